This design comes from an exercise in tuning for small area on the open sky130 flow, not from production work. RTL that was checked went through simulation tests only; none was proved equivalent to the original. Runs are listed by start time; runs that overlapped did not see each other's results, and the first one shown may already differ from the original design. Not every run is shown, and edits may drop behaviour that the tests do not exercise. The RTL of runs 2, 3, 20, 24 and 25 was laid out without a check of its function. No driver is modelled on the clock port, so clocking that relies on it looks cheaper here than on a real chip. Power is estimated from default activity; no workload was simulated.

<file path="design/flow/design.v">
module alu(input	[15:0] a, b, 
		   input	[1:0]  alucont,
           output reg [15:0] result);
  always@(*)
    case(alucont[1:0])
      2'b00: result <= a + b;
      2'b01: result <= a & b;
      2'b10: result <= a - b; 
      default: result <= 16'b0;
    endcase
endmodule
module regfile(input         clk, 
               input         RegWr, 
               input  [2:0]  Rs1, Rs2, Rd, 
               input  [15:0] WBus, 
               output [15:0] Bus1, Bus2);
	reg [15:0] rf[7:0];
	always @(posedge clk)
		if (RegWr && Rd != 0)
			rf[Rd] <= WBus ;
  	assign Bus1 = (Rs1 != 0) ? rf[Rs1] : 0 ;
  	assign Bus2 = (Rs2 != 0) ? rf[Rs2] : 0 ;
endmodule
module adder(input  [15:0] a, b,
             output [15:0] y);
  assign y = a + b;
endmodule
module subtractor(input  [15:0] a, b,
				output	Z, N, V, 
             	output [15:0] y);
	assign y = a - b;
	assign N = y[15];
	assign V = (a[15] ^ b[15]) & (a[15] ^ y[15]);
	assign Z = ~|y;
endmodule
module signext #(parameter WIDTH = 8)  
				(input  [WIDTH-1:0] a,
				input	extendcont,
				output [15:0] y);
  assign y = extendcont ? {{(16-WIDTH){a[WIDTH-1]}}, a} : {{(16-WIDTH){1'b0}}, a};
endmodule
module flopr #(parameter WIDTH = 16)  
              (input                  clk, reset,
               input      [WIDTH-1:0] d, 
               output reg [WIDTH-1:0] q);
  always @(negedge clk, posedge reset)
    if (reset) q <= 0;
    else       q <= d;
endmodule
module flopenr #(parameter WIDTH = 16)
                (input                  clk, reset,
                 input                  en,
                 input      [WIDTH-1:0] d, 
                 output reg [WIDTH-1:0] q);
  always @(negedge clk, posedge reset)
    if      (reset) q <= 0;
    else if (en)    q <= d;
endmodule
module mux2 #(parameter WIDTH = 16)
             (input  [WIDTH-1:0] d0, d1, 
              input              s, 
              output [WIDTH-1:0] y);
  assign y = s ? d1 : d0; 
endmodule
module mux4 #(parameter WIDTH = 16)
             (input  [WIDTH-1:0] d0, d1, d2, d3,
              input  [1:0]       s, 
              output [WIDTH-1:0] y);
  assign y = s[1] ? (s[0] ? d3 : d2) : (s[0] ? d1 : d0); 
endmodule
module controller(input        clk, reset,
                input  [3:0] opcode,
                input        M, N, V, Z, stall,
				output  [1:0] RegSrc1, RegSrc2, RegDest, MEMWBdata, EXALUOp, PCSrc,
				output sign_extend_imm, MEMMemRd, MEMMemWr, MEMSignExtendMemData, EXALUSrc, EXMemDataIn, 
    			output WBRegWr, EXRegWr, MEMRegWr, EXMemRd, EXMemWr, DMemWr, killF
				);
	wire  DRegWr, DALUSrc, DMemDataIn, DMemRd, DSignExtendMemData, selectedRegWr, selectedMemWr;
	wire  EXSignExtendMemData;
	wire [1:0] DALUOp, DWBdata, EXWBdata;
	mainControlUnit mcu(opcode, M,
	RegSrc1, RegSrc2, RegDest, DWBdata,
	sign_extend_imm, DRegWr, DALUSrc, DMemDataIn, DMemRd, DMemWr, DSignExtendMemData);
	alucontrol ac(opcode, DALUOp);
	pccontrol pc(opcode, Z, N, V, PCSrc, killF);
	mux2 #(2) ctrlSignalSelector({DRegWr, DMemWr}, 2'b00, stall, {selectedRegWr, selectedMemWr});
	flopr #(4) EX_IDEXBuffer(clk, reset, {DALUSrc, DALUOp, DMemDataIn}, {EXALUSrc, EXALUOp, EXMemDataIn});
	flopr #(5) MEM_IDEXBuffer(clk, reset, {DMemRd, selectedMemWr, DSignExtendMemData, DWBdata}, {EXMemRd, EXMemWr, EXSignExtendMemData, EXWBdata});
	flopr #(1) WB_IDEXBuffer(clk, reset, {selectedRegWr}, {EXRegWr}); 
	flopr #(5) MEM_EXMEMBuffer(clk, reset, {EXMemRd, EXMemWr, EXSignExtendMemData, EXWBdata}, {MEMMemRd, MEMMemWr, MEMSignExtendMemData, MEMWBdata});
	flopr #(1) WB_EXMEMBuffer(clk, reset, {EXRegWr}, {MEMRegWr});
	flopr #(1) WB_MEMWBBuffer(clk, reset, {MEMRegWr}, {WBRegWr});
endmodule
module mainControlUnit(input  [3:0] op, input mode,
               output       [1:0] RegSrc1, RegSrc2,
               output       [1:0] RegDest, WBdata,
               output       sign_extend_imm, RegWr,
               output       ALUsrc, MemDataIn,
               output 		MemRd, MemWr, 
			   output		Sign_Extend_Data);
  reg [14:0] controls;
  assign {RegSrc1, RegSrc2, RegDest,
          sign_extend_imm, RegWr,
          ALUsrc, MemDataIn, MemRd,
		  MemWr, Sign_Extend_Data, WBdata} = controls;
  always @(*)
    casez({op, mode})
      {4'b0000,   1'b?}: controls <= 15'b000000010000000;  
	  {4'b0001,   1'b?}: controls <= 15'b000000010000000;  
	  {4'b0010,   1'b?}: controls <= 15'b000000010000000;  
	  {4'b0011,  1'b?}: controls <= 15'b010101111000000;  
	  {4'b0100,  1'b?}: controls <= 15'b010101011000000;  
	  {4'b0101,    1'b?}: controls <= 15'b010101111010001;  
	  {4'b0110,   1'b0}: controls <= 15'b010101111010010;  
	  {4'b0110,   1'b1}: controls <= 15'b010101111010110;  
	  {4'b0111,    1'b?}: controls <= 15'b010100101001000;  
	  {4'b1000,   1'b0}: controls <= 15'b010100100000000;  
	  {4'b1000,  1'b1}: controls <= 15'b110100100000000;  
	  {4'b1001,   1'b0}: controls <= 15'b010100100000000;  
	  {4'b1001,  1'b1}: controls <= 15'b110100100000000;  
	  {4'b1010,   1'b0}: controls <= 15'b010100100000000;  
	  {4'b1010,  1'b1}: controls <= 15'b110100100000000;  
	  {4'b1011,   1'b0}: controls <= 15'b010100100000000;  
	  {4'b1011,  1'b1}: controls <= 15'b110100100000000;  
	  {4'b1100,   1'b?}: controls <= 15'b000000000000000;  
	  {4'b1101,  1'b?}: controls <= 15'b000010010000011;  
	  {4'b1110,   1'b?}: controls <= 15'b100000000000000;  
	  {4'b1111,   1'b?}: controls <= 15'b111100000101000;  
	  default: controls <= 15'b111111111111111;  
    endcase
endmodule
module alucontrol(input	[3:0] opcode,
				output reg	[1:0] ALUop);
  always @(*)
    case(opcode)
		4'b0000: ALUop <= 2'b01; 
     	4'b0001: ALUop <= 2'b00;
		4'b0010: ALUop <= 2'b10;
		4'b0011: ALUop <= 2'b00;
		4'b0100: ALUop <= 2'b01;
		4'b0101: ALUop <= 2'b00;
		4'b0110: ALUop <= 2'b00;
		4'b0111: ALUop <= 2'b00;
		4'b1000: ALUop <= 2'b00;
		4'b1001: ALUop <= 2'b00;
		4'b1010: ALUop <= 2'b00;
		4'b1011: ALUop <= 2'b00;
		4'b1100: ALUop <= 2'b00;
		4'b1101: ALUop <= 2'b00;
		4'b1110: ALUop <= 2'b00;
		4'b1111: ALUop <= 2'b00;
		default: ALUop <= 2'b00;
    endcase
endmodule
module pccontrol(input	[3:0] IDOpcode,
	input Z, N, V,
	output [1:0] PCsrc,
	output killF);
	wire branchTaken, jump, rtrn;
	assign branchTaken = ((IDOpcode == 4'b1000) && ((Z == 1) || (N != V))) ||
	((IDOpcode == 4'b1001) && (N == V)) ||
	((IDOpcode == 4'b1010) && (Z == 1)) ||
	((IDOpcode == 4'b1011) && (Z == 0));
	assign jump = (IDOpcode == 4'b1100) || (IDOpcode == 4'b1101);
	assign rtrn = IDOpcode == 4'b1110;
	assign PCsrc = branchTaken ? 2'b01 : 
	(jump ? 2'b10 : 
	(rtrn ?	2'b11 : 2'b00));
	assign killF = (IDOpcode[3:2] == 2'b10) || (IDOpcode == 4'b1100) || (IDOpcode == 4'b1101) || (IDOpcode == 4'b1110);
endmodule
module datapath(input         clk, reset,
				input  [1:0] RegSrc1, RegSrc2, RegDest, MEMWBdata, EXALUOp, PCSrc,
				input sign_extend_imm, MEMSignExtendMemData, EXALUSrc, EXMemDataIn,
    			input WBRegWr, EXRegWr, MEMRegWr, DMemWr, EXMemRd, EXMemWr, killF,
                output	Z, N, V, mode, stall,
                output [15:0] instrAddrF,
                input  [15:0] instrF,
                output [15:0] DataInM, ALUOutM,
                input  [15:0] DataOut, 
                output [3:0]  Opcode);
	wire [15:0] PCPlus2F, branchAddr, selectedInstruction;
	wire [15:0] untakenBranchPC;
	wire [15:0] PCNext;
	wire [1:0] ForwardBus1, ForwardBus2;
	wire ForwardME;
	wire [2:0] RegSrc1D, RegSrc2D, RegDestD;
	wire [15:0] Bus1D, Bus2D, SubOut, instrAddrD, PCPlus2D;
	wire [15:0] ForwardedData1, ForwardedData2, extendedImmediateD, extendedImmediateS, instrD;
	wire EXForwardME;
	wire [2:0] RegDestE;
	wire [15:0] ALUOutE, ALUIn2, SelectedDataIn, DataInE, extendedImmediateE, instrAddrE,
	Bus1E, Bus2E, PCPlus2E;
	wire [15:0] PCPlus2M, extendedDataOut, WrittenDataM;
	wire [2:0] RegDestM;
	wire [15:0] WrittenDataW;
	wire [2:0] RegDestW;
	hazard    h(RegDestE, RegDestM, RegSrc1D, RegSrc2D,
	EXRegWr, MEMRegWr, EXMemRd, DMemWr,
	ForwardME,
	ForwardBus1, ForwardBus2, 
	stall);
	mux2 #(16) untakenBranchMUX(PCPlus2F, instrAddrF, killF, untakenBranchPC);
	mux4 PCinput(untakenBranchPC, branchAddr, {instrAddrF[15:13], instrD[11:0], 1'b0}, Bus1D, PCSrc, PCNext);
	flopenr #(16) PC(clk, reset, ~stall, PCNext, instrAddrF);	 
	adder       pcadd1(instrAddrF, 16'b10, PCPlus2F);	 
	mux2 #(16) fetchedInstructionSelector(instrF, 16'b0000000000000000, killF, selectedInstruction);
	flopenr #(16) PCBufferF(clk, reset, ~stall, instrAddrF, instrAddrD);	 
	flopenr #(16) PCPlusBufferF(clk, reset, ~stall, PCPlus2F, PCPlus2D);	 
	flopenr #(16) FetchedInstrBufferF(clk, reset, ~stall, selectedInstruction, instrD);	 
	assign Opcode = instrD[15:12];
	assign mode = instrD[11];
	mux4 #(3) regSrc1Selector(instrD[8:6], instrD[7:5], 3'b111, 3'b000, RegSrc1, RegSrc1D);			
	mux4 #(3) regSrc2Selector(instrD[5:3], instrD[10:8], instrD[10:8], instrD[11:9], RegSrc2, RegSrc2D);
	mux4 #(3) regDestSelector(instrD[11:9], instrD[10:8], 3'b111, 3'b000, RegDest, RegDestD);
	regfile rf(clk, WBRegWr, RegSrc1D, RegSrc2D, RegDestW, WrittenDataW, Bus1D, Bus2D);
	mux4 #(16) ForwardBus1Selector(Bus1D, ALUOutE, WrittenDataM, WrittenDataW, ForwardBus1, ForwardedData1);
	mux4 #(16) ForwardBus2Selector(Bus2D, ALUOutE, WrittenDataM, WrittenDataW, ForwardBus2, ForwardedData2);
	signext #(5) itype_extender(instrD[4:0], sign_extend_imm, extendedImmediateD);
	adder branchAdder(extendedImmediateD, instrAddrD, branchAddr);
	subtractor sb(ForwardedData1, ForwardedData2, Z, N, V, SubOut);
	flopr #(16) ImmBufferE(clk, reset, extendedImmediateD, extendedImmediateE);
	flopr #(16) PCBufferE(clk, reset, instrAddrD, instrAddrE);
	flopr #(16) Bus1BufferE(clk, reset, ForwardedData1, Bus1E);
	flopr #(16) Bus2BufferE(clk, reset, ForwardedData2, Bus2E);
	flopr #(3) RdE(clk, reset, RegDestD, RegDestE);
	flopr #(16) PCPlusBufferE(clk, reset, PCPlus2D, PCPlus2E);
	flopr #(16) ExtendedSTypeImmediate(clk, reset, {{(7){instrD[8]}} ,instrD[8:0]}, extendedImmediateS);
	flopr #(1)  ForwardMEBuffer(clk, reset, ForwardME, EXForwardME);
	mux2 #(16) ALUInputSelector(Bus2E, extendedImmediateE, EXALUSrc, ALUIn2);
	alu ALU(Bus1E, ALUIn2, EXALUOp, ALUOutE);
	mux2 #(16) ForwardedMemDataSelector(Bus2E, DataOut, EXForwardME, DataInE);
	mux2 #(16) DataInSelector(DataInE, extendedImmediateS, EXMemDataIn, SelectedDataIn);
	flopr #(16) ALUOutBuffer(clk, reset, ALUOutE, ALUOutM);
	flopr #(16)	DataInBuffer(clk, reset, SelectedDataIn, DataInM);
	flopr #(16)	NextPCBuffer(clk, reset, PCPlus2E, PCPlus2M);
	flopr #(3)	RdMBuffer(clk, reset, RegDestE, RegDestM);
	signext #(8) MemDataExtender(DataOut[7:0], MEMSignExtendMemData, extendedDataOut);
	mux4 #(16) WBDataSelector(ALUOutM, DataOut, extendedDataOut, PCPlus2M, MEMWBdata, WrittenDataM);
	flopr #(16) WBDataBuffer(clk, reset, WrittenDataM, WrittenDataW);
	flopr #(3) RdWBuffer(clk, reset, RegDestM, RegDestW);	  
endmodule
module hazard(input [2:0] Rd2, Rd3, Rs1, Rs2, 
              input ExRegWr, MemRegWr, ExMemRd, DMemWr,
              output reg ForwardMemEx,
              output reg [1:0] ForwardBus1, ForwardBus2,
              output reg stall);
 	always @(*)
		begin
			ForwardBus1 = 2'b00; ForwardBus2 = 2'b00;
      		if (Rs1 != 0)
        		if (Rs1 == Rd2 & ExRegWr)
					ForwardBus1 = 2'b01 ;
        		else if (Rs1 == Rd3 & MemRegWr)
					ForwardBus1 = 2'b10 ;
      		if (Rs2 != 0)
        		if (Rs2 == Rd2 & ExRegWr)
					ForwardBus2 = 2'b01 ;
        		else if (Rs2 == Rd3 & MemRegWr)
					ForwardBus2 = 2'b10 ;
			ForwardMemEx = ExMemRd && DMemWr && Rd2 == Rd3 ;
			stall = ExMemRd && (ForwardBus1 == 1 || ForwardBus2 == 1) && !ForwardMemEx ;  
		end
endmodule
module cpu(input         clk, reset,
	input [15:0] dataout, instruction,
	output  MemRd, MemWr,
	output [15:0] datain, instrAddr, dataAddr);
  wire [3:0] opcode;
  wire M, Z, N, V, stall;
  wire [1:0] RegSrc1, RegSrc2, RegDest, MEMWBdata, EXALUOp, PCSrc;
  wire sign_extend_imm, MEMSignExtendMemData, EXALUSrc,
  WBRegWr, EXRegWr, MEMRegWr, EXMemRd, EXMemWr, killF, EXMemDataIn, DMemWr;
  controller c(clk, reset, opcode, M, N, V, Z, stall,
  RegSrc1, RegSrc2, RegDest, MEMWBdata, EXALUOp, PCSrc,
  sign_extend_imm, MemRd, MemWr, MEMSignExtendMemData, EXALUSrc, EXMemDataIn,
  WBRegWr, EXRegWr, MEMRegWr, EXMemRd, EXMemWr, DMemWr, killF);
  datapath dp(clk, reset, RegSrc1, RegSrc2, RegDest, MEMWBdata, EXALUOp, PCSrc,
  sign_extend_imm, MEMSignExtendMemData, EXALUSrc, EXMemDataIn,
  WBRegWr, EXRegWr, MEMRegWr, DMemWr, EXMemRd, EXMemWr, killF, Z, N, V, M, stall,
  instrAddr, instruction, datain, dataAddr, dataout, opcode);
endmodule
</file>
<file path="design/flow/run.sh">
#!/bin/bash
# synth_recipe.tcl (not shown) runs the flow's synth.tcl, then flattens the netlist and writes it again
# the make line also repeats each setting of config.mk as NAME=value (left out here)
make -C /OpenROAD-flow-scripts/flow DESIGN_CONFIG=/design/flow/config.mk WORK_HOME=/design/flow/orfs CLKGATE_MAP_FILE= SYNTH_SCRIPT=/design/flow/synth_recipe.tcl finish
</file>
<file path="design/flow/config.mk">
export PLATFORM = sky130hd
export DESIGN_NAME = cpu
export DESIGN_NICKNAME = cpu
export VERILOG_FILES = /design/flow/design.v
export SDC_FILE = /design/flow/constraint.sdc
export NUM_CORES = 4
export LEC_CHECK = 0
export CAP_MARGIN = 20
export CORE_MARGIN = 2
export CORE_UTILIZATION = 40
export SLEW_MARGIN = 20
</file>
<file path="design/flow/constraint.sdc">
create_clock -name core_clock -period 20.0 [get_ports {clk}]
set_input_delay 4.0000 -clock core_clock [delete_from_list [all_inputs] [get_ports {clk}]]
set_output_delay 4.0000 -clock core_clock [all_outputs]
set_load 0.01 [all_outputs]
</file>
==> results.toml, run 1 <==
[final_layout]
syn_to_final_growth_pct = 19.37
top_register = "dp.rf.rf"
final_cell_mix = "dfrtn_1 (212), nand2_1 (179), nor2_1 (145)"
seqCellArea_sq_um = 9149
nNetsFinal = 1966
multi_input_area_sq_um = 8287
final_common_cell = "dfrtn_1"
final_util_pct = 48.29
antenna-diode-count = 0
drive_gt1_share_pct = 10.79
largest_register_ffs = 128
num-fill-cells = 4077

[timing]
tightest_slew_ns = 1.117
grt_setup_unrepaired = "false"
setup_viol = 0
fin_skew_ns = 0.01670
setup_tns_ns = 0
hold_violations = 0
max-slew-margin-rel_pct = 25.10
maxSlewViolCount = 0

[place]
io_buffer_count = 83
place_congestion = 0.9478
place_hpwl_mm = 42.22

[floorplan]
dieHeight_um = 215.2
die-width_um = 215.2
ios = 84
coreArea_sq_um = 44120
die_area_sq_um = 46330
initial_core_util_pct = 40.45
rows = 77

[clock_network]
cts_hold_buffers = 0
cts_setup_buffers = 0
clk_latency_ns = 0.55
clock-sinks = 340
root_buffer = "clkbuf_16"
cts_buffers = 39
clock_path_buffers = 3
clk_pin_slew_ns = 0.05
htreeDepth = 2
cts_tree = "done"

[routing]
wl_mm = 58.10
vias_per_cell = 5.802
wl_per_cell_um = 23.23
detail-route-antenna-nets = 0
drcViolationCount = 0
drt-initial-drc-count = 1580
firstDrtPassIters = 5
vias = 14510

[run_status]
status = "complete, no violations"

[logic_synthesis]
ys.flop_type = "dfrtn_1"
ys_async_sr_fraction_pct = 62.35
yosysUniqueCellTypes = 77
synth-seq-cells = 340
synth_cells = 1736
avgSynthCellArea_sq_um = 10.28
synth-edff-count = 128
yosys_warnings = 11
synth_area_sq_um = 17850
ys_seq_area_share_pct = 51.25

[grt]
antenna_found_initial = 0
globalRouteOverflowTotal = 0
track_usage_pct = 24.83
grt_max_degree = 95
grt_pass1_vias = 13600
grt_pass1_wl_mm = 86.65

[min_path]
hp-class = "flop to flop"

[run]
cap_violations = 0

[worst_setup_path]
arrival_ns = 9.87
slowest_delay_ns = 0.58
slowest_stage = "clkdlybuf4s50_1"
startpoint_type = "input pin"
required_ns = 10.38
crit_type = "input pin to flop"
crit_top_cell = "a21oi_1"
critPathCaptureType = "flop"
cp_max_fo = 7
## path summary, 6_finish.rpt
| path | end | depth (start not counted) | from | slack [ns] |
|---|---|---|---|---|
| max | dp.PC.q[14]$_DFFE_NP0P_ | 26 | dataout[7] | 0.51 |
| max reg2reg | dp.PC.q[14]$_DFFE_NP0P_ | 26 | dp.rf.rf[6][2]$_DFFE_PP_ | 3.65 |
| min reg2reg | dp.NextPCBuffer.q[12]$_DFF_NP0_ | 0 | dp.PCPlusBufferE.q[12]$_DFF_NP0_ | 0.29 |
| max in group asynchronous | dp.PC.q[8]$_DFFE_NP0P_ | 3 | reset | 4.92 |
| min in group asynchronous | dp.DataInBuffer.q[10]$_DFF_NP0_ | 2 | reset | 13.84 |
| min | dp.NextPCBuffer.q[12]$_DFF_NP0_ | 0 | dp.PCPlusBufferE.q[12]$_DFF_NP0_ | 0.29 |
## cell type report
type                            count  area share (%)
Sequential cell                   340           42.94
Inverter                           44          0.8104
Tap cell                          592           3.476
Clock buffer                       53           5.121
Clock inverter                     16           1.122
Timing Repair Buffer              187           7.640
Multi-Input combinational cell   1269           38.89
## per-stage QoR
stage	cells	instance area [sq um]	setup slack [ns]	hold slack, ns
6_report	2501	21310	0.5062	0.2920
5_1_grt	2501	21310	0.1091	0.3000
4_1_cts	2501	21270	0.2131	0.2913
3_5_place_dp	2432	19940	-0.3495	0.2968
3_3_place_gp	2431	19940	-0.2050	0.2942
2_1_floorplan	1751	17910	0.4094	0.2917
## cells in the mapped netlist (all sizes together) (4+ instances only)
| master | instances | share of area [%] |
|---|---|---|
| dfrtn | 212 | 30 |
| nand4 | 11 | 0.39 |
| mux2 | 17 | 1.1 |
| nor4 | 6 | 0.21 |
| or2 | 6 | 0.21 |
| a2111oi | 4 | 0.23 |
| o211ai | 28 | 1.2 |
| o21a | 19 | 0.80 |
| a211oi | 82 | 3.4 |
| xnor2 | 42 | 2.1 |
| o31ai | 12 | 0.58 |
| o41ai | 4 | 0.24 |
| nand2b | 20 | 0.74 |
| a32oi | 12 | 0.59 |
| o22ai | 26 | 0.91 |
| nor2b | 54 | 1.9 |
| o32ai | 7 | 0.34 |
| and4 | 4 | 0.20 |
| buf | 28 | 0.72 |
| clkbuf | 70 | 1.5 |
| o21ai | 85 | 2.4 |
| nor2 | 145 | 3.0 |
| nand3 | 40 | 1.1 |
| o32a | 5 | 0.28 |
| inv | 44 | 0.93 |
| or3 | 10 | 0.35 |
| a21oi | 122 | 3.4 |
| nand2 | 179 | 3.8 |
| o221ai | 9 | 0.44 |
| nor3 | 33 | 0.99 |
| a22oi | 9 | 0.38 |
| a221o | 4 | 0.22 |
| o22a | 4 | 0.20 |
| a221oi | 6 | 0.36 |
| and2 | 8 | 0.28 |
| xor2 | 29 | 1.4 |
| a31oi | 10 | 0.35 |
| edfxtp | 128 | 22 |
| and3 | 14 | 0.49 |
| a21o | 12 | 0.50 |
| ha | 48 | 3.4 |
| mux2i | 87 | 4.9 |
## logic make-up (layout without fill, tap and decap cells)
kind of cell | Yosys count | in the layout | share of synthesized area [%]
mux | 104 | 104 | 5.951
simple gates | 539 | 539 | 14.11
flops | 340 | 340 | 51.25
other cells | 1 | 16 | 0.02101
compound gates | 488 | 488 | 18.36
xor+xnor | 71 | 71 | 3.484
buf+inv | 142 | 300 | 3.119
fa+ha+maj | 51 | 51 | 3.701
## critical path: cells and delay by family
kind | cells | cell delay (ns)
multiplexers | 1 | 0.09
AND/OR/NAND/NOR | 6 | 1.71
buffers and inverters | 2 | 0.77
adder cells (fa/ha/maj) | 2 | 0.73
AO/OA/AOI/OAI | 15 | 2.59
## metal layers
layer	vias to the layer above	wire length (um)	track usage, %
met4	0	1881	8.621
li1	6677	-	-
met5	-	0	0
met1	7215	26090	35.02
met3	101	3371	3.142
met2	517	26760	39.52
## timing repair
action	CTS	global route
setup endpoints to repair	0	16
resized for setup	0	7
endpoints found under the hold margin	0	0
Power of run 1 is not shown: the default activity estimate is doubtful for this run.
==> run 2, diff against run 1 <==
==> design/flow/design.v (replaced) <==
module cpu(input         clk, reset,
           input  [15:0] dataout, instruction,
           output        MemRd, MemWr,
           output [15:0] datain, instrAddr, dataAddr);
  reg  [15:0] pc;                       
  reg  [15:0] ins;                      
  reg         regwrE, memrdE, memwrE;   
  reg         fmeE;
  reg  [1:0]  wbE;
  reg  [2:0]  rdE;
  reg  [15:0] resE, sdE;
  reg         regwrM, memrdM, memwrM;   
  reg  [1:0]  wbM;
  reg  [2:0]  rdM;
  reg  [15:0] aluM, dinM;
  reg         regwrW;                   
  reg  [2:0]  rdW;
  reg  [15:0] wdW;
  reg  [15:0] r1, r2, r3, r4, r5, r6, r7;
  wire [3:0] op = ins[15:12];
  wire       m  = ins[11];
  wire isAnd  = op == 4'b0000;
  wire isSub  = op == 4'b0010;
  wire isAndi = op == 4'b0100;
  wire isLw   = op == 4'b0101;
  wire isLb   = op == 4'b0110;
  wire isSw   = op == 4'b0111;
  wire isBr   = op[3:2] == 2'b10;
  wire isJc   = op[3:1] == 3'b110;      
  wire isCall = op == 4'b1101;
  wire isRet  = op == 4'b1110;
  wire isSv   = op == 4'b1111;
  wire rtype  = op[3:2] == 2'b00 && op[1:0] != 2'b11;    
  wire itype  = !op[3] && !rtype;                        
  wire regWrD = rtype || (itype && !isSw) || isCall;
  wire memRdD = isLw || isLb;
  wire memWrD = isSw || isSv;
  wire killF  = op[3] && !isSv;
  reg [2:0] rs1, rs2, rd;
  always @(*) begin
    if (isRet)                 rs1 = 3'b111;
    else if (isSv || (isBr && m)) rs1 = 3'b000;
    else if (itype || isBr)    rs1 = ins[7:5];
    else                       rs1 = ins[8:6];
    if (isSv)                  rs2 = ins[11:9];
    else if (itype || isBr)    rs2 = ins[10:8];
    else                       rs2 = ins[5:3];
    if (isCall)                rd = 3'b111;
    else if (itype && !isSw)   rd = ins[10:8];
    else                       rd = ins[11:9];
  end
  function [15:0] rfread(input [2:0] a, input [15:0] x1, x2, x3, x4, x5, x6, x7);
    case (a)
      3'd1: rfread = x1;
      3'd2: rfread = x2;
      3'd3: rfread = x3;
      3'd4: rfread = x4;
      3'd5: rfread = x5;
      3'd6: rfread = x6;
      3'd7: rfread = x7;
      default: rfread = 16'd0;
    endcase
  endfunction
  wire [15:0] wdM = wbM == 2'b01 ? dataout :
                    wbM[1]       ? {{8{wbM[0] & dataout[7]}}, dataout[7:0]} :
                                   aluM;
  wire e1 = rs1 != 0 && rs1 == rdE && regwrE;
  wire m1 = rs1 != 0 && rs1 == rdM && regwrM;
  wire e2 = rs2 != 0 && rs2 == rdE && regwrE;
  wire m2 = rs2 != 0 && rs2 == rdM && regwrM;
  wire [15:0] A  = e1 ? resE : m1 ? wdM : rfread(rs1, r1, r2, r3, r4, r5, r6, r7);
  wire [15:0] F2 = e2 ? resE : m2 ? wdM : rfread(rs2, r1, r2, r3, r4, r5, r6, r7);
  wire fwdME = memrdE && memWrD && rdE == rdM;
  wire stall = memrdE && (e1 || e2) && !fwdME;
  wire [15:0] imm  = {{11{ins[4] && !isAndi}}, ins[4:0]};
  wire [15:0] B    = itype ? imm : F2;
  wire        sub  = isSub || isBr;
  wire [15:0] sum  = A + (sub ? ~B : B) + {15'd0, sub};
  wire [15:0] res  = isCall ? pc : (isAnd || isAndi) ? (A & B) : sum;
  wire Z = sum == 16'd0;
  wire N = sum[15];
  wire V = (A[15] ^ F2[15]) & (A[15] ^ sum[15]);
  wire taken = isBr && (op[1] ? (Z ^ op[0]) : (op[0] ? (N == V) : (Z || N != V)));
  wire [15:0] pc2 = pc + 16'd2;
  wire [15:0] bt  = pc + {{11{ins[4]}}, ins[4:0]} + 16'hfffe;
  wire [15:0] pcn = taken ? bt :
                    isJc  ? {pc[15:13], ins[11:0], 1'b0} :
                    isRet ? r7 :
                    killF ? pc : pc2;
  always @(negedge clk, posedge reset)
    if (reset) begin
      pc <= 16'd0; ins <= 16'd0;
      regwrE <= 1'b0; memrdE <= 1'b0; memwrE <= 1'b0;
      regwrM <= 1'b0; memrdM <= 1'b0; memwrM <= 1'b0;
      regwrW <= 1'b0;
    end else begin
      if (!stall) begin
        pc  <= pcn;
        ins <= killF ? 16'd0 : instruction;
      end
      regwrE <= regWrD && !stall;
      memwrE <= memWrD && !stall;
      memrdE <= memRdD;
      regwrM <= regwrE; memrdM <= memrdE; memwrM <= memwrE;
      regwrW <= regwrM;
    end
  always @(negedge clk) begin
    rdE  <= rd;
    wbE  <= {isLb, isLw || (isLb && m)};
    resE <= res;
    sdE  <= isSv ? {{7{ins[8]}}, ins[8:0]} : F2;
    fmeE <= memrdE && isSw && rdE == rdM;
    rdM  <= rdE; wbM <= wbE; aluM <= resE;
    dinM <= fmeE ? dataout : sdE;
    rdW  <= rdM; wdW <= wdM;
  end
  always @(posedge clk)
    if (regwrW)
      case (rdW)
        3'd1: r1 <= wdW;
        3'd2: r2 <= wdW;
        3'd3: r3 <= wdW;
        3'd4: r4 <= wdW;
        3'd5: r5 <= wdW;
        3'd6: r6 <= wdW;
        3'd7: r7 <= wdW;
        default: ;
      endcase
  assign instrAddr = pc;
  assign dataAddr  = aluM;
  assign datain    = dinM;
  assign MemWr     = memwrM;
  assign MemRd     = memrdM;
endmodule
--- a/design/flow/config.mk
+++ b/design/flow/config.mk
@@ -6,4 +6,5 @@
 export NUM_CORES = 4
 export LEC_CHECK = 0
+export ABC_AREA = 1
 export CAP_MARGIN = 20
 export CORE_MARGIN = 2
==> run 2 against run 1 <==
Still clean; critical path depth rose by 8; register-to-register slack gained 0.93 ns; global-route usage rose by 2.0 points; first-iteration DRC count increased by 0.95%; critical path type unchanged; largest cell class unchanged.
==> results.toml, run 2 <==
[grt]
grt_pass1_wl_mm = 69.76
globalRouteOverflowTotal = 0
grt_max_degree = 40
grt_pass1_vias = 11800
track_usage_pct = 26.81
antenna_found_initial = 1

[routing]
firstDrtPassIters = 6
drt-initial-drc-count = 1595
wl_per_cell_um = 20.56
vias = 12460
vias_per_cell = 5.558
drcViolationCount = 0
detail-route-antenna-nets = 0
wl_mm = 46.07

[final_layout]
nNetsFinal = 1857
final_common_cell = "nand2_1"
final_cell_mix = "nand2_1 (380), inv_1 (285), nand3_1 (122)"
antenna-diode-count = 0
syn_to_final_growth_pct = 19.88
drive_gt1_share_pct = 7.560

[clock_network]
cts_buffers = 28
clk_pin_slew_ns = 0.05
clk_latency_ns = 0.60
cts_resized = 0
cts_tree = "done"
cts_setup_buffers = 0
cts_hold_buffers = 0
root_buffer = "clkbuf_16"
clock_path_buffers = 3
clock-sinks = 245
htreeDepth = 1

[logic_synthesis]
yosysUniqueCellTypes = 53
synth-edff-count = 112
ys_seq_area_share_pct = 46.93
synth_area_leaders = "edfxtp_1 (25%), dfxtp_1 (14%), nand2_1 (11%), dfrtn_1 (7.4%), inv_1 (5.5%)"
synth-seq-cells = 245
yosysMostFrequentCell = "nand2_1"
avgSynthCellArea_sq_um = 8.254
synth_area_sq_um = 13260
yosys_warnings = 1
synth_area_leader_cell = "edfxtp_1"
synth_top_area_share_pct = 25.37
synth_cells = 1606
synth_common_cells = "nand2_1 (380), inv_1 (193), nand3_1 (122)"
ys.flop_type = "edfxtp_1"
ys_async_sr_fraction_pct = 15.92

[timing]
worst_hold_slack_ns = 0.3047
hold_violations = 0
fin_skew_ns = 0.06386
maxSlewViolCount = 0
setup_tns_ns = 0
max-slew-margin-rel_pct = 21.15
grt_setup_unrepaired = "false"
tightest_slew_ns = 1.183
setup_viol = 0

[pwr]
p_total_mw = 2.982
power_density_nw_per_um2 = 187.7
leakage_nw = 7.360
ir_worst_vdd_mv = 0.08148

[floorplan]
die_area_sq_um = 34610
die-width_um = 186.0
rows = 66
coreArea_sq_um = 32620
initial_core_util_pct = 40.64
dieHeight_um = 186.0
ios = 84

[run_status]
status = "complete, no violations"

[worst_setup_path]
slowest_stage = "clkdlybuf4s50_1"
required_ns = 10.39
critPathCaptureType = "flop"
cp_max_fo = 13
startpoint_type = "input pin"
slowest_delay_ns = 0.48
arrival_ns = 8.91
crit_type = "input pin to flop"
crit_top_cell = "nand2_1"

[place]
place_hpwl_mm = 33.52
place_congestion = 0.9626
io_buffer_count = 83

[run]
cap_violations = 0

[min_path]
hp-class = "flop to flop"
-- run 2: cell count changes in the layout (fill, tap and decap cells not counted), sizes merged, moves of 21 or more --
cell / change
dfrtn: -173
nor2: -41
a31oi: +21
buf: -84
nand2: +218
o21ai: +34
inv: +256
a211oi: -82
nor2b: -54
nand3: +87
dfxtp: +94
a21oi: -52
xnor2: -28
mux2i: -86
-- run 2: power by group --
| part | leakage (nW) | internal, mW | switching (mW) |
|---|---|---|---|
| registers | 2.30 | 0.707 | 0.129 |
| logic | 4.07 | 0.550 | 0.985 |
| clock network | 0.988 | 0.339 | 0.271 |
-- run 2: final cells by class --
cell class | count | area, sq um
Clock buffer | 35 | 822.0
Clock inverter | 111 | 508.0
Timing Repair Buffer | 103 | 980.9
Inverter | 202 | 760.7
Multi-Input combinational cell | 1103 | 6045
Sequential cell | 245 | 6221
Tap cell | 442 | 553.0
Fill cell | 3180 | 16730
-- run 2: final timing paths --
check                                 start  cells after the start  slack, ns             endpoint
setup / recovery                 dataout[1]                     34       1.48   pc[12]$_DFFE_NP0P_
hold / removal             memwrE$_DFF_NP0_                      0       0.30     memwrM$_DFF_NP0_
setup reg to reg            r7[2]$_DFFE_PP_                     33       4.58   pc[12]$_DFFE_NP0P_
hold reg to reg            memwrE$_DFF_NP0_                      0       0.30     memwrM$_DFF_NP0_
max in group asynchronous             reset                      3       5.80    pc[9]$_DFFE_NP0P_
min in group asynchronous             reset                      3      13.78  ins[15]$_DFFE_NP0N_
-- run 2: per-layer routing --
layer / vias to the layer above / track usage [%] / wire (um)
met2: 663 / 41.10 / 19990
met1: 5891 / 38.51 / 20290
met5: - / 0 / 0
met3: 97 / 4.167 / 4223
met4: 0 / 9.071 / 1564
li1: 5805 / - / -
-- run 2: cell families (layout without fill, tap and decap cells) --
kind of cell	Yosys count	in the layout	synth area share [%]
AND/OR/NAND/NOR	675	675	22.08
AO/OA/AOI/OAI	317	317	14.22
buffers and inverters	258	451	7.712
flip-flops	245	245	46.93
XOR/XNOR	48	48	3.172
adder cells (fa/ha/maj)	46	46	4.455
multiplexers	17	17	1.435
-- run 2: critical path, delay by kind of cell --
family	cells	cell delay, ns
xor+xnor	2	0.31
buf+inv	4	0.79
compound gates	6	1.24
fa+ha+maj	1	0.44
simple gates	21	2.11
-- run 2: through the flow --
step / std cells / setup WS, ns / cell area [sq um] / util [%]
2_1_floorplan: 1606 / 2.281 / 13260 / -
3_3_place_gp: 2096 / 1.109 / 14560 / 44.63
3_5_place_dp: 2096 / 1.025 / 14560 / 44.65
4_1_cts: 2241 / 1.567 / 15890 / 48.72
5_1_grt: 2241 / 0.8933 / 15890 / 48.72
6_report: 2241 / 1.482 / 15890 / 48.72
==> run 3, diff against run 2 <==
--- a/design/flow/design.v
+++ b/design/flow/design.v
@@ -14,7 +14,4 @@
   reg  [2:0]  rdM;
   reg  [15:0] aluM, dinM;
-  reg         regwrW;                   
-  reg  [2:0]  rdW;
-  reg  [15:0] wdW;
   reg  [15:0] r1, r2, r3, r4, r5, r6, r7;
   wire [3:0] op = ins[15:12];
@@ -93,5 +90,4 @@
       regwrE <= 1'b0; memrdE <= 1'b0; memwrE <= 1'b0;
       regwrM <= 1'b0; memrdM <= 1'b0; memwrM <= 1'b0;
-      regwrW <= 1'b0;
     end else begin
       if (!stall) begin
@@ -103,5 +99,4 @@
       memrdE <= memRdD;
       regwrM <= regwrE; memrdM <= memrdE; memwrM <= memwrE;
-      regwrW <= regwrM;
     end
   always @(negedge clk) begin
@@ -113,16 +108,15 @@
     rdM  <= rdE; wbM <= wbE; aluM <= resE;
     dinM <= fmeE ? dataout : sdE;
-    rdW  <= rdM; wdW <= wdM;
   end
-  always @(posedge clk)
-    if (regwrW)
-      case (rdW)
-        3'd1: r1 <= wdW;
-        3'd2: r2 <= wdW;
-        3'd3: r3 <= wdW;
-        3'd4: r4 <= wdW;
-        3'd5: r5 <= wdW;
-        3'd6: r6 <= wdW;
-        3'd7: r7 <= wdW;
+  always @(negedge clk)
+    if (regwrM)
+      case (rdM)
+        3'd1: r1 <= wdM;
+        3'd2: r2 <= wdM;
+        3'd3: r3 <= wdM;
+        3'd4: r4 <= wdM;
+        3'd5: r5 <= wdM;
+        3'd6: r6 <= wdM;
+        3'd7: r7 <= wdM;
         default: ;
       endcase
==> run 3 against run 2 <==
Cell count is 0.89% higher; hold slack worse by 0.0072 ns; global-route usage is 0.24 points higher; register-to-register slack better by 7.4 ns; die area is 3.0% lower; first-iteration DRC count is 5.8% lower; synthesized area is 3.0% lower; critical path type unchanged; critical endpoint unchanged; highest routed layer unchanged.
==> results.toml, run 3 <==
[run_status]
status = "complete, no violations"

[clock_network]
root_buffer = "clkbuf_16"
cts_hold_buffers = 0
clock-sinks = 225
htreeDepth = 1
clock_path_buffers = 3
cts_setup_buffers = 0
cts_resized = 0
cts_tree = "done"
clk_pin_slew_ns = 0.04
clk_latency_ns = 0.62
cts_buffers = 28

[grt]
globalRouteOverflowTotal = 0
grt_pass1_vias = 12460
track_usage_pct = 27.05
antenna_found_initial = 0
grt_pass1_wl_mm = 69.48
grt_max_degree = 39

[logic_synthesis]
yosys_warnings = 1
synth_common_cells = "nand2_1 (375), inv_1 (195), o21ai_0 (129)"
synthMuxAreaShare_pct = 1.479
synth-seq-cells = 225
synth-edff-count = 112
synth_fa_ha_area_share_pct = 4.594
ys.flop_type = "edfxtp_1"
synth_top_area_share_pct = 26.16
synth_area_leaders = "edfxtp_1 (26%), dfxtp_1 (12%), nand2_1 (11%), dfrtn_1 (7.4%), inv_1 (5.7%)"
synth_xor_area_share_pct = 3.270
avgSynthCellArea_sq_um = 8.173
ys_async_sr_fraction_pct = 16.89
yosysUniqueCellTypes = 51
yosysMostFrequentCell = "nand2_1"
synth_compound_area_share_pct = 15.42
synth_area_sq_um = 12860
synth_simple_gate_area_share_pct = 22.14
ys_seq_area_share_pct = 45.24
synth_top_family_by_area = "simple AND/OR/NAND/NOR gates"
synth_area_leader_cell = "edfxtp_1"
synth_cells = 1573

[min_path]
hold_start = "memwrE$_DFF_NP0_"
hp-class = "flop to flop"
hold_depth = 0
holdPathEnd = "memwrM$_DFF_NP0_"

[final_layout]
nNetsFinal = 1917
antenna-diode-count = 0
final_util_pct = 50.06
syn_to_final_growth_pct = 23.18
final_cell_mix = "inv_1 (382), nand2_1 (375), o21ai_0 (129)"
final_common_cell = "inv_1"
drive_gt1_share_pct = 7.639

[worst_setup_path]
crit_type = "input pin to flop"
cp_max_fo = 21
required_ns = 10.39
critPathCaptureType = "flop"
r2r-start = "ins[15]$_DFFE_NP0N_"
arrival_ns = 9.71
reg2reg_slack_ns = 11.95
crit_top_cell = "nand2_1"
startpoint_type = "input pin"
slowest_delay_ns = 0.47
slowest_stage = "clkdlybuf4s50_1"
reg2regPathDepth = 37
rr_endpoint = "pc[12]$_DFFE_NP0P_"

[routing]
dr.max_layer_used = "met4"
wl_per_cell_um = 20.24
drt-initial-drc-count = 1502
met3_length_mm = 4.353
vias_per_cell = 5.566
wl_mm = 45.77
drcViolationCount = 0
wl_met2_mm = 20.06
firstDrtPassIters = 6
detail-route-antenna-nets = 0
wl_met1_mm = 19.58
vias = 12580

[timing]
setup_tns_ns = 0
grt_setup_unrepaired = "false"
worst_hold_slack_ns = 0.2976
fin_skew_ns = 0.08250
hold_violations = 0
setup_viol = 0
tightest_slew_ns = 1.007
maxSlewViolCount = 0
max-slew-margin-rel_pct = 32.66

[floorplan]
die_area_sq_um = 33590
initial_core_util_pct = 40.64
coreArea_sq_um = 31640
ios = 84
dieHeight_um = 183.3
rows = 65
die-width_um = 183.3

[place]
io_buffer_count = 83
place_hpwl_mm = 33.16
place_congestion = 0.9435

[run]
cap_violations = 0
## run 3: worst max path at each step
stage | start | slack [ns] | end
2_1_floorplan | dataout[1] | 2.03 | pc[0]$_DFFE_NP0P_
3_3_place_gp | dataout[1] | 0.52 | pc[7]$_DFFE_NP0P_
3_5_place_dp | dataout[1] | 0.32 | pc[3]$_DFFE_NP0P_
4_1_cts | dataout[1] | 0.85 | pc[12]$_DFFE_NP0P_
5_1_grt | dataout[1] | 0.05 | pc[10]$_DFFE_NP0P_
6_report | dataout[1] | 0.68 | pc[12]$_DFFE_NP0P_
## run 3: through the flow
step           setup slack [ns]  cell area [sq um]  std cells
2_1_floorplan             2.026              12860       1573
3_3_place_gp             0.5176              14110       2023
3_5_place_dp             0.3168              14110       2023
4_1_cts                  0.8538              15830       2261
5_1_grt                 0.04560              15840       2261
6_report                 0.6772              15840       2261
## run 3: kinds of logic (layout without fill, tap and decap cells)
| family | after synthesis | after routing |
|---|---|---|
| buffers and inverters | 258 | 544 |
| adder cells (fa/ha/maj) | 46 | 46 |
| multiplexers | 17 | 17 |
| XOR/XNOR | 48 | 48 |
| flip-flops | 225 | 225 |
| AO/OA/AOI/OAI | 333 | 333 |
| AND/OR/NAND/NOR | 646 | 646 |
## run 3: layout make-up
cell class	instances	area (sq um)
Clock buffer	31	733.2
Clock inverter	208	998.5
Timing Repair Buffer	103	980.9
Sequential cell	225	5816
Fill cell	3064	15800
Multi-Input combinational cell	1090	6047
Tap cell	402	503.0
Inverter	202	758.2
## run 3: per-layer routing
layer / vias to the layer above / GRT usage (%)
li1: 5889 / -
met1: 5835 / 36.00
met2: 744 / 41.30
met3: 116 / 6.811
met4: 0 / 12.74
met5: - / 0
## run 3: critical path, delay by kind of cell
| kind | cells | cell delay (ns) |
|---|---|---|
| AND/OR/NAND/NOR | 19 | 2.91 |
| XOR/XNOR | 2 | 0.43 |
| buffers and inverters | 2 | 0.56 |
| AO/OA/AOI/OAI | 7 | 1.39 |
| adder cells (fa/ha/maj) | 1 | 0.43 |
Power of run 3 is not shown: the default activity estimate is doubtful for this run.
==> run 4, diff against run 3 <==
--- a/design/flow/design.v
+++ b/design/flow/design.v
@@ -4,5 +4,7 @@
            output [15:0] datain, instrAddr, dataAddr);
   reg  [15:0] pc;                       
-  reg  [15:0] ins;                      
+  reg  [15:9] insHi;                    
+  reg  [8:0]  insLo;
+  wire [15:0] ins = {insHi, insLo};
   reg         regwrE, memrdE, memwrE;   
   reg         fmeE;
@@ -59,4 +61,36 @@
     endcase
   endfunction
+  function [15:0] add16(input [15:0] a, b, input cin);
+    integer i;
+    reg c;
+    begin
+      c = cin;
+      for (i = 0; i < 16; i = i + 1) begin
+        add16[i] = a[i] ^ b[i] ^ c;
+        c = (a[i] & b[i]) | (c & (a[i] ^ b[i]));
+      end
+    end
+  endfunction
+  function [15:0] pfx16(input [15:0] a, b, input cin);
+    integer i, l;
+    reg [15:0] g, p, G, P;
+    begin
+      g = a & b;
+      p = a ^ b;
+      G = g; P = p;
+      G[0] = g[0] | (p[0] & cin);
+      for (l = 0; l < 4; l = l + 1)
+        for (i = (2 << l) - 1; i < 16; i = i + (2 << l)) begin
+          G[i] = G[i] | (P[i] & G[i - (1 << l)]);
+          P[i] = P[i] & P[i - (1 << l)];
+        end
+      for (l = 2; l >= 0; l = l - 1)
+        for (i = 3 * (1 << l) - 1; i < 16; i = i + (2 << l)) begin
+          G[i] = G[i] | (P[i] & G[i - (1 << l)]);
+          P[i] = P[i] & P[i - (1 << l)];
+        end
+      pfx16 = p ^ {G[14:0], cin};
+    end
+  endfunction
   wire [15:0] wdM = wbM == 2'b01 ? dataout :
                     wbM[1]       ? {{8{wbM[0] & dataout[7]}}, dataout[7:0]} :
@@ -73,5 +107,5 @@
   wire [15:0] B    = itype ? imm : F2;
   wire        sub  = isSub || isBr;
-  wire [15:0] sum  = A + (sub ? ~B : B) + {15'd0, sub};
+  wire [15:0] sum  = pfx16(A, sub ? ~B : B, sub);
   wire [15:0] res  = isCall ? pc : (isAnd || isAndi) ? (A & B) : sum;
   wire Z = sum == 16'd0;
@@ -79,6 +113,23 @@
   wire V = (A[15] ^ F2[15]) & (A[15] ^ sum[15]);
   wire taken = isBr && (op[1] ? (Z ^ op[0]) : (op[0] ? (N == V) : (Z || N != V)));
-  wire [15:0] pc2 = pc + 16'd2;
-  wire [15:0] bt  = pc + {{11{ins[4]}}, ins[4:0]} + 16'hfffe;
+  wire [5:0]  off = {ins[4], ins[4:0]} + 6'b111110;
+  wire [15:0] lo2 = add16({10'd0, pc[5:0]}, 16'd2, 1'b0);
+  wire [15:0] lob = add16({10'd0, pc[5:0]}, {10'd0, off}, 1'b0);
+  wire [9:0]  hi  = pc[15:6];
+  wire [9:0]  hiInc, hiDec;
+  wire [10:0] ci, bi;                    
+  assign ci[0] = 1'b1;
+  assign bi[0] = 1'b1;
+  genvar g;
+  generate
+    for (g = 0; g < 10; g = g + 1) begin : incdec
+      assign hiInc[g]  = hi[g] ^ ci[g];
+      assign hiDec[g]  = hi[g] ^ bi[g];
+      assign ci[g + 1] = ci[g] & hi[g];
+      assign bi[g + 1] = bi[g] & !hi[g];
+    end
+  endgenerate
+  wire [15:0] pc2 = {lo2[6] ? hiInc : hi, lo2[5:0]};
+  wire [15:0] bt  = {lob[6] == off[5] ? hi : lob[6] ? hiInc : hiDec, lob[5:0]};
   wire [15:0] pcn = taken ? bt :
                     isJc  ? {pc[15:13], ins[11:0], 1'b0} :
@@ -87,11 +138,11 @@
   always @(negedge clk, posedge reset)
     if (reset) begin
-      pc <= 16'd0; ins <= 16'd0;
+      pc <= 16'd0; insHi <= 7'd0;
       regwrE <= 1'b0; memrdE <= 1'b0; memwrE <= 1'b0;
       regwrM <= 1'b0; memrdM <= 1'b0; memwrM <= 1'b0;
     end else begin
       if (!stall) begin
-        pc  <= pcn;
-        ins <= killF ? 16'd0 : instruction;
+        pc         <= pcn;
+        insHi      <= killF ? 7'd0 : instruction[15:9];
       end
       regwrE <= regWrD && !stall;
@@ -100,4 +151,6 @@
       regwrM <= regwrE; memrdM <= memrdE; memwrM <= memwrE;
     end
+  always @(negedge clk)
+    if (!stall) insLo <= killF ? 9'd0 : instruction[8:0];
   always @(negedge clk) begin
     rdE  <= rd;
==> design/flow/flow/run.sh (new file) <==
#!/bin/bash
# The standard layout with 1x port buffers, one inverter for the
# falling-edge clock and a clock tree of small buffers without dummy loads.
# Each step's output goes to a log of its own in this folder.
set -euo pipefail
here=$(cd "$(dirname "${BASH_SOURCE[0]}")" && pwd)
export BUFFER_PORTS_ARGS="-buffer_cell sky130_fd_sc_hd__buf_1"
export CTS_ARGS="-sink_clustering_enable -repair_clock_nets -dont_use_dummy_load -buf_list \"sky130_fd_sc_hd__clkbuf_4 sky130_fd_sc_hd__clkbuf_8\" -sink_clustering_size 10 -sink_clustering_max_diameter 40"
export PRE_CTS_TCL="$here/pre_cts.tcl"
bash standard.sh synth > synth.log 2>&1
bash standard.sh floorplan > floorplan.log 2>&1
bash standard.sh place > place.log 2>&1
bash standard.sh cts > cts.log 2>&1
bash standard.sh finish > finish.log 2>&1
==> design/flow/flow/pre_cts.tcl (new file) <==
# Keep the one inverter that makes the falling-edge clock instead of cloning it
# next to every flip-flop; clock_tree_synthesis buffers the net it drives.
proc repair_clock_inverters {args} {
  puts "repair_clock_inverters skipped"
}
==> design/flow/standard.sh (new file) <==
#!/bin/bash
# synth_recipe.tcl (not shown) runs the flow's synth.tcl, then flattens the netlist and writes it again
# the make line also repeats each setting of config.mk as NAME=value (left out here)
make -C /OpenROAD-flow-scripts/flow DESIGN_CONFIG=/design/flow/config.mk WORK_HOME=/design/flow/orfs CLKGATE_MAP_FILE= SYNTH_SCRIPT=/design/flow/synth_recipe.tcl "${@:-finish}"
removed: design/flow/run.sh
==> run 4 against run 3 <==
Cell count fell by 15%; still clean on timing, DRC and antenna; die area decreased by 4.1%; first-iteration DRC count is 24% lower; setup slack better by 0.65 ns; sequential cell count stayed put; hold slack lost 0.0029 ns; cell area fell by 14%; routed wire length shrank 10%.
==> results.toml, run 4 <==
[logic_synthesis]
synth-seq-cells = 225
synth_compound_area_share_pct = 15.20
synth_xor_area_share_pct = 2.335
synth_simple_gate_area_share_pct = 21.78
ys_seq_area_share_pct = 47.56
ys_async_sr_fraction_pct = 12.89
ys.flop_type = "edfxtp_1"
synth-edff-count = 121
yosys_warnings = 1
synth_cells = 1427
yosysMostFrequentCell = "nand2_1"
synth_top_area_share_pct = 29.49
synth_area_leaders = "edfxtp_1 (29%), dfxtp_1 (12%), nand2_1 (9.5%), dfrtn_1 (5.9%), inv_1 (4.9%)"
yosysUniqueCellTypes = 53
synth_area_sq_um = 12320
synth_common_cells = "nand2_1 (311), inv_1 (160), edfxtp_1 (121)"
synth_area_leader_cell = "edfxtp_1"
avgSynthCellArea_sq_um = 8.635
synthMuxAreaShare_pct = 0.2742
synth_fa_ha_area_share_pct = 5.565
synth_top_family_by_area = "simple AND/OR/NAND/NOR gates"

[clock_network]
cts_setup_buffers = 0
cts_hold_buffers = 0
clk_pin_slew_ns = 0.05
cts_resized = 0
clk_latency_ns = 1.05
cts_tree = "done"

[routing]
drt-initial-drc-count = 1149
firstDrtPassIters = 6
drcViolationCount = 0
vias_per_cell = 5.568
vias = 10690
detail-route-antenna-nets = 0
wl_per_cell_um = 21.44
wl_mm = 41.15

[floorplan]
ios = 84
die_area_sq_um = 32220
die-width_um = 179.5
rows = 64
dieHeight_um = 179.5
initial_core_util_pct = 40.49
coreArea_sq_um = 30430

[timing]
fin_skew_ns = 0.06321
maxSlewViolCount = 0
setup_tns_ns = 0
setup_viol = 0
max-slew-margin-rel_pct = 25.44
tightest_slew_ns = 1.112
hold_violations = 0
grt_setup_unrepaired = "false"

[final_layout]
final_cell_mix = "nand2_1 (311), inv_1 (160), edfxtp_1 (121)"
nNetsFinal = 1606
layoutNonFillerInstCount = 1919
final_common_cell = "nand2_1"
final_util_pct = 44.64
drive_gt1_share_pct = 8.404
antenna-diode-count = 0
syn_to_final_growth_pct = 10.25

[worst_setup_path]
crit_top_cell = "o21ai_0"
arrival_ns = 9.56
reg2reg_slack_ns = 11.32
cp_max_fo = 25
worst-path-buf-inv = 4
crit_type = "input pin to flop"
slowest_delay_ns = 0.53
startpoint_type = "input pin"
required_ns = 10.89
slowest_stage = "fa_1"
critPathCaptureType = "flop"
crit_family = "compound AO/OA/AOI/OAI gates"

[min_path]
hp-class = "flop to flop"

[grt]
grt_max_degree = 36
globalRouteOverflowTotal = 0
grt_pass1_wl_mm = 62.06
track_usage_pct = 25.24
grt_pass1_vias = 10260
antenna_found_initial = 0

[run_status]
status = "complete, no violations"

[pwr]
ir_worst_vdd_mv = 0.09022
p_total_mw = 2.408
power_density_nw_per_um2 = 177.2
leakage_nw = 5.825

[place]
dp_cells = 1885
place_congestion = 0.9473
io_buffer_count = 83
place_hpwl_mm = 30.59

[run]
cap_violations = 0
-- run 4: cell count changes after synthesis, moves of 14 or more --
cell and delta:
a22oi_1 +17, inv_1 -35, o22ai_1 -19, o221ai_1 -14, xor2_1 -14, o21ai_0 -25
nand2_1 -64
-- run 4: area by class of cell --
| class | instances | area [sq um] |
|---|---|---|
| clock buffers | 34 | 467.9 |
| fillers | 3040 | 16840 |
| inverters | 175 | 660.6 |
| multi-input cells | 977 | 5569 |
| flip-flops and latches | 225 | 5862 |
| well taps | 396 | 495.5 |
| repair buffers | 112 | 529.3 |
-- run 4: final timing paths --
kind / startpoint / end / cells past startpoint
min in group asynchronous: reset / insHi[11]$_DFFE_NP0N_ / 3
hold reg to reg: memwrE$_DFF_NP0_ / memwrM$_DFF_NP0_ / 0
setup / recovery: dataout[1] / pc[14]$_DFFE_NP0P_ / 32
hold / removal: memwrE$_DFF_NP0_ / memwrM$_DFF_NP0_ / 0
setup reg to reg: insHi[15]$_DFFE_NP0N_ / pc[14]$_DFFE_NP0P_ / 39
max in group asynchronous: reset / pc[2]$_DFFE_NP0P_ / 3
-- run 4: cells by family after synthesis --
kind of cell	count (synthesis)
adders and majority gates	47
muxes	3
xor gates and xnor gates	32
buffers and inverters	225
DFF	225
and+or+nand+nor	579
AOI/OAI and AO/OA	316
-- run 4: per-layer routing --
metal | routed length (um) | GRT usage (%) | part of all wire (%) | up-vias
li1 | - | - | - | 5065
met1 | 17430 | 33.77 | 42 | 4983
met2 | 18600 | 39.88 | 45 | 527
met3 | 3439 | 4.417 | 8.4 | 110
met4 | 1680 | 11.90 | 4.1 | 0
met5 | 0 | 0 | 0 | -
-- run 4: through the flow --
step                worst slack [ns]  cell area [sq um]  hold slack, ns
floorplan                      1.182              12320          0.2917
global placement              0.3857              13120          0.2951
detailed placement            0.3297              13120          0.2952
CTS                            1.368              13580          0.2951
global route                  0.7231              13580          0.3196
finish                         1.327              13580          0.2946
-- run 4: where the power goes --
group          switching (mW)  internal [mW]
clock                   0.167          0.149
sequential             0.0966          0.657
combinational           0.892          0.446
total                    1.16           1.25
==> run 5, diff against run 4 <==
--- a/design/flow/flow/run.sh
+++ b/design/flow/flow/run.sh
@@ -6,5 +6,5 @@
 here=$(cd "$(dirname "${BASH_SOURCE[0]}")" && pwd)
 export BUFFER_PORTS_ARGS="-buffer_cell sky130_fd_sc_hd__buf_1"
-export CTS_ARGS="-sink_clustering_enable -repair_clock_nets -dont_use_dummy_load -buf_list \"sky130_fd_sc_hd__clkbuf_4 sky130_fd_sc_hd__clkbuf_8\" -sink_clustering_size 10 -sink_clustering_max_diameter 40"
+export CTS_ARGS="-sink_clustering_enable -repair_clock_nets -dont_use_dummy_load -buf_list sky130_fd_sc_hd__clkbuf_8 -sink_clustering_size 16 -sink_clustering_max_diameter 60"
 export PRE_CTS_TCL="$here/pre_cts.tcl"
 bash standard.sh synth > synth.log 2>&1
==> run 5 against run 4 <==
Combinational power about the same; count of clock-buffer cells in the layout unchanged; cell count unchanged; non-clock buffer count unchanged; largest cell class unchanged; critical endpoint unchanged; synthesized cell count unchanged; routed wire length unchanged; global-route usage unchanged; setup slack unchanged; critical path type unchanged; power unchanged; core utilization unchanged; sequential cell count unchanged.
==> results.toml, run 5 <==
[clock_network]
clk_pin_slew_ns = 0.05
cts_tree = "done"
cts_resized = 0
cts_setup_buffers = 0
clk_latency_ns = 1.05
cts_hold_buffers = 0

[timing]
hold_violations = 0
fin_skew_ns = 0.06321
setup_tns_ns = 0
setup_viol = 0
maxSlewViolCount = 0
max-slew-margin-rel_pct = 25.44
tightest_slew_ns = 1.112
setup_ws_ns = 1.327
worst_hold_slack_ns = 0.2946
grt_setup_unrepaired = "false"

[worst_setup_path]
arrival_ns = 9.56
critPathCaptureType = "flop"
reg2reg_slack_ns = 11.32
crit_family = "compound AO/OA/AOI/OAI gates"
required_ns = 10.89
startpoint_type = "input pin"
crit_type = "input pin to flop"
crit_top_cell = "o21ai_0"
crit_cells = 32
slowest_delay_ns = 0.53
cp_max_fo = 25
rr_endpoint = "pc[14]$_DFFE_NP0P_"
worst-path-buf-inv = 4
reg2regPathDepth = 39
r2r-start = "insHi[15]$_DFFE_NP0N_"
slowest_stage = "fa_1"

[routing]
drcViolationCount = 0
drt-initial-drc-count = 1149
detail-route-antenna-nets = 0
wl_per_cell_um = 21.44
firstDrtPassIters = 6
wl_mm = 41.15
vias = 10690
vias_per_cell = 5.568

[pwr]
leakage_nw = 5.825
ir_worst_vdd_mv = 0.09022
power_density_nw_per_um2 = 177.2
p_total_mw = 2.408

[logic_synthesis]
yosys_warnings = 1
avgSynthCellArea_sq_um = 8.635
synth-edff-count = 121
synth_area_leaders = "edfxtp_1 (29%), dfxtp_1 (12%), nand2_1 (9.5%), dfrtn_1 (5.9%), inv_1 (4.9%)"
ys.flop_type = "edfxtp_1"
yosysUniqueCellTypes = 53
synth_area_leader_cell = "edfxtp_1"
yosysMostFrequentCell = "nand2_1"
synth-seq-cells = 225
synth_top_area_share_pct = 29.49
synth_common_cells = "nand2_1 (311), inv_1 (160), edfxtp_1 (121)"
synth_cells = 1427
ys_seq_area_share_pct = 47.56
synth_area_sq_um = 12320
ys_async_sr_fraction_pct = 12.89

[final_layout]
final_area_sq_um = 13580
final_cell_mix = "nand2_1 (311), inv_1 (160), edfxtp_1 (121)"
layoutNonFillerInstCount = 1919
nNetsFinal = 1606
final_util_pct = 44.64
final_common_cell = "nand2_1"
syn_to_final_growth_pct = 10.25
antenna-diode-count = 0
drive_gt1_share_pct = 8.404

[grt]
globalRouteOverflowTotal = 0
antenna_found_initial = 0
grt_pass1_wl_mm = 62.06
grt_pass1_vias = 10260
track_usage_pct = 25.24
grt_max_degree = 36

[min_path]
hp-class = "flop to flop"
hold_depth = 0
hold_start = "memwrE$_DFF_NP0_"
holdPathEnd = "memwrM$_DFF_NP0_"

[floorplan]
dieHeight_um = 179.5
die-width_um = 179.5
coreArea_sq_um = 30430
rows = 64
ios = 84
initial_core_util_pct = 40.49
die_area_sq_um = 32220

[place]
io_buffer_count = 83
placed_area_sq_um = 13120
place_hpwl_mm = 30.59
place_congestion = 0.9473
dp_slack_ns = 0.3297
dp_cells = 1885

[run_status]
status = "complete, no violations"

[run]
cap_violations = 0
==> run 5: cell counts after synthesis <==
Identical to the previous run, type by type.
==> run 5: logic make-up (layout without fill, tap and decap cells) <==
| family | after synthesis | count (layout) | synth area share (%) |
|---|---|---|---|
| AOI/OAI and AO/OA | 316 | 316 | 15.20 |
| xor gates and xnor gates | 32 | 32 | 2.336 |
| adders and majority gates | 47 | 47 | 5.565 |
| buffers and inverters | 225 | 321 | 7.281 |
| DFF | 225 | 225 | 47.56 |
| muxes | 3 | 3 | 0.2741 |
| and+or+nand+nor | 579 | 579 | 21.78 |
==> run 5: report_power, final <==
part	switching, mW	internal (mW)	total (mW)
clock	0.167	0.149	0.316
sequential	0.0966	0.657	0.753
combinational	0.892	0.446	1.34
total	1.16	1.25	2.41
==> run 5: metal layers <==
| metal | up-vias | global-route usage [%] | part of all wire, % |
|---|---|---|---|
| met5 | - | 0 | 0 |
| met4 | 0 | 11.90 | 4.1 |
| met3 | 110 | 4.417 | 8.4 |
| met2 | 527 | 39.88 | 45 |
| met1 | 4983 | 33.77 | 42 |
| li1 | 5065 | - | - |
==> run 5: layout make-up <==
| class | instances | area (sq um) |
|---|---|---|
| Multi-Input combinational cell | 977 | 5569 |
| Fill cell | 3040 | 16840 |
| Inverter | 175 | 660.6 |
| Clock buffer | 34 | 467.9 |
| Tap cell | 396 | 495.5 |
| Sequential cell | 225 | 5862 |
| Timing Repair Buffer | 112 | 529.3 |
==> run 5: worst max path at each step <==
stage | startpoint | endpoint | slack [ns]
2_1_floorplan | dataout[1] | pc[15]$_DFFE_NP0P_ | 1.18
3_3_place_gp | dataout[1] | pc[7]$_DFFE_NP0P_ | 0.39
3_5_place_dp | dataout[1] | pc[6]$_DFFE_NP0P_ | 0.33
4_1_cts | dataout[1] | pc[15]$_DFFE_NP0P_ | 1.37
5_1_grt | dataout[1] | pc[6]$_DFFE_NP0P_ | 0.72
6_report | dataout[1] | pc[14]$_DFFE_NP0P_ | 1.33
==> run 6, diff against run 5 <==
--- a/design/flow/flow/run.sh
+++ b/design/flow/flow/run.sh
@@ -6,5 +6,5 @@
 here=$(cd "$(dirname "${BASH_SOURCE[0]}")" && pwd)
 export BUFFER_PORTS_ARGS="-buffer_cell sky130_fd_sc_hd__buf_1"
-export CTS_ARGS="-sink_clustering_enable -repair_clock_nets -dont_use_dummy_load -buf_list sky130_fd_sc_hd__clkbuf_8 -sink_clustering_size 16 -sink_clustering_max_diameter 60"
+export CTS_ARGS="-sink_clustering_enable -repair_clock_nets -dont_use_dummy_load -buf_list sky130_fd_sc_hd__clkbuf_8 -sink_clustering_size 16 -sink_clustering_max_diameter 60 -delay_buffer_derate 0"
 export PRE_CTS_TCL="$here/pre_cts.tcl"
 bash standard.sh synth > synth.log 2>&1
--- a/design/flow/config.mk
+++ b/design/flow/config.mk
@@ -7,6 +7,7 @@
 export LEC_CHECK = 0
 export ABC_AREA = 1
-export CAP_MARGIN = 20
+export CAP_MARGIN = 5
 export CORE_MARGIN = 2
 export CORE_UTILIZATION = 40
-export SLEW_MARGIN = 20
+export GPL_TIMING_DRIVEN = 0
+export SLEW_MARGIN = 5
==> run 6 against run 5 <==
Critical endpoint unchanged; still clean; hold slack worse by 0.0011 ns; synthesized cell count unchanged; count of clock-buffer cells in the layout did not move; register-to-register slack improved by 0.18 ns; cell count up 1.5%; non-clock buffer count grew 29; largest power group unchanged; first-iteration DRC count is 17% higher; via count increased by 2.9%; critical path type unchanged; routed wire length increased by 5.0%; combinational power about the same; power up 1.0%.
==> results.toml, run 6 <==
[pwr]
ir_worst_vdd_mv = 0.08714
power_density_nw_per_um2 = 177.3
leakage_nw = 5.834

[floorplan]
die_area_sq_um = 32220
coreArea_sq_um = 30430
initial_core_util_pct = 40.49
die-width_um = 179.5
rows = 64
dieHeight_um = 179.5
ios = 84

[routing]
wl_per_cell_um = 22.18
detail-route-antenna-nets = 0
vias = 11000
wl_mm = 43.21
drt-initial-drc-count = 1348
vias_per_cell = 5.644
drcViolationCount = 0
firstDrtPassIters = 7

[worst_setup_path]
cp_max_fo = 9
arrival_ns = 10.23
worst-path-buf-inv = 4
slowest_delay_ns = 0.90
reg2regPathDepth = 42
critPathCaptureType = "flop"
crit_type = "input pin to flop"
crit_family = "compound AO/OA/AOI/OAI gates"
startpoint_type = "input pin"
required_ns = 10.90
rr_endpoint = "pc[14]$_DFFE_NP0P_"
slowest_stage = "o21ai_0"
reg2reg_slack_ns = 11.50
r2r-start = "insHi[15]$_DFFE_NP0N_"
crit_top_cell = "nand2_1"

[place]
dp_slack_ns = -0.4677
placed_area_sq_um = 13250
place_congestion = 0.9371
io_buffer_count = 83
dp_cells = 1914
place_hpwl_mm = 33.04

[clock_network]
clk_pin_slew_ns = 0.05
clk_latency_ns = 1.05
cts_tree = "done"
cts_setup_buffers = 0

[timing]
fin_skew_ns = 0.04823
hold_violations = 0
tightest_slew_ns = 1.279
grt_setup_unrepaired = "false"
setup_viol = 0
setup_tns_ns = 0
maxSlewViolCount = 0
setup_ws_ns = 0.6710
max-slew-margin-rel_pct = 13.82

[min_path]
hold_depth = 0
hp-class = "flop to flop"
holdPathEnd = "memwrM$_DFF_NP0_"
hold_start = "memwrE$_DFF_NP0_"

[logic_synthesis]
synth_xor_area_share_pct = 2.335
synth_cells = 1427
synth_area_leader_cell = "edfxtp_1"
synth-seq-cells = 225
ys_async_sr_fraction_pct = 12.89
synth_simple_gate_area_share_pct = 21.78
yosys_warnings = 1
synth_area_leaders = "edfxtp_1 (29%), dfxtp_1 (12%), nand2_1 (9.5%), dfrtn_1 (5.9%), inv_1 (4.9%)"
yosysMostFrequentCell = "nand2_1"
yosysUniqueCellTypes = 53
synth_fa_ha_area_share_pct = 5.565
synth_compound_area_share_pct = 15.20
ys_seq_area_share_pct = 47.56
synthMuxAreaShare_pct = 0.2742
synth_common_cells = "nand2_1 (311), inv_1 (160), edfxtp_1 (121)"
ys.flop_type = "edfxtp_1"
synth-edff-count = 121
synth_top_family_by_area = "simple AND/OR/NAND/NOR gates"
synth_top_area_share_pct = 29.49
avgSynthCellArea_sq_um = 8.635
synth_area_sq_um = 12320

[final_layout]
final_cell_mix = "nand2_1 (311), inv_1 (159), edfxtp_1 (121)"
drive_gt1_share_pct = 8.183
syn_to_final_growth_pct = 11.36
layoutNonFillerInstCount = 1948
nNetsFinal = 1635
final_area_sq_um = 13720
antenna-diode-count = 0
final_common_cell = "nand2_1"
num-fill-cells = 3038

[run_status]
status = "complete, no violations"

[grt]
track_usage_pct = 26.55
grt_pass1_wl_mm = 65.11
grt_max_degree = 30
antenna_found_initial = 1
grt_pass1_vias = 10780
globalRouteOverflowTotal = 0

[run]
cap_violations = 0
## run 6: cell counts after synthesis
No cell type changed its count.
## run 6: layout make-up
class                      count  area [sq um]  share of cell area [%]
buffer                        50         236.5                   1.723
clock buffer                  34         467.9                   3.410
inverter                     175         660.6                   4.814
multi-input combinational    977          5584                   40.69
sequential                   225          5861                   42.71
tap                          396         495.5                   3.611
timing repair buffer          91         416.7                   3.036
## run 6: cell families after synthesis
kind of cell,Yosys count
multiplexers,3
adder cells (fa/ha/maj),47
flip-flops,225
AND/OR/NAND/NOR,579
buffers and inverters,225
XOR/XNOR,32
AO/OA/AOI/OAI,316
## run 6: worst register-to-register path: cells and delay by family (launching register included)
| kind | cells | cell delay [ns] |
|---|---|---|
| AND/OR/NAND/NOR | 18 | 3.06 |
| adder cells (fa/ha/maj) | 2 | 1.01 |
| XOR/XNOR | 1 | 0.15 |
| flip-flops | 1 | 0.38 |
| AO/OA/AOI/OAI | 14 | 2.64 |
| buffers and inverters | 7 | 1.12 |
## run 6: repair_timing
item,4_1_cts,5_1_grt
gates resized for setup,0,1
hold buffers,0,0
setup endpoints to repair,0,3
## run 6: per-layer routing
metal	share of wire (%)	vias up	wire, um	global-route usage, %
li1	-	5124	-	-
met1	42	5177	18110	35.22
met2	47	590	20130	43.19
met3	7.6	102	3275	3.505
met4	3.9	2	1676	12.42
met5	0.023	-	10	0
## run 6: per-stage QoR
| step | hold slack, ns | utilization (%) | total power, mW |
|---|---|---|---|
| floorplan | 0.2917 | - | 1.704 |
| global placement | 0.2941 | 43.15 | 2.120 |
| detailed placement | 0.2952 | 43.56 | 2.146 |
| CTS | 0.2952 | 45.09 | 2.410 |
| global route | 0.3197 | 45.09 | 2.607 |
| finish | 0.2935 | 45.09 | 2.432 |
## run 6: where the power goes
| group | switching, mW | leakage [nW] | internal [mW] |
|---|---|---|---|
| registers | 0.0948 | 2.12 | 0.658 |
| logic | 0.912 | 3.46 | 0.445 |
| clock network | 0.174 | 0.250 | 0.149 |
| total | 1.18 | 5.83 | 1.25 |
## run 6: worst max path at each step
stage / from / endpoint / slack [ns] / cells after the start
2_1_floorplan: dataout[1] / pc[15]$_DFFE_NP0P_ / 1.18 / 31
4_1_cts: dataout[1] / pc[14]$_DFFE_NP0P_ / 0.60 / 32
5_1_grt: dataout[2] / pc[15]$_DFFE_NP0P_ / 0.05 / 33
3_3_place_gp: dataout[1] / pc[15]$_DFFE_NP0P_ / -0.35 / 32
3_5_place_dp: dataout[1] / pc[14]$_DFFE_NP0P_ / -0.47 / 32
6_report: dataout[2] / pc[14]$_DFFE_NP0P_ / 0.67 / 33
==> run 7, diff against run 6 <==
--- a/design/flow/design.v
+++ b/design/flow/design.v
@@ -4,7 +4,5 @@
            output [15:0] datain, instrAddr, dataAddr);
   reg  [15:0] pc;                       
-  reg  [15:9] insHi;                    
-  reg  [8:0]  insLo;
-  wire [15:0] ins = {insHi, insLo};
+  reg  [15:0] ins;                      
   reg         regwrE, memrdE, memwrE;   
   reg         fmeE;
@@ -138,11 +136,11 @@
   always @(negedge clk, posedge reset)
     if (reset) begin
-      pc <= 16'd0; insHi <= 7'd0;
+      pc <= 16'd0; ins <= 16'd0;
       regwrE <= 1'b0; memrdE <= 1'b0; memwrE <= 1'b0;
       regwrM <= 1'b0; memrdM <= 1'b0; memwrM <= 1'b0;
     end else begin
       if (!stall) begin
-        pc         <= pcn;
-        insHi      <= killF ? 7'd0 : instruction[15:9];
+        pc  <= pcn;
+        ins <= killF ? 16'd0 : instruction;
       end
       regwrE <= regWrD && !stall;
@@ -151,6 +149,4 @@
       regwrM <= regwrE; memrdM <= memrdE; memwrM <= memwrE;
     end
-  always @(negedge clk)
-    if (!stall) insLo <= killF ? 9'd0 : instruction[8:0];
   always @(negedge clk) begin
     rdE  <= rd;
--- a/design/flow/flow/run.sh
+++ b/design/flow/flow/run.sh
@@ -6,5 +6,5 @@
 here=$(cd "$(dirname "${BASH_SOURCE[0]}")" && pwd)
 export BUFFER_PORTS_ARGS="-buffer_cell sky130_fd_sc_hd__buf_1"
-export CTS_ARGS="-sink_clustering_enable -repair_clock_nets -dont_use_dummy_load -buf_list sky130_fd_sc_hd__clkbuf_8 -sink_clustering_size 16 -sink_clustering_max_diameter 60 -delay_buffer_derate 0"
+export CTS_ARGS="-sink_clustering_enable -repair_clock_nets -dont_use_dummy_load -buf_list sky130_fd_sc_hd__clkbuf_16 -sink_clustering_size 35 -sink_clustering_max_diameter 80 -delay_buffer_derate 0"
 export PRE_CTS_TCL="$here/pre_cts.tcl"
 bash standard.sh synth > synth.log 2>&1
--- a/design/flow/config.mk
+++ b/design/flow/config.mk
@@ -9,5 +9,5 @@
 export CAP_MARGIN = 5
 export CORE_MARGIN = 2
-export CORE_UTILIZATION = 40
+export CORE_UTILIZATION = 65
 export GPL_TIMING_DRIVEN = 0
 export SLEW_MARGIN = 5
==> run 7 against run 6 <==
Cell count down 7.6%; largest cell class unchanged; via count up 4.8%; non-clock buffer count up 4; critical endpoint is now pc[8]$_DFFE_NP0P_; synthesized area down 1.3%; critical path type unchanged; still clean.
==> results.toml, run 7 <==
[clock_network]
clk_pin_slew_ns = 0.05
cts_hold_buffers = 0
cts_tree = "done"
clk_latency_ns = 1.00

[worst_setup_path]
critPathCaptureType = "flop"
crit_top_cell = "o21ai_0"
required_ns = 10.79
cp_max_fo = 9
arrival_ns = 10.19
reg2reg_slack_ns = 11.72
crit_type = "input pin to flop"
slowest_stage = "o21ai_1"
startpoint_type = "input pin"
slowest_delay_ns = 0.69

[min_path]
hp-class = "flop to flop"

[routing]
drcViolationCount = 0
firstDrtPassIters = 7
vias = 11520
wl_mm = 40.86
wl_per_cell_um = 22.71
drt-initial-drc-count = 1442
detail-route-antenna-nets = 0
vias_per_cell = 6.403

[timing]
grt_setup_unrepaired = "false"
hold_violations = 0
maxSlewViolCount = 0
max-slew-margin-rel_pct = 14.83
setup_viol = 0
tightest_slew_ns = 1.264
fin_skew_ns = 0.05768

[floorplan]
die_area_sq_um = 19810
rows = 50
die-width_um = 140.8
ios = 84
coreArea_sq_um = 18520
initial_core_util_pct = 65.66
dieHeight_um = 140.8

[grt]
grt_pass1_vias = 10760
globalRouteOverflowTotal = 0
antenna_found_initial = 1
track_usage_pct = 41.59
grt_pass1_wl_mm = 61.45
grt_max_degree = 39

[logic_synthesis]
synth_area_sq_um = 12160
synth_common_cells = "nand2_1 (292), inv_1 (180), o21ai_0 (161)"
ys_async_sr_fraction_pct = 16.89
avgSynthCellArea_sq_um = 8.420
yosys_warnings = 1
synth-seq-cells = 225
synth_top_area_share_pct = 27.66
yosysUniqueCellTypes = 51
synth_area_leader_cell = "edfxtp_1"
synth_area_leaders = "edfxtp_1 (28%), dfxtp_1 (12%), nand2_1 (9.0%), dfrtn_1 (7.8%), o21ai_0 (6.6%)"
ys_seq_area_share_pct = 47.83
synth-edff-count = 112
synth_cells = 1444
yosysMostFrequentCell = "nand2_1"
ys.flop_type = "edfxtp_1"

[final_layout]
antenna-diode-count = 0
syn_to_final_growth_pct = 12.50
final_area_sq_um = 13680
nNetsFinal = 1648
final_common_cell = "nand2_1"
final_cell_mix = "nand2_1 (292), inv_1 (179), o21ai_0 (158)"
drive_gt1_share_pct = 6.709
num-fill-cells = 1413

[place]
io_buffer_count = 83
placed_area_sq_um = 12870
place_hpwl_mm = 31.06
place_congestion = 1.033

[run_status]
status = "complete, no violations"

[run]
cap_violations = 0
==> run 7: changes by cell type in the layout (fill, tap and decap cells not counted), sizes merged, moves of 7 or more <==
cell / delta
o22ai: +13
o21bai: -7
dfrtn: +9
nand4: -14
inv: +18
a31oi: -13
nand2: -19
nand3: -12
o21ai: +64
a22oi: -17
edfxtp: -9
o221ai: +12
==> run 7: area by class of cell <==
type,count,area (sq um),share of cell area (%)
Tap cell,234,292.8,2.141
Inverter,189,711.9,5.205
Multi-Input combinational cell,974,5394,39.43
Buffer,56,256.5,1.875
Timing Repair Buffer,89,406.6,2.973
Sequential cell,225,5816,42.52
Clock buffer,32,800.8,5.854
==> run 7: cells by family after synthesis <==
family                     count (synthesis)  share of synthesized area [%]
muxes                                      2                         0.1852
buffers and inverters                    245                          7.966
AOI/OAI and AO/OA                        357                          16.83
DFF                                      225                          47.83
and+or+nand+nor                          536                          19.24
adders and majority gates                 47                          5.640
xor gates and xnor gates                  32                          2.305
==> run 7: repair_timing <==
action	CTS	global route
buffers inserted	0	0
gates resized for setup	0	1
setup endpoints to repair	0	3
==> run 7: path summary, 6_finish.rpt <==
kind	start	to	cells past startpoint
worst min register to register	memwrE$_DFF_NP0_	memwrM$_DFF_NP0_	0
worst max register to register	ins[15]$_DFFE_NP0N_	pc[8]$_DFFE_NP0P_	43
worst max-delay path	dataout[3]	pc[8]$_DFFE_NP0P_	35
worst min-delay path	memwrE$_DFF_NP0_	memwrM$_DFF_NP0_	0
min in group asynchronous	reset	ins[9]$_DFFE_NP0N_	2
max in group asynchronous	reset	pc[9]$_DFFE_NP0P_	2
==> run 7: per-stage QoR <==
step                hold slack, ns  setup TNS [ns]  cells  utilization [%]  setup slack [ns]
finish                      0.3104               0   1799            73.86            0.6072
global route                0.3201               0   1799            73.86           0.03095
CTS                         0.3093               0   1799            73.85            0.3143
detailed placement          0.2969          -8.072   1767            69.53           -0.6235
global placement            0.3051          -3.435   1761            68.92           -0.3331
floorplan                   0.2917               0   1444                -             1.082
==> run 7: worst max-delay path: cells and delay by family <==
kind / cells / cell delay [ns]
buf+inv: 3 / 0.24
simple gates: 16 / 1.94
compound gates: 13 / 3.26
xor+xnor: 1 / 0.12
fa+ha+maj: 2 / 0.63
==> run 7: metal layers <==
| layer | global-route usage, % | part of all wire, % | vias to the layer above |
|---|---|---|---|
| li1 | - | - | 5139 |
| met1 | 53.32 | 37 | 5378 |
| met2 | 67.73 | 46 | 823 |
| met3 | 7.846 | 11 | 177 |
| met4 | 21.79 | 6.1 | 2 |
| met5 | 0 | 0.032 | - |
Power of run 7 is not shown: the default activity estimate is doubtful for this run.
==> run 8, diff against run 7 <==
--- a/design/flow/flow/run.sh
+++ b/design/flow/flow/run.sh
@@ -6,6 +6,7 @@
 here=$(cd "$(dirname "${BASH_SOURCE[0]}")" && pwd)
 export BUFFER_PORTS_ARGS="-buffer_cell sky130_fd_sc_hd__buf_1"
-export CTS_ARGS="-sink_clustering_enable -repair_clock_nets -dont_use_dummy_load -buf_list sky130_fd_sc_hd__clkbuf_16 -sink_clustering_size 35 -sink_clustering_max_diameter 80 -delay_buffer_derate 0"
+export CTS_ARGS="-sink_clustering_enable -repair_clock_nets -dont_use_dummy_load -buf_list sky130_fd_sc_hd__clkbuf_8 -sink_clustering_size 16 -sink_clustering_max_diameter 60"
 export PRE_CTS_TCL="$here/pre_cts.tcl"
+export POST_CTS_TCL="$here/post_cts.tcl"
 bash standard.sh synth > synth.log 2>&1
 bash standard.sh floorplan > floorplan.log 2>&1
==> design/flow/flow/post_cts.tcl (new file) <==
set upsized 0
foreach inst [[ord::get_db_block] getInsts] {
  if {[[$inst getMaster] getName] != "sky130_fd_sc_hd__clkbuf_8"} { continue }
  set net [[$inst findITerm X] getNet]
  if {$net == "NULL"} { continue }
  if {[llength [$net getITerms]] - 1 > 16} {
    replace_cell [$inst getName] sky130_fd_sc_hd__clkbuf_16
    incr upsized
  }
}
puts "post_cts: upsized $upsized clock buffers"
if {$upsized > 0} {
  detailed_placement
  check_placement -verbose
}
--- a/design/flow/config.mk
+++ b/design/flow/config.mk
@@ -7,7 +7,6 @@
 export LEC_CHECK = 0
 export ABC_AREA = 1
-export CAP_MARGIN = 5
+export CAP_MARGIN = 20
 export CORE_MARGIN = 2
-export CORE_UTILIZATION = 65
-export GPL_TIMING_DRIVEN = 0
-export SLEW_MARGIN = 5
+export CORE_UTILIZATION = 40
+export SLEW_MARGIN = 20
==> run 8 against run 7 <==
Largest cell class unchanged; non-clock buffer count decreased by 34; cell count up 6.9%; die area is 61% higher; critical path type unchanged; cell area is 2.0% lower; setup slack improved by 0.73 ns; core utilization is 29 points lower; count of clock-buffer cells in the layout grew 2; critical path depth decreased by 2; still clean on timing, DRC and antenna; sequential share of layout area increased by 0.86 points.
==> results.toml, run 8 <==
[logic_synthesis]
avgSynthCellArea_sq_um = 8.420
yosysMostFrequentCell = "nand2_1"
yosys_warnings = 1
ys.flop_type = "edfxtp_1"
synth_common_cells = "nand2_1 (292), inv_1 (180), o21ai_0 (161)"
synthMuxAreaShare_pct = 0.1852
synth-edff-count = 112
synth_simple_gate_area_share_pct = 19.24
synth-seq-cells = 225
synth_fa_ha_area_share_pct = 5.640
ys_async_sr_fraction_pct = 16.89
yosysUniqueCellTypes = 51
synth_area_leaders = "edfxtp_1 (28%), dfxtp_1 (12%), nand2_1 (9.0%), dfrtn_1 (7.8%), o21ai_0 (6.6%)"
synth_area_sq_um = 12160
synth_top_area_share_pct = 27.66
synth_area_leader_cell = "edfxtp_1"
synth_top_family_by_area = "simple AND/OR/NAND/NOR gates"
synth_compound_area_share_pct = 16.83
ys_seq_area_share_pct = 47.83
synth_xor_area_share_pct = 2.305
synth_cells = 1444

[final_layout]
final_util_pct = 44.99
drive_gt1_share_pct = 7.306
final_common_cell = "nand2_1"
layoutNonFillerInstCount = 1923
seqCellArea_sq_um = 5816
nNetsFinal = 1616
final_cell_mix = "nand2_1 (292), inv_1 (180), o21ai_0 (161)"
multi_input_area_sq_um = 5379
syn_to_final_growth_pct = 10.27
final_area_sq_um = 13410
num-fill-cells = 2912
antenna-diode-count = 0

[worst_setup_path]
slowest_delay_ns = 0.37
crit_type = "input pin to flop"
crit_top_cell = "o21ai_0"
startpoint_type = "input pin"
required_ns = 10.89
slowest_stage = "ha_1"
worst-path-buf-inv = 3
crit_family = "compound AO/OA/AOI/OAI gates"
critPathCaptureType = "flop"
cp_max_fo = 29
arrival_ns = 9.55

[timing]
hold_violations = 0
grt_setup_unrepaired = "false"
fin_skew_ns = 0.04134
setup_viol = 0
maxSlewViolCount = 0
tightest_slew_ns = 0.9825
setup_tns_ns = 0
max-slew-margin-rel_pct = 34.50

[routing]
vias_per_cell = 5.707
wl_mm = 41.29
drcViolationCount = 0
detail-route-antenna-nets = 0
firstDrtPassIters = 6
wl_per_cell_um = 21.47
vias = 10970
drt-initial-drc-count = 1406

[floorplan]
ios = 84
dieHeight_um = 178.3
rows = 63
die_area_sq_um = 31810
coreArea_sq_um = 29800
initial_core_util_pct = 40.80
die-width_um = 178.3

[place]
place_hpwl_mm = 29.90
dp_cells = 1889
place_congestion = 0.9678
io_buffer_count = 83
placed_area_sq_um = 12920

[pwr]
power_density_nw_per_um2 = 181.7
p_total_mw = 2.435
leakage_nw = 5.844
ir_worst_vdd_mv = 0.09501

[clock_network]
clk_latency_ns = 1.03
cts_tree = "done"
clk_pin_slew_ns = 0.05

[grt]
grt_pass1_vias = 10490
grt_max_degree = 39
globalRouteOverflowTotal = 0
antenna_found_initial = 1
track_usage_pct = 26.67
grt_pass1_wl_mm = 62.58

[run]
cap_violations = 0

[min_path]
hp-class = "flop to flop"

[run_status]
status = "complete, no violations"
[run 8: path summary, 6_finish.rpt]
kind	end	slack [ns]	startpoint	cells after the start
worst max-delay path	pc[7]$_DFFE_NP0P_	1.34	dataout[3]	33
worst min-delay path	memwrM$_DFF_NP0_	0.30	memwrE$_DFF_NP0_	0
worst max register to register	pc[7]$_DFFE_NP0P_	11.79	ins[15]$_DFFE_NP0N_	41
worst min register to register	memwrM$_DFF_NP0_	0.30	memwrE$_DFF_NP0_	0
max in group asynchronous	ins[1]$_DFFE_NP0N_	6.67	reset	3
min in group asynchronous	ins[8]$_DFFE_NP0N_	12.94	reset	3
[run 8: metrics by stage]
stage	hold WS [ns]	setup WS, ns
2_1_floorplan	0.2917	1.082
3_3_place_gp	0.2950	0.4021
5_1_grt	0.3136	0.6445
6_report	0.2970	1.337
3_5_place_dp	0.2992	0.2863
[run 8: where the power goes]
group / leakage [nW] / internal, mW / switching [mW] / total [mW]
clock: 0.260 / 0.157 / 0.170 / 0.327
sequential: 2.14 / 0.654 / 0.0904 / 0.744
combinational: 3.45 / 0.455 / 0.909 / 1.36
total: 5.84 / 1.27 / 1.17 / 2.44
[run 8: layer usage]
layer / up-vias / GRT usage, % / share of wire, %
met2: 569 / 40.67 / 44
met5: - / 0 / 0
met3: 110 / 4.390 / 9.3
met1: 5216 / 36.73 / 42
met4: 0 / 13.21 / 4.1
li1: 5079 / - / -
[run 8: kinds of logic after synthesis]
family          Yosys count
simple gates            536
compound gates          357
xor+xnor                 32
buf+inv                 245
fa+ha+maj                47
flops                   225
mux                       2
[run 8: cell type report]
cell class              count  share of cell area (%)
flip-flops and latches    225                   43.38
multi-input cells         974                   40.12
inverters                 189                   5.310
repair buffers            111                   3.892
clock buffers              34                   3.658
well taps                 390                   3.640
==> run 9, diff against run 8 <==
--- a/design/flow/flow/run.sh
+++ b/design/flow/flow/run.sh
@@ -9,4 +9,5 @@
 export PRE_CTS_TCL="$here/pre_cts.tcl"
 export POST_CTS_TCL="$here/post_cts.tcl"
+export PRE_GLOBAL_PLACE_TCL="$here/pre_place.tcl"
 bash standard.sh synth > synth.log 2>&1
 bash standard.sh floorplan > floorplan.log 2>&1
==> design/flow/flow/pre_place.tcl (new file) <==
# Global placement runs without its timing-driven repair; remove the buffers synthesis
# left, as the timing-driven mode would, and leave fixes to the later repair steps.
remove_buffers
--- a/design/flow/config.mk
+++ b/design/flow/config.mk
@@ -10,3 +10,4 @@
 export CORE_MARGIN = 2
 export CORE_UTILIZATION = 40
+export GPL_TIMING_DRIVEN = 0
 export SLEW_MARGIN = 20
==> run 9 against run 8 <==
Still clean; clock power barely moved; combinational power barely moved; global-route usage fell by 0.32 points; core utilization fell by 0.17 points; sequential cell count did not move; die area did not move; highest routed layer unchanged.
==> results.toml, run 9 <==
[place]
io_buffer_count = 83
dp_slack_ns = -0.6573
place_congestion = 0.9345
place_hpwl_mm = 30.22
dp_cells = 1872

[grt]
antenna_found_initial = 1
grt_max_degree = 33
grt_pass1_vias = 10270
track_usage_pct = 26.35
globalRouteOverflowTotal = 0
grt_pass1_wl_mm = 61.60

[floorplan]
rows = 63
die_area_sq_um = 31810
coreArea_sq_um = 29800
dieHeight_um = 178.3
die-width_um = 178.3
initial_core_util_pct = 40.80
ios = 84

[logic_synthesis]
ys_seq_area_share_pct = 47.83
synth_area_leader_cell = "edfxtp_1"
synth_common_cells = "nand2_1 (292), inv_1 (180), o21ai_0 (161)"
yosys_warnings = 1
synth_area_sq_um = 12160
synth-edff-count = 112
synth_compound_area_share_pct = 16.83
synthMuxAreaShare_pct = 0.1852
synth_simple_gate_area_share_pct = 19.24
yosysUniqueCellTypes = 51
avgSynthCellArea_sq_um = 8.420
synth_cells = 1444
synth_top_area_share_pct = 27.66
ys_async_sr_fraction_pct = 16.89
synth-seq-cells = 225
yosysMostFrequentCell = "nand2_1"
synth_xor_area_share_pct = 2.305
synth_fa_ha_area_share_pct = 5.640
synth_area_leaders = "edfxtp_1 (28%), dfxtp_1 (12%), nand2_1 (9.0%), dfrtn_1 (7.8%), o21ai_0 (6.6%)"
synth_top_family_by_area = "simple AND/OR/NAND/NOR gates"
ys.flop_type = "edfxtp_1"

[routing]
vias = 10770
firstDrtPassIters = 8
drcViolationCount = 0
wl_mm = 40.76
vias_per_cell = 5.647
drt-initial-drc-count = 1335
wl_per_cell_um = 21.37
detail-route-antenna-nets = 0

[final_layout]
final_common_cell = "nand2_1"
nNetsFinal = 1599
drive_gt1_share_pct = 7.058
layoutNonFillerInstCount = 1907
final_cell_mix = "nand2_1 (292), inv_1 (179), o21ai_0 (152)"
syn_to_final_growth_pct = 9.859

[clock_network]
clk_pin_slew_ns = 0.05
cts_tree = "done"
clk_latency_ns = 1.03

[worst_setup_path]
crit_type = "input pin to flop"
reg2reg_slack_ns = 10.86
arrival_ns = 10.17
slowest_stage = "o21ai_1"
rr_endpoint = "pc[14]$_DFFE_NP0P_"
startpoint_type = "input pin"
slowest_delay_ns = 0.69
cp-startpoint = "dataout[2]"
required_ns = 10.87
worst-path-buf-inv = 4
crit_family = "compound AO/OA/AOI/OAI gates"
critPathCaptureType = "flop"
crit_end = "pc[14]$_DFFE_NP0P_"
r2r-start = "ins[15]$_DFFE_NP0N_"
cp_max_fo = 29
reg2regPathDepth = 43
crit_cells = 35

[pwr]
switchingPower_mw = 1.163
seq_power_share_pct = 30.8
leakage_nw = 5.767
swShare_pct = 48.13
ir_worst_vdd_mv = 0.09964
power_density_nw_per_um2 = 181.0
p_int_mw = 1.254
power_frac_comb_pct = 55.7
power_frac_clock_pct = 13.5

[timing]
maxSlewViolCount = 0
tightest_slew_ns = 1.072
grt_setup_unrepaired = "false"
fin_skew_ns = 0.1566
hold_violations = 0
setup_viol = 0
setup_ws_ns = 0.7037
max-slew-margin-rel_pct = 28.36

[run_status]
status = "complete, no violations"

[run]
cap_violations = 0

[min_path]
hp-class = "flop to flop"
run 9: metal layers:
layer / vias to the layer above / track usage, % / wire [um]
met2: 592 / 41.51 / 18320
met4: 0 / 12.26 / 1978
met1: 5013 / 35.82 / 16750
li1: 5039 / - / -
met3: 124 / 3.815 / 3703
met5: - / 0 / 0
run 9: kinds of logic after synthesis:
kind of cell | count (synthesis)
AO/OA/AOI/OAI | 357
XOR/XNOR | 32
adder cells (fa/ha/maj) | 47
buffers and inverters | 245
flip-flops | 225
multiplexers | 2
AND/OR/NAND/NOR | 536
run 9: final cells by class:
| type | count | area, sq um |
|---|---|---|
| inverter | 189 | 711.9 |
| tap | 390 | 488.0 |
| sequential | 225 | 5817 |
| multi-input combinational | 974 | 5420 |
| antenna | 1 | 2.502 |
| timing repair buffer | 94 | 426.7 |
| clock buffer | 34 | 490.5 |
| fill | 2972 | 16440 |
run 9: worst min-delay path by stage:
stage | from | endpoint | slack, ns | cells after the start
after floorplan | memwrE$_DFF_NP0_ | memwrM$_DFF_NP0_ | 0.29 | 0
after global placement | memwrE$_DFF_NP0_ | memwrM$_DFF_NP0_ | 0.29 | 0
after detailed placement | memwrE$_DFF_NP0_ | memwrM$_DFF_NP0_ | 0.30 | 0
after global routing | memwrE$_DFF_NP0_ | memwrM$_DFF_NP0_ | 0.31 | 0
final | memwrE$_DFF_NP0_ | memwrM$_DFF_NP0_ | 0.30 | 0
run 9: stage by stage:
step / total power, mW / setup TNS [ns] / instance area [sq um] / hold slack [ns] / util [%]
2_1_floorplan: 1.696 / 0 / 12160 / 0.2917 / -
3_3_place_gp: 2.090 / -9.280 / 12700 / 0.2939 / 42.63
3_5_place_dp: 2.122 / -9.674 / 12860 / 0.2992 / 43.16
5_1_grt: 2.592 / 0 / 13350 / 0.3098 / 44.82
6_report: 2.417 / 0 / 13360 / 0.2979 / 44.83
run 9: worst register-to-register path, delay by kind of cell (launching register included):
family                   cells  cell delay [ns]
flip-flops                   1             0.50
adder cells (fa/ha/maj)      2             1.10
buffers and inverters        5             0.50
AND/OR/NAND/NOR             26             5.38
AO/OA/AOI/OAI               10             1.46
run 9: power by group through the flow:
stage | clock network [mW] | registers [mW] | logic [mW]
finish | 0.327 | 0.744 | 1.35
global route | 0.343 | 0.756 | 1.49
detailed placement | 0.0561 | 0.752 | 1.31
global placement | 0.0561 | 0.752 | 1.28
floorplan | 0.0561 | 0.736 | 0.904
==> run 10, diff against run 9 <==
--- a/design/flow/config.mk
+++ b/design/flow/config.mk
@@ -9,5 +9,5 @@
 export CAP_MARGIN = 20
 export CORE_MARGIN = 2
-export CORE_UTILIZATION = 40
+export CORE_UTILIZATION = 55
 export GPL_TIMING_DRIVEN = 0
 export SLEW_MARGIN = 20
==> run 10 against run 9 <==
Still clean; count of clock-buffer cells in the layout unchanged; first-iteration DRC count is 13% lower; clock power hardly changed; global-route usage is 8.6 points higher; power fell by 0.36%; sequential cell count unchanged; sequential share of layout area up 0.37 points; sequential power is 0.7% lower; synthesized cell count unchanged; largest cell class unchanged.
==> results.toml, run 10 <==
[final_layout]
num-fill-cells = 1986
final_common_cell = "nand2_1"
final_util_pct = 60.87
syn_to_final_growth_pct = 8.923
final_cell_mix = "nand2_1 (292), inv_1 (179), o21ai_0 (151)"
drive_gt1_share_pct = 7.312
antenna-diode-count = 0
nNetsFinal = 1601

[pwr]
leakage_nw = 5.790
switchingPower_mw = 1.153
p_total_mw = 2.408
power_frac_clock_pct = 13.5
swShare_pct = 47.89
power_density_nw_per_um2 = 181.8
seq_power_share_pct = 30.7
power_frac_comb_pct = 55.8
p_int_mw = 1.255
ir_worst_vdd_mv = 0.1014

[timing]
fin_skew_ns = 0.1506
worst_hold_slack_ns = 0.3078
hold_violations = 0
grt_setup_unrepaired = "false"
maxSlewViolCount = 0
tightest_slew_ns = 1.104
setup_viol = 0
setup_ws_ns = 0.8175
max-slew-margin-rel_pct = 26.22
setup_tns_ns = 0

[worst_setup_path]
slowest_delay_ns = 0.37
required_ns = 10.73
critPathCaptureType = "flop"
worst-path-buf-inv = 3
startpoint_type = "input pin"
crit_type = "input pin to flop"
arrival_ns = 9.91
crit_top_cell = "o21ai_0"
slowest_stage = "o21ai_2"
crit_family = "compound AO/OA/AOI/OAI gates"
cp_max_fo = 29

[logic_synthesis]
synth_fa_ha_area_share_pct = 5.640
synth_simple_gate_area_share_pct = 19.24
yosysUniqueCellTypes = 51
synth_area_leader_cell = "edfxtp_1"
synth_area_leaders = "edfxtp_1 (28%), dfxtp_1 (12%), nand2_1 (9.0%), dfrtn_1 (7.8%), o21ai_0 (6.6%)"
synth_common_cells = "nand2_1 (292), inv_1 (180), o21ai_0 (161)"
ys_seq_area_share_pct = 47.83
yosys_warnings = 1
synthMuxAreaShare_pct = 0.1852
synth_cells = 1444
yosysMostFrequentCell = "nand2_1"
synth-seq-cells = 225
synth_xor_area_share_pct = 2.305
ys.flop_type = "edfxtp_1"
synth_top_area_share_pct = 27.66
synth_area_sq_um = 12160
synth_top_family_by_area = "simple AND/OR/NAND/NOR gates"
synth-edff-count = 112
ys_async_sr_fraction_pct = 16.89
avgSynthCellArea_sq_um = 8.420
synth_compound_area_share_pct = 16.83

[floorplan]
coreArea_sq_um = 21760
initial_core_util_pct = 55.88
die_area_sq_um = 23310
rows = 54
die-width_um = 152.7
ios = 84
dieHeight_um = 152.7

[routing]
drt-initial-drc-count = 1166
wl_per_cell_um = 22.47
wl_mm = 40.40
drcViolationCount = 0
vias_per_cell = 6.075
vias = 10920
detail-route-antenna-nets = 0
firstDrtPassIters = 6

[grt]
grt_pass1_vias = 10450
grt_max_degree = 33
antenna_found_initial = 0
globalRouteOverflowTotal = 0
track_usage_pct = 35.00
grt_pass1_wl_mm = 62.02

[place]
place_hpwl_mm = 29.60
io_buffer_count = 83
dp_slack_ns = -0.6371
place_congestion = 0.9649

[clock_network]
clk_pin_slew_ns = 0.06
cts_tree = "done"
clk_latency_ns = 1.03

[min_path]
hp-class = "flop to flop"

[run]
cap_violations = 0

[run_status]
status = "complete, no violations"
-- run 10: cell counts after synthesis --
No cell type changed its count.
-- run 10: cells by family after synthesis --
| family | count (synthesis) |
|---|---|
| fa+ha+maj | 47 |
| flops | 225 |
| compound gates | 357 |
| mux | 2 |
| simple gates | 536 |
| xor+xnor | 32 |
| buf+inv | 245 |
-- run 10: final cells by class --
class | count | area [sq um] | area share, %
Clock buffer | 34 | 490.5 | 3.704
Inverter | 189 | 711.9 | 5.376
Multi-Input combinational cell | 974 | 5418 | 40.91
Sequential cell | 225 | 5817 | 43.92
Tap cell | 280 | 350.3 | 2.646
Timing Repair Buffer | 96 | 455.4 | 3.439
-- run 10: path summary, 6_finish.rpt --
path	startpoint	to	slack, ns	cells past startpoint
min in group asynchronous	reset	pc[10]$_DFFE_NP0P_	12.85	2
hold reg to reg	memwrE$_DFF_NP0_	memwrM$_DFF_NP0_	0.31	0
hold / removal	memwrE$_DFF_NP0_	memwrM$_DFF_NP0_	0.31	0
setup / recovery	dataout[3]	pc[6]$_DFFE_NP0P_	0.82	33
max in group asynchronous	reset	pc[2]$_DFFE_NP0P_	6.70	3
setup reg to reg	ins[15]$_DFFE_NP0N_	pc[6]$_DFFE_NP0P_	10.99	41
-- run 10: worst reg2reg max path: cells and delay by family, from the launching register on --
family                   cells  cell delay (ns)
AO/OA/AOI/OAI               10             1.51
adder cells (fa/ha/maj)      2             1.10
buffers and inverters        4             0.47
flip-flops                   1             0.49
AND/OR/NAND/NOR             25             5.26
-- run 10: layer usage --
| metal | GRT usage (%) | share of wire [%] | vias up |
|---|---|---|---|
| li1 | - | - | 5032 |
| met1 | 48.74 | 42 | 5161 |
| met2 | 54.45 | 45 | 614 |
| met3 | 5.461 | 9.5 | 115 |
| met4 | 15.56 | 4.4 | 0 |
| met5 | 0 | 0 | - |
-- run 10: metrics by stage --
stage	std cells	cell area, sq um
after global routing	1798	13240
after floorplan	1444	12160
after detailed placement	1764	12730
after global placement	1751	12560
final	1798	13240
-- run 10: power groups by stage --
| stage | clock network, mW | logic [mW] | registers [mW] |
|---|---|---|---|
| floorplan | 0.0561 | 0.904 | 0.736 |
| global route | 0.349 | 1.49 | 0.749 |
| global placement | 0.0561 | 1.28 | 0.746 |
| finish | 0.324 | 1.34 | 0.739 |
| detailed placement | 0.0561 | 1.31 | 0.747 |
==> run 11, diff against run 10 <==
--- a/design/flow/flow/run.sh
+++ b/design/flow/flow/run.sh
@@ -6,5 +6,5 @@
 here=$(cd "$(dirname "${BASH_SOURCE[0]}")" && pwd)
 export BUFFER_PORTS_ARGS="-buffer_cell sky130_fd_sc_hd__buf_1"
-export CTS_ARGS="-sink_clustering_enable -repair_clock_nets -dont_use_dummy_load -buf_list sky130_fd_sc_hd__clkbuf_8 -sink_clustering_size 16 -sink_clustering_max_diameter 60"
+export CTS_ARGS="-sink_clustering_enable -repair_clock_nets -dont_use_dummy_load -buf_list \"sky130_fd_sc_hd__clkbuf_8 sky130_fd_sc_hd__clkbuf_2\" -root_buf sky130_fd_sc_hd__clkbuf_8 -sink_clustering_size 16 -sink_clustering_max_diameter 60"
 export PRE_CTS_TCL="$here/pre_cts.tcl"
 export POST_CTS_TCL="$here/post_cts.tcl"
==> design/flow/flow/post_cts.tcl (replaced) <==
set upsized 0
foreach inst [[ord::get_db_block] getInsts] {
  set master [[$inst getMaster] getName]
  if {![regexp {^sky130_fd_sc_hd__clkbuf_(\d+)$} $master -> size]} { continue }
  set net [[$inst findITerm X] getNet]
  if {$net == "NULL"} { continue }
  set loads [expr {[llength [$net getITerms]] - 1}]
  set want $size
  if {$loads > 16} { set want 16 } elseif {$loads > 8 && $size < 8} { set want 8 } elseif {$loads > 4 && $size < 4} { set want 4 }
  if {$want > $size} {
    replace_cell [$inst getName] sky130_fd_sc_hd__clkbuf_$want
    incr upsized
  }
}
puts "post_cts: upsized $upsized clock buffers"
if {$upsized > 0} {
  detailed_placement
  check_placement -verbose
}
--- a/design/flow/config.mk
+++ b/design/flow/config.mk
@@ -9,5 +9,5 @@
 export CAP_MARGIN = 20
 export CORE_MARGIN = 2
-export CORE_UTILIZATION = 55
+export CORE_UTILIZATION = 40
 export GPL_TIMING_DRIVEN = 0
 export SLEW_MARGIN = 20
==> run 11 against run 10 <==
Synthesized cell count did not move; routed wire length is 0.89% higher; sequential power is 0.7% higher; clock power barely moved; combinational power about the same; cell area is 0.86% higher; setup slack got worse by 0.11 ns; critical endpoint is now pc[14]$_DFFE_NP0P_; largest power group unchanged.
==> results.toml, run 11 <==
[grt]
grt_pass1_wl_mm = 61.60
grt_max_degree = 33
track_usage_pct = 26.35
antenna_found_initial = 1
globalRouteOverflowTotal = 0
grt_pass1_vias = 10270

[timing]
setup_viol = 0
maxSlewViolCount = 0
fin_skew_ns = 0.1566
worst_hold_slack_ns = 0.2979
grt_setup_unrepaired = "false"
tightest_slew_ns = 1.072
max-slew-margin-rel_pct = 28.36
hold_violations = 0

[worst_setup_path]
critPathCaptureType = "flop"
slowest_stage = "o21ai_1"
required_ns = 10.87
crit_type = "input pin to flop"
rr_endpoint = "pc[14]$_DFFE_NP0P_"
slowest_delay_ns = 0.69
arrival_ns = 10.17
r2r-start = "ins[15]$_DFFE_NP0N_"
reg2regPathDepth = 43
cp-startpoint = "dataout[2]"
reg2reg_slack_ns = 10.86
cp_max_fo = 29
startpoint_type = "input pin"

[floorplan]
die-width_um = 178.3
die_area_sq_um = 31810
rows = 63
dieHeight_um = 178.3
initial_core_util_pct = 40.80
coreArea_sq_um = 29800
ios = 84

[min_path]
holdPathEnd = "memwrM$_DFF_NP0_"
hp-class = "flop to flop"
hold_start = "memwrE$_DFF_NP0_"
hold_depth = 0

[routing]
detail-route-antenna-nets = 0
drt-initial-drc-count = 1335
wl_mm = 40.76
drcViolationCount = 0
firstDrtPassIters = 8
wl_per_cell_um = 21.37
vias_per_cell = 5.647
vias = 10770

[logic_synthesis]
yosys_warnings = 1
synth_top_area_share_pct = 27.66
ys_seq_area_share_pct = 47.83
synth-edff-count = 112
synth-seq-cells = 225
avgSynthCellArea_sq_um = 8.420
synth_common_cells = "nand2_1 (292), inv_1 (180), o21ai_0 (161)"
ys.flop_type = "edfxtp_1"
synth_area_sq_um = 12160
synth_area_leader_cell = "edfxtp_1"
ys_async_sr_fraction_pct = 16.89
synth_cells = 1444
yosysUniqueCellTypes = 51
yosysMostFrequentCell = "nand2_1"
synth_area_leaders = "edfxtp_1 (28%), dfxtp_1 (12%), nand2_1 (9.0%), dfrtn_1 (7.8%), o21ai_0 (6.6%)"

[run]
cap_violations = 0

[final_layout]
final_common_cell = "nand2_1"
nNetsFinal = 1599
layoutNonFillerInstCount = 1907
drive_gt1_share_pct = 7.058
syn_to_final_growth_pct = 9.859
final_cell_mix = "nand2_1 (292), inv_1 (179), o21ai_0 (152)"
final_util_pct = 44.83

[clock_network]
clk_pin_slew_ns = 0.05
clk_latency_ns = 1.03
cts_tree = "done"

[place]
place_congestion = 0.9345
place_hpwl_mm = 30.22
io_buffer_count = 83
dp_cells = 1872

[pwr]
power_density_nw_per_um2 = 181.0
ir_worst_vdd_mv = 0.09964
leakage_nw = 5.767

[run_status]
status = "complete, no violations"
run 11: metal layers:
metal / track usage [%] / part of all wire (%) / wire length, um / up-vias
li1: - / - / - / 5039
met4: 12.26 / 4.9 / 1978 / 0
met5: 0 / 0 / 0 / -
met2: 41.51 / 45 / 18320 / 592
met3: 3.815 / 9.1 / 3703 / 124
met1: 35.82 / 41 / 16750 / 5013
run 11: area by class of cell:
cell class	count	area, sq um
inverter	189	711.9
antenna	1	2.502
tap	390	488.0
multi-input combinational	974	5420
fill	2972	16440
clock buffer	34	490.5
sequential	225	5817
timing repair buffer	94	426.7
run 11: through the flow:
stage	cell area, sq um	power, mW	setup WS [ns]	TNS [ns]
after global placement	12700	2.090	-0.6517	-9.280
after floorplan	12160	1.696	1.082	0
after detailed placement	12860	2.122	-0.6573	-9.674
after global routing	13350	2.592	0.04596	0
final	13360	2.417	0.7037	0
run 11: logic make-up (layout without fill, tap and decap cells):
family          after synthesis  after routing  synth area share (%)
xor+xnor                     32             32                 2.305
fa+ha+maj                    47             47                 5.640
other cells                   0              1                     0
mux                           2              2                0.1852
compound gates              357            357                 16.83
buf+inv                     245            317                 7.966
flops                       225            225                 47.83
simple gates                536            536                 19.24
run 11: where the power goes:
group	internal, mW	switching, mW	total, mW	leakage (nW)
registers	0.655	0.0893	0.744	2.14
logic	0.441	0.905	1.35	3.37
clock network	0.158	0.170	0.327	0.260
total	1.25	1.16	2.42	5.77
run 11: critical path, delay by kind of cell:
| family | cells | cell delay (ns) |
|---|---|---|
| adder cells (fa/ha/maj) | 2 | 0.48 |
| buffers and inverters | 4 | 0.30 |
| AO/OA/AOI/OAI | 13 | 3.18 |
| AND/OR/NAND/NOR | 15 | 2.04 |
| XOR/XNOR | 1 | 0.14 |
run 11: worst max-delay path by stage:
stage                                     to
after floorplan            pc[6]$_DFFE_NP0P_
after global placement    pc[14]$_DFFE_NP0P_
after detailed placement  pc[14]$_DFFE_NP0P_
after global routing       pc[9]$_DFFE_NP0P_
final                     pc[14]$_DFFE_NP0P_
==> run 12, diff against run 11 <==
--- a/design/flow/flow/run.sh
+++ b/design/flow/flow/run.sh
@@ -6,5 +6,5 @@
 here=$(cd "$(dirname "${BASH_SOURCE[0]}")" && pwd)
 export BUFFER_PORTS_ARGS="-buffer_cell sky130_fd_sc_hd__buf_1"
-export CTS_ARGS="-sink_clustering_enable -repair_clock_nets -dont_use_dummy_load -buf_list \"sky130_fd_sc_hd__clkbuf_8 sky130_fd_sc_hd__clkbuf_2\" -root_buf sky130_fd_sc_hd__clkbuf_8 -sink_clustering_size 16 -sink_clustering_max_diameter 60"
+export CTS_ARGS="-sink_clustering_enable -repair_clock_nets -dont_use_dummy_load -buf_list sky130_fd_sc_hd__clkbuf_8 -sink_clustering_size 16 -sink_clustering_max_diameter 60"
 export PRE_CTS_TCL="$here/pre_cts.tcl"
 export POST_CTS_TCL="$here/post_cts.tcl"
==> design/flow/flow/post_cts.tcl (replaced) <==
set resized 0
foreach inst [[ord::get_db_block] getInsts] {
  set master [[$inst getMaster] getName]
  if {![regexp {^sky130_fd_sc_hd__clkbuf_(\d+)$} $master -> size]} { continue }
  set net [[$inst findITerm X] getNet]
  if {$net == "NULL"} { continue }
  set loads [expr {[llength [$net getITerms]] - 1}]
  set want $size
  if {$loads > 16} {
    set want 16
  } elseif {[string match "delaybuf_*" [$inst getName]] && $loads == 1} {
    set want 2
  }
  if {$want != $size} {
    replace_cell [$inst getName] sky130_fd_sc_hd__clkbuf_$want
    incr resized
  }
}
puts "post_cts: resized $resized clock buffers"
if {$resized > 0} {
  detailed_placement
  check_placement -verbose
}
==> run 12 against run 11 <==
Clock skew rose by 0.026 ns; core utilization fell by 0.24 points; power down 1.5%; synthesized area unchanged; global-route usage shrank 0.19 points.
==> results.toml, run 12 <==
[logic_synthesis]
synth_top_family_by_area = "simple AND/OR/NAND/NOR gates"
synth-seq-cells = 225
synth_simple_gate_area_share_pct = 19.24
avgSynthCellArea_sq_um = 8.420
synth_common_cells = "nand2_1 (292), inv_1 (180), o21ai_0 (161)"
synth_cells = 1444
yosys_warnings = 1
ys_async_sr_fraction_pct = 16.89
synth_area_leaders = "edfxtp_1 (28%), dfxtp_1 (12%), nand2_1 (9.0%), dfrtn_1 (7.8%), o21ai_0 (6.6%)"
yosysMostFrequentCell = "nand2_1"
synth_compound_area_share_pct = 16.83
synth_fa_ha_area_share_pct = 5.640
ys.flop_type = "edfxtp_1"
synthMuxAreaShare_pct = 0.1852
ys_seq_area_share_pct = 47.83
synth_area_sq_um = 12160
synth_top_area_share_pct = 27.66
synth_area_leader_cell = "edfxtp_1"
synth_xor_area_share_pct = 2.305
yosysUniqueCellTypes = 51
synth-edff-count = 112

[final_layout]
seqCellArea_sq_um = 5817
final_common_cell = "nand2_1"
syn_to_final_growth_pct = 9.272
num-fill-cells = 2988
multi_input_area_sq_um = 5428
drive_gt1_share_pct = 7.190
final_cell_mix = "nand2_1 (292), inv_1 (179), o21ai_0 (152)"
nNetsFinal = 1599
final_util_pct = 44.59

[worst_setup_path]
reg2reg_slack_ns = 10.92
arrival_ns = 10.01
slowest_stage = "nand2_2"
cp_max_fo = 29
rr_endpoint = "pc[14]$_DFFE_NP0P_"
crit_type = "input pin to flop"
required_ns = 10.74
startpoint_type = "input pin"
critPathCaptureType = "flop"
r2r-start = "ins[15]$_DFFE_NP0N_"
slowest_delay_ns = 0.43
crit_top_cell = "o21ai_0"
reg2regPathDepth = 43

[timing]
setup_viol = 0
max-slew-margin-rel_pct = 29.64
hold_violations = 0
tightest_slew_ns = 1.053
maxSlewViolCount = 0
fin_skew_ns = 0.1829
grt_setup_unrepaired = "false"
setup_tns_ns = 0

[routing]
detail-route-antenna-nets = 0
drt-initial-drc-count = 1241
vias_per_cell = 5.620
wl_mm = 40.63
vias = 10720
firstDrtPassIters = 6
wl_per_cell_um = 21.30
drcViolationCount = 0

[clock_network]
clk_latency_ns = 0.96
cts_tree = "done"
clk_pin_slew_ns = 0.05

[floorplan]
dieHeight_um = 178.3
coreArea_sq_um = 29800
die-width_um = 178.3
rows = 63
die_area_sq_um = 31810
initial_core_util_pct = 40.80
ios = 84

[min_path]
hold_start = "memwrE$_DFF_NP0_"
holdPathEnd = "memwrM$_DFF_NP0_"
hp-class = "flop to flop"
hold_depth = 0

[run_status]
status = "complete, no violations"

[grt]
antenna_found_initial = 1
globalRouteOverflowTotal = 0
track_usage_pct = 26.16
grt_pass1_wl_mm = 61.33
grt_pass1_vias = 10250
grt_max_degree = 33

[pwr]
ir_worst_vdd_mv = 0.09943
power_density_nw_per_um2 = 179.2
p_total_mw = 2.380
leakage_nw = 5.742

[place]
io_buffer_count = 83
place_congestion = 0.9345
place_hpwl_mm = 30.22

[run]
cap_violations = 0
run 12: how the worst max path moves through the flow:
stage,startpoint,to,slack (ns),cells past startpoint
after floorplan,dataout[1],pc[6]$_DFFE_NP0P_,1.08,33
after global placement,dataout[1],pc[14]$_DFFE_NP0P_,-0.65,34
after detailed placement,dataout[3],pc[14]$_DFFE_NP0P_,-0.66,35
after global routing,dataout[3],pc[9]$_DFFE_NP0P_,0.03,33
final,dataout[3],pc[14]$_DFFE_NP0P_,0.73,35
run 12: routing by layer:
metal | wire (um) | vias to the layer above | track usage, %
li1 | - | 5041 | -
met1 | 16990 | 5029 | 35.44
met2 | 18080 | 534 | 40.78
met3 | 3413 | 114 | 3.645
met4 | 2142 | 0 | 13.62
met5 | 0 | - | 0
run 12: area by class of cell:
class	instances	area share, %
well taps	390	3.673
diodes	1	0.01884
clock buffers	34	3.099
inverters	189	5.359
multi-input cells	974	40.86
flip-flops and latches	225	43.78
repair buffers	94	3.212
run 12: power by group:
group | total [mW] | switching [mW] | leakage [nW] | internal, mW
clock network | 0.295 | 0.163 | 0.233 | 0.131
registers | 0.745 | 0.0896 | 2.14 | 0.655
logic | 1.34 | 0.900 | 3.37 | 0.441
total | 2.38 | 1.15 | 5.74 | 1.23
run 12: critical path, delay by kind of cell:
kind / cells / cell delay, ns
buffers and inverters: 4 / 0.31
and+or+nand+nor: 14 / 1.90
adders and majority gates: 2 / 0.61
AOI/OAI and AO/OA: 14 / 3.05
xor gates and xnor gates: 1 / 0.11
run 12: cells by family after synthesis:
kind of cell | Yosys count
compound gates | 357
buf+inv | 245
mux | 2
fa+ha+maj | 47
simple gates | 536
xor+xnor | 32
flops | 225
run 12: through the flow:
stage	setup WS, ns	instance area (sq um)	cells	hold slack, ns
floorplan	1.082	12160	1444	0.2917
finish	0.7275	13290	1907	0.2978
global placement	-0.6517	12700	1861	0.2939
detailed placement	-0.6573	12860	1872	0.2992
global route	0.02815	13280	1906	0.3098
==> run 13, diff against run 12 <==
--- a/design/flow/flow/post_cts.tcl
+++ b/design/flow/flow/post_cts.tcl
@@ -11,4 +11,8 @@
   } elseif {[string match "delaybuf_*" [$inst getName]] && $loads == 1} {
     set want 2
+  } elseif {$loads <= 6 && $size > 4} {
+    set want 4
+  } elseif {0} {
+    set want 2
   }
   if {$want != $size} {
==> run 13 against run 12 <==
Largest power group unchanged; largest cell class unchanged; critical path type unchanged; die area unchanged; combinational power about the same; critical endpoint unchanged; setup slack worse by 0.036 ns; highest routed layer unchanged; still clean on timing, DRC and antenna.
==> results.toml, run 13 <==
[run_status]
status = "complete, no violations"

[place]
io_buffer_count = 83
dp_cells = 1872
placed_area_sq_um = 12860
place_congestion = 0.9345
place_hpwl_mm = 30.22

[worst_setup_path]
critPathCaptureType = "flop"
cp_max_fo = 29
startpoint_type = "input pin"
required_ns = 10.76
reg2regPathDepth = 43
r2r-start = "ins[15]$_DFFE_NP0N_"
crit_top_cell = "o21ai_0"
crit_type = "input pin to flop"
slowest_delay_ns = 0.44
reg2reg_slack_ns = 10.88
arrival_ns = 10.07
rr_endpoint = "pc[14]$_DFFE_NP0P_"
slowest_stage = "nand2_2"

[logic_synthesis]
synth-edff-count = 112
avgSynthCellArea_sq_um = 8.420
ys_async_sr_fraction_pct = 16.89
synth-seq-cells = 225
yosys_warnings = 1
synth_area_leaders = "edfxtp_1 (28%), dfxtp_1 (12%), nand2_1 (9.0%), dfrtn_1 (7.8%), o21ai_0 (6.6%)"
synth_area_sq_um = 12160
synth_common_cells = "nand2_1 (292), inv_1 (180), o21ai_0 (161)"
yosysMostFrequentCell = "nand2_1"
ys_seq_area_share_pct = 47.83
synth_area_leader_cell = "edfxtp_1"
ys.flop_type = "edfxtp_1"
synth_cells = 1444
yosysUniqueCellTypes = 51
synth_top_area_share_pct = 27.66

[routing]
wl_per_cell_um = 21.35
vias_per_cell = 5.626
detail-route-antenna-nets = 0
wl_met2_mm = 18.12
firstDrtPassIters = 8
vias = 10740
wl_met1_mm = 16.91
wl_mm = 40.74
drt-initial-drc-count = 1156
drcViolationCount = 0
dr.max_layer_used = "met4"
met3_length_mm = 3.557

[final_layout]
syn_to_final_growth_pct = 8.984
final_common_cell = "nand2_1"
seqCellArea_sq_um = 5817
num-fill-cells = 2994
final_cell_mix = "nand2_1 (292), inv_1 (179), o21ai_0 (152)"
drive_gt1_share_pct = 7.190
layoutNonFillerInstCount = 1908
final_area_sq_um = 13250
final_util_pct = 44.47
multi_input_area_sq_um = 5428
nNetsFinal = 1599

[clock_network]
cts_tree = "done"
clk_pin_slew_ns = 0.05
clk_latency_ns = 0.99

[grt]
grt_pass1_vias = 10260
track_usage_pct = 26.18
globalRouteOverflowTotal = 0
antenna_found_initial = 2
grt_pass1_wl_mm = 61.39
grt_max_degree = 33

[timing]
fin_skew_ns = 0.1835
grt_setup_unrepaired = "false"
max-slew-margin-rel_pct = 28.65
maxSlewViolCount = 0
tightest_slew_ns = 1.068
hold_violations = 0
setup_viol = 0
worst_hold_slack_ns = 0.2981

[floorplan]
coreArea_sq_um = 29800
ios = 84
rows = 63
die_area_sq_um = 31810
dieHeight_um = 178.3
die-width_um = 178.3
initial_core_util_pct = 40.80

[run]
cap_violations = 0

[min_path]
holdPathEnd = "memwrM$_DFF_NP0_"
hold_start = "memwrE$_DFF_NP0_"
hold_depth = 0
hp-class = "flop to flop"

[pwr]
p_total_mw = 2.369
ir_worst_vdd_mv = 0.09967
leakage_nw = 5.727
power_density_nw_per_um2 = 178.8
## run 13: cell count changes in the layout (fill, tap and decap cells not counted), sizes merged
| cell | before | now |
|---|---|---|
| diode | 1 | 2 |
## run 13: per-layer routing
layer	up-vias	track usage, %
met3	122	3.687
li1	5034	-
met4	0	13.72
met2	575	40.72
met5	-	0
met1	5004	35.49
## run 13: power breakdown
part / internal [mW] / switching [mW]
combinational: 0.440 / 0.904
sequential: 0.655 / 0.0894
clock: 0.119 / 0.162
total: 1.21 / 1.15
## run 13: cell type report
class                   instances  share of cell area (%)
multi-input cells             974                   40.96
clock buffers                  34                   2.823
repair buffers                 94                   3.220
flip-flops and latches        225                   43.90
inverters                     189                   5.373
diodes                          2                 0.03777
well taps                     390                   3.683
## run 13: worst max-delay path by stage
| stage | start | endpoint | slack (ns) | depth (start not counted) |
|---|---|---|---|---|
| after floorplan | dataout[1] | pc[6]$_DFFE_NP0P_ | 1.08 | 33 |
| after global placement | dataout[1] | pc[14]$_DFFE_NP0P_ | -0.65 | 34 |
| after detailed placement | dataout[3] | pc[14]$_DFFE_NP0P_ | -0.66 | 35 |
| after global routing | dataout[3] | pc[9]$_DFFE_NP0P_ | 0.05 | 33 |
| final | dataout[3] | pc[14]$_DFFE_NP0P_ | 0.69 | 35 |
## run 13: cell families (layout without fill, tap and decap cells)
kind of cell	Yosys count	after routing	share of synthesized area (%)
buf+inv	245	317	7.966
simple gates	536	536	19.24
other cells	0	2	0
flops	225	225	47.83
mux	2	2	0.1852
xor+xnor	32	32	2.305
compound gates	357	357	16.83
fa+ha+maj	47	47	5.640
## run 13: per-stage QoR
step	setup WS [ns]	setup TNS, ns
6_report	0.6912	0
5_1_grt	0.05486	0
3_5_place_dp	-0.6573	-9.674
3_3_place_gp	-0.6517	-9.280
2_1_floorplan	1.082	0
## run 13: worst max-delay path, delay by kind of cell
family / cells / cell delay [ns]
AO/OA/AOI/OAI: 14 / 3.12
buffers and inverters: 4 / 0.31
XOR/XNOR: 1 / 0.11
AND/OR/NAND/NOR: 14 / 1.92
adder cells (fa/ha/maj): 2 / 0.61
==> run 14, diff against run 13 <==
--- a/design/flow/flow/post_cts.tcl
+++ b/design/flow/flow/post_cts.tcl
@@ -26,2 +26,7 @@
   check_placement -verbose
 }
+
+# Synthesis leaves cells sized for speed on paths with slack to spare; size them down.
+repair_timing -recover_power 100 -verbose
+detailed_placement
+check_placement -verbose
==> run 14 against run 13 <==
Cell area is 0.77% lower; sequential power hardly changed; sequential cell count stayed put; count of clock-buffer cells in the layout stayed put; hold slack hardly changed; register-to-register slack better by 0.07 ns; cell count hardly changed; power is 0.49% lower; critical endpoint unchanged; highest routed layer unchanged.
==> results.toml, run 14 <==
[timing]
tightest_slew_ns = 1.063
maxSlewViolCount = 0
worst_hold_slack_ns = 0.2981
fin_skew_ns = 0.1829
grt_setup_unrepaired = "false"
hold_violations = 0
max-slew-margin-rel_pct = 28.94
setup_viol = 0

[logic_synthesis]
synth_xor_area_share_pct = 2.305
yosysMostFrequentCell = "nand2_1"
synth-seq-cells = 225
synth_area_leader_cell = "edfxtp_1"
avgSynthCellArea_sq_um = 8.420
synth_simple_gate_area_share_pct = 19.24
synth_top_family_by_area = "simple AND/OR/NAND/NOR gates"
synth_area_sq_um = 12160
synth_top_area_share_pct = 27.66
yosys_warnings = 1
ys_seq_area_share_pct = 47.83
synth_common_cells = "nand2_1 (292), inv_1 (180), o21ai_0 (161)"
synth_area_leaders = "edfxtp_1 (28%), dfxtp_1 (12%), nand2_1 (9.0%), dfrtn_1 (7.8%), o21ai_0 (6.6%)"
synthMuxAreaShare_pct = 0.1852
ys_async_sr_fraction_pct = 16.89
synth_compound_area_share_pct = 16.83
yosysUniqueCellTypes = 51
synth_cells = 1444
ys.flop_type = "edfxtp_1"
synth-edff-count = 112
synth_fa_ha_area_share_pct = 5.640

[pwr]
swShare_pct = 48.76
power_density_nw_per_um2 = 179.3
p_int_mw = 1.208
seq_power_share_pct = 31.6
switchingPower_mw = 1.149
p_total_mw = 2.357
power_frac_comb_pct = 56.5
leakage_nw = 5.698
ir_worst_vdd_mv = 0.09771
power_frac_clock_pct = 11.9

[final_layout]
nNetsFinal = 1599
final_common_cell = "nand2_1"
final_util_pct = 44.13
syn_to_final_growth_pct = 8.140
final_cell_mix = "nand2_1 (295), inv_1 (181), o21ai_0 (158)"
layoutNonFillerInstCount = 1907
drive_gt1_share_pct = 5.937

[grt]
grt_pass1_vias = 10260
antenna_found_initial = 1
track_usage_pct = 26.19
grt_pass1_wl_mm = 61.45
globalRouteOverflowTotal = 0
grt_max_degree = 33

[routing]
drcViolationCount = 0
wl_mm = 40.76
wl_per_cell_um = 21.37
drt-initial-drc-count = 1269
vias = 10760
vias_per_cell = 5.644
detail-route-antenna-nets = 0
firstDrtPassIters = 9

[worst_setup_path]
worst-path-buf-inv = 4
crit_family = "compound AO/OA/AOI/OAI gates"
slowest_delay_ns = 0.47
cp_max_fo = 29
crit_top_cell = "o21ai_0"
required_ns = 10.76
crit_type = "input pin to flop"
startpoint_type = "input pin"
arrival_ns = 10.01
critPathCaptureType = "flop"
slowest_stage = "fa_1"

[floorplan]
die-width_um = 178.3
ios = 84
initial_core_util_pct = 40.80
die_area_sq_um = 31810
dieHeight_um = 178.3
rows = 63
coreArea_sq_um = 29800

[place]
place_hpwl_mm = 30.22
io_buffer_count = 83
place_congestion = 0.9345
dp_cells = 1872

[run_status]
status = "complete, no violations"

[run]
cap_violations = 0

[min_path]
hp-class = "flop to flop"

[clock_network]
cts_tree = "done"
clk_latency_ns = 0.99
clk_pin_slew_ns = 0.05
run 14: final cells by class:
cell class,instances,area (sq um)
flip-flops and latches,225,5817
well taps,390,488.0
repair buffers,94,374.1
diodes,1,2.502
fillers,3015,16650
clock buffers,34,374.1
multi-input cells,974,5380
inverters,189,711.9
run 14: kinds of logic (layout without fill, tap and decap cells):
group,Yosys count,after routing
simple gates,536,536
compound gates,357,357
buf+inv,245,317
flops,225,225
fa+ha+maj,47,47
xor+xnor,32,32
mux,2,2
other cells,0,1
run 14: worst paths after layout:
| kind | from | to | slack, ns | cells after the start |
|---|---|---|---|---|
| min in group asynchronous | reset | ins[5]$_DFFE_NP0N_ | 12.87 | 2 |
| setup / recovery | dataout[3] | pc[14]$_DFFE_NP0P_ | 0.75 | 34 |
| setup reg to reg | ins[15]$_DFFE_NP0N_ | pc[14]$_DFFE_NP0P_ | 10.95 | 38 |
| max in group asynchronous | reset | pc[9]$_DFFE_NP0P_ | 6.03 | 3 |
| hold / removal | memwrE$_DFF_NP0_ | memwrM$_DFF_NP0_ | 0.30 | 0 |
| hold reg to reg | memwrE$_DFF_NP0_ | memwrM$_DFF_NP0_ | 0.30 | 0 |
run 14: worst reg2reg max path, delay by kind of cell (launching register included):
kind                       cells  cell delay [ns]
adders and majority gates      2             0.81
AOI/OAI and AO/OA             12             2.63
buffers and inverters          3             0.49
DFF                            1             0.50
and+or+nand+nor               21             4.46
run 14: power by group through the flow:
stage	logic (mW)	registers [mW]	clock network (mW)
final	1.33	0.744	0.281
after floorplan	0.904	0.736	0.0561
after detailed placement	1.31	0.752	0.0561
after global routing	1.48	0.755	0.298
after global placement	1.28	0.752	0.0561
run 14: layer usage:
layer / part of all wire, % / track usage (%) / vias up
met1: 42 / 35.77 / 5035
met2: 45 / 41.33 / 559
met4: 5.1 / 12.70 / 0
met3: 8.5 / 3.133 / 132
met5: 0 / 0 / -
li1: - / - / 5038
run 14: per-stage QoR:
step | worst slack (ns) | area, sq um | TNS, ns
final | 0.7525 | 13150 | 0
after global routing | 0.1196 | 13150 | 0
after floorplan | 1.082 | 12160 | 0
after detailed placement | -0.6573 | 12860 | -9.674
after global placement | -0.6517 | 12700 | -9.280
==> run 15, diff against run 14 <==
--- a/design/flow/flow/run.sh
+++ b/design/flow/flow/run.sh
@@ -10,4 +10,8 @@
 export POST_CTS_TCL="$here/post_cts.tcl"
 export PRE_GLOBAL_PLACE_TCL="$here/pre_place.tcl"
+# the Liberty file restructure maps to: the platform's, less its don't-use cells
+dont_use=$(sed -n '/^export DONT_USE_CELLS/,/^$/p' "$FLOW_HOME/platforms/sky130hd/config.mk" | grep -oE 'sky130_fd_sc_hd__[A-Za-z0-9_]+' | tr '\n' ' ')
+python3 "$here/filter_lib.py" "$FLOW_HOME/platforms/sky130hd/lib/sky130_fd_sc_hd__tt_025C_1v80.lib" "$PWD/restructure.lib" $dont_use > filter_lib.log 2>&1
+export RESTRUCTURE_LIB="$PWD/restructure.lib"
 bash standard.sh synth > synth.log 2>&1
 bash standard.sh floorplan > floorplan.log 2>&1
==> design/flow/flow/filter_lib.py (new file) <==
#!/usr/bin/env python3
"""Copy a Liberty file without the cells named on the command line (the platform's
don't-use cells), so that a mapping that reads it cannot pick them."""
import re
import sys

src, dst, drop = sys.argv[1], sys.argv[2], set(sys.argv[3:])
text = open(src).read()
out = []
pos = 0
for m in re.finditer(r'\n(\s*)cell\s*\(\s*"?([\w$]+)"?\s*\)\s*\{', text):
    if m.start() < pos:
        continue
    if m.group(2) not in drop:
        continue
    # find the brace that closes this cell group
    depth, i = 0, m.end() - 1
    while True:
        c = text[i]
        if c == '{':
            depth += 1
        elif c == '}':
            depth -= 1
            if depth == 0:
                break
        i += 1
    out.append(text[pos:m.start()])
    pos = i + 1
out.append(text[pos:])
open(dst, 'w').write(''.join(out))
==> design/flow/flow/pre_place.tcl (replaced) <==
# Before global placement: map the combinational logic again for area with OpenROAD's
# restructure (ABC), to the platform's cells less its don't-use ones, leaving every register as synthesis made it, then remove the buffers
# synthesis left, as timing-driven placement would; later repair steps fix timing.
set_dont_use $::env(DONT_USE_CELLS)
restructure -target area -liberty_file $::env(RESTRUCTURE_LIB) \
  -tielo_port sky130_fd_sc_hd__conb_1/LO -tiehi_port sky130_fd_sc_hd__conb_1/HI \
  -work_dir $::env(OBJECTS_DIR) -abc_logfile $::env(LOG_DIR)/restructure_abc.log
remove_buffers
==> run 15 against run 14 <==
Largest power group unchanged; non-clock buffer count increased by 46; synthesized area unchanged; core utilization decreased by 2.2 points; sequential power increased by 0.9%.
==> results.toml, run 15 <==
[run_status]
status = "complete, no violations"

[timing]
setup_viol = 0
fin_skew_ns = 0.1746
maxSlewViolCount = 0
max-slew-margin-rel_pct = 28.66
grt_setup_unrepaired = "false"
tightest_slew_ns = 1.065
setup_tns_ns = 0
setup_ws_ns = 0.3799
hold_violations = 0
worst_hold_slack_ns = 0.2950

[routing]
vias_per_cell = 6.298
firstDrtPassIters = 10
wl_mm = 39.34
drcViolationCount = 0
drt-initial-drc-count = 1581
vias = 10130
wl_per_cell_um = 24.45
detail-route-antenna-nets = 0

[worst_setup_path]
crit_family = "compound AO/OA/AOI/OAI gates"
crit_type = "input pin to flop"
required_ns = 10.67
cp_max_fo = 16
reg2regPathDepth = 46
arrival_ns = 10.29
reg2reg_slack_ns = 9.15
r2r-start = "ins[13]$_DFFE_NP0N_"
worst-path-buf-inv = 3
slowest_stage = "or4_1"
startpoint_type = "input pin"
slowest_delay_ns = 0.48
critPathCaptureType = "flop"
rr_endpoint = "pc[9]$_DFFE_NP0P_"

[logic_synthesis]
synth_cells = 1444
synth-seq-cells = 225
ys_async_sr_fraction_pct = 16.89
synth_area_sq_um = 12160
yosys_warnings = 1
avgSynthCellArea_sq_um = 8.420
yosysUniqueCellTypes = 51
synth_area_leaders = "edfxtp_1 (28%), dfxtp_1 (12%), nand2_1 (9.0%), dfrtn_1 (7.8%), o21ai_0 (6.6%)"
synth_area_leader_cell = "edfxtp_1"
synth-edff-count = 112
ys_seq_area_share_pct = 47.83
ys.flop_type = "edfxtp_1"
yosysMostFrequentCell = "nand2_1"
synth_common_cells = "nand2_1 (292), inv_1 (180), o21ai_0 (161)"
synth_top_area_share_pct = 27.66

[pwr]
p_total_mw = 2.225
leakage_nw = 4.105
ir_worst_vdd_mv = 0.07382
power_density_nw_per_um2 = 177.9

[floorplan]
dieHeight_um = 178.3
rows = 63
coreArea_sq_um = 29800
die-width_um = 178.3
initial_core_util_pct = 40.80
die_area_sq_um = 31810
ios = 84

[grt]
globalRouteOverflowTotal = 0
antenna_found_initial = 0
track_usage_pct = 24.74
grt_pass1_wl_mm = 58.10
grt_max_degree = 39
grt_pass1_vias = 9409

[final_layout]
final_area_sq_um = 12510
final_common_cell = "clkinv_1"
nNetsFinal = 1255
num-fill-cells = 2988
final_cell_mix = "clkinv_1 (129), edfxtp_1 (112), o22ai_1 (94)"
drive_gt1_share_pct = 9.106
layoutNonFillerInstCount = 1609
final_util_pct = 41.98
antenna-diode-count = 0
syn_to_final_growth_pct = 2.871

[clock_network]
clk_pin_slew_ns = 0.06
clk_latency_ns = 1.00
cts_tree = "done"

[place]
dp_slack_ns = -2.190
place_hpwl_mm = 30.18
dp_cells = 1568
place_congestion = 0.9814
placed_area_sq_um = 12080
io_buffer_count = 83

[min_path]
holdPathEnd = "memwrM$_DFF_NP0_"
hold_start = "memwrE$_DFF_NP0_"
hp-class = "flop to flop"
hold_depth = 0

[run]
cap_violations = 0
==> run 15: cell types whose count changed in the layout (fill, tap and decap cells not counted), sizes merged, moves of 33 or more <==
cell    delta
o21ai    -110
clkinv   +129
a22oi     +55
inv      -186
nand3     -90
a222oi    +33
o22a      +54
ha        -34
nand2    -246
o22ai     +55
buf       +35
==> run 15: cell families after synthesis <==
kind of cell	share of synthesized area, %
and+or+nand+nor	19.24
AOI/OAI and AO/OA	16.83
buffers and inverters	7.966
DFF	47.83
adders and majority gates	5.640
xor gates and xnor gates	2.305
muxes	0.1852
==> run 15: how the worst max path moves through the flow <==
stage | cells past startpoint | from | endpoint | slack (ns)
5_1_grt | 31 | dataout[2] | pc[0]$_DFFE_NP0P_ | 0.04
2_1_floorplan | 33 | dataout[1] | pc[6]$_DFFE_NP0P_ | 1.08
3_5_place_dp | 31 | dataout[1] | pc[5]$_DFFE_NP0P_ | -2.19
3_3_place_gp | 31 | dataout[1] | pc[10]$_DFFE_NP0P_ | -3.58
6_report | 31 | dataout[2] | pc[9]$_DFFE_NP0P_ | 0.38
==> run 15: worst register-to-register path: cells and delay by family, from the launching register on <==
kind,cells,cell delay [ns]
buffers and inverters,9,2.25
AO/OA/AOI/OAI,23,5.17
flip-flops,1,0.47
AND/OR/NAND/NOR,14,2.64
==> run 15: where the power goes <==
group          internal [mW]  switching [mW]
logic                  0.439           0.762
registers              0.650           0.101
clock network          0.117           0.157
total                   1.21            1.02
==> run 15: metal layers <==
layer / track usage (%) / routed length, um
met4: 10.98 / 1583
met1: 31.94 / 15760
met2: 39.82 / 18170
met3: 5.413 / 3836
met5: 0 / 0
==> run 15: final cells by class <==
type | count | area, sq um | share of cell area (%)
clock buffers | 35 | 370.4 | 2.961
inverters | 133 | 508.0 | 4.062
multi-input cells | 686 | 4581 | 36.62
flip-flops and latches | 225 | 5816 | 46.50
well taps | 390 | 488.0 | 3.902
repair buffers | 140 | 744.5 | 5.952
==> run 16, diff against run 15 <==
==> design/flow/flow/pre_place.tcl (replaced) <==
# Before global placement: map the combinational logic again for area with OpenROAD's
# restructure (ABC), to the platform's cells less its don't-use ones, leaving every register as synthesis made it, then remove the buffers
# synthesis left, as timing-driven placement would; later repair steps fix timing.
set_dont_use $::env(DONT_USE_CELLS)
foreach pass {1 2} {
  restructure -target area -liberty_file $::env(RESTRUCTURE_LIB) \
    -tielo_port sky130_fd_sc_hd__conb_1/LO -tiehi_port sky130_fd_sc_hd__conb_1/HI \
    -work_dir $::env(OBJECTS_DIR) -abc_logfile $::env(LOG_DIR)/restructure_abc.log
}
remove_buffers
==> run 16 against run 15 <==
Sequential share of layout area decreased by 0.14 points; register-to-register slack got worse by 0.85 ns; setup slack got worse by 0.022 ns; die area unchanged; critical path type unchanged; global-route usage decreased by 0.072 points; critical path depth increased by 2; sequential power increased by 1%; via count increased by 0.90%.
==> results.toml, run 16 <==
[grt]
track_usage_pct = 24.66
grt_pass1_wl_mm = 57.84
globalRouteOverflowTotal = 0
antenna_found_initial = 0
grt_pass1_vias = 9542
grt_max_degree = 39

[routing]
detail-route-antenna-nets = 0
wl_met2_mm = 17.97
wl_mm = 39.42
drt-initial-drc-count = 1735
firstDrtPassIters = 7
wl_per_cell_um = 24.51
wl_met1_mm = 15.55
vias_per_cell = 6.358
met3_length_mm = 4.002
dr.max_layer_used = "met4"
drcViolationCount = 0
vias = 10220

[logic_synthesis]
yosysMostFrequentCell = "nand2_1"
synth_common_cells = "nand2_1 (292), inv_1 (180), o21ai_0 (161)"
synth_top_area_share_pct = 27.66
ys_seq_area_share_pct = 47.83
synth_area_sq_um = 12160
ys_async_sr_fraction_pct = 16.89
ys.flop_type = "edfxtp_1"
avgSynthCellArea_sq_um = 8.420
synth-seq-cells = 225
synth_area_leader_cell = "edfxtp_1"
synth_cells = 1444
synth_area_leaders = "edfxtp_1 (28%), dfxtp_1 (12%), nand2_1 (9.0%), dfrtn_1 (7.8%), o21ai_0 (6.6%)"
yosysUniqueCellTypes = 51
yosys_warnings = 1
synth-edff-count = 112

[min_path]
hold_depth = 0
hold_start = "memwrE$_DFF_NP0_"
holdPathEnd = "memwrM$_DFF_NP0_"
hp-class = "flop to flop"

[floorplan]
die_area_sq_um = 31810
rows = 63
initial_core_util_pct = 40.80
coreArea_sq_um = 29800
dieHeight_um = 178.3
die-width_um = 178.3
ios = 84

[pwr]
power_density_nw_per_um2 = 183.2
p_total_mw = 2.298
leakage_nw = 4.135
ir_worst_vdd_mv = 0.08938

[worst_setup_path]
cp-startpoint = "dataout[2]"
reg2reg_slack_ns = 8.30
slowest_delay_ns = 0.48
arrival_ns = 10.31
crit_top_cell = "o22ai_1"
critPathCaptureType = "flop"
rr_endpoint = "pc[11]$_DFFE_NP0P_"
slowest_stage = "or4_1"
cp_max_fo = 12
required_ns = 10.67
r2r-start = "ins[12]$_DFFE_NP0N_"
crit_type = "input pin to flop"
reg2regPathDepth = 46
startpoint_type = "input pin"

[run_status]
status = "complete, no violations"

[final_layout]
final_util_pct = 42.11
num-fill-cells = 2935
final_cell_mix = "clkinv_1 (131), edfxtp_1 (112), o22ai_1 (89)"
final_common_cell = "clkinv_1"
drive_gt1_share_pct = 9.031
final_area_sq_um = 12550
antenna-diode-count = 0
syn_to_final_growth_pct = 3.190
multi_input_area_sq_um = 4601
seqCellArea_sq_um = 5816
nNetsFinal = 1254
layoutNonFillerInstCount = 1608

[clock_network]
clk_latency_ns = 0.98
clk_pin_slew_ns = 0.05
cts_tree = "done"

[timing]
hold_violations = 0
fin_skew_ns = 0.1672
max-slew-margin-rel_pct = 24.86
tightest_slew_ns = 1.127
setup_viol = 0
maxSlewViolCount = 0

[place]
dp_cells = 1559
io_buffer_count = 83
place_congestion = 0.9423
place_hpwl_mm = 29.54
placed_area_sq_um = 12080

[run]
cap_violations = 0
run 16: worst max-delay path, delay by kind of cell:
family	cells	cell delay [ns]
compound gates	16	3.48
simple gates	9	1.68
buf+inv	7	0.94
xor+xnor	1	0.17
run 16: per-stage QoR:
step | hold WS [ns] | setup TNS, ns | setup slack (ns)
5_1_grt | 0.3074 | -0.01085 | -0.01085
2_1_floorplan | 0.2917 | 0 | 1.082
3_5_place_dp | 0.2952 | -30.10 | -2.211
3_3_place_gp | 0.2952 | -55.08 | -3.764
6_report | 0.2948 | 0 | 0.3582
run 16: logic make-up after synthesis:
family / after synthesis / synth area share, %
fa+ha+maj: 47 / 5.640
buf+inv: 245 / 7.966
flops: 225 / 47.83
compound gates: 357 / 16.83
mux: 2 / 0.1852
simple gates: 536 / 19.24
xor+xnor: 32 / 2.305
run 16: where the power goes:
group	switching (mW)	total (mW)	internal (mW)
combinational	0.778	1.26	0.478
clock	0.161	0.282	0.121
sequential	0.108	0.760	0.652
total	1.05	2.30	1.25
run 16: layer usage:
metal	vias to the layer above	track usage, %
met5	-	0
met4	0	12.60
met3	134	3.623
met2	698	39.24
met1	4847	32.71
li1	4545	-
run 16: layout make-up:
cell class | count | share of cell area [%]
clock buffer | 36 | 3.062
inverter | 134 | 4.079
multi-input combinational | 683 | 36.67
sequential | 225 | 46.35
tap | 390 | 3.889
timing repair buffer | 140 | 5.944
run 16: how the worst max path moves through the flow:
| stage | to | slack (ns) | cells past startpoint |
|---|---|---|---|
| 5_1_grt | pc[11]$_DFFE_NP0P_ | -0.01 | 34 |
| 6_report | pc[11]$_DFFE_NP0P_ | 0.36 | 33 |
| 2_1_floorplan | pc[6]$_DFFE_NP0P_ | 1.08 | 33 |
| 3_5_place_dp | pc[3]$_DFFE_NP0P_ | -2.21 | 32 |
| 3_3_place_gp | pc[8]$_DFFE_NP0P_ | -3.76 | 29 |
==> run 17, diff against run 16 <==
==> design/flow/flow/pre_place.tcl (replaced) <==
# Before global placement: map the combinational logic again for area with OpenROAD's
# restructure (ABC), to the platform's cells less its don't-use ones, leaving every register as synthesis made it, then remove the buffers
# synthesis left, as timing-driven placement would; later repair steps fix timing.
set_dont_use $::env(DONT_USE_CELLS)
restructure -target area -liberty_file $::env(RESTRUCTURE_LIB) \
  -tielo_port sky130_fd_sc_hd__conb_1/LO -tiehi_port sky130_fd_sc_hd__conb_1/HI \
  -work_dir $::env(OBJECTS_DIR) -abc_logfile $::env(LOG_DIR)/restructure_abc.log
remove_buffers
--- a/design/flow/config.mk
+++ b/design/flow/config.mk
@@ -7,7 +7,7 @@
 export LEC_CHECK = 0
 export ABC_AREA = 1
-export CAP_MARGIN = 20
+export CAP_MARGIN = 10
 export CORE_MARGIN = 2
 export CORE_UTILIZATION = 40
 export GPL_TIMING_DRIVEN = 0
-export SLEW_MARGIN = 20
+export SLEW_MARGIN = 10
==> run 17 against run 16 <==
Routed wire length is 0.40% lower; synthesized area did not move; non-clock buffer count down 7; combinational power fell by 6%; global-route usage increased by 0.37 points; clock skew up 0.0077 ns; sequential power fell by 1%; core utilization shrank 0.45 points; sequential cell count unchanged; still clean; largest power group unchanged.
==> results.toml, run 17 <==
[pwr]
power_density_nw_per_um2 = 178.3
ir_worst_vdd_mv = 0.08503
seq_power_share_pct = 33.9
power_frac_comb_pct = 53.9
p_total_mw = 2.213
p_int_mw = 1.195
swShare_pct = 46.01
power_frac_clock_pct = 12.2
leakage_nw = 4.056
switchingPower_mw = 1.018

[floorplan]
initial_core_util_pct = 40.80
ios = 84
die_area_sq_um = 31810
coreArea_sq_um = 29800
rows = 63
die-width_um = 178.3
dieHeight_um = 178.3

[logic_synthesis]
ys_async_sr_fraction_pct = 16.89
synth_cells = 1444
yosys_warnings = 1
synth_area_sq_um = 12160
ys.flop_type = "edfxtp_1"
synth_top_area_share_pct = 27.66
avgSynthCellArea_sq_um = 8.420
yosysMostFrequentCell = "nand2_1"
synth-seq-cells = 225
ys_seq_area_share_pct = 47.83
synth_common_cells = "nand2_1 (292), inv_1 (180), o21ai_0 (161)"
synth-edff-count = 112
synth_area_leaders = "edfxtp_1 (28%), dfxtp_1 (12%), nand2_1 (9.0%), dfrtn_1 (7.8%), o21ai_0 (6.6%)"
yosysUniqueCellTypes = 51
synth_area_leader_cell = "edfxtp_1"

[place]
io_buffer_count = 83
placed_area_sq_um = 12050
place_congestion = 0.9814
place_hpwl_mm = 29.98
dp_cells = 1561
dp_slack_ns = -2.189

[timing]
maxSlewViolCount = 0
setup_viol = 0
setup_ws_ns = 0.3641
fin_skew_ns = 0.1749
max-slew-margin-rel_pct = 18.59
setup_tns_ns = 0
grt_setup_unrepaired = "false"
hold_violations = 0
tightest_slew_ns = 1.217

[worst_setup_path]
slowest_stage = "or4_1"
cp_max_fo = 12
critPathCaptureType = "flop"
reg2regPathDepth = 46
worst-path-buf-inv = 5
startpoint_type = "input pin"
arrival_ns = 10.44
slowest_delay_ns = 0.48
required_ns = 10.80
crit_family = "compound AO/OA/AOI/OAI gates"
reg2reg_slack_ns = 8.49
crit_cells = 34
crit_type = "input pin to flop"

[grt]
antenna_found_initial = 1
grt_pass1_vias = 9552
grt_max_degree = 39
globalRouteOverflowTotal = 0
track_usage_pct = 25.03
grt_pass1_wl_mm = 58.44

[routing]
detail-route-antenna-nets = 0
wl_per_cell_um = 24.51
firstDrtPassIters = 6
vias_per_cell = 6.315
drcViolationCount = 0
drt-initial-drc-count = 1486
wl_mm = 39.26
vias = 10120

[final_layout]
final_common_cell = "clkinv_1"
nNetsFinal = 1247
drive_gt1_share_pct = 8.340
syn_to_final_growth_pct = 2.089
num-fill-cells = 2965
final_cell_mix = "clkinv_1 (129), edfxtp_1 (112), o22ai_1 (94)"
layoutNonFillerInstCount = 1602
final_area_sq_um = 12410

[run_status]
status = "complete, no violations"

[clock_network]
clk_pin_slew_ns = 0.06
clk_latency_ns = 1.02
cts_tree = "done"

[run]
cap_violations = 0

[min_path]
hold_depth = 0
hp-class = "flop to flop"
[run 17: cell counts after synthesis]
No cell type changed its count.
[run 17: cells by family after synthesis]
kind of cell | count (synthesis) | synth area share [%]
adder cells (fa/ha/maj) | 47 | 5.640
AND/OR/NAND/NOR | 536 | 19.24
XOR/XNOR | 32 | 2.305
AO/OA/AOI/OAI | 357 | 16.83
flip-flops | 225 | 47.83
multiplexers | 2 | 0.1852
buffers and inverters | 245 | 7.966
[run 17: path summary, 6_finish.rpt]
path | start | end
setup / recovery | dataout[1] | pc[11]$_DFFE_NP0P_
hold / removal | memwrE$_DFF_NP0_ | memwrM$_DFF_NP0_
setup reg to reg | ins[12]$_DFFE_NP0N_ | pc[11]$_DFFE_NP0P_
hold reg to reg | memwrE$_DFF_NP0_ | memwrM$_DFF_NP0_
max in group asynchronous | reset | regwrM$_DFF_NP0_
min in group asynchronous | reset | pc[4]$_DFFE_NP0P_
[run 17: layout make-up]
class / instances / area, sq um / share of cell area (%)
Antenna cell: 1 / 2.502 / 0.02016
Clock buffer: 34 / 356.6 / 2.873
Timing Repair Buffer: 133 / 676.9 / 5.454
Tap cell: 390 / 488.0 / 3.931
Sequential cell: 225 / 5816 / 46.85
Inverter: 133 / 509.2 / 4.103
Multi-Input combinational cell: 686 / 4563 / 36.76
[run 17: metrics by stage]
stage / util, % / hold slack, ns
final: 41.66 / 0.3040
after global routing: 41.66 / 0.3250
after detailed placement: 40.43 / 0.3014
after global placement: 38.70 / 0.2953
after floorplan: - / 0.2917
[run 17: worst reg2reg max path, delay by kind of cell, from the launching register on]
family | cells | cell delay [ns]
AOI/OAI and AO/OA | 23 | 5.42
DFF | 1 | 0.54
buffers and inverters | 10 | 2.48
and+or+nand+nor | 13 | 3.00
[run 17: power by group through the flow]
stage               logic, mW  clock network (mW)  registers, mW
finish                   1.19               0.271          0.750
detailed placement       1.14              0.0561          0.757
global placement         1.08              0.0561          0.756
global route             1.29               0.299          0.762
floorplan               0.904              0.0561          0.736
[run 17: layer usage]
metal | vias up | GRT usage [%] | wire (um)
met5 | - | 0 | 0
met4 | 0 | 14.16 | 1731
met3 | 103 | 4.817 | 3717
met2 | 662 | 38.98 | 17870
met1 | 4784 | 32.63 | 15950
li1 | 4567 | - | -
==> run 18, diff against run 17 <==
--- a/design/flow/config.mk
+++ b/design/flow/config.mk
@@ -7,7 +7,7 @@
 export LEC_CHECK = 0
 export ABC_AREA = 1
-export CAP_MARGIN = 10
+export CAP_MARGIN = 0
 export CORE_MARGIN = 2
 export CORE_UTILIZATION = 40
 export GPL_TIMING_DRIVEN = 0
-export SLEW_MARGIN = 10
+export SLEW_MARGIN = 0
==> run 18 against run 17 <==
Cell area is 0.16% lower; via count is 0.12% lower; setup slack worse by 0.073 ns; die area stayed put; largest cell class unchanged; count of clock-buffer cells in the layout is 1 higher; still clean.
==> results.toml, run 18 <==
[worst_setup_path]
reg2reg_slack_ns = 8.30
reg2regPathDepth = 47
slowest_delay_ns = 0.49
rr_endpoint = "pc[10]$_DFFE_NP0P_"
critPathCaptureType = "flop"
crit_top_cell = "o22ai_1"
startpoint_type = "input pin"
arrival_ns = 10.39
cp_max_fo = 19
r2r-start = "ins[12]$_DFFE_NP0N_"
crit_type = "input pin to flop"
slowest_stage = "or4_1"
required_ns = 10.68

[floorplan]
die-width_um = 178.3
dieHeight_um = 178.3
ios = 84
initial_core_util_pct = 40.80
coreArea_sq_um = 29800
die_area_sq_um = 31810
rows = 63

[logic_synthesis]
synth_area_sq_um = 12160
synth_top_area_share_pct = 27.66
yosysMostFrequentCell = "nand2_1"
ys.flop_type = "edfxtp_1"
yosysUniqueCellTypes = 51
synth_cells = 1444
ys_seq_area_share_pct = 47.83
synth_common_cells = "nand2_1 (292), inv_1 (180), o21ai_0 (161)"
synth-seq-cells = 225
avgSynthCellArea_sq_um = 8.420
yosys_warnings = 1
ys_async_sr_fraction_pct = 16.89
synth_area_leader_cell = "edfxtp_1"
synth_area_leaders = "edfxtp_1 (28%), dfxtp_1 (12%), nand2_1 (9.0%), dfrtn_1 (7.8%), o21ai_0 (6.6%)"
synth-edff-count = 112

[timing]
hold_violations = 0
setup_tns_ns = 0
fin_skew_ns = 0.1797
tightest_slew_ns = 1.345
setup_viol = 0
max-slew-margin-rel_pct = 9.991
maxSlewViolCount = 0

[clock_network]
clk_latency_ns = 0.98
clk_pin_slew_ns = 0.06
cts_tree = "done"

[pwr]
switchingPower_mw = 1.026
power_frac_clock_pct = 12.2
power_frac_comb_pct = 54.1
seq_power_share_pct = 33.8
swShare_pct = 46.13
ir_worst_vdd_mv = 0.08842
power_density_nw_per_um2 = 179.4
p_int_mw = 1.198
leakage_nw = 4.010

[final_layout]
final_area_sq_um = 12390
nNetsFinal = 1233
final_cell_mix = "clkinv_1 (129), edfxtp_1 (112), o22ai_1 (91)"
seqCellArea_sq_um = 5816
final_util_pct = 41.59
multi_input_area_sq_um = 4631
syn_to_final_growth_pct = 1.925
antenna-diode-count = 0
drive_gt1_share_pct = 8.605
num-fill-cells = 2949
final_common_cell = "clkinv_1"

[routing]
firstDrtPassIters = 10
detail-route-antenna-nets = 0
vias = 10100
wl_mm = 39.13
drt-initial-drc-count = 1738
vias_per_cell = 6.367
wl_per_cell_um = 24.66
drcViolationCount = 0

[grt]
track_usage_pct = 24.51
grt_pass1_wl_mm = 57.88
antenna_found_initial = 0
grt_pass1_vias = 9373
grt_max_degree = 39
globalRouteOverflowTotal = 0

[place]
place_congestion = 0.9814
place_hpwl_mm = 29.72
io_buffer_count = 83
placed_area_sq_um = 12000

[run]
cap_violations = 0

[min_path]
hp-class = "flop to flop"
hold_start = "memwrE$_DFF_NP0_"
hold_depth = 0
holdPathEnd = "memwrM$_DFF_NP0_"

[run_status]
status = "complete, no violations"
==> run 18: cell counts after synthesis <==
No cell type changed its count.
==> run 18: final cells by class <==
class / count / area share, %
Sequential cell: 225 / 46.93
Multi-Input combinational cell: 686 / 37.37
Timing Repair Buffer: 118 / 4.735
Inverter: 133 / 4.109
Tap cell: 390 / 3.938
Clock buffer: 35 / 2.918
==> run 18: power groups by stage <==
stage	clock, mW	combinational [mW]	sequential (mW)
floorplan	0.0561	0.904	0.736
global route	0.291	1.29	0.763
global placement	0.0561	1.08	0.756
finish	0.271	1.20	0.750
detailed placement	0.0561	1.14	0.758
==> run 18: kinds of logic (layout without fill, tap and decap cells) <==
group           after synthesis  count (layout)  share of synthesized area (%)
simple gates                536             182                          19.24
xor+xnor                     32               2                          2.305
fa+ha+maj                    47               0                          5.640
flops                       225             225                          47.83
compound gates              357             502                          16.83
buf+inv                     245             286                          7.966
mux                           2               0                         0.1852
==> run 18: how the worst max path moves through the flow <==
stage,start,end,slack (ns),cells past startpoint
finish,dataout[3],pc[10]$_DFFE_NP0P_,0.29,32
global route,dataout[1],pc[11]$_DFFE_NP0P_,-0.03,34
detailed placement,dataout[1],pc[5]$_DFFE_NP0P_,-1.99,32
global placement,dataout[1],pc[10]$_DFFE_NP0P_,-3.58,31
floorplan,dataout[1],pc[6]$_DFFE_NP0P_,1.08,33
==> run 18: through the flow <==
stage | setup WS (ns) | total power, mW | instances | hold slack (ns)
finish | 0.2911 | 2.223 | 1587 | 0.3011
global route | -0.03196 | 2.345 | 1587 | 0.3250
detailed placement | -1.989 | 1.951 | 1552 | 0.3014
global placement | -3.577 | 1.894 | 1517 | 0.2953
floorplan | 1.082 | 1.696 | 1444 | 0.2917
==> run 18: routing by layer <==
layer | up-vias | routed length, um | global-route usage (%)
met4 | 0 | 1365 | 9.485
met3 | 101 | 4039 | 4.774
li1 | 4536 | - | -
met5 | - | 0 | 0
met1 | 4814 | 15620 | 32.27
met2 | 653 | 18110 | 39.80
==> run 18: worst max-delay path: cells and delay by family <==
| kind | cells | cell delay, ns |
|---|---|---|
| AND/OR/NAND/NOR | 9 | 1.72 |
| AO/OA/AOI/OAI | 18 | 3.64 |
| buffers and inverters | 5 | 1.00 |
==> run 19, diff against run 18 <==
--- a/design/flow/design.v
+++ b/design/flow/design.v
@@ -112,5 +112,5 @@
   wire taken = isBr && (op[1] ? (Z ^ op[0]) : (op[0] ? (N == V) : (Z || N != V)));
   wire [5:0]  off = {ins[4], ins[4:0]} + 6'b111110;
-  wire [15:0] lo2 = add16({10'd0, pc[5:0]}, 16'd2, 1'b0);
+  wire [15:0] lo2 = add16({10'd0, pc[5:0]}, {14'd0, !killF, 1'b0}, 1'b0);
   wire [15:0] lob = add16({10'd0, pc[5:0]}, {10'd0, off}, 1'b0);
   wire [9:0]  hi  = pc[15:6];
@@ -133,5 +133,5 @@
                     isJc  ? {pc[15:13], ins[11:0], 1'b0} :
                     isRet ? r7 :
-                    killF ? pc : pc2;
+                    pc2;
   always @(negedge clk, posedge reset)
     if (reset) begin
--- a/design/flow/config.mk
+++ b/design/flow/config.mk
@@ -7,7 +7,7 @@
 export LEC_CHECK = 0
 export ABC_AREA = 1
-export CAP_MARGIN = 0
+export CAP_MARGIN = 10
 export CORE_MARGIN = 2
 export CORE_UTILIZATION = 40
 export GPL_TIMING_DRIVEN = 0
-export SLEW_MARGIN = 0
+export SLEW_MARGIN = 10
==> run 19 against run 18 <==
Synthesized cell count fell by 2.4%; sequential share of layout area rose by 0.14 points; cell count rose by 0.25%; largest power group unchanged; still clean; critical path depth rose by 1; cell area fell by 0.30%.
==> results.toml, run 19 <==
[pwr]
leakage_nw = 4.068
power_frac_comb_pct = 56.4
switchingPower_mw = 1.095
p_int_mw = 1.250
power_density_nw_per_um2 = 189.9
p_total_mw = 2.346
seq_power_share_pct = 32.3
power_frac_clock_pct = 11.3
swShare_pct = 46.69
ir_worst_vdd_mv = 0.08867

[timing]
worst_hold_slack_ns = 0.3038
grt_setup_unrepaired = "false"
setup_ws_ns = 0.4161
tightest_slew_ns = 1.142
maxSlewViolCount = 0
fin_skew_ns = 0.1690
setup_viol = 0
max-slew-margin-rel_pct = 23.58
hold_violations = 0

[logic_synthesis]
yosysUniqueCellTypes = 59
synth_simple_gate_area_share_pct = 21.34
synth_area_sq_um = 12300
synth_cells = 1409
synth-edff-count = 112
synth_common_cells = "nand2_1 (286), inv_1 (150), o21ai_0 (113)"
avgSynthCellArea_sq_um = 8.730
synth-seq-cells = 225
synth_area_leaders = "edfxtp_1 (27%), dfxtp_1 (12%), nand2_1 (8.7%), dfrtn_1 (7.7%), o21ai_0 (4.6%)"
synth_fa_ha_area_share_pct = 5.676
synth_xor_area_share_pct = 2.350
ys_seq_area_share_pct = 47.28
synth_top_area_share_pct = 27.34
synth_top_family_by_area = "simple AND/OR/NAND/NOR gates"
synthMuxAreaShare_pct = 0.2645
yosys_warnings = 1
yosysMostFrequentCell = "nand2_1"
synth_area_leader_cell = "edfxtp_1"
synth_compound_area_share_pct = 15.64
ys_async_sr_fraction_pct = 16.89
ys.flop_type = "edfxtp_1"

[final_layout]
drive_gt1_share_pct = 7.454
nNetsFinal = 1230
syn_to_final_growth_pct = 0.4370
final_common_cell = "clkinv_1"
final_cell_mix = "clkinv_1 (119), edfxtp_1 (112), o22ai_1 (102)"
final_util_pct = 40.60

[floorplan]
coreArea_sq_um = 30430
dieHeight_um = 179.4
die_area_sq_um = 32170
die-width_um = 179.4
ios = 84
rows = 64
initial_core_util_pct = 40.42

[min_path]
hp-class = "flop to flop"
hold_depth = 0
hold_start = "memwrE$_DFF_NP0_"

[place]
dp_slack_ns = -2.015
place_hpwl_mm = 29.56
io_buffer_count = 83
place_congestion = 0.9588

[routing]
drt-initial-drc-count = 1401
detail-route-antenna-nets = 0
drcViolationCount = 0
wl_met2_mm = 17.91
wl_mm = 39.23
met3_length_mm = 3.927
dr.max_layer_used = "met5"
vias = 10100
wl_per_cell_um = 24.65
vias_per_cell = 6.346
firstDrtPassIters = 7
wl_met1_mm = 15.53

[clock_network]
cts_tree = "done"
clk_pin_slew_ns = 0.06
clk_latency_ns = 0.85

[worst_setup_path]
slowest_delay_ns = 0.32
worst-path-buf-inv = 7
crit_cells = 33
critPathCaptureType = "flop"
cp-startpoint = "dataout[0]"
slowest_stage = "a22oi_1"
r2r-start = "ins[12]$_DFFE_NP0N_"
required_ns = 10.52
cp_max_fo = 10
crit_type = "input pin to flop"
startpoint_type = "input pin"
reg2regPathDepth = 43
crit_family = "compound AO/OA/AOI/OAI gates"
arrival_ns = 10.11

[run]
cap_violations = 0

[grt]
grt_pass1_vias = 9556
globalRouteOverflowTotal = 0
track_usage_pct = 24.16
antenna_found_initial = 3
grt_pass1_wl_mm = 57.94
grt_max_degree = 39

[run_status]
status = "complete, no violations"
run 19: cell count changes after synthesis, moves of 9 or more:
cell	change
a21oi_1	-25
a221oi_1	+10
a31oi_1	+14
inv_1	-30
nand2_4	+10
o211ai_1	+9
o21ai_0	-48
o22ai_1	-9
run 19: cell type report:
cell class | count | area [sq um]
multi-input cells | 687 | 4553
inverters | 123 | 465.4
clock buffers | 31 | 354.1
well taps | 396 | 495.5
repair buffers | 128 | 668.1
fillers | 2994 | 18070
flip-flops and latches | 225 | 5816
diodes | 1 | 2.502
run 19: path summary, 6_finish.rpt:
kind,end,slack (ns)
max,pc[8]$_DFFE_NP0P_,0.42
max in group asynchronous,pc[4]$_DFFE_NP0N_,6.48
max reg2reg,pc[8]$_DFFE_NP0P_,8.62
min,memwrM$_DFF_NP0_,0.30
min reg2reg,memwrM$_DFF_NP0_,0.30
min in group asynchronous,pc[10]$_DFFE_NP0P_,13.05
run 19: stage by stage:
stage | TNS, ns | std cells | area (sq um)
3_3_place_gp | -50.46 | 1514 | 11510
5_1_grt | 0 | 1591 | 12350
6_report | 0 | 1591 | 12350
2_1_floorplan | 0 | 1409 | 12300
3_5_place_dp | -25.01 | 1555 | 12040
run 19: power by group through the flow:
stage | Sequential (mW) | Combinational, mW | Clock (mW)
3_3_place_gp | 0.766 | 1.21 | 0.0561
6_report | 0.758 | 1.32 | 0.265
5_1_grt | 0.769 | 1.42 | 0.288
2_1_floorplan | 0.743 | 1.01 | 0.0561
3_5_place_dp | 0.765 | 1.26 | 0.0561
run 19: per-layer routing:
metal / vias up / global-route usage (%)
met2: 647 / 37.84
li1: 4539 / -
met4: 2 / 12.23
met3: 115 / 4.662
met1: 4793 / 31.95
met5: - / 0
run 19: cells by family (layout without fill, tap and decap cells):
| family | count (synthesis) | in the layout |
|---|---|---|
| flops | 225 | 225 |
| fa+ha+maj | 48 | 0 |
| xor+xnor | 33 | 6 |
| compound gates | 314 | 476 |
| buf+inv | 225 | 282 |
| other cells | 0 | 1 |
| mux | 3 | 0 |
| simple gates | 561 | 205 |
run 19: worst register-to-register path, delay by kind of cell (launching register included):
kind            cells  cell delay [ns]
simple gates       15             4.45
compound gates     20             3.89
buf+inv             8             2.27
flops               1             0.57
==> run 20, diff against run 19 <==
--- a/design/flow/design.v
+++ b/design/flow/design.v
@@ -98,5 +98,5 @@
   wire e2 = rs2 != 0 && rs2 == rdE && regwrE;
   wire m2 = rs2 != 0 && rs2 == rdM && regwrM;
-  wire [15:0] A  = e1 ? resE : m1 ? wdM : rfread(rs1, r1, r2, r3, r4, r5, r6, r7);
+  wire [15:0] A  = e1 && !isRet ? resE : m1 && !isRet ? wdM : rfread(rs1, r1, r2, r3, r4, r5, r6, r7);
   wire [15:0] F2 = e2 ? resE : m2 ? wdM : rfread(rs2, r1, r2, r3, r4, r5, r6, r7);
   wire fwdME = memrdE && memWrD && rdE == rdM;
@@ -112,5 +112,5 @@
   wire taken = isBr && (op[1] ? (Z ^ op[0]) : (op[0] ? (N == V) : (Z || N != V)));
   wire [5:0]  off = {ins[4], ins[4:0]} + 6'b111110;
-  wire [15:0] lo2 = add16({10'd0, pc[5:0]}, {14'd0, !killF, 1'b0}, 1'b0);
+  wire [15:0] lo2 = add16({10'd0, pc[5:0]}, 16'd2, 1'b0);
   wire [15:0] lob = add16({10'd0, pc[5:0]}, {10'd0, off}, 1'b0);
   wire [9:0]  hi  = pc[15:6];
@@ -132,6 +132,6 @@
   wire [15:0] pcn = taken ? bt :
                     isJc  ? {pc[15:13], ins[11:0], 1'b0} :
-                    isRet ? r7 :
-                    pc2;
+                    isRet ? A :
+                    killF ? pc : pc2;
   always @(negedge clk, posedge reset)
     if (reset) begin
==> run 20 against run 19 <==
Clock skew is 0.0069 ns higher; power is 7.4% lower; setup slack got worse by 0.12 ns; clock power grew 4%; routed wire length up 0.57%; sequential cell count unchanged; critical path depth shrank 6; critical path type unchanged; critical endpoint is now pc[11]$_DFFE_NP0P_; highest routed layer is now met4.
==> results.toml, run 20 <==
[run_status]
status = "complete, no violations"

[logic_synthesis]
ys.flop_type = "edfxtp_1"
synth_common_cells = "nand2_1 (318), inv_1 (181), o21ai_0 (154)"
synth_area_leader_cell = "edfxtp_1"
ys_seq_area_share_pct = 47.38
synth_area_leaders = "edfxtp_1 (27%), dfxtp_1 (12%), nand2_1 (9.7%), dfrtn_1 (7.7%), o21ai_0 (6.3%)"
yosysMostFrequentCell = "nand2_1"
avgSynthCellArea_sq_um = 8.396
yosys_warnings = 1
synth-seq-cells = 225
synth-edff-count = 112
synth_area_sq_um = 12280
yosysUniqueCellTypes = 50
synth_cells = 1462
ys_async_sr_fraction_pct = 16.89
synth_top_area_share_pct = 27.40

[worst_setup_path]
rr_endpoint = "pc[11]$_DFFE_NP0P_"
required_ns = 10.68
reg2regPathDepth = 45
reg2reg_slack_ns = 6.28
slowest_delay_ns = 0.86
crit_type = "input pin to flop"
arrival_ns = 10.39
r2r-start = "ins[15]$_DFFE_NP0N_"
startpoint_type = "input pin"
crit_top_cell = "o21ai_0"
cp_max_fo = 18
slowest_stage = "o21ai_0"
critPathCaptureType = "flop"

[timing]
setup_tns_ns = 0
max-slew-margin-rel_pct = 16.08
setup_viol = 0
setup_ws_ns = 0.2921
hold_violations = 0
fin_skew_ns = 0.1759
tightest_slew_ns = 1.259
maxSlewViolCount = 0

[grt]
globalRouteOverflowTotal = 0
grt_pass1_vias = 9671
grt_pass1_wl_mm = 58.74
track_usage_pct = 24.91
antenna_found_initial = 1
grt_max_degree = 39

[routing]
wl_mm = 39.45
drt-initial-drc-count = 1707
drcViolationCount = 0
firstDrtPassIters = 9
vias_per_cell = 6.375
detail-route-antenna-nets = 0
wl_per_cell_um = 24.75
vias = 10160

[final_layout]
final_common_cell = "clkinv_1"
drive_gt1_share_pct = 7.686
final_cell_mix = "clkinv_1 (115), edfxtp_1 (112), buf_1 (83)"
num-fill-cells = 2994
syn_to_final_growth_pct = 0.6727
nNetsFinal = 1233

[clock_network]
clk_latency_ns = 1.00
cts_tree = "done"
clk_pin_slew_ns = 0.06

[pwr]
leakage_nw = 4.066
ir_worst_vdd_mv = 0.07710
power_density_nw_per_um2 = 175.7

[min_path]
hold_depth = 0
holdPathEnd = "memwrM$_DFF_NP0_"
hp-class = "flop to flop"
hold_start = "memwrE$_DFF_NP0_"

[floorplan]
dieHeight_um = 179.2
rows = 64
initial_core_util_pct = 40.34
die-width_um = 179.2
coreArea_sq_um = 30430
ios = 84
die_area_sq_um = 32110

[place]
place_congestion = 0.9602
place_hpwl_mm = 29.15
dp_slack_ns = -2.415
io_buffer_count = 83

[run]
cap_violations = 0
-- run 20: layout make-up --
type	instances	area, sq um	share of cell area [%]
Inverter	119	455.4	3.685
Timing Repair Buffer	127	654.4	5.295
Multi-Input combinational cell	693	4571	36.98
Tap cell	396	495.5	4.009
Clock buffer	33	364.1	2.946
Antenna cell	1	2.502	0.02025
Sequential cell	225	5816	47.06
-- run 20: worst max-delay path: cells and delay by family --
| kind | cells | cell delay [ns] |
|---|---|---|
| AO/OA/AOI/OAI | 14 | 3.88 |
| XOR/XNOR | 2 | 0.32 |
| buffers and inverters | 4 | 0.70 |
| AND/OR/NAND/NOR | 7 | 1.46 |
-- run 20: per-stage QoR --
stage | hold WS, ns | cell area, sq um | power (mW) | cells | util, %
after floorplan | 0.2917 | 12280 | 1.794 | 1462 | -
final | 0.3053 | 12360 | 2.172 | 1594 | 40.61
after detailed placement | 0.3123 | 12010 | 1.905 | 1558 | 39.48
after global placement | 0.2990 | 11500 | 1.849 | 1516 | 37.81
after global routing | 0.2650 | 12360 | 2.295 | 1594 | 40.61
-- run 20: metal layers --
metal,part of all wire (%),vias to the layer above,track usage [%]
li1,-,4501,-
met1,39,4781,31.64
met5,0,-,0
met4,5.4,0,14.45
met3,9.9,142,4.326
met2,46,737,39.94
-- run 20: kinds of logic after synthesis --
logic type      share of synthesized area [%]
compound gates                          15.70
xor+xnor                                2.212
fa+ha+maj                               5.586
buf+inv                                 7.736
flops                                   47.38
mux                                    0.3669
simple gates                            21.03
-- run 20: worst max-delay path by stage --
| stage | start | end | cells past startpoint |
|---|---|---|---|
| 2_1_floorplan | dataout[3] | pc[9]$_DFFE_NP0P_ | 33 |
| 3_3_place_gp | dataout[2] | pc[7]$_DFFE_NP0P_ | 35 |
| 3_5_place_dp | dataout[1] | pc[8]$_DFFE_NP0P_ | 35 |
| 5_1_grt | dataout[0] | pc[12]$_DFFE_NP0P_ | 36 |
| 6_report | dataout[7] | pc[11]$_DFFE_NP0P_ | 27 |
-- run 20: power breakdown --
| part | internal, mW | switching, mW | total, mW |
|---|---|---|---|
| combinational | 0.419 | 0.737 | 1.16 |
| clock | 0.115 | 0.160 | 0.276 |
| sequential | 0.643 | 0.0975 | 0.741 |
| total | 1.18 | 0.995 | 2.17 |
==> run 21, diff against run 20 <==
--- a/design/flow/design.v
+++ b/design/flow/design.v
@@ -112,5 +112,5 @@
   wire taken = isBr && (op[1] ? (Z ^ op[0]) : (op[0] ? (N == V) : (Z || N != V)));
   wire [5:0]  off = {ins[4], ins[4:0]} + 6'b111110;
-  wire [15:0] lo2 = add16({10'd0, pc[5:0]}, 16'd2, 1'b0);
+  wire [15:0] lo2 = add16({10'd0, pc[5:0]}, {14'd0, !killF, 1'b0}, 1'b0);
   wire [15:0] lob = add16({10'd0, pc[5:0]}, {10'd0, off}, 1'b0);
   wire [9:0]  hi  = pc[15:6];
@@ -133,5 +133,5 @@
                     isJc  ? {pc[15:13], ins[11:0], 1'b0} :
                     isRet ? A :
-                    killF ? pc : pc2;
+                    pc2;
   always @(negedge clk, posedge reset)
     if (reset) begin
--- a/design/flow/flow/run.sh
+++ b/design/flow/flow/run.sh
@@ -1,5 +1,10 @@
 #!/bin/bash
-# The standard layout with 1x port buffers, one inverter for the
-# falling-edge clock and a clock tree of small buffers without dummy loads.
+# The standard layout (standard.sh) with these changes, made through ORFS's own
+# variables and step hooks:
+# - 1x buffers on the ports;
+# - before global placement, the combinational logic is mapped again for area
+#   (pre_place.tcl);
+# - one inverter makes the falling-edge clock (pre_cts.tcl), and the clock tree is built
+#   of clkbuf_8 without dummy loads, then resized and the logic sized down (post_cts.tcl).
 # Each step's output goes to a log of its own in this folder.
 set -euo pipefail
--- a/design/flow/flow/post_cts.tcl
+++ b/design/flow/flow/post_cts.tcl
@@ -1,2 +1,6 @@
+# After clock tree synthesis:
+# - a lightly loaded clock buffer (6 loads or fewer) gets clkbuf_4;
+# - a delay buffer that evens out the two clock nets' latencies drives one buffer and
+#   gets clkbuf_2.
 set resized 0
 foreach inst [[ord::get_db_block] getInsts] {
@@ -13,6 +17,4 @@
   } elseif {$loads <= 6 && $size > 4} {
     set want 4
-  } elseif {0} {
-    set want 2
   }
   if {$want != $size} {
@@ -27,5 +29,5 @@
 }
 
-# Synthesis leaves cells sized for speed on paths with slack to spare; size them down.
+# Cells on paths with slack to spare are sized down.
 repair_timing -recover_power 100 -verbose
 detailed_placement
==> design/flow/flow/pre_place.tcl (replaced) <==
# Before global placement: map the combinational logic again for area with OpenROAD's
# restructure (ABC), to the platform's cells less its don't-use ones. Registers stay as
# synthesis made them. Then remove the buffers synthesis left, as timing-driven placement
# would; the later repair steps fix slew, capacitance and timing.
set_dont_use $::env(DONT_USE_CELLS)
restructure -target area -liberty_file $::env(RESTRUCTURE_LIB) \
  -tielo_port sky130_fd_sc_hd__conb_1/LO -tiehi_port sky130_fd_sc_hd__conb_1/HI \
  -work_dir $::env(OBJECTS_DIR) -abc_logfile $::env(LOG_DIR)/restructure_abc.log
remove_buffers
==> run 21 against run 20 <==
Critical endpoint is now pc[5]$_DFFE_NP0N_; power increased by 11%; sequential cell count unchanged; via count decreased by 1.9%; largest power group unchanged; count of clock-buffer cells in the layout decreased by 1; critical path depth decreased by 6.
==> results.toml, run 21 <==
[floorplan]
coreArea_sq_um = 30510
rows = 64
dieHeight_um = 179.7
initial_core_util_pct = 40.47
ios = 84
die_area_sq_um = 32280
die-width_um = 179.7

[logic_synthesis]
synth_top_family_by_area = "simple AND/OR/NAND/NOR gates"
synth_top_area_share_pct = 27.24
ys_async_sr_fraction_pct = 16.89
synth_simple_gate_area_share_pct = 22.05
synth-seq-cells = 225
synth_common_cells = "nand2_1 (337), inv_1 (147), o21ai_0 (118)"
synth_area_leaders = "edfxtp_1 (27%), dfxtp_1 (12%), nand2_1 (10%), dfrtn_1 (7.7%), o21ai_0 (4.8%)"
synth_area_sq_um = 12350
synth_cells = 1430
ys_seq_area_share_pct = 47.11
yosysMostFrequentCell = "nand2_1"
yosysUniqueCellTypes = 56
synth_area_leader_cell = "edfxtp_1"
yosys_warnings = 1
synthMuxAreaShare_pct = 1.328
avgSynthCellArea_sq_um = 8.633
synth_xor_area_share_pct = 2.199
synth_fa_ha_area_share_pct = 5.655
synth_compound_area_share_pct = 14.28
ys.flop_type = "edfxtp_1"
synth-edff-count = 112

[routing]
firstDrtPassIters = 8
drt-initial-drc-count = 1522
detail-route-antenna-nets = 0
wl_mm = 37.87
drcViolationCount = 0
vias_per_cell = 6.253
wl_per_cell_um = 23.76
vias = 9968

[timing]
fin_skew_ns = 0.1884
setup_tns_ns = 0
hold_violations = 0
tightest_slew_ns = 1.094
setup_ws_ns = 0.2487
setup_viol = 0
worst_hold_slack_ns = 0.2976
maxSlewViolCount = 0
grt_setup_unrepaired = "false"
max-slew-margin-rel_pct = 26.97

[pwr]
power_density_nw_per_um2 = 194.8
leakage_nw = 4.069
ir_worst_vdd_mv = 0.08093

[clock_network]
clk_latency_ns = 0.98
cts_tree = "done"
clk_pin_slew_ns = 0.05

[place]
dp_slack_ns = -0.7175
io_buffer_count = 83
place_congestion = 0.9520
place_hpwl_mm = 28.74

[final_layout]
drive_gt1_share_pct = 6.427
num-fill-cells = 2972
syn_to_final_growth_pct = 0.3549
antenna-diode-count = 0
multi_input_area_sq_um = 4682
final_common_cell = "edfxtp_1"
seqCellArea_sq_um = 5816
final_util_pct = 40.61
nNetsFinal = 1234
final_cell_mix = "edfxtp_1 (112), clkinv_1 (108), nor2_1 (88)"

[min_path]
hp-class = "flop to flop"

[worst_setup_path]
crit_family = "simple AND/OR/NAND/NOR gates"
required_ns = 10.65
worstPathCellList = "buf_1 > a22oi_1 > o21ai_0 > o22ai_1 > o22ai_1 > a2bb2oi_1 > nand2_1 > a21oi_1 > a31oi_1 > a2bb2oi_1 > or4b_1 > or4_1 > or4_1 > or4_1 > or4_1 > o211a_1 > nor3_2 > buf_6 > clkinvlp_4 > o32a_1 > o22a_1"
cp_max_fo = 16
slowest_delay_ns = 0.61
worst-path-buf-inv = 3
crit_type = "input pin to flop"
slowest_stage = "or4_1"
crit_top_cell = "or4_1"
startpoint_type = "input pin"
critPathCaptureType = "flop"
arrival_ns = 10.40

[grt]
grt_pass1_wl_mm = 57.30
grt_max_degree = 39
grt_pass1_vias = 9447
globalRouteOverflowTotal = 0
track_usage_pct = 22.81
antenna_found_initial = 0

[run_status]
status = "complete, no violations"

[run]
cap_violations = 0
==> run 21: cell count changes in the layout (fill, tap and decap cells not counted), sizes merged, moves of 14 or more <==
cell / change
nor2: +26
and3: +17
a32o: +16
o22a: +14
==> run 21: cell type report <==
class	instances	area share (%)
flip-flops and latches	225	46.94
multi-input cells	709	37.79
inverters	111	3.424
clock buffers	32	2.787
well taps	396	3.999
repair buffers	121	5.060
==> run 21: final timing paths <==
check | from | endpoint | slack (ns) | cells after the start
worst min register to register | memwrE$_DFF_NP0_ | memwrM$_DFF_NP0_ | 0.30 | 0
max in group asynchronous | reset | pc[14]$_DFFE_NP0P_ | 6.29 | 2
worst max register to register | ins[13]$_DFFE_NP0N_ | pc[5]$_DFFE_NP0N_ | 8.56 | 30
min in group asynchronous | reset | ins[10]$_DFFE_NP0N_ | 13.22 | 2
worst max-delay path | dataout[1] | pc[5]$_DFFE_NP0N_ | 0.25 | 21
worst min-delay path | memwrE$_DFF_NP0_ | memwrM$_DFF_NP0_ | 0.30 | 0
==> run 21: where the power goes <==
part	leakage, nW	switching, mW	internal [mW]
clock network	0.201	0.152	0.109
registers	2.13	0.103	0.661
logic	1.74	0.862	0.527
==> run 21: layer usage <==
metal | global-route usage, % | vias up | wire length (um)
li1 | - | 4533 | -
met2 | 38.02 | 558 | 18010
met4 | 8.748 | 0 | 1180
met1 | 30.09 | 4799 | 15660
met5 | 0 | - | 0
met3 | 3.201 | 78 | 3025
==> run 21: cell families (layout without fill, tap and decap cells) <==
family | count (synthesis) | after routing
AOI/OAI and AO/OA | 299 | 477
adders and majority gates | 48 | 0
muxes | 15 | 0
DFF | 225 | 225
buffers and inverters | 219 | 264
and+or+nand+nor | 593 | 225
xor gates and xnor gates | 31 | 7
==> run 21: stage by stage <==
| stage | total power [mW] | cells | instance area (sq um) |
|---|---|---|---|
| detailed placement | 2.180 | 1562 | 12150 |
| floorplan | 1.758 | 1430 | 12350 |
| finish | 2.413 | 1594 | 12390 |
| global placement | 2.110 | 1524 | 11640 |
| global route | 2.564 | 1594 | 12390 |
==> run 22, diff against run 21 <==
--- a/design/flow/design.v
+++ b/design/flow/design.v
@@ -98,5 +98,5 @@
   wire e2 = rs2 != 0 && rs2 == rdE && regwrE;
   wire m2 = rs2 != 0 && rs2 == rdM && regwrM;
-  wire [15:0] A  = e1 && !isRet ? resE : m1 && !isRet ? wdM : rfread(rs1, r1, r2, r3, r4, r5, r6, r7);
+  wire [15:0] A  = e1 ? resE : m1 ? wdM : rfread(rs1, r1, r2, r3, r4, r5, r6, r7);
   wire [15:0] F2 = e2 ? resE : m2 ? wdM : rfread(rs2, r1, r2, r3, r4, r5, r6, r7);
   wire fwdME = memrdE && memWrD && rdE == rdM;
@@ -132,5 +132,5 @@
   wire [15:0] pcn = taken ? bt :
                     isJc  ? {pc[15:13], ins[11:0], 1'b0} :
-                    isRet ? A :
+                    isRet ? r7 :
                     pc2;
   always @(negedge clk, posedge reset)
==> run 22 against run 21 <==
Synthesized cell count shrank 1.5%; cell count fell by 0.19%; highest routed layer is now met5; power is 2.8% lower; register-to-register slack improved by 0.06 ns; sequential power down 0.8%.
==> results.toml, run 22 <==
[timing]
worst_hold_slack_ns = 0.3038
setup_tns_ns = 0
tightest_slew_ns = 1.142
hold_violations = 0
setup_viol = 0
maxSlewViolCount = 0
fin_skew_ns = 0.1690
max-slew-margin-rel_pct = 23.58
grt_setup_unrepaired = "false"

[worst_setup_path]
slowest_stage = "a22oi_1"
required_ns = 10.52
cp_max_fo = 10
rr_endpoint = "pc[8]$_DFFE_NP0P_"
crit_family = "compound AO/OA/AOI/OAI gates"
reg2regPathDepth = 43
reg2reg_slack_ns = 8.62
arrival_ns = 10.11
cp-startpoint = "dataout[0]"
crit_cells = 33
startpoint_type = "input pin"
crit_type = "input pin to flop"
slowest_delay_ns = 0.32
r2r-start = "ins[12]$_DFFE_NP0N_"
worst-path-buf-inv = 7
crit_end = "pc[8]$_DFFE_NP0P_"
critPathCaptureType = "flop"

[logic_synthesis]
synth_common_cells = "nand2_1 (286), inv_1 (150), o21ai_0 (113)"
synth-seq-cells = 225
synth_area_sq_um = 12300
synth_area_leader_cell = "edfxtp_1"
yosysMostFrequentCell = "nand2_1"
synth_area_leaders = "edfxtp_1 (27%), dfxtp_1 (12%), nand2_1 (8.7%), dfrtn_1 (7.7%), o21ai_0 (4.6%)"
ys_async_sr_fraction_pct = 16.89
synth_cells = 1409
avgSynthCellArea_sq_um = 8.730
yosys_warnings = 1
synth-edff-count = 112
yosysUniqueCellTypes = 59
synth_top_area_share_pct = 27.34
ys_seq_area_share_pct = 47.28
ys.flop_type = "edfxtp_1"

[pwr]
p_int_mw = 1.250
switchingPower_mw = 1.095
power_frac_clock_pct = 11.3
swShare_pct = 46.69
leakage_nw = 4.068
seq_power_share_pct = 32.3
power_density_nw_per_um2 = 189.9
power_frac_comb_pct = 56.4
ir_worst_vdd_mv = 0.08867

[routing]
detail-route-antenna-nets = 0
vias = 10100
drt-initial-drc-count = 1401
vias_per_cell = 6.346
wl_mm = 39.23
drcViolationCount = 0
firstDrtPassIters = 7
wl_per_cell_um = 24.65

[final_layout]
layoutNonFillerInstCount = 1591
nNetsFinal = 1230
final_util_pct = 40.60
syn_to_final_growth_pct = 0.4370
multi_input_area_sq_um = 4553
final_cell_mix = "clkinv_1 (119), edfxtp_1 (112), o22ai_1 (102)"
final_common_cell = "clkinv_1"
num-fill-cells = 2994
drive_gt1_share_pct = 7.454
seqCellArea_sq_um = 5816

[run]
cap_violations = 0

[clock_network]
cts_tree = "done"
clk_latency_ns = 0.85
clk_pin_slew_ns = 0.06

[grt]
globalRouteOverflowTotal = 0
grt_pass1_wl_mm = 57.94
grt_max_degree = 39
track_usage_pct = 24.16
grt_pass1_vias = 9556
antenna_found_initial = 3

[floorplan]
die_area_sq_um = 32170
initial_core_util_pct = 40.42
dieHeight_um = 179.4
rows = 64
ios = 84
coreArea_sq_um = 30430
die-width_um = 179.4

[min_path]
hp-class = "flop to flop"
hold_depth = 0

[run_status]
status = "complete, no violations"

[place]
place_hpwl_mm = 29.56
place_congestion = 0.9588
dp_cells = 1555
io_buffer_count = 83
run 22: changes by cell type in the layout (fill, tap and decap cells not counted), moves of 16 or more:
cell / delta
o21ai_0: -19
and3_1: -16
o22ai_1: +41
a22oi_1: -17
nor2_1: -20
run 22: worst min path at each step:
stage / from / end / slack (ns)
2_1_floorplan: memwrE$_DFF_NP0_ / memwrM$_DFF_NP0_ / 0.29
3_3_place_gp: memwrE$_DFF_NP0_ / memwrM$_DFF_NP0_ / 0.30
3_5_place_dp: memwrE$_DFF_NP0_ / memwrM$_DFF_NP0_ / 0.30
5_1_grt: memwrE$_DFF_NP0_ / memwrM$_DFF_NP0_ / 0.32
6_report: memwrE$_DFF_NP0_ / memwrM$_DFF_NP0_ / 0.30
run 22: per-layer routing:
metal / share of wire (%) / wire length, um / track usage, % / up-vias
met2: 46 / 17910 / 37.84 / 647
met3: 10 / 3927 / 4.662 / 115
li1: - / - / - / 4539
met5: 0.033 / 13 / 0 / -
met1: 40 / 15530 / 31.95 / 4793
met4: 4.7 / 1846 / 12.23 / 2
run 22: power by group through the flow:
| stage | Sequential [mW] | Clock (mW) | Combinational (mW) |
|---|---|---|---|
| 3_5_place_dp | 0.765 | 0.0561 | 1.26 |
| 6_report | 0.758 | 0.265 | 1.32 |
| 5_1_grt | 0.769 | 0.288 | 1.42 |
| 2_1_floorplan | 0.743 | 0.0561 | 1.01 |
| 3_3_place_gp | 0.766 | 0.0561 | 1.21 |
run 22: worst reg2reg max path, delay by kind of cell (launching register included):
kind	cells	cell delay, ns
simple gates	15	4.45
compound gates	20	3.89
buf+inv	8	2.27
flops	1	0.57
run 22: cell families after synthesis:
kind of cell               count (synthesis)  share of synthesized area, %
AOI/OAI and AO/OA                        314                         15.64
xor gates and xnor gates                  33                         2.350
adders and majority gates                 48                         5.676
buffers and inverters                    225                         7.446
DFF                                      225                         47.28
muxes                                      3                        0.2645
and+or+nand+nor                          561                         21.34
run 22: area by class of cell:
class | instances | area share, %
inverter | 123 | 3.767
clock buffer | 31 | 2.866
timing repair buffer | 128 | 5.408
antenna | 1 | 0.02026
sequential | 225 | 47.07
multi-input combinational | 687 | 36.85
tap | 396 | 4.011
run 22: stage by stage:
stage          instance area [sq um]  total power [mW]  setup slack, ns
2_1_floorplan                  12300             1.808            1.352
3_3_place_gp                   11510             2.028           -3.404
3_5_place_dp                   12040             2.086           -2.015
5_1_grt                        12350             2.478          0.08960
6_report                       12350             2.346           0.4161
==> run 23, diff against run 22 <==
--- a/design/flow/design.v
+++ b/design/flow/design.v
@@ -98,5 +98,5 @@
   wire e2 = rs2 != 0 && rs2 == rdE && regwrE;
   wire m2 = rs2 != 0 && rs2 == rdM && regwrM;
-  wire [15:0] A  = e1 ? resE : m1 ? wdM : rfread(rs1, r1, r2, r3, r4, r5, r6, r7);
+  wire [15:0] A  = e1 && !isRet ? resE : m1 && !isRet ? wdM : rfread(rs1, r1, r2, r3, r4, r5, r6, r7);
   wire [15:0] F2 = e2 ? resE : m2 ? wdM : rfread(rs2, r1, r2, r3, r4, r5, r6, r7);
   wire fwdME = memrdE && memWrD && rdE == rdM;
@@ -132,5 +132,5 @@
   wire [15:0] pcn = taken ? bt :
                     isJc  ? {pc[15:13], ins[11:0], 1'b0} :
-                    isRet ? r7 :
+                    isRet ? A :
                     pc2;
   always @(negedge clk, posedge reset)
--- a/design/flow/config.mk
+++ b/design/flow/config.mk
@@ -7,7 +7,7 @@
 export LEC_CHECK = 0
 export ABC_AREA = 1
-export CAP_MARGIN = 10
+export CAP_MARGIN = 0
 export CORE_MARGIN = 2
 export CORE_UTILIZATION = 40
 export GPL_TIMING_DRIVEN = 0
-export SLEW_MARGIN = 10
+export SLEW_MARGIN = 0
==> run 23 against run 22 <==
Still clean on timing, DRC and antenna; routed wire length decreased by 4.6%; combinational power increased by 5%; register-to-register slack lost 0.22 ns; cell area is 0.20% lower; via count down 1.3%; count of clock-buffer cells in the layout up 1; synthesized cell count grew 1.5%; sequential power up 0.7%; first-iteration DRC count up 4.1%; non-clock buffer count shrank 15; largest power group unchanged; highest routed layer is now met4.
==> results.toml, run 23 <==
[worst_setup_path]
startpoint_type = "input pin"
crit_top_cell = "or4_1"
r2r-start = "ins[13]$_DFFE_NP0N_"
required_ns = 10.67
worstPathCellList = "buf_1 > a22oi_1 > o22ai_1 > o22ai_1 > nor2_1 > a21oi_1 > a21oi_1 > a31oi_1 > a2bb2oi_1 > or4b_1 > or4_1 > or4_1 > or4_1 > or4_1 > o211a_1 > nor3_2 > buf_6 > clkinvlp_4 > o32a_1 > o22a_1"
critPathCaptureType = "flop"
crit_family = "simple AND/OR/NAND/NOR gates"
slowest_delay_ns = 0.61
cp_max_fo = 16
cp-startpoint = "dataout[0]"
worst-path-buf-inv = 3
crit_type = "input pin to flop"
arrival_ns = 10.47
slowest_stage = "or4_1"

[min_path]
hold_start = "memwrE$_DFF_NP0_"
hp-class = "flop to flop"

[routing]
firstDrtPassIters = 6
wl_mm = 37.41
detail-route-antenna-nets = 0
vias_per_cell = 6.277
wl_per_cell_um = 23.57
drcViolationCount = 0
drt-initial-drc-count = 1459
vias = 9961

[place]
place_congestion = 0.9520
io_buffer_count = 83
place_hpwl_mm = 27.62

[timing]
fin_skew_ns = 0.1557
tightest_slew_ns = 1.408
max-slew-margin-rel_pct = 5.397
worst_hold_slack_ns = 0.2977
setup_viol = 0
maxSlewViolCount = 0
setup_tns_ns = 0
hold_violations = 0
grt_setup_unrepaired = "false"

[run]
cap_violations = 0

[logic_synthesis]
yosys_warnings = 1
ys.flop_type = "edfxtp_1"
synth-edff-count = 112
synth-seq-cells = 225
yosysMostFrequentCell = "nand2_1"
synth_area_leader_cell = "edfxtp_1"
synth_common_cells = "nand2_1 (337), inv_1 (147), o21ai_0 (118)"
synth_cells = 1430
synth_area_leaders = "edfxtp_1 (27%), dfxtp_1 (12%), nand2_1 (10%), dfrtn_1 (7.7%), o21ai_0 (4.8%)"
synth_area_sq_um = 12350
ys_seq_area_share_pct = 47.11
synth_top_area_share_pct = 27.24
yosysUniqueCellTypes = 56
ys_async_sr_fraction_pct = 16.89
avgSynthCellArea_sq_um = 8.633

[floorplan]
coreArea_sq_um = 30510
die-width_um = 179.7
dieHeight_um = 179.7
ios = 84
die_area_sq_um = 32280
rows = 64
initial_core_util_pct = 40.47

[grt]
antenna_found_initial = 1
globalRouteOverflowTotal = 0
grt_pass1_vias = 9288
grt_pass1_wl_mm = 56.24
track_usage_pct = 22.54
grt_max_degree = 25

[run_status]
status = "complete, no violations"

[pwr]
power_density_nw_per_um2 = 195.0
ir_worst_vdd_mv = 0.08823
leakage_nw = 4.033

[final_layout]
final_common_cell = "edfxtp_1"
nNetsFinal = 1226
syn_to_final_growth_pct = -0.1319
drive_gt1_share_pct = 6.218
final_cell_mix = "edfxtp_1 (112), clkinv_1 (109), nor2_1 (87)"

[clock_network]
cts_tree = "done"
clk_latency_ns = 0.96
clk_pin_slew_ns = 0.05
run 23: changes by cell type after synthesis, sizes merged, moves of 4 or more:
cell	before	now
nand4	13	21
a221oi	18	9
inv	164	159
a31oi	26	21
a21oi	46	61
clkbuf	42	38
mux2	2	11
nand3	110	106
o22ai	30	24
nor2	107	96
o211ai	13	7
nand2	314	360
run 23: where the power goes:
part / switching, mW / internal, mW
combinational: 0.861 / 0.520
clock: 0.151 / 0.109
sequential: 0.103 / 0.661
run 23: cell type report:
cell class | count | area [sq um]
flip-flops and latches | 225 | 5816
repair buffers | 113 | 549.3
well taps | 396 | 495.5
fillers | 2951 | 18180
multi-input cells | 709 | 4701
inverters | 111 | 420.4
clock buffers | 32 | 345.3
diodes | 1 | 2.502
run 23: metrics by stage:
step	setup slack, ns	total power, mW	cell area [sq um]	utilization (%)	cells
2_1_floorplan	1.626	1.758	12350	-	1430
3_3_place_gp	-2.272	2.110	11640	38.15	1524
3_5_place_dp	-1.146	2.165	12070	39.57	1553
5_1_grt	0.07177	2.551	12330	40.41	1587
6_report	0.1971	2.405	12330	40.41	1587
run 23: cells by family after synthesis:
group	Yosys count	share of synthesized area [%]
adders and majority gates	48	5.655
AOI/OAI and AO/OA	299	14.28
muxes	15	1.328
and+or+nand+nor	593	22.05
buffers and inverters	219	7.378
DFF	225	47.11
xor gates and xnor gates	31	2.199
run 23: final timing paths:
kind	to	slack (ns)	cells after the start
setup / recovery	pc[5]$_DFFE_NP0N_	0.20	20
hold / removal	memwrM$_DFF_NP0_	0.30	0
setup reg to reg	pc[5]$_DFFE_NP0N_	8.40	28
hold reg to reg	memwrM$_DFF_NP0_	0.30	0
max in group asynchronous	pc[8]$_DFFE_NP0P_	6.04	3
min in group asynchronous	ins[8]$_DFFE_NP0N_	13.00	2
run 23: metal layers:
metal / track usage, % / share of wire (%) / vias to the layer above
met2: 37.06 / 47 / 586
met1: 30.10 / 41 / 4770
met4: 9.496 / 3.5 / 0
met3: 2.735 / 8.2 / 96
li1: - / - / 4509
met5: 0 / 0 / -
==> run 24, diff against run 23 <==
--- a/design/flow/design.v
+++ b/design/flow/design.v
@@ -98,5 +98,5 @@
   wire e2 = rs2 != 0 && rs2 == rdE && regwrE;
   wire m2 = rs2 != 0 && rs2 == rdM && regwrM;
-  wire [15:0] A  = e1 && !isRet ? resE : m1 && !isRet ? wdM : rfread(rs1, r1, r2, r3, r4, r5, r6, r7);
+  wire [15:0] A  = e1 ? resE : m1 ? wdM : rfread(rs1, r1, r2, r3, r4, r5, r6, r7);
   wire [15:0] F2 = e2 ? resE : m2 ? wdM : rfread(rs2, r1, r2, r3, r4, r5, r6, r7);
   wire fwdME = memrdE && memWrD && rdE == rdM;
@@ -105,5 +105,5 @@
   wire [15:0] B    = itype ? imm : F2;
   wire        sub  = isSub || isBr;
-  wire [15:0] sum  = pfx16(A, sub ? ~B : B, sub);
+  wire [15:0] sum  = add16(A, sub ? ~B : B, sub);
   wire [15:0] res  = isCall ? pc : (isAnd || isAndi) ? (A & B) : sum;
   wire Z = sum == 16'd0;
@@ -132,5 +132,5 @@
   wire [15:0] pcn = taken ? bt :
                     isJc  ? {pc[15:13], ins[11:0], 1'b0} :
-                    isRet ? A :
+                    isRet ? r7 :
                     pc2;
   always @(negedge clk, posedge reset)
--- a/design/flow/config.mk
+++ b/design/flow/config.mk
@@ -7,7 +7,7 @@
 export LEC_CHECK = 0
 export ABC_AREA = 1
-export CAP_MARGIN = 0
+export CAP_MARGIN = 10
 export CORE_MARGIN = 2
 export CORE_UTILIZATION = 40
 export GPL_TIMING_DRIVEN = 0
-export SLEW_MARGIN = 0
+export SLEW_MARGIN = 10
==> run 24 against run 23 <==
Die area is 3.0% lower; setup slack worse by 0.010 ns; largest cell class unchanged; count of clock-buffer cells in the layout is 2 higher; global-route usage is 2.0 points higher; combinational power is 7% lower; register-to-register slack worse by 0.53 ns; critical path depth is 27 higher; routed wire length is 4.2% higher; synthesized cell count is 3.8% lower; sequential cell count stayed put; largest power group unchanged; synthesized area is 3.1% lower; clock skew is 0.020 ns higher.
==> results.toml, run 24 <==
[run_status]
status = "complete, no violations"

[worst_setup_path]
required_ns = 10.64
crit_type = "input pin to flop"
r2r-start = "ins[12]$_DFFE_NP0N_"
cp_max_fo = 6
rr_endpoint = "pc[14]$_DFFE_NP0P_"
reg2reg_slack_ns = 7.87
reg2regPathDepth = 53
slowest_delay_ns = 0.29
crit_top_cell = "o21ai_2"
slowest_stage = "mux2i_2"
startpoint_type = "input pin"
arrival_ns = 10.45
critPathCaptureType = "flop"

[min_path]
holdPathEnd = "memwrM$_DFF_NP0_"
hold_start = "memwrE$_DFF_NP0_"
hold_depth = 0
hp-class = "flop to flop"

[place]
place_congestion = 0.9459
place_hpwl_mm = 28.79
dp_cells = 1584
io_buffer_count = 83

[routing]
vias_per_cell = 6.354
firstDrtPassIters = 9
wl_per_cell_um = 23.83
detail-route-antenna-nets = 0
vias = 10400
drcViolationCount = 0
drt-initial-drc-count = 1633
wl_mm = 38.99

[timing]
max-slew-margin-rel_pct = 19.64
setup_viol = 0
worst_hold_slack_ns = 0.3015
fin_skew_ns = 0.1753
setup_tns_ns = 0
hold_violations = 0
grt_setup_unrepaired = "true"
maxSlewViolCount = 0
tightest_slew_ns = 1.201

[pwr]
p_total_mw = 2.297
ir_worst_vdd_mv = 0.06098
power_density_nw_per_um2 = 180.9
leakage_nw = 4.224

[logic_synthesis]
synth_top_area_share_pct = 28.12
avgSynthCellArea_sq_um = 8.693
synth-edff-count = 112
yosysMostFrequentCell = "nand2_1"
yosysUniqueCellTypes = 53
synth_area_leader_cell = "edfxtp_1"
ys_seq_area_share_pct = 48.62
synth_area_leaders = "edfxtp_1 (28%), dfxtp_1 (13%), nand2_1 (9.5%), dfrtn_1 (7.9%), o21ai_0 (5.8%)"
ys.flop_type = "edfxtp_1"
synth_area_sq_um = 11960
synth-seq-cells = 225
synth_cells = 1376
yosys_warnings = 1
ys_async_sr_fraction_pct = 16.89
synth_common_cells = "nand2_1 (302), inv_1 (153), o21ai_0 (139)"

[floorplan]
initial_core_util_pct = 40.47
die_area_sq_um = 31300
ios = 84
die-width_um = 176.9
rows = 63
dieHeight_um = 176.9
coreArea_sq_um = 29560

[grt]
grt_max_degree = 39
antenna_found_initial = 1
grt_pass1_wl_mm = 57.32
track_usage_pct = 24.50
grt_pass1_vias = 9608
globalRouteOverflowTotal = 0

[final_layout]
syn_to_final_growth_pct = 6.161
nNetsFinal = 1281
num-fill-cells = 2886
drive_gt1_share_pct = 11.41
final_cell_mix = "edfxtp_1 (112), clkinv_1 (112), nor2_1 (88)"
seqCellArea_sq_um = 5816
layoutNonFillerInstCount = 1636
final_util_pct = 42.96
multi_input_area_sq_um = 4820

[clock_network]
clk_pin_slew_ns = 0.06
clk_latency_ns = 0.98
cts_tree = "done"

[run]
cap_violations = 0
[run 24: routing by layer]
layer / track usage [%] / part of all wire, % / up-vias
li1: - / - / 4614
met2: 37.30 / 44 / 701
met5: 0 / 0 / -
met4: 10.88 / 4.3 / 0
met3: 4.317 / 11 / 113
met1: 34.14 / 42 / 4967
[run 24: worst max-delay path: cells and delay by family]
kind,cells,cell delay [ns]
compound gates,22,3.96
xor+xnor,2,0.31
buf+inv,3,0.32
mux,1,0.29
simple gates,19,1.54
[run 24: how the worst max path moves through the flow]
stage,start,endpoint,slack (ns)
2_1_floorplan,dataout[0],pc[15]$_DFFE_NP0P_,-1.69
3_3_place_gp,dataout[1],pc[11]$_DFFE_NP0P_,-5.27
3_5_place_dp,dataout[0],pc[10]$_DFFE_NP0P_,-3.80
5_1_grt,dataout[0],pc[15]$_DFFE_NP0P_,-0.12
6_report,dataout[0],pc[14]$_DFFE_NP0P_,0.19
[run 24: area by class of cell]
type                    instances  share of cell area, %
diodes                          1                0.01971
clock buffers                  34                  2.907
inverters                     115                  3.508
multi-input cells             732                  37.95
flip-flops and latches        225                  45.80
well taps                     390                  3.843
repair buffers                139                  5.971
[run 24: through the flow]
step	area [sq um]	setup WS [ns]
floorplan	12020	-1.691
global placement	11540	-5.275
detailed placement	12040	-3.799
global route	12700	-0.1152
finish	12700	0.1868
[run 24: power by group]
part	switching, mW	internal (mW)
Combinational	0.801	0.480
Clock	0.158	0.117
Sequential	0.0967	0.645
[run 24: cells by family after synthesis]
logic type	after synthesis	share of synthesized area (%)
compound gates	316	15.19
xor+xnor	26	1.904
fa+ha+maj	42	5.586
buf+inv	218	7.186
flops	225	48.62
mux	17	1.590
simple gates	532	19.93
==> run 25, diff against run 24 <==
--- a/design/flow/config.mk
+++ b/design/flow/config.mk
@@ -7,7 +7,7 @@
 export LEC_CHECK = 0
 export ABC_AREA = 1
-export CAP_MARGIN = 10
+export CAP_MARGIN = 0
 export CORE_MARGIN = 2
 export CORE_UTILIZATION = 40
 export GPL_TIMING_DRIVEN = 0
-export SLEW_MARGIN = 10
+export SLEW_MARGIN = 0
==> run 25 against run 24 <==
Clock skew grew 0.11 ns; via count shrank 0.86%; die area is the same; sequential cell count is the same; combinational power shrank 4%; global-route usage grew 0.066 points; register-to-register slack lost 0.17 ns; synthesized area is the same; sequential power is essentially flat; cell count shrank 1.2%; sequential share of layout area grew 0.63 points.
==> results.toml, run 25 <==
[run_status]
status = "complete, no violations"

[routing]
vias = 10310
firstDrtPassIters = 6
wl_mm = 38.77
detail-route-antenna-nets = 0
drcViolationCount = 0
wl_per_cell_um = 23.98
vias_per_cell = 6.374
drt-initial-drc-count = 1730

[worst_setup_path]
slowest_stage = "a22o_4"
arrival_ns = 10.31
critPathCaptureType = "flop"
slowest_delay_ns = 0.31
cp_max_fo = 16
startpoint_type = "input pin"
required_ns = 10.77
crit_type = "input pin to flop"

[pwr]
leakage_nw = 4.148
seq_power_share_pct = 32.8
switchingPower_mw = 1.037
ir_worst_vdd_mv = 0.05810
swShare_pct = 46.00
p_total_mw = 2.254
power_frac_comb_pct = 54.6
p_int_mw = 1.217
power_density_nw_per_um2 = 179.9
power_frac_clock_pct = 12.6

[clock_network]
clk_latency_ns = 1.09
clk_pin_slew_ns = 0.06
cts_tree = "done"

[grt]
globalRouteOverflowTotal = 0
grt_max_degree = 29
track_usage_pct = 24.57
antenna_found_initial = 1
grt_pass1_wl_mm = 57.38
grt_pass1_vias = 9535

[logic_synthesis]
yosysMostFrequentCell = "nand2_1"
synth-edff-count = 112
synth_common_cells = "nand2_1 (302), inv_1 (153), o21ai_0 (139)"
ys.flop_type = "edfxtp_1"
synth_cells = 1376
ys_seq_area_share_pct = 48.62
yosys_warnings = 1
synth_top_area_share_pct = 28.12
yosysUniqueCellTypes = 53
synth_area_leaders = "edfxtp_1 (28%), dfxtp_1 (13%), nand2_1 (9.5%), dfrtn_1 (7.9%), o21ai_0 (5.8%)"
synth_area_leader_cell = "edfxtp_1"
synth-seq-cells = 225
synth_area_sq_um = 11960
avgSynthCellArea_sq_um = 8.693
ys_async_sr_fraction_pct = 16.89

[place]
place_hpwl_mm = 28.46
io_buffer_count = 83
place_congestion = 0.9459

[floorplan]
dieHeight_um = 176.9
rows = 63
die_area_sq_um = 31300
initial_core_util_pct = 40.47
die-width_um = 176.9
coreArea_sq_um = 29560
ios = 84

[timing]
hold_violations = 0
tightest_slew_ns = 1.360
max-slew-margin-rel_pct = 8.990
setup_viol = 0
setup_tns_ns = 0
grt_setup_unrepaired = "false"
fin_skew_ns = 0.2875
maxSlewViolCount = 0

[final_layout]
final_cell_mix = "clkinv_1 (113), edfxtp_1 (112), nor2_1 (94)"
drive_gt1_share_pct = 9.617
final_util_pct = 42.37
antenna-diode-count = 0
syn_to_final_growth_pct = 4.718
final_common_cell = "clkinv_1"
nNetsFinal = 1263

[min_path]
hp-class = "flop to flop"

[run]
cap_violations = 0
==> run 25: cell counts after synthesis <==
No cell type changed its count.
==> run 25: kinds of logic (layout without fill, tap and decap cells) <==
kind of cell / Yosys count / in the layout / share of synthesized area [%]
adders and majority gates: 42 / 0 / 5.586
buffers and inverters: 218 / 271 / 7.186
and+or+nand+nor: 532 / 227 / 19.93
DFF: 225 / 225 / 48.62
xor gates and xnor gates: 26 / 14 / 1.904
AOI/OAI and AO/OA: 316 / 489 / 15.19
muxes: 17 / 1 / 1.590
==> run 25: path summary, 6_finish.rpt <==
check                                      to  slack, ns  cells after the start                 from
min                          memwrM$_DFF_NP0_       0.30                      0     memwrE$_DFF_NP0_
max in group asynchronous  ins[2]$_DFFE_NP0N_       5.45                      3                reset
min in group asynchronous  ins[5]$_DFFE_NP0N_      12.90                      2                reset
min reg2reg                  memwrM$_DFF_NP0_       0.30                      0     memwrE$_DFF_NP0_
max                        pc[14]$_DFFE_NP0P_       0.46                     47           dataout[1]
max reg2reg                pc[14]$_DFFE_NP0P_       7.70                     53  ins[12]$_DFFE_NP0N_
==> run 25: final cells by class <==
| cell class | count | area (sq um) |
|---|---|---|
| timing repair buffer | 121 | 623.1 |
| sequential | 225 | 5816 |
| clock buffer | 35 | 390.4 |
| inverter | 115 | 439.2 |
| fill | 2922 | 17030 |
| multi-input combinational | 731 | 4770 |
| tap | 390 | 488.0 |
==> run 25: metal layers <==
layer / routed length (um) / vias up / global-route usage, %
met5: 0 / - / 0
met4: 1255 / 0 / 8.196
met3: 4244 / 106 / 4.510
met2: 17340 / 712 / 38.41
met1: 15930 / 4915 / 34.35
li1: - / 4573 / -
==> run 25: through the flow <==
stage               std cells  setup WS, ns  hold WS [ns]  instance area [sq um]
detailed placement       1575        -3.774        0.2993                  12010
global route             1617       0.03695        0.3149                  12530
floorplan                1376        -1.691        0.2917                  12020
global placement         1544        -5.275        0.2984                  11540
finish                   1617        0.4598        0.3004                  12530
==> run 25: power by group through the flow <==
| stage | registers, mW | clock network [mW] | logic [mW] |
|---|---|---|---|
| 6_report | 0.739 | 0.284 | 1.23 |
| 5_1_grt | 0.750 | 0.310 | 1.34 |
| 3_5_place_dp | 0.746 | 0.0561 | 1.12 |
| 3_3_place_gp | 0.747 | 0.0561 | 1.06 |
| 2_1_floorplan | 0.729 | 0.0561 | 0.811 |
==> run 25: critical path, delay by kind of cell <==
kind | cells | cell delay (ns)
compound gates | 23 | 3.83
simple gates | 17 | 1.45
buf+inv | 4 | 0.45
mux | 1 | 0.30
xor+xnor | 2 | 0.28
==> run 26, diff against run 25 <==
--- a/design/flow/design.v
+++ b/design/flow/design.v
@@ -105,5 +105,5 @@
   wire [15:0] B    = itype ? imm : F2;
   wire        sub  = isSub || isBr;
-  wire [15:0] sum  = add16(A, sub ? ~B : B, sub);
+  wire [15:0] sum  = pfx16(A, sub ? ~B : B, sub);
   wire [15:0] res  = isCall ? pc : (isAnd || isAndi) ? (A & B) : sum;
   wire Z = sum == 16'd0;
==> run 26 against run 25 <==
Now fails the layout checks on max-capacitance violations, max-slew violations; combinational power grew 8%; power up 4.6%; setup slack worse by 0.087 ns; cell area decreased by 1.4%; count of clock-buffer cells in the layout shrank 3; routed wire length is 1.6% higher; largest power group unchanged.
==> results.toml, run 26 <==
[floorplan]
die_area_sq_um = 32170
coreArea_sq_um = 30430
dieHeight_um = 179.4
rows = 64
die-width_um = 179.4
initial_core_util_pct = 40.42
ios = 84

[timing]
max-slew-margin-rel_pct = -0.1281
hold_violations = 0
maxSlewViolCount = 1
grt_setup_unrepaired = "false"
setup_viol = 0
worst_hold_slack_ns = 0.3129
tightest_slew_ns = 1.488
fin_skew_ns = 0.1443

[clock_network]
cts_tree = "done"
clk_latency_ns = 0.90
clk_pin_slew_ns = 0.06

[routing]
vias = 10080
drt-initial-drc-count = 1593
firstDrtPassIters = 8
wl_per_cell_um = 24.80
vias_per_cell = 6.350
drcViolationCount = 0
wl_mm = 39.38
detail-route-antenna-nets = 0

[logic_synthesis]
synth_cells = 1409
ys_seq_area_share_pct = 47.28
synth_area_leader_cell = "edfxtp_1"
synth_xor_area_share_pct = 2.350
yosysMostFrequentCell = "nand2_1"
synth_common_cells = "nand2_1 (286), inv_1 (150), o21ai_0 (113)"
synth_top_area_share_pct = 27.34
yosysUniqueCellTypes = 59
synth_area_leaders = "edfxtp_1 (27%), dfxtp_1 (12%), nand2_1 (8.7%), dfrtn_1 (7.7%), o21ai_0 (4.6%)"
synth-seq-cells = 225
synth-edff-count = 112
synth_area_sq_um = 12300
yosys_warnings = 1
synth_simple_gate_area_share_pct = 21.34
ys.flop_type = "edfxtp_1"
avgSynthCellArea_sq_um = 8.730
synth_compound_area_share_pct = 15.64
ys_async_sr_fraction_pct = 16.89
synthMuxAreaShare_pct = 0.2645
synth_top_family_by_area = "simple AND/OR/NAND/NOR gates"
synth_fa_ha_area_share_pct = 5.676

[grt]
grt_pass1_vias = 9403
grt_max_degree = 39
globalRouteOverflowTotal = 0
antenna_found_initial = 1
track_usage_pct = 24.58
grt_pass1_wl_mm = 58.59

[run]
cap_violations = 1

[place]
place_congestion = 0.9588
io_buffer_count = 83
place_hpwl_mm = 29.47

[pwr]
leakage_nw = 4.054
p_int_mw = 1.256
switchingPower_mw = 1.101
swShare_pct = 46.72
power_density_nw_per_um2 = 190.9
ir_worst_vdd_mv = 0.08828
power_frac_comb_pct = 56.4
seq_power_share_pct = 32.2
power_frac_clock_pct = 11.4

[worst_setup_path]
rr_endpoint = "pc[8]$_DFFE_NP0P_"
arrival_ns = 10.38
crit_type = "input pin to flop"
crit_end = "pc[8]$_DFFE_NP0P_"
slowest_stage = "a31oi_2"
required_ns = 10.75
reg2regPathDepth = 41
critPathCaptureType = "flop"
cp_max_fo = 13
cp-startpoint = "dataout[0]"
slowest_delay_ns = 0.32
reg2reg_slack_ns = 8.35
startpoint_type = "input pin"
r2r-start = "ins[12]$_DFFE_NP0N_"

[run_status]
checkFailReasons = "max-capacitance violations, max-slew violations"
status = "failed layout checks"

[min_path]
hp-class = "flop to flop"

[final_layout]
syn_to_final_growth_pct = 0.3663
final_cell_mix = "clkinv_1 (119), edfxtp_1 (112), o22ai_1 (102)"
drive_gt1_share_pct = 7.557
final_common_cell = "clkinv_1"
nNetsFinal = 1227
final_util_pct = 40.57
## run 26: cell types whose count changed after synthesis, sizes merged, moves of 8 or more
| cell | before | now |
|---|---|---|
| a221oi | 10 | 18 |
| nor2 | 92 | 107 |
| a22oi | 1 | 14 |
| a31oi | 3 | 26 |
| nand3 | 98 | 110 |
| a21oi | 74 | 46 |
| ha | 23 | 35 |
| o21ai | 150 | 136 |
| o22ai | 41 | 30 |
| mux2 | 16 | 2 |
## run 26: power by group through the flow
stage	sequential (mW)	clock [mW]	combinational, mW
after floorplan	0.743	0.0561	1.01
after global placement	0.766	0.0561	1.21
after detailed placement	0.766	0.0561	1.27
after global routing	0.771	0.291	1.43
final	0.758	0.268	1.33
## run 26: worst min path at each step
stage / from / end / slack, ns / cells past startpoint
3_3_place_gp: memwrE$_DFF_NP0_ / memwrM$_DFF_NP0_ / 0.30 / 0
2_1_floorplan: memwrE$_DFF_NP0_ / memwrM$_DFF_NP0_ / 0.29 / 0
5_1_grt: memwrE$_DFF_NP0_ / memwrM$_DFF_NP0_ / 0.32 / 0
6_report: memwrE$_DFF_NP0_ / memwrM$_DFF_NP0_ / 0.31 / 0
3_5_place_dp: memwrE$_DFF_NP0_ / memwrM$_DFF_NP0_ / 0.30 / 0
## run 26: cell families after synthesis
family                     Yosys count
xor gates and xnor gates            33
muxes                                3
and+or+nand+nor                    561
adders and majority gates           48
AOI/OAI and AO/OA                  314
DFF                                225
buffers and inverters              225
## run 26: stage by stage
stage / setup slack, ns / std cells / area, sq um / TNS (ns) / total power [mW]
global placement: -3.404 / 1514 / 11510 / -50.46 / 2.028
detailed placement: -1.920 / 1550 / 12030 / -22.66 / 2.088
finish: 0.3728 / 1588 / 12350 / 0 / 2.357
floorplan: 1.352 / 1409 / 12300 / 0 / 1.808
global route: 0.05689 / 1588 / 12350 / 0 / 2.494
## run 26: per-layer routing
metal	wire [um]	track usage, %	vias up
met2	17840	38.57	696
met1	15730	33.02	4750
met5	0	0	-
met4	1750	12.03	0
li1	-	-	4528
met3	4063	4.114	110
## run 26: layout make-up
type                            count  area (sq um)
Inverter                          123         466.7
Tap cell                          396         495.5
Sequential cell                   225          5816
Fill cell                        2986         18080
Multi-Input combinational cell    687          4553
Antenna cell                        1         2.502
Timing Repair Buffer              124         653.1
Clock buffer                       32         359.1
## run 26: critical path: cells and delay by family
family,cells,cell delay (ns)
simple gates,3,0.37
buf+inv,7,1.06
compound gates,22,4.91
==> run 27, diff against run 26 <==
--- a/design/flow/config.mk
+++ b/design/flow/config.mk
@@ -7,7 +7,7 @@
 export LEC_CHECK = 0
 export ABC_AREA = 1
-export CAP_MARGIN = 0
+export CAP_MARGIN = 10
 export CORE_MARGIN = 2
-export CORE_UTILIZATION = 40
+export CORE_UTILIZATION = 55
 export GPL_TIMING_DRIVEN = 0
-export SLEW_MARGIN = 0
+export SLEW_MARGIN = 10
==> run 27 against run 26 <==
The run now finishes clean; synthesized area unchanged; die area down 27%; routed wire length up 2.1%; sequential power about the same; sequential cell count unchanged; cell count down 6.6%; synthesized cell count unchanged; setup slack better by 0.079 ns.
==> results.toml, run 27 <==
[pwr]
ir_worst_vdd_mv = 0.06959
seq_power_share_pct = 31.9
swShare_pct = 46.95
p_total_mw = 2.376
power_frac_clock_pct = 12.0
power_frac_comb_pct = 56.0
p_int_mw = 1.260
leakage_nw = 4.119
power_density_nw_per_um2 = 193.5
switchingPower_mw = 1.115

[clock_network]
clk_latency_ns = 1.08
cts_tree = "done"
clk_pin_slew_ns = 0.10

[routing]
wl_mm = 40.19
met3_length_mm = 4.433
dr.max_layer_used = "met5"
vias = 10330
firstDrtPassIters = 8
wl_met2_mm = 17.37
wl_met1_mm = 16.57
drt-initial-drc-count = 1542
drcViolationCount = 0
wl_per_cell_um = 27.10
vias_per_cell = 6.967
detail-route-antenna-nets = 0

[logic_synthesis]
ys_async_sr_fraction_pct = 16.89
yosysMostFrequentCell = "nand2_1"
synth_cells = 1409
synth-seq-cells = 225
yosys_warnings = 1
ys.flop_type = "edfxtp_1"
synth_area_leader_cell = "edfxtp_1"
synth-edff-count = 112
synth_area_leaders = "edfxtp_1 (27%), dfxtp_1 (12%), nand2_1 (8.7%), dfrtn_1 (7.7%), o21ai_0 (4.6%)"
ys_seq_area_share_pct = 47.28
synth_area_sq_um = 12300
avgSynthCellArea_sq_um = 8.730
synth_common_cells = "nand2_1 (286), inv_1 (150), o21ai_0 (113)"
synth_top_area_share_pct = 27.34
yosysUniqueCellTypes = 59

[final_layout]
nNetsFinal = 1238
final_area_sq_um = 12270
drive_gt1_share_pct = 8.070
final_cell_mix = "clkinv_1 (118), edfxtp_1 (112), o22ai_1 (102)"
syn_to_final_growth_pct = -0.2134
final_common_cell = "clkinv_1"

[floorplan]
ios = 84
coreArea_sq_um = 21890
die_area_sq_um = 23580
initial_core_util_pct = 56.19
dieHeight_um = 153.6
die-width_um = 153.6
rows = 54

[place]
io_buffer_count = 83
placed_area_sq_um = 11910
place_hpwl_mm = 29.51
place_congestion = 0.9656

[timing]
maxSlewViolCount = 0
setup_viol = 0
setup_tns_ns = 0
max-slew-margin-rel_pct = 22.61
grt_setup_unrepaired = "false"
hold_violations = 0
fin_skew_ns = 0.1708
tightest_slew_ns = 1.150

[grt]
track_usage_pct = 33.74
grt_max_degree = 39
antenna_found_initial = 1
grt_pass1_wl_mm = 59.86
globalRouteOverflowTotal = 0
grt_pass1_vias = 9614

[worst_setup_path]
startpoint_type = "input pin"
slowest_delay_ns = 0.54
slowest_stage = "a22oi_1"
critPathCaptureType = "flop"
crit_type = "input pin to flop"
cp-startpoint = "dataout[1]"
required_ns = 10.75
r2r-start = "ins[13]$_DFFE_NP0N_"
cp_max_fo = 15
arrival_ns = 10.30

[min_path]
hp-class = "flop to flop"
hold_start = "resE[9]$_DFF_N_"

[run_status]
status = "complete, no violations"

[run]
cap_violations = 0
==> run 27: cell counts after synthesis <==
Identical to the previous run, type by type.
==> run 27: cells by family after synthesis <==
| kind of cell | after synthesis | share of synthesized area (%) |
|---|---|---|
| buffers and inverters | 225 | 7.446 |
| XOR/XNOR | 33 | 2.350 |
| multiplexers | 3 | 0.2645 |
| flip-flops | 225 | 47.28 |
| adder cells (fa/ha/maj) | 48 | 5.676 |
| AO/OA/AOI/OAI | 314 | 15.64 |
| AND/OR/NAND/NOR | 561 | 21.34 |
==> run 27: cell type report <==
cell class	count	area, sq um
diodes	1	2.502
clock buffers	35	385.4
fillers	1990	9617
inverters	123	466.7
multi-input cells	687	4534
flip-flops and latches	225	5816
well taps	280	350.3
repair buffers	132	719.4
==> run 27: critical path, delay by kind of cell <==
family                 cells  cell delay [ns]
AO/OA/AOI/OAI             20             4.83
buffers and inverters      7             1.11
AND/OR/NAND/NOR            3             0.31
==> run 27: power by group through the flow <==
| stage | clock network [mW] | registers [mW] | logic [mW] |
|---|---|---|---|
| after global routing | 0.311 | 0.768 | 1.43 |
| after detailed placement | 0.0561 | 0.764 | 1.27 |
| after global placement | 0.0561 | 0.765 | 1.22 |
| final | 0.286 | 0.759 | 1.33 |
| after floorplan | 0.0561 | 0.743 | 1.01 |
==> run 27: path summary, 6_finish.rpt <==
kind | end | slack (ns) | cells past startpoint
setup / recovery | pc[3]$_DFFE_NP0N_ | 0.45 | 30
hold / removal | aluM[9]$_DFF_N_ | 0.34 | 0
setup reg to reg | pc[3]$_DFFE_NP0N_ | 8.61 | 41
hold reg to reg | aluM[9]$_DFF_N_ | 0.34 | 0
max in group asynchronous | ins[12]$_DFFE_NP0N_ | 6.59 | 3
min in group asynchronous | pc[15]$_DFFE_NP0P_ | 12.93 | 2
==> run 27: per-layer routing <==
metal / vias up / GRT usage (%)
met1: 4914 / 48.37
met5: - / 0
li1: 4539 / -
met4: 2 / 13.89
met3: 121 / 6.172
met2: 756 / 50.69
==> run 27: stage by stage <==
step | util, % | instances | hold WS [ns] | setup slack [ns]
floorplan | - | 1409 | 0.2917 | 1.352
global placement | 51.90 | 1398 | 0.3060 | -3.382
detailed placement | 54.39 | 1443 | 0.3068 | -2.073
global route | 56.06 | 1482 | 0.3533 | 0.05960
finish | 56.07 | 1483 | 0.3356 | 0.4519
